This design comes from an exercise in tuning for small area and a short achievable clock period on the open sky130 flow, not from production work. At most, simulation tests tie the RTL to the original design; equivalence was not proved. The runs stand in the order in which they began. Some may have run side by side, so a run need not build on the results above it, and the first need not be the original design. Some runs may be left out. An edit can pass the tests and still lose a function that they never use. Only the layout flow was run in runs 7 and 8; the RTL was not checked for function there. Power is estimated from default activity; no workload was simulated.

==> design.v <==
module DECOODER 
  (
  input wire [3:0] alu_fun ,
  output reg arith_enable , logic_enable , shift_enable , cmp_enable 
  );
always @ (*)
      begin
          casex (alu_fun)
            4'b00xx :      
            begin
              arith_enable =1'b1;
              logic_enable =1'b0;
              shift_enable =1'b0;
              cmp_enable =1'b0;
            end
            4'b01xx :    
            begin
              arith_enable =1'b0;
              logic_enable =1'b1;
              shift_enable =1'b0;
              cmp_enable =1'b0;
            end
            4'b10xx:     
            begin
              arith_enable =1'b0;
              logic_enable =1'b0;
              shift_enable =1'b0;
              cmp_enable =1'b1;
            end
             4'b11xx:      
            begin
              arith_enable =1'b0;
              logic_enable =1'b0;
              shift_enable =1'b1;
              cmp_enable =1'b0;
            end
           default :
                begin
                  arith_enable =1'b0;
                  logic_enable =1'b0;
                  shift_enable =1'b0;
                  cmp_enable =1'b0;
                end
          endcase
        end
      endmodule          
module ARITHMETIC_UNIT #(parameter width = 32)
  (
  input wire [width-17:0] a, b ,
  input wire [3:0] alu_fun ,
  input wire clk , arith_enable , rst ,
  output reg [width-1:0] arith_out ,
  output reg arith_flag , carry_out
  );
  always @ (posedge clk or negedge rst )
  if (!rst)
    begin
    arith_out <=1'b0;
    carry_out <= 1'b0;
    arith_flag <=1'b0;
    end
  else
    begin
      if (arith_enable)
        begin
        casex (alu_fun)
        4'bxx00 : 
        begin
        {carry_out , arith_out } <= a + b ;
        arith_flag <= 1'b1;
        end
        4'bxx01: 
        begin
        {carry_out , arith_out } <= a - b ;
        arith_flag <= 1'b1;
        end
        4'bxx10 : 
        begin
        {carry_out , arith_out } <= a * b ;
        arith_flag <= 1'b1;
        end
        4'bxx11 : 
        begin
        if (b == 0)
          {carry_out , arith_out } <= 33'h0_0000_FFFF ;  
        else
          {carry_out , arith_out } <= a / b ;
        arith_flag <= 1'b1;
        end
        default :
        begin 
          arith_out <= 1'b0;
          arith_flag <= 1'b0;
          carry_out<= 1'b0;
        end
      endcase
    end
    else
      begin
      arith_flag <= 1'b0;
      arith_out <='b0;
      carry_out <= 1'b0;
    end
  end 
  endmodule
module LOGIC_UNIT #(parameter width = 16)
  (
  input wire [width-1:0] a, b ,
  input wire [3:0] alu_fun ,
  input wire clk , logic_enable , rst ,
  output reg [width-1:0] logic_out ,
  output reg logic_flag
  );
  always @ (posedge clk or negedge rst )
  if (!rst)
    begin
    logic_out <='b0;
    logic_flag <=1'b0;
    end
    else
    begin
      if (logic_enable)
        begin
        casex (alu_fun)
        'bxx00 : 
        begin
        logic_out <= a & b ;
        logic_flag <=1'b1;
        end
        'bxx01 : 
        begin
        logic_out <= a | b ;
        logic_flag <=1'b1;
        end
        'bxx10 : 
        begin
        logic_out <= ~(a & b) ;
        logic_flag <=1'b1;
        end
        'bxx11 : 
        begin
        logic_out <= ~(a | b) ;
        logic_flag <=1'b1;
        end
        default :
        begin 
          logic_out <= 'b0;
          logic_flag <= 1'b0;
        end
      endcase
    end
    else
      begin
      logic_out <='b0;
      logic_flag<= 1'b0;
    end
  end 
  endmodule
module CMP_UNIT #(parameter width = 16)
  (
  input wire [width-1:0] a, b ,
  input wire [3:0] alu_fun ,
  input wire clk , cmp_enable , rst ,
  output reg [width-1:0] cmp_out ,
  output reg cmp_flag
  );
  always @ (posedge clk or negedge rst )
  if (!rst)
    begin
    cmp_out <='b0;
    cmp_flag <=1'b0;
    end
    else
    begin
      if (cmp_enable)
        begin
          casex (alu_fun)
            'bxx00 :      
            begin
              cmp_out <= 'b0;
              cmp_flag <= 1'b1;
            end 
             'bxx01 :    
              begin
                if (a==b)
                  begin
                    cmp_out <= 'b1;
                    cmp_flag <= 1'b1;
                  end
                else
                  begin
                    cmp_out <= 'b0;
                    cmp_flag <= 1'b0;
                  end
                end
              'bxx10 :  
              begin
                if(a>b)
                  begin
                    cmp_out <= 'b1;
                    cmp_flag <= 1'b1;
                  end
                else
                  begin
                    cmp_out <= 'b0;
                    cmp_flag <= 1'b0;
                  end
                end
                'bxx11 :  
                begin
                  if(a<b)
                    begin
                      cmp_out <= 'b1;
                      cmp_flag <= 1'b1;
                    end
                  else
                    begin
                      cmp_out <= 'b0;
                      cmp_flag <= 1'b0;
                    end
                  end
                default :
                begin
                  cmp_out <= 'b0;
                  cmp_flag <= 1'b0;
                end
              endcase
            end
          else
            begin
              cmp_flag <= 1'b0;
              cmp_out <='b0;
            end
          end
          endmodule
module SHIFT_UNIT #(parameter width = 16)
  (
  input wire [width-1:0] a, b ,
  input wire [3:0] alu_fun ,
  input wire clk , shift_enable , rst ,
  output reg [width-1:0] shift_out ,
  output reg shift_flag
  );
  always @ (posedge clk or negedge rst )
  if (!rst)
    begin
    shift_out <='b0;
    shift_flag <=1'b0;
    end
    else
    begin
      if (shift_enable)
        begin
          casex (alu_fun)
            'bxx00 :      
            begin
              shift_out <=  a>>1;
              shift_flag <= 1'b1;
            end 
            'bxx01 :    
            begin
              shift_out <=  a<<1;
              shift_flag <= 1'b1;
            end
            'bxx10:     
            begin
              shift_out <=  b>>1;
              shift_flag <= 1'b1;
            end
            'bxx11:      
            begin
              shift_out <=  b<<1;
              shift_flag <= 1'b1;
            end
          endcase
        end
      else
        begin
          shift_out <=  'b0;
          shift_flag <= 1'b0;
        end
      end
      endmodule          
module ALU_TOP #(parameter width = 32)
  (
  input wire [width-17:0] A ,B,
  input wire [3:0] ALU_FUN,
  input wire CLK,
  input wire RST,
  output wire [width-1:0] ARITH_OUT , 
  output wire [width-17:0] LOGIC_OUT ,CMP_OUT ,SHIFT_OUT ,
  output wire CMP_FLAG ,CARRY_OUT ,LOGIC_FLAG ,SHIFT_FLAG , ARITH_FLAG
  );
  wire ARITH_ENABLE , CMP_ENABLE , SHIFT_ENABLE ,LOGIC_ENABLE ;
      DECOODER  U_decoder(
      .alu_fun(ALU_FUN),
      .arith_enable(ARITH_ENABLE),
      .cmp_enable(CMP_ENABLE),
      .shift_enable(SHIFT_ENABLE),
      .logic_enable(LOGIC_ENABLE)
      );
       ARITHMETIC_UNIT U_arithmetic (
       .a(A),
       .b(B),
       .rst(RST),
       .clk(CLK),
       .alu_fun(ALU_FUN),
       .arith_enable(ARITH_ENABLE),
       .arith_out(ARITH_OUT),
       .carry_out(CARRY_OUT),
       .arith_flag(ARITH_FLAG)
       );
       LOGIC_UNIT U_logic (
       .a(A),
       .b(B),
       .clk(CLK),
       .rst(RST),
       .alu_fun(ALU_FUN),
       .logic_flag(LOGIC_FLAG),
       .logic_out(LOGIC_OUT),
       .logic_enable(LOGIC_ENABLE)
       );
       CMP_UNIT U_cmp (
       .a(A),
       .b(B),
       .rst(RST),
       .clk(CLK),
       .alu_fun(ALU_FUN),
       .cmp_enable(CMP_ENABLE),
       .cmp_flag(CMP_FLAG),
       .cmp_out(CMP_OUT)
       );
       SHIFT_UNIT U_shift (
       .a(A),
       .b(B),
       .rst(RST),
       .clk(CLK),
       .alu_fun(ALU_FUN),
       .shift_enable(SHIFT_ENABLE),
       .shift_flag(SHIFT_FLAG),
       .shift_out(SHIFT_OUT)
       );
     endmodule
==> run.sh <==
#!/bin/bash
# synth_recipe.tcl (not shown) runs the flow's synth.tcl, then flattens the netlist and writes it again
# the make line also repeats each setting of config.mk as NAME=value (left out here)
make -C /OpenROAD-flow-scripts/flow DESIGN_CONFIG=/design/flow/config.mk WORK_HOME=/design/flow/orfs CLKGATE_MAP_FILE= SYNTH_SCRIPT=/design/flow/synth_recipe.tcl finish
==> config.mk <==
export PLATFORM = sky130hd
export DESIGN_NAME = ALU_TOP
export DESIGN_NICKNAME = ALU_TOP
export VERILOG_FILES = /design/flow/design.v
export SDC_FILE = /design/flow/constraint.sdc
export NUM_CORES = 4
export LEC_CHECK = 0
export CAP_MARGIN = 20
export CORE_MARGIN = 2
export CORE_UTILIZATION = 40
export SLEW_MARGIN = 20
==> constraint.sdc <==
create_clock -name core_clock -period 130.0 [get_ports {CLK}]
set_input_delay 26.0000 -clock core_clock [delete_from_list [all_inputs] [get_ports {CLK}]]
set_output_delay 26.0000 -clock core_clock [all_outputs]
set_load 0.01 [all_outputs]
==> impl_results.md, run 1 <==
* Routed vias/inst at 6.06
* Status: finished clean
* Hpwl dp at 101,000 um
* Antenna violations before repair at 0
* Global-route wire length before repair at 202,000 um
* Mapped Cells at 4,873
* Top area cells in the synthesized netlist: ha_1, fa_1, nor2_1
* WP data required at 130.26 ns
* Multi-input logic area at 33,200 sq um
* Ports at 123
* Fin crit share at 94.3%
* Netlist cell types at 122
* Final slew viol count at 0
* Max-slew headroom at 19.5%
* Die width at 307 um
* Via count at 37,066
* DR iter-0 viols at 3,250
* Post-route antenna net violation count at 0
* Final TNS setup at 0 ns
* Final Wtd Congestion at 0.966
* Vias in the first global route at 34,768
* Fmax at 0.00816 GHz
* Total iterations of the first detailed-routing run at 6
* HP Class: input port to async pin
* Async set or reset register ratio after synthesis at 100%
* Reg clk slew, reported paths at 0.07 ns
* Worst-margin pin slew at 1.20 ns
* Die Y at 307 um
* Area Growth Syn to Fin at 8.57%
* FP Rows at 111
* Routed len/inst at 21.3 um
* Worst EP arrival at 122.82 ns
* Met1 WL at 61,500 um
* Final Util at 43.7%
* Cell accounting for the most synthesized area: ha_1
* Synth top area share at 19.2%
* Clock Tree Buf Depth at 2
* Met3 Wirelength at 10,600 um
* Ys flop type: dfrtp_1
* WL met2 at 55,300 um
* Storage element area at 1750 sq um
* Crit end category: flop
* Max incr delay on CP at 0.53 ns
* Total global-route track usage at 27.1%
* H-tree depth at 3
* Remaining routing DRC violations at 0
* Port Buffers at 107
* Grt ovf at 0
* Worst Slack Setup Final at 7.43 ns
* Avg Cell Area, Syn at 7.53 sq um
* # diodes at 0
* Initial cell density of the core at 40.2%
* Yosys warns at 5
* CP max stage cell: a2111oi_1
* Crit path time final at 122.57 ns
* # setup viols final at 0
* DR top layer: met4
* Die area at 94,200 sq um
* Seq cells post-synth at 70
* Post-Syn Area at 36,700 sq um
* Final Hold Viols at 0
* Final WL at 131,000 um
* EDFF count, synth at 0
* Sequential element share of the synthesized area at 4.77%
* CP max FO at 32
* Setup Slack @ Placement at 1.75 ns
* Top cell by count, worst path: o21a_1
* Share of cells above drive strength 1 at 8.49%
* Design area at 39,800 sq um
* CTS tree: yes
* # Max-Cap Violations at 0
* Clock Sinks at 70
* Core area at 91,200 sq um
* CTS Root Cell: clkbuf_16
* CTS buffer count at 9
* Largest net degree at the start of global routing at 50
* Type of the worst setup path: input port to flop
* Placed instance area at 39,100 sq um
* Fillers at 9,373
* Final Net Count at 5,727
* CP Launch Type: input port
==> per-layer routing <==
metal | up-vias | track usage, %
met5 | - | 0
met4 | 0 | 6.91
met3 | 173 | 3.94
met2 | 1377 | 41.4
met1 | 17740 | 39.5
li1 | 17776 | -
==> layout make-up <==
cell class                      instances  area share [%]
Sequential cell                        70            4.40
Tap cell                             1186            3.72
Inverter                              337            3.17
Timing Repair Buffer                  206            4.55
Clock buffer                            9           0.565
Multi-Input combinational cell       4306            83.4
Clock inverter                          7           0.173
==> worst max path at each step <==
| stage | from | slack, ns | endpoint | cells after the start |
|---|---|---|---|---|
| after global routing | B[0] | -0.09 | U_arithmetic.arith_out[0] | 450 |
| final | B[0] | 7.43 | U_arithmetic.arith_out[0] | 446 |
| after global placement | B[0] | 4.24 | U_arithmetic.arith_out[0] | 432 |
| after detailed placement | B[0] | 1.75 | U_arithmetic.arith_out[0] | 431 |
| after floorplan | B[1] | 9.47 | U_arithmetic.arith_out[0] | 465 |
| after CTS | B[0] | 1.84 | U_arithmetic.arith_out[0] | 433 |
==> logic make-up after synthesis <==
family / share of synthesized area (%)
adder cells (fa/ha/maj): 29.9
flip-flops: 4.77
other: 0.0102
AND/OR/NAND/NOR: 23.7
XOR/XNOR: 5.87
multiplexers: 5.23
AO/OA/AOI/OAI: 24.7
buffers and inverters: 5.82
==> cells in the mapped netlist (all sizes together), types with 12 or more instances <==
library cell / n
nor2b: 61
nand2b: 48
mux2: 98
a221oi: 14
or3: 45
and3: 30
a21o: 102
and2: 38
o21ai: 195
or4: 19
nand3: 101
dfrtp: 70
fa: 196
nor2: 525
nor4: 47
or2: 55
buf: 58
xnor2: 168
nand2: 454
o31a: 18
a2111oi: 12
o2111ai: 13
a211o: 13
inv: 333
clkbuf: 136
o221ai: 13
ha: 563
xor2: 78
a211oi: 37
and4: 13
o21a: 217
o22ai: 18
mux4: 14
mux2i: 48
a31oi: 39
o21bai: 31
a21oi: 312
o211ai: 41
nor3: 255
nand4: 56
o31ai: 112
==> layout by cell type, fill, tap and decap left out, types with 35 or more instances in the layout <==
cell / instances
a21o_1: 102
a21oi_1: 300
a31oi_1: 36
and2_1: 35
buf_4: 99
clkdlybuf4s50_1: 104
dfrtp_1: 70
fa_1: 196
ha_1: 563
inv_1: 324
mux2_2: 95
mux2i_1: 43
nand2_1: 449
nand2b_1: 48
nand3_1: 101
nand4_1: 55
nor2_1: 522
nor2b_1: 60
nor3_1: 244
nor4_1: 38
o211ai_1: 40
o21a_1: 217
o21ai_0: 181
o31ai_1: 110
or2_2: 49
or3_1: 45
xnor2_1: 168
xor2_1: 78
==> worst max-delay path, delay by kind of cell <==
kind | cells | cell delay, ns
AOI/OAI and AO/OA | 275 | 58.27
xor gates and xnor gates | 1 | 0.16
adders and majority gates | 32 | 10.01
buffers and inverters | 27 | 4.51
muxes | 14 | 4.30
and+or+nand+nor | 97 | 19.22
==> metrics by stage <==
stage | cells | hold slack (ns)
2_1_floorplan | 4904 | 25.70
3_3_place_gp | 6084 | 25.96
3_5_place_dp | 6084 | 25.96
4_1_cts | 6100 | 25.55
5_1_grt | 6121 | 25.56
6_report | 6121 | 25.55
==> what timing repair did <==
| action | CTS | global route |
|---|---|---|
| hold buffers | 0 | 0 |
| buffers inserted | 0 | 17 |
| setup endpoints to repair | 0 | 2 |
| resized for setup | 0 | 53 |
==> state kept, by name (all words and copies together) (netlist names) <==
| signal | flops |
|---|---|
| U_cmp.cmp_flag | 1 |
| U_cmp.cmp_out | 1 |
| U_arithmetic.arith_flag | 1 |
| U_arithmetic.carry_out | 1 |
| U_shift.shift_out | 16 |
| U_logic.logic_out | 16 |
| U_arithmetic.arith_out | 32 |
| U_shift.shift_flag | 1 |
| U_logic.logic_flag | 1 |
Power of run 1 is not shown: default switching activity piles up to over one toggle a cycle in this logic, so the estimate is an artifact.
==> inputs of run 2 (changes only) <==
==> design.v (replaced) <==
module ALU_TOP (
  input  wire [15:0] A, B,
  input  wire [3:0]  ALU_FUN,
  input  wire        CLK,
  input  wire        RST,
  output reg  [31:0] ARITH_OUT,
  output reg  [15:0] LOGIC_OUT,
  output wire [15:0] CMP_OUT,
  output reg  [15:0] SHIFT_OUT,
  output reg         CMP_FLAG, CARRY_OUT, LOGIC_FLAG, SHIFT_FLAG, ARITH_FLAG
);
  wire [1:0] unit = ALU_FUN[3:2];
  wire [1:0] op   = ALU_FUN[1:0];
  wire        sub = unit[1] | op[0];
  wire [16:0] s   = {1'b0, A} + {1'b0, B ^ {16{sub}}} + sub;
  wire        c16 = s[16];
  wire        eq  = (A == B);
  wire        lt  = ~c16;
  wire        gt  = c16 & ~eq;
  wire [31:0] prod = A * B;
  wire [15:0] q;
  wire [15:0] r [0:16];
  assign r[0] = 16'd0;
  genvar k;
  generate
    for (k = 1; k <= 16; k = k + 1) begin : div_row
      wire [k-1:0] x = (k == 1) ? A[16-k] : {r[k-1][k-2:0], A[16-k]};
      wire hiz;
      if (k == 16) begin : top
        assign hiz = 1'b1;
      end else begin : nt
        assign hiz = ~|B[15:k];
      end
      wire [k:0] d = {1'b0, x} - {1'b0, B[k-1:0]};
      assign q[16-k] = hiz & ~d[k];
      if (k < 16) begin : rr
        assign r[k] = {{(16-k){1'b0}}, (q[16-k] ? d[k-1:0] : x)};
      end
    end
  endgenerate
  reg [32:0] arith;
  always @* begin
    case (op)
      2'b00: arith = {16'd0, s};
      2'b01: arith = {{16{~c16}}, s[16:0] ^ 17'h10000} ;
      2'b10: arith = {1'b0, prod};
      default: arith = {17'd0, q};
    endcase
  end
  reg [15:0] logic_r;
  always @* begin
    case (op)
      2'b00: logic_r = A & B;
      2'b01: logic_r = A | B;
      2'b10: logic_r = ~(A & B);
      default: logic_r = ~(A | B);
    endcase
  end
  reg cmp_r;
  always @* begin
    case (op)
      2'b00: cmp_r = 1'b0;
      2'b01: cmp_r = eq;
      2'b10: cmp_r = gt;
      default: cmp_r = lt;
    endcase
  end
  reg [15:0] shift_r;
  always @* begin
    case (op)
      2'b00: shift_r = {1'b0, A[15:1]};
      2'b01: shift_r = {A[14:0], 1'b0};
      2'b10: shift_r = {1'b0, B[15:1]};
      default: shift_r = {B[14:0], 1'b0};
    endcase
  end
  reg cmp_bit;
  assign CMP_OUT = {15'd0, cmp_bit};
  always @(posedge CLK or negedge RST) begin
    if (!RST) begin
      {CARRY_OUT, ARITH_OUT} <= 33'd0;
      ARITH_FLAG <= 1'b0;
      LOGIC_OUT  <= 16'd0;
      LOGIC_FLAG <= 1'b0;
      cmp_bit    <= 1'b0;
      CMP_FLAG   <= 1'b0;
      SHIFT_OUT  <= 16'd0;
      SHIFT_FLAG <= 1'b0;
    end else begin
      {CARRY_OUT, ARITH_OUT} <= (unit == 2'b00) ? arith : 33'd0;
      ARITH_FLAG <= (unit == 2'b00);
      LOGIC_OUT  <= (unit == 2'b01) ? logic_r : 16'd0;
      LOGIC_FLAG <= (unit == 2'b01);
      cmp_bit    <= (unit == 2'b10) & cmp_r;
      CMP_FLAG   <= (unit == 2'b10) & (cmp_r | (op == 2'b00));
      SHIFT_OUT  <= (unit == 2'b11) ? shift_r : 16'd0;
      SHIFT_FLAG <= (unit == 2'b11);
    end
  end
endmodule
==> impl_results.md, run 2 <==
* Fmax at 0.0180 GHz (was 0.00816 GHz)
* CP Launch Type: input port (unchanged)
* Cell accounting for the most synthesized area: fa_1 (was ha_1)
* Final Wtd Congestion at 0.944 (was 0.966)
* Initial cell density of the core at 40.3% (was 40.2%)
* Via count at 18,253 (was 37,066)
* Reg clk slew, reported paths at 0.07 ns (about the same)
* Inst Count DP at 3,185 (was 6,084)
* Antenna violations before repair at 3 (was 0)
* Final TNS setup at 0 ns (unchanged)
* Maximum vdd ir drop at 0.0217 mV
* Remaining routing DRC violations at 0 (unchanged)
* Max incr delay on CP at 0.85 ns (was 0.53 ns)
* CTS Root Cell: clkbuf_16 (unchanged)
* Avg Cell Area, Syn at 8.24 sq um (was 7.53 sq um)
* CP max stage cell: nor2_1 (was a2111oi_1)
* CTS tree: yes (unchanged)
* Async set or reset register ratio after synthesis at 100% (unchanged)
* Final cell count without fillers at 3,201 (was 6,121)
* # Max-Cap Violations at 0 (unchanged)
* HP Class: input port to async pin (unchanged)
* Commonest non-fill, non-tap cell in the layout: inv_1 (was ha_1)
* Top area cells in the synthesized netlist: fa_1, ha_1, dfrtp_1 (was ha_1, fa_1, nor2_1)
* CTS resizes at 0 (unchanged)
* CP max FO at 24 (was 32)
* Post-synth top cells: inv_1, ha_1, nor2_1, nand2_1, fa_1 (was ha_1, nor2_1, nand2_1, inv_1, a21oi_1)
* Largest net degree at the start of global routing at 50 (unchanged)
* Post-CTS Setup Bufs at 0 (unchanged)
* DR iter-0 viols at 1,658 (was 3,250)
* Sequential element share of the synthesized area at 8.69% (was 4.77%)
* Final Hold Viols at 0 (unchanged)
* RSZ-0062 raised after global routing: false
* Total iterations of the first detailed-routing run at 6 (unchanged)
* Port Buffers at 107 (unchanged)
* WP data required at 130.26 ns (about the same)
* Routed len/inst at 21.6 um (was 21.3 um)
* Global-route wire length before repair at 107,000 um (was 202,000 um)
* Die Y at 228 um (was 307 um)
* Die area at 52,200 sq um (was 94,200 sq um)
* FP Rows at 82 (was 111)
* H-tree depth at 3 (unchanged)
* Leakage at 10.7 nW
* Final Net Count at 3,072 (was 5,727)
* Max-slew headroom at 22.5% (was 19.5%)
* Final slew viol count at 0 (unchanged)
* Type of the worst setup path: input port to flop (unchanged)
* Mapped Cells at 2,447 (was 4,873)
* Fin crit share at 42.8% (was 94.3%)
* Hpwl dp at 53,100 um (was 101,000 um)
* Total global-route track usage at 26.5% (was 27.1%)
* Synth top area share at 20.8% (was 19.2%)
* Netlist cell types at 88 (was 122)
* EDFF count, synth at 0 (unchanged)
* Worst-margin pin slew at 1.16 ns (was 1.20 ns)
* # setup viols final at 0 (unchanged)
* Post-route antenna net violation count at 0 (unchanged)
* Yosys warns at 1 (was 5)
* Share of cells above drive strength 1 at 5.77% (was 8.49%)
* Ports at 123 (unchanged)
* Status: finished clean (unchanged)
* CTS buffer count at 9 (unchanged)
* Fillers at 4,948 (was 9,373)
* CTS Hold Buffers Added at 0 (unchanged)
* Grt ovf at 0 (unchanged)
* Largest register FFs at 32 (unchanged)
* Final WL at 69,200 um (was 131,000 um)
* Die width at 228 um (was 307 um)
* Vias in the first global route at 18,313 (was 34,768)
* Most numerous cell in the Yosys netlist: inv_1 (was ha_1)
* Power Density at 17.1 nW/um^2
* Clock Sinks at 70 (unchanged)
* Post-Syn Area at 20,200 sq um (was 36,700 sq um)
* Seq cells post-synth at 70 (unchanged)
* Routed vias/inst at 5.70 (was 6.06)
* Clock Tree Buf Depth at 2 (unchanged)
* # diodes at 0 (unchanged)
* Area Growth Syn to Fin at 10.8% (was 8.57%)
* Ys flop type: dfrtp_1 (unchanged)
* Most frequent cells in the layout: inv_1, ha_1, nor2_1 (was ha_1, nor2_1, nand2_1)
* Crit end category: flop (unchanged)
* Top cell by count, worst path: ha_1 (was o21a_1)
* Core area at 50,000 sq um (was 91,200 sq um)
* Worst EP arrival at 55.89 ns (was 122.82 ns)
* Crit path time final at 55.63 ns (was 122.57 ns)
run 2: cell types whose count changed in the layout (fill, tap and decap cells not counted), sizes merged, moves of 167 or more:
cell,before,now
a21oi,312,112
ha,563,301
nand2,454,245
nor2,525,266
nor3,255,56
o21a,217,50
run 2: worst max-delay path: cells and delay by family:
family,cells,cell delay [ns]
AND/OR/NAND/NOR,32,7.49
adder cells (fa/ha/maj),15,4.95
AO/OA/AOI/OAI,56,14.59
buffers and inverters,8,1.53
multiplexers,3,1.32
run 2: report_power, final:
part | internal, W | switching, W | leakage [nW]
clock network | 0.0000174 | 0.0000116 | 0.160
registers | 0.0000245 | 0.000000849 | 0.947
logic | 0.000141 | 0.000186 | 9.64
run 2: layout make-up:
| cell class | count | area, sq um | share of cell area, % |
|---|---|---|---|
| multi-input combinational | 1964 | 16800 | 75.1 |
| timing repair buffer | 159 | 1450 | 6.50 |
| inverter | 320 | 1200 | 5.38 |
| sequential | 70 | 1750 | 7.84 |
| clock buffer | 11 | 243 | 1.09 |
| clock inverter | 5 | 82.6 | 0.370 |
| tap | 672 | 841 | 3.76 |
run 2: stage by stage:
stage | worst slack (ns) | hold WS, ns | instance area [sq um] | power [W] | utilization [%]
global placement | 75.17 | 25.93 | 22000 | 0.000347 | 44.0
CTS | 74.70 | 25.52 | 22300 | 0.000382 | 44.7
global route | 72.15 | 25.54 | 22300 | 0.000422 | 44.7
finish | 74.37 | 25.51 | 22300 | 0.000382 | 44.7
detailed placement | 74.43 | 25.94 | 22000 | 0.000349 | 44.1
floorplan | 78.89 | 25.70 | 20200 | 0.000268 | -
run 2: worst paths after layout:
check / from / to / cells past startpoint
max in group asynchronous: RST / ARITH_OUT[10] / 2
setup / recovery: B[15] / ARITH_OUT[0] / 114
min in group core_clock: ALU_FUN[1] / ARITH_OUT[1] / 2
hold / removal: RST / ARITH_OUT[25] / 1
run 2: layer usage:
layer	part of all wire, %	track usage [%]
met2	46	43.6
met5	0.039	0
met3	8.0	4.07
met4	4.0	10.8
met1	42	34.7
run 2: cell families after synthesis:
kind of cell | Yosys count | share of synthesized area [%]
XOR/XNOR | 139 | 6.04
AO/OA/AOI/OAI | 476 | 16.0
multiplexers | 61 | 4.01
buffers and inverters | 427 | 8.45
AND/OR/NAND/NOR | 763 | 17.3
other | 1 | 0.0186
flip-flops | 70 | 8.69
adder cells (fa/ha/maj) | 510 | 39.4
==> inputs of run 3 (changes only) <==
--- a/design.v
+++ b/design.v
@@ -1,3 +1,1183 @@
+module mul16 (input wire [15:0] a, input wire [15:0] b, output wire [31:0] p);
+  wire pp_0_0 = a[0] & b[0];
+  wire pp_0_1 = a[1] & b[0];
+  wire pp_0_2 = a[2] & b[0];
+  wire pp_0_3 = a[3] & b[0];
+  wire pp_0_4 = a[4] & b[0];
+  wire pp_0_5 = a[5] & b[0];
+  wire pp_0_6 = a[6] & b[0];
+  wire pp_0_7 = a[7] & b[0];
+  wire pp_0_8 = a[8] & b[0];
+  wire pp_0_9 = a[9] & b[0];
+  wire pp_0_10 = a[10] & b[0];
+  wire pp_0_11 = a[11] & b[0];
+  wire pp_0_12 = a[12] & b[0];
+  wire pp_0_13 = a[13] & b[0];
+  wire pp_0_14 = a[14] & b[0];
+  wire pp_0_15 = a[15] & b[0];
+  wire pp_1_0 = a[0] & b[1];
+  wire pp_1_1 = a[1] & b[1];
+  wire pp_1_2 = a[2] & b[1];
+  wire pp_1_3 = a[3] & b[1];
+  wire pp_1_4 = a[4] & b[1];
+  wire pp_1_5 = a[5] & b[1];
+  wire pp_1_6 = a[6] & b[1];
+  wire pp_1_7 = a[7] & b[1];
+  wire pp_1_8 = a[8] & b[1];
+  wire pp_1_9 = a[9] & b[1];
+  wire pp_1_10 = a[10] & b[1];
+  wire pp_1_11 = a[11] & b[1];
+  wire pp_1_12 = a[12] & b[1];
+  wire pp_1_13 = a[13] & b[1];
+  wire pp_1_14 = a[14] & b[1];
+  wire pp_1_15 = a[15] & b[1];
+  wire pp_2_0 = a[0] & b[2];
+  wire pp_2_1 = a[1] & b[2];
+  wire pp_2_2 = a[2] & b[2];
+  wire pp_2_3 = a[3] & b[2];
+  wire pp_2_4 = a[4] & b[2];
+  wire pp_2_5 = a[5] & b[2];
+  wire pp_2_6 = a[6] & b[2];
+  wire pp_2_7 = a[7] & b[2];
+  wire pp_2_8 = a[8] & b[2];
+  wire pp_2_9 = a[9] & b[2];
+  wire pp_2_10 = a[10] & b[2];
+  wire pp_2_11 = a[11] & b[2];
+  wire pp_2_12 = a[12] & b[2];
+  wire pp_2_13 = a[13] & b[2];
+  wire pp_2_14 = a[14] & b[2];
+  wire pp_2_15 = a[15] & b[2];
+  wire pp_3_0 = a[0] & b[3];
+  wire pp_3_1 = a[1] & b[3];
+  wire pp_3_2 = a[2] & b[3];
+  wire pp_3_3 = a[3] & b[3];
+  wire pp_3_4 = a[4] & b[3];
+  wire pp_3_5 = a[5] & b[3];
+  wire pp_3_6 = a[6] & b[3];
+  wire pp_3_7 = a[7] & b[3];
+  wire pp_3_8 = a[8] & b[3];
+  wire pp_3_9 = a[9] & b[3];
+  wire pp_3_10 = a[10] & b[3];
+  wire pp_3_11 = a[11] & b[3];
+  wire pp_3_12 = a[12] & b[3];
+  wire pp_3_13 = a[13] & b[3];
+  wire pp_3_14 = a[14] & b[3];
+  wire pp_3_15 = a[15] & b[3];
+  wire pp_4_0 = a[0] & b[4];
+  wire pp_4_1 = a[1] & b[4];
+  wire pp_4_2 = a[2] & b[4];
+  wire pp_4_3 = a[3] & b[4];
+  wire pp_4_4 = a[4] & b[4];
+  wire pp_4_5 = a[5] & b[4];
+  wire pp_4_6 = a[6] & b[4];
+  wire pp_4_7 = a[7] & b[4];
+  wire pp_4_8 = a[8] & b[4];
+  wire pp_4_9 = a[9] & b[4];
+  wire pp_4_10 = a[10] & b[4];
+  wire pp_4_11 = a[11] & b[4];
+  wire pp_4_12 = a[12] & b[4];
+  wire pp_4_13 = a[13] & b[4];
+  wire pp_4_14 = a[14] & b[4];
+  wire pp_4_15 = a[15] & b[4];
+  wire pp_5_0 = a[0] & b[5];
+  wire pp_5_1 = a[1] & b[5];
+  wire pp_5_2 = a[2] & b[5];
+  wire pp_5_3 = a[3] & b[5];
+  wire pp_5_4 = a[4] & b[5];
+  wire pp_5_5 = a[5] & b[5];
+  wire pp_5_6 = a[6] & b[5];
+  wire pp_5_7 = a[7] & b[5];
+  wire pp_5_8 = a[8] & b[5];
+  wire pp_5_9 = a[9] & b[5];
+  wire pp_5_10 = a[10] & b[5];
+  wire pp_5_11 = a[11] & b[5];
+  wire pp_5_12 = a[12] & b[5];
+  wire pp_5_13 = a[13] & b[5];
+  wire pp_5_14 = a[14] & b[5];
+  wire pp_5_15 = a[15] & b[5];
+  wire pp_6_0 = a[0] & b[6];
+  wire pp_6_1 = a[1] & b[6];
+  wire pp_6_2 = a[2] & b[6];
+  wire pp_6_3 = a[3] & b[6];
+  wire pp_6_4 = a[4] & b[6];
+  wire pp_6_5 = a[5] & b[6];
+  wire pp_6_6 = a[6] & b[6];
+  wire pp_6_7 = a[7] & b[6];
+  wire pp_6_8 = a[8] & b[6];
+  wire pp_6_9 = a[9] & b[6];
+  wire pp_6_10 = a[10] & b[6];
+  wire pp_6_11 = a[11] & b[6];
+  wire pp_6_12 = a[12] & b[6];
+  wire pp_6_13 = a[13] & b[6];
+  wire pp_6_14 = a[14] & b[6];
+  wire pp_6_15 = a[15] & b[6];
+  wire pp_7_0 = a[0] & b[7];
+  wire pp_7_1 = a[1] & b[7];
+  wire pp_7_2 = a[2] & b[7];
+  wire pp_7_3 = a[3] & b[7];
+  wire pp_7_4 = a[4] & b[7];
+  wire pp_7_5 = a[5] & b[7];
+  wire pp_7_6 = a[6] & b[7];
+  wire pp_7_7 = a[7] & b[7];
+  wire pp_7_8 = a[8] & b[7];
+  wire pp_7_9 = a[9] & b[7];
+  wire pp_7_10 = a[10] & b[7];
+  wire pp_7_11 = a[11] & b[7];
+  wire pp_7_12 = a[12] & b[7];
+  wire pp_7_13 = a[13] & b[7];
+  wire pp_7_14 = a[14] & b[7];
+  wire pp_7_15 = a[15] & b[7];
+  wire pp_8_0 = a[0] & b[8];
+  wire pp_8_1 = a[1] & b[8];
+  wire pp_8_2 = a[2] & b[8];
+  wire pp_8_3 = a[3] & b[8];
+  wire pp_8_4 = a[4] & b[8];
+  wire pp_8_5 = a[5] & b[8];
+  wire pp_8_6 = a[6] & b[8];
+  wire pp_8_7 = a[7] & b[8];
+  wire pp_8_8 = a[8] & b[8];
+  wire pp_8_9 = a[9] & b[8];
+  wire pp_8_10 = a[10] & b[8];
+  wire pp_8_11 = a[11] & b[8];
+  wire pp_8_12 = a[12] & b[8];
+  wire pp_8_13 = a[13] & b[8];
+  wire pp_8_14 = a[14] & b[8];
+  wire pp_8_15 = a[15] & b[8];
+  wire pp_9_0 = a[0] & b[9];
+  wire pp_9_1 = a[1] & b[9];
+  wire pp_9_2 = a[2] & b[9];
+  wire pp_9_3 = a[3] & b[9];
+  wire pp_9_4 = a[4] & b[9];
+  wire pp_9_5 = a[5] & b[9];
+  wire pp_9_6 = a[6] & b[9];
+  wire pp_9_7 = a[7] & b[9];
+  wire pp_9_8 = a[8] & b[9];
+  wire pp_9_9 = a[9] & b[9];
+  wire pp_9_10 = a[10] & b[9];
+  wire pp_9_11 = a[11] & b[9];
+  wire pp_9_12 = a[12] & b[9];
+  wire pp_9_13 = a[13] & b[9];
+  wire pp_9_14 = a[14] & b[9];
+  wire pp_9_15 = a[15] & b[9];
+  wire pp_10_0 = a[0] & b[10];
+  wire pp_10_1 = a[1] & b[10];
+  wire pp_10_2 = a[2] & b[10];
+  wire pp_10_3 = a[3] & b[10];
+  wire pp_10_4 = a[4] & b[10];
+  wire pp_10_5 = a[5] & b[10];
+  wire pp_10_6 = a[6] & b[10];
+  wire pp_10_7 = a[7] & b[10];
+  wire pp_10_8 = a[8] & b[10];
+  wire pp_10_9 = a[9] & b[10];
+  wire pp_10_10 = a[10] & b[10];
+  wire pp_10_11 = a[11] & b[10];
+  wire pp_10_12 = a[12] & b[10];
+  wire pp_10_13 = a[13] & b[10];
+  wire pp_10_14 = a[14] & b[10];
+  wire pp_10_15 = a[15] & b[10];
+  wire pp_11_0 = a[0] & b[11];
+  wire pp_11_1 = a[1] & b[11];
+  wire pp_11_2 = a[2] & b[11];
+  wire pp_11_3 = a[3] & b[11];
+  wire pp_11_4 = a[4] & b[11];
+  wire pp_11_5 = a[5] & b[11];
+  wire pp_11_6 = a[6] & b[11];
+  wire pp_11_7 = a[7] & b[11];
+  wire pp_11_8 = a[8] & b[11];
+  wire pp_11_9 = a[9] & b[11];
+  wire pp_11_10 = a[10] & b[11];
+  wire pp_11_11 = a[11] & b[11];
+  wire pp_11_12 = a[12] & b[11];
+  wire pp_11_13 = a[13] & b[11];
+  wire pp_11_14 = a[14] & b[11];
+  wire pp_11_15 = a[15] & b[11];
+  wire pp_12_0 = a[0] & b[12];
+  wire pp_12_1 = a[1] & b[12];
+  wire pp_12_2 = a[2] & b[12];
+  wire pp_12_3 = a[3] & b[12];
+  wire pp_12_4 = a[4] & b[12];
+  wire pp_12_5 = a[5] & b[12];
+  wire pp_12_6 = a[6] & b[12];
+  wire pp_12_7 = a[7] & b[12];
+  wire pp_12_8 = a[8] & b[12];
+  wire pp_12_9 = a[9] & b[12];
+  wire pp_12_10 = a[10] & b[12];
+  wire pp_12_11 = a[11] & b[12];
+  wire pp_12_12 = a[12] & b[12];
+  wire pp_12_13 = a[13] & b[12];
+  wire pp_12_14 = a[14] & b[12];
+  wire pp_12_15 = a[15] & b[12];
+  wire pp_13_0 = a[0] & b[13];
+  wire pp_13_1 = a[1] & b[13];
+  wire pp_13_2 = a[2] & b[13];
+  wire pp_13_3 = a[3] & b[13];
+  wire pp_13_4 = a[4] & b[13];
+  wire pp_13_5 = a[5] & b[13];
+  wire pp_13_6 = a[6] & b[13];
+  wire pp_13_7 = a[7] & b[13];
+  wire pp_13_8 = a[8] & b[13];
+  wire pp_13_9 = a[9] & b[13];
+  wire pp_13_10 = a[10] & b[13];
+  wire pp_13_11 = a[11] & b[13];
+  wire pp_13_12 = a[12] & b[13];
+  wire pp_13_13 = a[13] & b[13];
+  wire pp_13_14 = a[14] & b[13];
+  wire pp_13_15 = a[15] & b[13];
+  wire pp_14_0 = a[0] & b[14];
+  wire pp_14_1 = a[1] & b[14];
+  wire pp_14_2 = a[2] & b[14];
+  wire pp_14_3 = a[3] & b[14];
+  wire pp_14_4 = a[4] & b[14];
+  wire pp_14_5 = a[5] & b[14];
+  wire pp_14_6 = a[6] & b[14];
+  wire pp_14_7 = a[7] & b[14];
+  wire pp_14_8 = a[8] & b[14];
+  wire pp_14_9 = a[9] & b[14];
+  wire pp_14_10 = a[10] & b[14];
+  wire pp_14_11 = a[11] & b[14];
+  wire pp_14_12 = a[12] & b[14];
+  wire pp_14_13 = a[13] & b[14];
+  wire pp_14_14 = a[14] & b[14];
+  wire pp_14_15 = a[15] & b[14];
+  wire pp_15_0 = a[0] & b[15];
+  wire pp_15_1 = a[1] & b[15];
+  wire pp_15_2 = a[2] & b[15];
+  wire pp_15_3 = a[3] & b[15];
+  wire pp_15_4 = a[4] & b[15];
+  wire pp_15_5 = a[5] & b[15];
+  wire pp_15_6 = a[6] & b[15];
+  wire pp_15_7 = a[7] & b[15];
+  wire pp_15_8 = a[8] & b[15];
+  wire pp_15_9 = a[9] & b[15];
+  wire pp_15_10 = a[10] & b[15];
+  wire pp_15_11 = a[11] & b[15];
+  wire pp_15_12 = a[12] & b[15];
+  wire pp_15_13 = a[13] & b[15];
+  wire pp_15_14 = a[14] & b[15];
+  wire pp_15_15 = a[15] & b[15];
+  wire s1, c1;
+  assign s1 = pp_0_13 ^ pp_1_12;
+  assign c1 = pp_0_13 & pp_1_12;
+  wire s2, c2;
+  assign s2 = pp_0_14 ^ pp_1_13 ^ pp_2_12;
+  assign c2 = (pp_0_14 & pp_1_13) | (pp_0_14 & pp_2_12) | (pp_1_13 & pp_2_12);
+  wire s3, c3;
+  assign s3 = pp_3_11 ^ pp_4_10;
+  assign c3 = pp_3_11 & pp_4_10;
+  wire s4, c4;
+  assign s4 = pp_0_15 ^ pp_1_14 ^ pp_2_13;
+  assign c4 = (pp_0_15 & pp_1_14) | (pp_0_15 & pp_2_13) | (pp_1_14 & pp_2_13);
+  wire s5, c5;
+  assign s5 = pp_3_12 ^ pp_4_11 ^ pp_5_10;
+  assign c5 = (pp_3_12 & pp_4_11) | (pp_3_12 & pp_5_10) | (pp_4_11 & pp_5_10);
+  wire s6, c6;
+  assign s6 = pp_6_9 ^ pp_7_8;
+  assign c6 = pp_6_9 & pp_7_8;
+  wire s7, c7;
+  assign s7 = pp_1_15 ^ pp_2_14 ^ pp_3_13;
+  assign c7 = (pp_1_15 & pp_2_14) | (pp_1_15 & pp_3_13) | (pp_2_14 & pp_3_13);
+  wire s8, c8;
+  assign s8 = pp_4_12 ^ pp_5_11 ^ pp_6_10;
+  assign c8 = (pp_4_12 & pp_5_11) | (pp_4_12 & pp_6_10) | (pp_5_11 & pp_6_10);
+  wire s9, c9;
+  assign s9 = pp_7_9 ^ pp_8_8;
+  assign c9 = pp_7_9 & pp_8_8;
+  wire s10, c10;
+  assign s10 = pp_2_15 ^ pp_3_14 ^ pp_4_13;
+  assign c10 = (pp_2_15 & pp_3_14) | (pp_2_15 & pp_4_13) | (pp_3_14 & pp_4_13);
+  wire s11, c11;
+  assign s11 = pp_5_12 ^ pp_6_11 ^ pp_7_10;
+  assign c11 = (pp_5_12 & pp_6_11) | (pp_5_12 & pp_7_10) | (pp_6_11 & pp_7_10);
+  wire s12, c12;
+  assign s12 = pp_3_15 ^ pp_4_14 ^ pp_5_13;
+  assign c12 = (pp_3_15 & pp_4_14) | (pp_3_15 & pp_5_13) | (pp_4_14 & pp_5_13);
+  wire s13, c13;
+  assign s13 = pp_0_9 ^ pp_1_8;
+  assign c13 = pp_0_9 & pp_1_8;
+  wire s14, c14;
+  assign s14 = pp_0_10 ^ pp_1_9 ^ pp_2_8;
+  assign c14 = (pp_0_10 & pp_1_9) | (pp_0_10 & pp_2_8) | (pp_1_9 & pp_2_8);
+  wire s15, c15;
+  assign s15 = pp_3_7 ^ pp_4_6;
+  assign c15 = pp_3_7 & pp_4_6;
+  wire s16, c16;
+  assign s16 = pp_0_11 ^ pp_1_10 ^ pp_2_9;
+  assign c16 = (pp_0_11 & pp_1_10) | (pp_0_11 & pp_2_9) | (pp_1_10 & pp_2_9);
+  wire s17, c17;
+  assign s17 = pp_3_8 ^ pp_4_7 ^ pp_5_6;
+  assign c17 = (pp_3_8 & pp_4_7) | (pp_3_8 & pp_5_6) | (pp_4_7 & pp_5_6);
+  wire s18, c18;
+  assign s18 = pp_6_5 ^ pp_7_4;
+  assign c18 = pp_6_5 & pp_7_4;
+  wire s19, c19;
+  assign s19 = pp_0_12 ^ pp_1_11 ^ pp_2_10;
+  assign c19 = (pp_0_12 & pp_1_11) | (pp_0_12 & pp_2_10) | (pp_1_11 & pp_2_10);
+  wire s20, c20;
+  assign s20 = pp_3_9 ^ pp_4_8 ^ pp_5_7;
+  assign c20 = (pp_3_9 & pp_4_8) | (pp_3_9 & pp_5_7) | (pp_4_8 & pp_5_7);
+  wire s21, c21;
+  assign s21 = pp_6_6 ^ pp_7_5 ^ pp_8_4;
+  assign c21 = (pp_6_6 & pp_7_5) | (pp_6_6 & pp_8_4) | (pp_7_5 & pp_8_4);
+  wire s22, c22;
+  assign s22 = pp_9_3 ^ pp_10_2;
+  assign c22 = pp_9_3 & pp_10_2;
+  wire s23, c23;
+  assign s23 = s1 ^ pp_2_11 ^ pp_3_10;
+  assign c23 = (s1 & pp_2_11) | (s1 & pp_3_10) | (pp_2_11 & pp_3_10);
+  wire s24, c24;
+  assign s24 = pp_4_9 ^ pp_5_8 ^ pp_6_7;
+  assign c24 = (pp_4_9 & pp_5_8) | (pp_4_9 & pp_6_7) | (pp_5_8 & pp_6_7);
+  wire s25, c25;
+  assign s25 = pp_7_6 ^ pp_8_5 ^ pp_9_4;
+  assign c25 = (pp_7_6 & pp_8_5) | (pp_7_6 & pp_9_4) | (pp_8_5 & pp_9_4);
+  wire s26, c26;
+  assign s26 = pp_10_3 ^ pp_11_2 ^ pp_12_1;
+  assign c26 = (pp_10_3 & pp_11_2) | (pp_10_3 & pp_12_1) | (pp_11_2 & pp_12_1);
+  wire s27, c27;
+  assign s27 = c1 ^ s2 ^ s3;
+  assign c27 = (c1 & s2) | (c1 & s3) | (s2 & s3);
+  wire s28, c28;
+  assign s28 = pp_5_9 ^ pp_6_8 ^ pp_7_7;
+  assign c28 = (pp_5_9 & pp_6_8) | (pp_5_9 & pp_7_7) | (pp_6_8 & pp_7_7);
+  wire s29, c29;
+  assign s29 = pp_8_6 ^ pp_9_5 ^ pp_10_4;
+  assign c29 = (pp_8_6 & pp_9_5) | (pp_8_6 & pp_10_4) | (pp_9_5 & pp_10_4);
+  wire s30, c30;
+  assign s30 = pp_11_3 ^ pp_12_2 ^ pp_13_1;
+  assign c30 = (pp_11_3 & pp_12_2) | (pp_11_3 & pp_13_1) | (pp_12_2 & pp_13_1);
+  wire s31, c31;
+  assign s31 = c2 ^ c3 ^ s4;
+  assign c31 = (c2 & c3) | (c2 & s4) | (c3 & s4);
+  wire s32, c32;
+  assign s32 = s5 ^ s6 ^ pp_8_7;
+  assign c32 = (s5 & s6) | (s5 & pp_8_7) | (s6 & pp_8_7);
+  wire s33, c33;
+  assign s33 = pp_9_6 ^ pp_10_5 ^ pp_11_4;
+  assign c33 = (pp_9_6 & pp_10_5) | (pp_9_6 & pp_11_4) | (pp_10_5 & pp_11_4);
+  wire s34, c34;
+  assign s34 = pp_12_3 ^ pp_13_2 ^ pp_14_1;
+  assign c34 = (pp_12_3 & pp_13_2) | (pp_12_3 & pp_14_1) | (pp_13_2 & pp_14_1);
+  wire s35, c35;
+  assign s35 = c4 ^ c5 ^ c6;
+  assign c35 = (c4 & c5) | (c4 & c6) | (c5 & c6);
+  wire s36, c36;
+  assign s36 = s7 ^ s8 ^ s9;
+  assign c36 = (s7 & s8) | (s7 & s9) | (s8 & s9);
+  wire s37, c37;
+  assign s37 = pp_9_7 ^ pp_10_6 ^ pp_11_5;
+  assign c37 = (pp_9_7 & pp_10_6) | (pp_9_7 & pp_11_5) | (pp_10_6 & pp_11_5);
+  wire s38, c38;
+  assign s38 = pp_12_4 ^ pp_13_3 ^ pp_14_2;
+  assign c38 = (pp_12_4 & pp_13_3) | (pp_12_4 & pp_14_2) | (pp_13_3 & pp_14_2);
+  wire s39, c39;
+  assign s39 = c7 ^ c8 ^ c9;
+  assign c39 = (c7 & c8) | (c7 & c9) | (c8 & c9);
+  wire s40, c40;
+  assign s40 = s10 ^ s11 ^ pp_8_9;
+  assign c40 = (s10 & s11) | (s10 & pp_8_9) | (s11 & pp_8_9);
+  wire s41, c41;
+  assign s41 = pp_9_8 ^ pp_10_7 ^ pp_11_6;
+  assign c41 = (pp_9_8 & pp_10_7) | (pp_9_8 & pp_11_6) | (pp_10_7 & pp_11_6);
+  wire s42, c42;
+  assign s42 = pp_12_5 ^ pp_13_4 ^ pp_14_3;
+  assign c42 = (pp_12_5 & pp_13_4) | (pp_12_5 & pp_14_3) | (pp_13_4 & pp_14_3);
+  wire s43, c43;
+  assign s43 = c10 ^ c11 ^ s12;
+  assign c43 = (c10 & c11) | (c10 & s12) | (c11 & s12);
+  wire s44, c44;
+  assign s44 = pp_6_12 ^ pp_7_11 ^ pp_8_10;
+  assign c44 = (pp_6_12 & pp_7_11) | (pp_6_12 & pp_8_10) | (pp_7_11 & pp_8_10);
+  wire s45, c45;
+  assign s45 = pp_9_9 ^ pp_10_8 ^ pp_11_7;
+  assign c45 = (pp_9_9 & pp_10_8) | (pp_9_9 & pp_11_7) | (pp_10_8 & pp_11_7);
+  wire s46, c46;
+  assign s46 = pp_12_6 ^ pp_13_5 ^ pp_14_4;
+  assign c46 = (pp_12_6 & pp_13_5) | (pp_12_6 & pp_14_4) | (pp_13_5 & pp_14_4);
+  wire s47, c47;
+  assign s47 = c12 ^ pp_4_15 ^ pp_5_14;
+  assign c47 = (c12 & pp_4_15) | (c12 & pp_5_14) | (pp_4_15 & pp_5_14);
+  wire s48, c48;
+  assign s48 = pp_6_13 ^ pp_7_12 ^ pp_8_11;
+  assign c48 = (pp_6_13 & pp_7_12) | (pp_6_13 & pp_8_11) | (pp_7_12 & pp_8_11);
+  wire s49, c49;
+  assign s49 = pp_9_10 ^ pp_10_9 ^ pp_11_8;
+  assign c49 = (pp_9_10 & pp_10_9) | (pp_9_10 & pp_11_8) | (pp_10_9 & pp_11_8);
+  wire s50, c50;
+  assign s50 = pp_12_7 ^ pp_13_6 ^ pp_14_5;
+  assign c50 = (pp_12_7 & pp_13_6) | (pp_12_7 & pp_14_5) | (pp_13_6 & pp_14_5);
+  wire s51, c51;
+  assign s51 = pp_5_15 ^ pp_6_14 ^ pp_7_13;
+  assign c51 = (pp_5_15 & pp_6_14) | (pp_5_15 & pp_7_13) | (pp_6_14 & pp_7_13);
+  wire s52, c52;
+  assign s52 = pp_8_12 ^ pp_9_11 ^ pp_10_10;
+  assign c52 = (pp_8_12 & pp_9_11) | (pp_8_12 & pp_10_10) | (pp_9_11 & pp_10_10);
+  wire s53, c53;
+  assign s53 = pp_11_9 ^ pp_12_8 ^ pp_13_7;
+  assign c53 = (pp_11_9 & pp_12_8) | (pp_11_9 & pp_13_7) | (pp_12_8 & pp_13_7);
+  wire s54, c54;
+  assign s54 = pp_6_15 ^ pp_7_14 ^ pp_8_13;
+  assign c54 = (pp_6_15 & pp_7_14) | (pp_6_15 & pp_8_13) | (pp_7_14 & pp_8_13);
+  wire s55, c55;
+  assign s55 = pp_9_12 ^ pp_10_11 ^ pp_11_10;
+  assign c55 = (pp_9_12 & pp_10_11) | (pp_9_12 & pp_11_10) | (pp_10_11 & pp_11_10);
+  wire s56, c56;
+  assign s56 = pp_7_15 ^ pp_8_14 ^ pp_9_13;
+  assign c56 = (pp_7_15 & pp_8_14) | (pp_7_15 & pp_9_13) | (pp_8_14 & pp_9_13);
+  wire s57, c57;
+  assign s57 = pp_0_6 ^ pp_1_5;
+  assign c57 = pp_0_6 & pp_1_5;
+  wire s58, c58;
+  assign s58 = pp_0_7 ^ pp_1_6 ^ pp_2_5;
+  assign c58 = (pp_0_7 & pp_1_6) | (pp_0_7 & pp_2_5) | (pp_1_6 & pp_2_5);
+  wire s59, c59;
+  assign s59 = pp_3_4 ^ pp_4_3;
+  assign c59 = pp_3_4 & pp_4_3;
+  wire s60, c60;
+  assign s60 = pp_0_8 ^ pp_1_7 ^ pp_2_6;
+  assign c60 = (pp_0_8 & pp_1_7) | (pp_0_8 & pp_2_6) | (pp_1_7 & pp_2_6);
+  wire s61, c61;
+  assign s61 = pp_3_5 ^ pp_4_4 ^ pp_5_3;
+  assign c61 = (pp_3_5 & pp_4_4) | (pp_3_5 & pp_5_3) | (pp_4_4 & pp_5_3);
+  wire s62, c62;
+  assign s62 = pp_6_2 ^ pp_7_1;
+  assign c62 = pp_6_2 & pp_7_1;
+  wire s63, c63;
+  assign s63 = s13 ^ pp_2_7 ^ pp_3_6;
+  assign c63 = (s13 & pp_2_7) | (s13 & pp_3_6) | (pp_2_7 & pp_3_6);
+  wire s64, c64;
+  assign s64 = pp_4_5 ^ pp_5_4 ^ pp_6_3;
+  assign c64 = (pp_4_5 & pp_5_4) | (pp_4_5 & pp_6_3) | (pp_5_4 & pp_6_3);
+  wire s65, c65;
+  assign s65 = pp_7_2 ^ pp_8_1 ^ pp_9_0;
+  assign c65 = (pp_7_2 & pp_8_1) | (pp_7_2 & pp_9_0) | (pp_8_1 & pp_9_0);
+  wire s66, c66;
+  assign s66 = c13 ^ s14 ^ s15;
+  assign c66 = (c13 & s14) | (c13 & s15) | (s14 & s15);
+  wire s67, c67;
+  assign s67 = pp_5_5 ^ pp_6_4 ^ pp_7_3;
+  assign c67 = (pp_5_5 & pp_6_4) | (pp_5_5 & pp_7_3) | (pp_6_4 & pp_7_3);
+  wire s68, c68;
+  assign s68 = pp_8_2 ^ pp_9_1 ^ pp_10_0;
+  assign c68 = (pp_8_2 & pp_9_1) | (pp_8_2 & pp_10_0) | (pp_9_1 & pp_10_0);
+  wire s69, c69;
+  assign s69 = c14 ^ c15 ^ s16;
+  assign c69 = (c14 & c15) | (c14 & s16) | (c15 & s16);
+  wire s70, c70;
+  assign s70 = s17 ^ s18 ^ pp_8_3;
+  assign c70 = (s17 & s18) | (s17 & pp_8_3) | (s18 & pp_8_3);
+  wire s71, c71;
+  assign s71 = pp_9_2 ^ pp_10_1 ^ pp_11_0;
+  assign c71 = (pp_9_2 & pp_10_1) | (pp_9_2 & pp_11_0) | (pp_10_1 & pp_11_0);
+  wire s72, c72;
+  assign s72 = c16 ^ c17 ^ c18;
+  assign c72 = (c16 & c17) | (c16 & c18) | (c17 & c18);
+  wire s73, c73;
+  assign s73 = s19 ^ s20 ^ s21;
+  assign c73 = (s19 & s20) | (s19 & s21) | (s20 & s21);
+  wire s74, c74;
+  assign s74 = s22 ^ pp_11_1 ^ pp_12_0;
+  assign c74 = (s22 & pp_11_1) | (s22 & pp_12_0) | (pp_11_1 & pp_12_0);
+  wire s75, c75;
+  assign s75 = c19 ^ c20 ^ c21;
+  assign c75 = (c19 & c20) | (c19 & c21) | (c20 & c21);
+  wire s76, c76;
+  assign s76 = c22 ^ s23 ^ s24;
+  assign c76 = (c22 & s23) | (c22 & s24) | (s23 & s24);
+  wire s77, c77;
+  assign s77 = s25 ^ s26 ^ pp_13_0;
+  assign c77 = (s25 & s26) | (s25 & pp_13_0) | (s26 & pp_13_0);
+  wire s78, c78;
+  assign s78 = c23 ^ c24 ^ c25;
+  assign c78 = (c23 & c24) | (c23 & c25) | (c24 & c25);
+  wire s79, c79;
+  assign s79 = c26 ^ s27 ^ s28;
+  assign c79 = (c26 & s27) | (c26 & s28) | (s27 & s28);
+  wire s80, c80;
+  assign s80 = s29 ^ s30 ^ pp_14_0;
+  assign c80 = (s29 & s30) | (s29 & pp_14_0) | (s30 & pp_14_0);
+  wire s81, c81;
+  assign s81 = c27 ^ c28 ^ c29;
+  assign c81 = (c27 & c28) | (c27 & c29) | (c28 & c29);
+  wire s82, c82;
+  assign s82 = c30 ^ s31 ^ s32;
+  assign c82 = (c30 & s31) | (c30 & s32) | (s31 & s32);
+  wire s83, c83;
+  assign s83 = s33 ^ s34 ^ pp_15_0;
+  assign c83 = (s33 & s34) | (s33 & pp_15_0) | (s34 & pp_15_0);
+  wire s84, c84;
+  assign s84 = c31 ^ c32 ^ c33;
+  assign c84 = (c31 & c32) | (c31 & c33) | (c32 & c33);
+  wire s85, c85;
+  assign s85 = c34 ^ s35 ^ s36;
+  assign c85 = (c34 & s35) | (c34 & s36) | (s35 & s36);
+  wire s86, c86;
+  assign s86 = s37 ^ s38 ^ pp_15_1;
+  assign c86 = (s37 & s38) | (s37 & pp_15_1) | (s38 & pp_15_1);
+  wire s87, c87;
+  assign s87 = c35 ^ c36 ^ c37;
+  assign c87 = (c35 & c36) | (c35 & c37) | (c36 & c37);
+  wire s88, c88;
+  assign s88 = c38 ^ s39 ^ s40;
+  assign c88 = (c38 & s39) | (c38 & s40) | (s39 & s40);
+  wire s89, c89;
+  assign s89 = s41 ^ s42 ^ pp_15_2;
+  assign c89 = (s41 & s42) | (s41 & pp_15_2) | (s42 & pp_15_2);
+  wire s90, c90;
+  assign s90 = c39 ^ c40 ^ c41;
+  assign c90 = (c39 & c40) | (c39 & c41) | (c40 & c41);
+  wire s91, c91;
+  assign s91 = c42 ^ s43 ^ s44;
+  assign c91 = (c42 & s43) | (c42 & s44) | (s43 & s44);
+  wire s92, c92;
+  assign s92 = s45 ^ s46 ^ pp_15_3;
+  assign c92 = (s45 & s46) | (s45 & pp_15_3) | (s46 & pp_15_3);
+  wire s93, c93;
+  assign s93 = c43 ^ c44 ^ c45;
+  assign c93 = (c43 & c44) | (c43 & c45) | (c44 & c45);
+  wire s94, c94;
+  assign s94 = c46 ^ s47 ^ s48;
+  assign c94 = (c46 & s47) | (c46 & s48) | (s47 & s48);
+  wire s95, c95;
+  assign s95 = s49 ^ s50 ^ pp_15_4;
+  assign c95 = (s49 & s50) | (s49 & pp_15_4) | (s50 & pp_15_4);
+  wire s96, c96;
+  assign s96 = c47 ^ c48 ^ c49;
+  assign c96 = (c47 & c48) | (c47 & c49) | (c48 & c49);
+  wire s97, c97;
+  assign s97 = c50 ^ s51 ^ s52;
+  assign c97 = (c50 & s51) | (c50 & s52) | (s51 & s52);
+  wire s98, c98;
+  assign s98 = s53 ^ pp_14_6 ^ pp_15_5;
+  assign c98 = (s53 & pp_14_6) | (s53 & pp_15_5) | (pp_14_6 & pp_15_5);
+  wire s99, c99;
+  assign s99 = c51 ^ c52 ^ c53;
+  assign c99 = (c51 & c52) | (c51 & c53) | (c52 & c53);
+  wire s100, c100;
+  assign s100 = s54 ^ s55 ^ pp_12_9;
+  assign c100 = (s54 & s55) | (s54 & pp_12_9) | (s55 & pp_12_9);
+  wire s101, c101;
+  assign s101 = pp_13_8 ^ pp_14_7 ^ pp_15_6;
+  assign c101 = (pp_13_8 & pp_14_7) | (pp_13_8 & pp_15_6) | (pp_14_7 & pp_15_6);
+  wire s102, c102;
+  assign s102 = c54 ^ c55 ^ s56;
+  assign c102 = (c54 & c55) | (c54 & s56) | (c55 & s56);
+  wire s103, c103;
+  assign s103 = pp_10_12 ^ pp_11_11 ^ pp_12_10;
+  assign c103 = (pp_10_12 & pp_11_11) | (pp_10_12 & pp_12_10) | (pp_11_11 & pp_12_10);
+  wire s104, c104;
+  assign s104 = pp_13_9 ^ pp_14_8 ^ pp_15_7;
+  assign c104 = (pp_13_9 & pp_14_8) | (pp_13_9 & pp_15_7) | (pp_14_8 & pp_15_7);
+  wire s105, c105;
+  assign s105 = c56 ^ pp_8_15 ^ pp_9_14;
+  assign c105 = (c56 & pp_8_15) | (c56 & pp_9_14) | (pp_8_15 & pp_9_14);
+  wire s106, c106;
+  assign s106 = pp_10_13 ^ pp_11_12 ^ pp_12_11;
+  assign c106 = (pp_10_13 & pp_11_12) | (pp_10_13 & pp_12_11) | (pp_11_12 & pp_12_11);
+  wire s107, c107;
+  assign s107 = pp_13_10 ^ pp_14_9 ^ pp_15_8;
+  assign c107 = (pp_13_10 & pp_14_9) | (pp_13_10 & pp_15_8) | (pp_14_9 & pp_15_8);
+  wire s108, c108;
+  assign s108 = pp_9_15 ^ pp_10_14 ^ pp_11_13;
+  assign c108 = (pp_9_15 & pp_10_14) | (pp_9_15 & pp_11_13) | (pp_10_14 & pp_11_13);
+  wire s109, c109;
+  assign s109 = pp_12_12 ^ pp_13_11 ^ pp_14_10;
+  assign c109 = (pp_12_12 & pp_13_11) | (pp_12_12 & pp_14_10) | (pp_13_11 & pp_14_10);
+  wire s110, c110;
+  assign s110 = pp_10_15 ^ pp_11_14 ^ pp_12_13;
+  assign c110 = (pp_10_15 & pp_11_14) | (pp_10_15 & pp_12_13) | (pp_11_14 & pp_12_13);
+  wire s111, c111;
+  assign s111 = pp_0_4 ^ pp_1_3;
+  assign c111 = pp_0_4 & pp_1_3;
+  wire s112, c112;
+  assign s112 = pp_0_5 ^ pp_1_4 ^ pp_2_3;
+  assign c112 = (pp_0_5 & pp_1_4) | (pp_0_5 & pp_2_3) | (pp_1_4 & pp_2_3);
+  wire s113, c113;
+  assign s113 = pp_3_2 ^ pp_4_1;
+  assign c113 = pp_3_2 & pp_4_1;
+  wire s114, c114;
+  assign s114 = s57 ^ pp_2_4 ^ pp_3_3;
+  assign c114 = (s57 & pp_2_4) | (s57 & pp_3_3) | (pp_2_4 & pp_3_3);
+  wire s115, c115;
+  assign s115 = pp_4_2 ^ pp_5_1 ^ pp_6_0;
+  assign c115 = (pp_4_2 & pp_5_1) | (pp_4_2 & pp_6_0) | (pp_5_1 & pp_6_0);
+  wire s116, c116;
+  assign s116 = c57 ^ s58 ^ s59;
+  assign c116 = (c57 & s58) | (c57 & s59) | (s58 & s59);
+  wire s117, c117;
+  assign s117 = pp_5_2 ^ pp_6_1 ^ pp_7_0;
+  assign c117 = (pp_5_2 & pp_6_1) | (pp_5_2 & pp_7_0) | (pp_6_1 & pp_7_0);
+  wire s118, c118;
+  assign s118 = c58 ^ c59 ^ s60;
+  assign c118 = (c58 & c59) | (c58 & s60) | (c59 & s60);
+  wire s119, c119;
+  assign s119 = s61 ^ s62 ^ pp_8_0;
+  assign c119 = (s61 & s62) | (s61 & pp_8_0) | (s62 & pp_8_0);
+  wire s120, c120;
+  assign s120 = c60 ^ c61 ^ c62;
+  assign c120 = (c60 & c61) | (c60 & c62) | (c61 & c62);
+  wire s121, c121;
+  assign s121 = s63 ^ s64 ^ s65;
+  assign c121 = (s63 & s64) | (s63 & s65) | (s64 & s65);
+  wire s122, c122;
+  assign s122 = c63 ^ c64 ^ c65;
+  assign c122 = (c63 & c64) | (c63 & c65) | (c64 & c65);
+  wire s123, c123;
+  assign s123 = s66 ^ s67 ^ s68;
+  assign c123 = (s66 & s67) | (s66 & s68) | (s67 & s68);
+  wire s124, c124;
+  assign s124 = c66 ^ c67 ^ c68;
+  assign c124 = (c66 & c67) | (c66 & c68) | (c67 & c68);
+  wire s125, c125;
+  assign s125 = s69 ^ s70 ^ s71;
+  assign c125 = (s69 & s70) | (s69 & s71) | (s70 & s71);
+  wire s126, c126;
+  assign s126 = c69 ^ c70 ^ c71;
+  assign c126 = (c69 & c70) | (c69 & c71) | (c70 & c71);
+  wire s127, c127;
+  assign s127 = s72 ^ s73 ^ s74;
+  assign c127 = (s72 & s73) | (s72 & s74) | (s73 & s74);
+  wire s128, c128;
+  assign s128 = c72 ^ c73 ^ c74;
+  assign c128 = (c72 & c73) | (c72 & c74) | (c73 & c74);
+  wire s129, c129;
+  assign s129 = s75 ^ s76 ^ s77;
+  assign c129 = (s75 & s76) | (s75 & s77) | (s76 & s77);
+  wire s130, c130;
+  assign s130 = c75 ^ c76 ^ c77;
+  assign c130 = (c75 & c76) | (c75 & c77) | (c76 & c77);
+  wire s131, c131;
+  assign s131 = s78 ^ s79 ^ s80;
+  assign c131 = (s78 & s79) | (s78 & s80) | (s79 & s80);
+  wire s132, c132;
+  assign s132 = c78 ^ c79 ^ c80;
+  assign c132 = (c78 & c79) | (c78 & c80) | (c79 & c80);
+  wire s133, c133;
+  assign s133 = s81 ^ s82 ^ s83;
+  assign c133 = (s81 & s82) | (s81 & s83) | (s82 & s83);
+  wire s134, c134;
+  assign s134 = c81 ^ c82 ^ c83;
+  assign c134 = (c81 & c82) | (c81 & c83) | (c82 & c83);
+  wire s135, c135;
+  assign s135 = s84 ^ s85 ^ s86;
+  assign c135 = (s84 & s85) | (s84 & s86) | (s85 & s86);
+  wire s136, c136;
+  assign s136 = c84 ^ c85 ^ c86;
+  assign c136 = (c84 & c85) | (c84 & c86) | (c85 & c86);
+  wire s137, c137;
+  assign s137 = s87 ^ s88 ^ s89;
+  assign c137 = (s87 & s88) | (s87 & s89) | (s88 & s89);
+  wire s138, c138;
+  assign s138 = c87 ^ c88 ^ c89;
+  assign c138 = (c87 & c88) | (c87 & c89) | (c88 & c89);
+  wire s139, c139;
+  assign s139 = s90 ^ s91 ^ s92;
+  assign c139 = (s90 & s91) | (s90 & s92) | (s91 & s92);
+  wire s140, c140;
+  assign s140 = c90 ^ c91 ^ c92;
+  assign c140 = (c90 & c91) | (c90 & c92) | (c91 & c92);
+  wire s141, c141;
+  assign s141 = s93 ^ s94 ^ s95;
+  assign c141 = (s93 & s94) | (s93 & s95) | (s94 & s95);
+  wire s142, c142;
+  assign s142 = c93 ^ c94 ^ c95;
+  assign c142 = (c93 & c94) | (c93 & c95) | (c94 & c95);
+  wire s143, c143;
+  assign s143 = s96 ^ s97 ^ s98;
+  assign c143 = (s96 & s97) | (s96 & s98) | (s97 & s98);
+  wire s144, c144;
+  assign s144 = c96 ^ c97 ^ c98;
+  assign c144 = (c96 & c97) | (c96 & c98) | (c97 & c98);
+  wire s145, c145;
+  assign s145 = s99 ^ s100 ^ s101;
+  assign c145 = (s99 & s100) | (s99 & s101) | (s100 & s101);
+  wire s146, c146;
+  assign s146 = c99 ^ c100 ^ c101;
+  assign c146 = (c99 & c100) | (c99 & c101) | (c100 & c101);
+  wire s147, c147;
+  assign s147 = s102 ^ s103 ^ s104;
+  assign c147 = (s102 & s103) | (s102 & s104) | (s103 & s104);
+  wire s148, c148;
+  assign s148 = c102 ^ c103 ^ c104;
+  assign c148 = (c102 & c103) | (c102 & c104) | (c103 & c104);
+  wire s149, c149;
+  assign s149 = s105 ^ s106 ^ s107;
+  assign c149 = (s105 & s106) | (s105 & s107) | (s106 & s107);
+  wire s150, c150;
+  assign s150 = c105 ^ c106 ^ c107;
+  assign c150 = (c105 & c106) | (c105 & c107) | (c106 & c107);
+  wire s151, c151;
+  assign s151 = s108 ^ s109 ^ pp_15_9;
+  assign c151 = (s108 & s109) | (s108 & pp_15_9) | (s109 & pp_15_9);
+  wire s152, c152;
+  assign s152 = c108 ^ c109 ^ s110;
+  assign c152 = (c108 & c109) | (c108 & s110) | (c109 & s110);
+  wire s153, c153;
+  assign s153 = pp_13_12 ^ pp_14_11 ^ pp_15_10;
+  assign c153 = (pp_13_12 & pp_14_11) | (pp_13_12 & pp_15_10) | (pp_14_11 & pp_15_10);
+  wire s154, c154;
+  assign s154 = c110 ^ pp_11_15 ^ pp_12_14;
+  assign c154 = (c110 & pp_11_15) | (c110 & pp_12_14) | (pp_11_15 & pp_12_14);
+  wire s155, c155;
+  assign s155 = pp_13_13 ^ pp_14_12 ^ pp_15_11;
+  assign c155 = (pp_13_13 & pp_14_12) | (pp_13_13 & pp_15_11) | (pp_14_12 & pp_15_11);
+  wire s156, c156;
+  assign s156 = pp_12_15 ^ pp_13_14 ^ pp_14_13;
+  assign c156 = (pp_12_15 & pp_13_14) | (pp_12_15 & pp_14_13) | (pp_13_14 & pp_14_13);
+  wire s157, c157;
+  assign s157 = pp_0_3 ^ pp_1_2;
+  assign c157 = pp_0_3 & pp_1_2;
+  wire s158, c158;
+  assign s158 = s111 ^ pp_2_2 ^ pp_3_1;
+  assign c158 = (s111 & pp_2_2) | (s111 & pp_3_1) | (pp_2_2 & pp_3_1);
+  wire s159, c159;
+  assign s159 = c111 ^ s112 ^ s113;
+  assign c159 = (c111 & s112) | (c111 & s113) | (s112 & s113);
+  wire s160, c160;
+  assign s160 = c112 ^ c113 ^ s114;
+  assign c160 = (c112 & c113) | (c112 & s114) | (c113 & s114);
+  wire s161, c161;
+  assign s161 = c114 ^ c115 ^ s116;
+  assign c161 = (c114 & c115) | (c114 & s116) | (c115 & s116);
+  wire s162, c162;
+  assign s162 = c116 ^ c117 ^ s118;
+  assign c162 = (c116 & c117) | (c116 & s118) | (c117 & s118);
+  wire s163, c163;
+  assign s163 = c118 ^ c119 ^ s120;
+  assign c163 = (c118 & c119) | (c118 & s120) | (c119 & s120);
+  wire s164, c164;
+  assign s164 = c120 ^ c121 ^ s122;
+  assign c164 = (c120 & c121) | (c120 & s122) | (c121 & s122);
+  wire s165, c165;
+  assign s165 = c122 ^ c123 ^ s124;
+  assign c165 = (c122 & c123) | (c122 & s124) | (c123 & s124);
+  wire s166, c166;
+  assign s166 = c124 ^ c125 ^ s126;
+  assign c166 = (c124 & c125) | (c124 & s126) | (c125 & s126);
+  wire s167, c167;
+  assign s167 = c126 ^ c127 ^ s128;
+  assign c167 = (c126 & c127) | (c126 & s128) | (c127 & s128);
+  wire s168, c168;
+  assign s168 = c128 ^ c129 ^ s130;
+  assign c168 = (c128 & c129) | (c128 & s130) | (c129 & s130);
+  wire s169, c169;
+  assign s169 = c130 ^ c131 ^ s132;
+  assign c169 = (c130 & c131) | (c130 & s132) | (c131 & s132);
+  wire s170, c170;
+  assign s170 = c132 ^ c133 ^ s134;
+  assign c170 = (c132 & c133) | (c132 & s134) | (c133 & s134);
+  wire s171, c171;
+  assign s171 = c134 ^ c135 ^ s136;
+  assign c171 = (c134 & c135) | (c134 & s136) | (c135 & s136);
+  wire s172, c172;
+  assign s172 = c136 ^ c137 ^ s138;
+  assign c172 = (c136 & c137) | (c136 & s138) | (c137 & s138);
+  wire s173, c173;
+  assign s173 = c138 ^ c139 ^ s140;
+  assign c173 = (c138 & c139) | (c138 & s140) | (c139 & s140);
+  wire s174, c174;
+  assign s174 = c140 ^ c141 ^ s142;
+  assign c174 = (c140 & c141) | (c140 & s142) | (c141 & s142);
+  wire s175, c175;
+  assign s175 = c142 ^ c143 ^ s144;
+  assign c175 = (c142 & c143) | (c142 & s144) | (c143 & s144);
+  wire s176, c176;
+  assign s176 = c144 ^ c145 ^ s146;
+  assign c176 = (c144 & c145) | (c144 & s146) | (c145 & s146);
+  wire s177, c177;
+  assign s177 = c146 ^ c147 ^ s148;
+  assign c177 = (c146 & c147) | (c146 & s148) | (c147 & s148);
+  wire s178, c178;
+  assign s178 = c148 ^ c149 ^ s150;
+  assign c178 = (c148 & c149) | (c148 & s150) | (c149 & s150);
+  wire s179, c179;
+  assign s179 = c150 ^ c151 ^ s152;
+  assign c179 = (c150 & c151) | (c150 & s152) | (c151 & s152);
+  wire s180, c180;
+  assign s180 = c152 ^ c153 ^ s154;
+  assign c180 = (c152 & c153) | (c152 & s154) | (c153 & s154);
+  wire s181, c181;
+  assign s181 = c154 ^ c155 ^ s156;
+  assign c181 = (c154 & c155) | (c154 & s156) | (c155 & s156);
+  wire s182, c182;
+  assign s182 = c156 ^ pp_13_15 ^ pp_14_14;
+  assign c182 = (c156 & pp_13_15) | (c156 & pp_14_14) | (pp_13_15 & pp_14_14);
+  wire s183, c183;
+  assign s183 = pp_0_2 ^ pp_1_1;
+  assign c183 = pp_0_2 & pp_1_1;
+  wire s184, c184;
+  assign s184 = s157 ^ pp_2_1 ^ pp_3_0;
+  assign c184 = (s157 & pp_2_1) | (s157 & pp_3_0) | (pp_2_1 & pp_3_0);
+  wire s185, c185;
+  assign s185 = c157 ^ s158 ^ pp_4_0;
+  assign c185 = (c157 & s158) | (c157 & pp_4_0) | (s158 & pp_4_0);
+  wire s186, c186;
+  assign s186 = c158 ^ s159 ^ pp_5_0;
+  assign c186 = (c158 & s159) | (c158 & pp_5_0) | (s159 & pp_5_0);
+  wire s187, c187;
+  assign s187 = c159 ^ s160 ^ s115;
+  assign c187 = (c159 & s160) | (c159 & s115) | (s160 & s115);
+  wire s188, c188;
+  assign s188 = c160 ^ s161 ^ s117;
+  assign c188 = (c160 & s161) | (c160 & s117) | (s161 & s117);
+  wire s189, c189;
+  assign s189 = c161 ^ s162 ^ s119;
+  assign c189 = (c161 & s162) | (c161 & s119) | (s162 & s119);
+  wire s190, c190;
+  assign s190 = c162 ^ s163 ^ s121;
+  assign c190 = (c162 & s163) | (c162 & s121) | (s163 & s121);
+  wire s191, c191;
+  assign s191 = c163 ^ s164 ^ s123;
+  assign c191 = (c163 & s164) | (c163 & s123) | (s164 & s123);
+  wire s192, c192;
+  assign s192 = c164 ^ s165 ^ s125;
+  assign c192 = (c164 & s165) | (c164 & s125) | (s165 & s125);
+  wire s193, c193;
+  assign s193 = c165 ^ s166 ^ s127;
+  assign c193 = (c165 & s166) | (c165 & s127) | (s166 & s127);
+  wire s194, c194;
+  assign s194 = c166 ^ s167 ^ s129;
+  assign c194 = (c166 & s167) | (c166 & s129) | (s167 & s129);
+  wire s195, c195;
+  assign s195 = c167 ^ s168 ^ s131;
+  assign c195 = (c167 & s168) | (c167 & s131) | (s168 & s131);
+  wire s196, c196;
+  assign s196 = c168 ^ s169 ^ s133;
+  assign c196 = (c168 & s169) | (c168 & s133) | (s169 & s133);
+  wire s197, c197;
+  assign s197 = c169 ^ s170 ^ s135;
+  assign c197 = (c169 & s170) | (c169 & s135) | (s170 & s135);
+  wire s198, c198;
+  assign s198 = c170 ^ s171 ^ s137;
+  assign c198 = (c170 & s171) | (c170 & s137) | (s171 & s137);
+  wire s199, c199;
+  assign s199 = c171 ^ s172 ^ s139;
+  assign c199 = (c171 & s172) | (c171 & s139) | (s172 & s139);
+  wire s200, c200;
+  assign s200 = c172 ^ s173 ^ s141;
+  assign c200 = (c172 & s173) | (c172 & s141) | (s173 & s141);
+  wire s201, c201;
+  assign s201 = c173 ^ s174 ^ s143;
+  assign c201 = (c173 & s174) | (c173 & s143) | (s174 & s143);
+  wire s202, c202;
+  assign s202 = c174 ^ s175 ^ s145;
+  assign c202 = (c174 & s175) | (c174 & s145) | (s175 & s145);
+  wire s203, c203;
+  assign s203 = c175 ^ s176 ^ s147;
+  assign c203 = (c175 & s176) | (c175 & s147) | (s176 & s147);
+  wire s204, c204;
+  assign s204 = c176 ^ s177 ^ s149;
+  assign c204 = (c176 & s177) | (c176 & s149) | (s177 & s149);
+  wire s205, c205;
+  assign s205 = c177 ^ s178 ^ s151;
+  assign c205 = (c177 & s178) | (c177 & s151) | (s178 & s151);
+  wire s206, c206;
+  assign s206 = c178 ^ s179 ^ s153;
+  assign c206 = (c178 & s179) | (c178 & s153) | (s179 & s153);
+  wire s207, c207;
+  assign s207 = c179 ^ s180 ^ s155;
+  assign c207 = (c179 & s180) | (c179 & s155) | (s180 & s155);
+  wire s208, c208;
+  assign s208 = c180 ^ s181 ^ pp_15_12;
+  assign c208 = (c180 & s181) | (c180 & pp_15_12) | (s181 & pp_15_12);
+  wire s209, c209;
+  assign s209 = c181 ^ s182 ^ pp_15_13;
+  assign c209 = (c181 & s182) | (c181 & pp_15_13) | (s182 & pp_15_13);
+  wire s210, c210;
+  assign s210 = c182 ^ pp_14_15 ^ pp_15_14;
+  assign c210 = (c182 & pp_14_15) | (c182 & pp_15_14) | (pp_14_15 & pp_15_14);
+  assign p[0] = pp_0_0;
+  wire s211, c211;
+  assign s211 = pp_0_1 ^ pp_1_0;
+  assign c211 = pp_0_1 & pp_1_0;
+  assign p[1] = s211;
+  wire s212, c212;
+  assign s212 = s183 ^ pp_2_0 ^ c211;
+  assign c212 = (s183 & pp_2_0) | (s183 & c211) | (pp_2_0 & c211);
+  assign p[2] = s212;
+  wire s213, c213;
+  assign s213 = c183 ^ s184 ^ c212;
+  assign c213 = (c183 & s184) | (c183 & c212) | (s184 & c212);
+  assign p[3] = s213;
+  wire s214, c214;
+  assign s214 = c184 ^ s185 ^ c213;
+  assign c214 = (c184 & s185) | (c184 & c213) | (s185 & c213);
+  assign p[4] = s214;
+  wire s215, c215;
+  assign s215 = c185 ^ s186 ^ c214;
+  assign c215 = (c185 & s186) | (c185 & c214) | (s186 & c214);
+  assign p[5] = s215;
+  wire s216, c216;
+  assign s216 = c186 ^ s187 ^ c215;
+  assign c216 = (c186 & s187) | (c186 & c215) | (s187 & c215);
+  assign p[6] = s216;
+  wire s217, c217;
+  assign s217 = c187 ^ s188 ^ c216;
+  assign c217 = (c187 & s188) | (c187 & c216) | (s188 & c216);
+  assign p[7] = s217;
+  wire s218, c218;
+  assign s218 = c188 ^ s189 ^ c217;
+  assign c218 = (c188 & s189) | (c188 & c217) | (s189 & c217);
+  assign p[8] = s218;
+  wire s219, c219;
+  assign s219 = c189 ^ s190 ^ c218;
+  assign c219 = (c189 & s190) | (c189 & c218) | (s190 & c218);
+  assign p[9] = s219;
+  wire s220, c220;
+  assign s220 = c190 ^ s191 ^ c219;
+  assign c220 = (c190 & s191) | (c190 & c219) | (s191 & c219);
+  assign p[10] = s220;
+  wire s221, c221;
+  assign s221 = c191 ^ s192 ^ c220;
+  assign c221 = (c191 & s192) | (c191 & c220) | (s192 & c220);
+  assign p[11] = s221;
+  wire s222, c222;
+  assign s222 = c192 ^ s193 ^ c221;
+  assign c222 = (c192 & s193) | (c192 & c221) | (s193 & c221);
+  assign p[12] = s222;
+  wire s223, c223;
+  assign s223 = c193 ^ s194 ^ c222;
+  assign c223 = (c193 & s194) | (c193 & c222) | (s194 & c222);
+  assign p[13] = s223;
+  wire s224, c224;
+  assign s224 = c194 ^ s195 ^ c223;
+  assign c224 = (c194 & s195) | (c194 & c223) | (s195 & c223);
+  assign p[14] = s224;
+  wire s225, c225;
+  assign s225 = c195 ^ s196 ^ c224;
+  assign c225 = (c195 & s196) | (c195 & c224) | (s196 & c224);
+  assign p[15] = s225;
+  wire s226, c226;
+  assign s226 = c196 ^ s197 ^ c225;
+  assign c226 = (c196 & s197) | (c196 & c225) | (s197 & c225);
+  assign p[16] = s226;
+  wire s227, c227;
+  assign s227 = c197 ^ s198 ^ c226;
+  assign c227 = (c197 & s198) | (c197 & c226) | (s198 & c226);
+  assign p[17] = s227;
+  wire s228, c228;
+  assign s228 = c198 ^ s199 ^ c227;
+  assign c228 = (c198 & s199) | (c198 & c227) | (s199 & c227);
+  assign p[18] = s228;
+  wire s229, c229;
+  assign s229 = c199 ^ s200 ^ c228;
+  assign c229 = (c199 & s200) | (c199 & c228) | (s200 & c228);
+  assign p[19] = s229;
+  wire s230, c230;
+  assign s230 = c200 ^ s201 ^ c229;
+  assign c230 = (c200 & s201) | (c200 & c229) | (s201 & c229);
+  assign p[20] = s230;
+  wire s231, c231;
+  assign s231 = c201 ^ s202 ^ c230;
+  assign c231 = (c201 & s202) | (c201 & c230) | (s202 & c230);
+  assign p[21] = s231;
+  wire s232, c232;
+  assign s232 = c202 ^ s203 ^ c231;
+  assign c232 = (c202 & s203) | (c202 & c231) | (s203 & c231);
+  assign p[22] = s232;
+  wire s233, c233;
+  assign s233 = c203 ^ s204 ^ c232;
+  assign c233 = (c203 & s204) | (c203 & c232) | (s204 & c232);
+  assign p[23] = s233;
+  wire s234, c234;
+  assign s234 = c204 ^ s205 ^ c233;
+  assign c234 = (c204 & s205) | (c204 & c233) | (s205 & c233);
+  assign p[24] = s234;
+  wire s235, c235;
+  assign s235 = c205 ^ s206 ^ c234;
+  assign c235 = (c205 & s206) | (c205 & c234) | (s206 & c234);
+  assign p[25] = s235;
+  wire s236, c236;
+  assign s236 = c206 ^ s207 ^ c235;
+  assign c236 = (c206 & s207) | (c206 & c235) | (s207 & c235);
+  assign p[26] = s236;
+  wire s237, c237;
+  assign s237 = c207 ^ s208 ^ c236;
+  assign c237 = (c207 & s208) | (c207 & c236) | (s208 & c236);
+  assign p[27] = s237;
+  wire s238, c238;
+  assign s238 = c208 ^ s209 ^ c237;
+  assign c238 = (c208 & s209) | (c208 & c237) | (s209 & c237);
+  assign p[28] = s238;
+  wire s239, c239;
+  assign s239 = c209 ^ s210 ^ c238;
+  assign c239 = (c209 & s210) | (c209 & c238) | (s210 & c238);
+  assign p[29] = s239;
+  wire s240, c240;
+  assign s240 = c210 ^ pp_15_15 ^ c239;
+  assign c240 = (c210 & pp_15_15) | (c210 & c239) | (pp_15_15 & c239);
+  assign p[30] = s240;
+  assign p[31] = c240;
+endmodule
+module div16 (input wire [15:0] a, input wire [15:0] b, output wire [15:0] q);
+  wire [0:0] r1;
+  wire [1:0] r2;
+  wire [2:0] r3;
+  wire [3:0] r4;
+  wire [4:0] r5;
+  wire [5:0] r6;
+  wire [6:0] r7;
+  wire [7:0] r8;
+  wire [8:0] r9;
+  wire [9:0] r10;
+  wire [10:0] r11;
+  wire [11:0] r12;
+  wire [12:0] r13;
+  wire [13:0] r14;
+  wire [14:0] r15;
+  wire [15:0] r0 = 16'd0;
+  wire [1:0] d1 = {1'b0, {a[15]}} - {1'b0, b[0:0]};
+  assign q[15] = (~|b[15:1]) & ~d1[1];
+  assign r1[0] = q[15] ? d1[0] : a[15];
+  wire [2:0] d2 = {1'b0, {r1[0], a[14]}} - {1'b0, b[1:0]};
+  assign q[14] = (~|b[15:2]) & ~d2[2];
+  assign r2[0] = q[14] ? d2[0] : a[14];
+  assign r2[1] = q[14] ? d2[1] : r1[0];
+  wire [3:0] d3 = {1'b0, {r2[1], r2[0], a[13]}} - {1'b0, b[2:0]};
+  assign q[13] = (~|b[15:3]) & ~d3[3];
+  assign r3[0] = q[13] ? d3[0] : a[13];
+  assign r3[1] = q[13] ? d3[1] : r2[0];
+  assign r3[2] = q[13] ? d3[2] : r2[1];
+  wire [4:0] d4 = {1'b0, {r3[2], r3[1], r3[0], a[12]}} - {1'b0, b[3:0]};
+  assign q[12] = (~|b[15:4]) & ~d4[4];
+  assign r4[0] = q[12] ? d4[0] : a[12];
+  assign r4[1] = q[12] ? d4[1] : r3[0];
+  assign r4[2] = q[12] ? d4[2] : r3[1];
+  assign r4[3] = q[12] ? d4[3] : r3[2];
+  wire [5:0] d5 = {1'b0, {r4[3], r4[2], r4[1], r4[0], a[11]}} - {1'b0, b[4:0]};
+  assign q[11] = (~|b[15:5]) & ~d5[5];
+  assign r5[0] = q[11] ? d5[0] : a[11];
+  assign r5[1] = q[11] ? d5[1] : r4[0];
+  assign r5[2] = q[11] ? d5[2] : r4[1];
+  assign r5[3] = q[11] ? d5[3] : r4[2];
+  assign r5[4] = q[11] ? d5[4] : r4[3];
+  wire [6:0] d6 = {1'b0, {r5[4], r5[3], r5[2], r5[1], r5[0], a[10]}} - {1'b0, b[5:0]};
+  assign q[10] = (~|b[15:6]) & ~d6[6];
+  assign r6[0] = q[10] ? d6[0] : a[10];
+  assign r6[1] = q[10] ? d6[1] : r5[0];
+  assign r6[2] = q[10] ? d6[2] : r5[1];
+  assign r6[3] = q[10] ? d6[3] : r5[2];
+  assign r6[4] = q[10] ? d6[4] : r5[3];
+  assign r6[5] = q[10] ? d6[5] : r5[4];
+  wire [7:0] d7 = {1'b0, {r6[5], r6[4], r6[3], r6[2], r6[1], r6[0], a[9]}} - {1'b0, b[6:0]};
+  assign q[9] = (~|b[15:7]) & ~d7[7];
+  assign r7[0] = q[9] ? d7[0] : a[9];
+  assign r7[1] = q[9] ? d7[1] : r6[0];
+  assign r7[2] = q[9] ? d7[2] : r6[1];
+  assign r7[3] = q[9] ? d7[3] : r6[2];
+  assign r7[4] = q[9] ? d7[4] : r6[3];
+  assign r7[5] = q[9] ? d7[5] : r6[4];
+  assign r7[6] = q[9] ? d7[6] : r6[5];
+  wire [8:0] d8 = {1'b0, {r7[6], r7[5], r7[4], r7[3], r7[2], r7[1], r7[0], a[8]}} - {1'b0, b[7:0]};
+  assign q[8] = (~|b[15:8]) & ~d8[8];
+  assign r8[0] = q[8] ? d8[0] : a[8];
+  assign r8[1] = q[8] ? d8[1] : r7[0];
+  assign r8[2] = q[8] ? d8[2] : r7[1];
+  assign r8[3] = q[8] ? d8[3] : r7[2];
+  assign r8[4] = q[8] ? d8[4] : r7[3];
+  assign r8[5] = q[8] ? d8[5] : r7[4];
+  assign r8[6] = q[8] ? d8[6] : r7[5];
+  assign r8[7] = q[8] ? d8[7] : r7[6];
+  wire [9:0] d9 = {1'b0, {r8[7], r8[6], r8[5], r8[4], r8[3], r8[2], r8[1], r8[0], a[7]}} - {1'b0, b[8:0]};
+  assign q[7] = (~|b[15:9]) & ~d9[9];
+  assign r9[0] = q[7] ? d9[0] : a[7];
+  assign r9[1] = q[7] ? d9[1] : r8[0];
+  assign r9[2] = q[7] ? d9[2] : r8[1];
+  assign r9[3] = q[7] ? d9[3] : r8[2];
+  assign r9[4] = q[7] ? d9[4] : r8[3];
+  assign r9[5] = q[7] ? d9[5] : r8[4];
+  assign r9[6] = q[7] ? d9[6] : r8[5];
+  assign r9[7] = q[7] ? d9[7] : r8[6];
+  assign r9[8] = q[7] ? d9[8] : r8[7];
+  wire [10:0] d10 = {1'b0, {r9[8], r9[7], r9[6], r9[5], r9[4], r9[3], r9[2], r9[1], r9[0], a[6]}} - {1'b0, b[9:0]};
+  assign q[6] = (~|b[15:10]) & ~d10[10];
+  assign r10[0] = q[6] ? d10[0] : a[6];
+  assign r10[1] = q[6] ? d10[1] : r9[0];
+  assign r10[2] = q[6] ? d10[2] : r9[1];
+  assign r10[3] = q[6] ? d10[3] : r9[2];
+  assign r10[4] = q[6] ? d10[4] : r9[3];
+  assign r10[5] = q[6] ? d10[5] : r9[4];
+  assign r10[6] = q[6] ? d10[6] : r9[5];
+  assign r10[7] = q[6] ? d10[7] : r9[6];
+  assign r10[8] = q[6] ? d10[8] : r9[7];
+  assign r10[9] = q[6] ? d10[9] : r9[8];
+  wire [11:0] d11 = {1'b0, {r10[9], r10[8], r10[7], r10[6], r10[5], r10[4], r10[3], r10[2], r10[1], r10[0], a[5]}} - {1'b0, b[10:0]};
+  assign q[5] = (~|b[15:11]) & ~d11[11];
+  assign r11[0] = q[5] ? d11[0] : a[5];
+  assign r11[1] = q[5] ? d11[1] : r10[0];
+  assign r11[2] = q[5] ? d11[2] : r10[1];
+  assign r11[3] = q[5] ? d11[3] : r10[2];
+  assign r11[4] = q[5] ? d11[4] : r10[3];
+  assign r11[5] = q[5] ? d11[5] : r10[4];
+  assign r11[6] = q[5] ? d11[6] : r10[5];
+  assign r11[7] = q[5] ? d11[7] : r10[6];
+  assign r11[8] = q[5] ? d11[8] : r10[7];
+  assign r11[9] = q[5] ? d11[9] : r10[8];
+  assign r11[10] = q[5] ? d11[10] : r10[9];
+  wire [12:0] d12 = {1'b0, {r11[10], r11[9], r11[8], r11[7], r11[6], r11[5], r11[4], r11[3], r11[2], r11[1], r11[0], a[4]}} - {1'b0, b[11:0]};
+  assign q[4] = (~|b[15:12]) & ~d12[12];
+  assign r12[0] = q[4] ? d12[0] : a[4];
+  assign r12[1] = q[4] ? d12[1] : r11[0];
+  assign r12[2] = q[4] ? d12[2] : r11[1];
+  assign r12[3] = q[4] ? d12[3] : r11[2];
+  assign r12[4] = q[4] ? d12[4] : r11[3];
+  assign r12[5] = q[4] ? d12[5] : r11[4];
+  assign r12[6] = q[4] ? d12[6] : r11[5];
+  assign r12[7] = q[4] ? d12[7] : r11[6];
+  assign r12[8] = q[4] ? d12[8] : r11[7];
+  assign r12[9] = q[4] ? d12[9] : r11[8];
+  assign r12[10] = q[4] ? d12[10] : r11[9];
+  assign r12[11] = q[4] ? d12[11] : r11[10];
+  wire [13:0] d13 = {1'b0, {r12[11], r12[10], r12[9], r12[8], r12[7], r12[6], r12[5], r12[4], r12[3], r12[2], r12[1], r12[0], a[3]}} - {1'b0, b[12:0]};
+  assign q[3] = (~|b[15:13]) & ~d13[13];
+  assign r13[0] = q[3] ? d13[0] : a[3];
+  assign r13[1] = q[3] ? d13[1] : r12[0];
+  assign r13[2] = q[3] ? d13[2] : r12[1];
+  assign r13[3] = q[3] ? d13[3] : r12[2];
+  assign r13[4] = q[3] ? d13[4] : r12[3];
+  assign r13[5] = q[3] ? d13[5] : r12[4];
+  assign r13[6] = q[3] ? d13[6] : r12[5];
+  assign r13[7] = q[3] ? d13[7] : r12[6];
+  assign r13[8] = q[3] ? d13[8] : r12[7];
+  assign r13[9] = q[3] ? d13[9] : r12[8];
+  assign r13[10] = q[3] ? d13[10] : r12[9];
+  assign r13[11] = q[3] ? d13[11] : r12[10];
+  assign r13[12] = q[3] ? d13[12] : r12[11];
+  wire [14:0] d14 = {1'b0, {r13[12], r13[11], r13[10], r13[9], r13[8], r13[7], r13[6], r13[5], r13[4], r13[3], r13[2], r13[1], r13[0], a[2]}} - {1'b0, b[13:0]};
+  assign q[2] = (~|b[15:14]) & ~d14[14];
+  assign r14[0] = q[2] ? d14[0] : a[2];
+  assign r14[1] = q[2] ? d14[1] : r13[0];
+  assign r14[2] = q[2] ? d14[2] : r13[1];
+  assign r14[3] = q[2] ? d14[3] : r13[2];
+  assign r14[4] = q[2] ? d14[4] : r13[3];
+  assign r14[5] = q[2] ? d14[5] : r13[4];
+  assign r14[6] = q[2] ? d14[6] : r13[5];
+  assign r14[7] = q[2] ? d14[7] : r13[6];
+  assign r14[8] = q[2] ? d14[8] : r13[7];
+  assign r14[9] = q[2] ? d14[9] : r13[8];
+  assign r14[10] = q[2] ? d14[10] : r13[9];
+  assign r14[11] = q[2] ? d14[11] : r13[10];
+  assign r14[12] = q[2] ? d14[12] : r13[11];
+  assign r14[13] = q[2] ? d14[13] : r13[12];
+  wire [15:0] d15 = {1'b0, {r14[13], r14[12], r14[11], r14[10], r14[9], r14[8], r14[7], r14[6], r14[5], r14[4], r14[3], r14[2], r14[1], r14[0], a[1]}} - {1'b0, b[14:0]};
+  assign q[1] = (~|b[15:15]) & ~d15[15];
+  assign r15[0] = q[1] ? d15[0] : a[1];
+  assign r15[1] = q[1] ? d15[1] : r14[0];
+  assign r15[2] = q[1] ? d15[2] : r14[1];
+  assign r15[3] = q[1] ? d15[3] : r14[2];
+  assign r15[4] = q[1] ? d15[4] : r14[3];
+  assign r15[5] = q[1] ? d15[5] : r14[4];
+  assign r15[6] = q[1] ? d15[6] : r14[5];
+  assign r15[7] = q[1] ? d15[7] : r14[6];
+  assign r15[8] = q[1] ? d15[8] : r14[7];
+  assign r15[9] = q[1] ? d15[9] : r14[8];
+  assign r15[10] = q[1] ? d15[10] : r14[9];
+  assign r15[11] = q[1] ? d15[11] : r14[10];
+  assign r15[12] = q[1] ? d15[12] : r14[11];
+  assign r15[13] = q[1] ? d15[13] : r14[12];
+  assign r15[14] = q[1] ? d15[14] : r14[13];
+  wire [16:0] d16 = {1'b0, {r15[14], r15[13], r15[12], r15[11], r15[10], r15[9], r15[8], r15[7], r15[6], r15[5], r15[4], r15[3], r15[2], r15[1], r15[0], a[0]}} - {1'b0, b[15:0]};
+  assign q[0] = (1'b1) & ~d16[16];
+endmodule
 module ALU_TOP (
   input  wire [15:0] A, B,
   input  wire [3:0]  ALU_FUN,
@@ -17,27 +1197,10 @@
   wire        eq  = (A == B);
   wire        lt  = ~c16;
   wire        gt  = c16 & ~eq;
-  wire [31:0] prod = A * B;
+  wire [31:0] prod;
+  mul16 u_mul (.a(A), .b(B), .p(prod));
   wire [15:0] q;
-  wire [15:0] r [0:16];
-  assign r[0] = 16'd0;
-  genvar k;
-  generate
-    for (k = 1; k <= 16; k = k + 1) begin : div_row
-      wire [k-1:0] x = (k == 1) ? A[16-k] : {r[k-1][k-2:0], A[16-k]};
-      wire hiz;
-      if (k == 16) begin : top
-        assign hiz = 1'b1;
-      end else begin : nt
-        assign hiz = ~|B[15:k];
-      end
-      wire [k:0] d = {1'b0, x} - {1'b0, B[k-1:0]};
-      assign q[16-k] = hiz & ~d[k];
-      if (k < 16) begin : rr
-        assign r[k] = {{(16-k){1'b0}}, (q[16-k] ? d[k-1:0] : x)};
-      end
-    end
-  endgenerate
+  div16 u_div (.a(A), .b(B), .q(q));
   reg [32:0] arith;
   always @* begin
     case (op)
--- a/config.mk
+++ b/config.mk
@@ -5,6 +5,7 @@
 export SDC_FILE = /design/flow/constraint.sdc
 export NUM_CORES = 4
 export LEC_CHECK = 0
+export ABC_AREA = 1
 export CAP_MARGIN = 20
 export CORE_MARGIN = 2
 export CORE_UTILIZATION = 40
==> impl_results.md, run 3 <==
* Post-synth top cells: inv_1, nand2_1, fa_1, ha_1, a21oi_1 (was inv_1, ha_1, nor2_1, nand2_1, fa_1)
* Share of cells above drive strength 1 at 5.40% (was 5.77%)
* Leakage at 11.4 nW (was 10.7 nW)
* Clock Tree Buf Depth at 2 (unchanged)
* Hold_ws at 25.66 ns (was 25.51 ns)
* Most numerous cell in the Yosys netlist: inv_1 (unchanged)
* Worst Path Buf+Inv at 17 (was 8)
* Crit path time final at 55.83 ns (was 55.63 ns)
* Netlist cell types at 51 (was 88)
* Final Hold Viols at 0 (unchanged)
* Setup Slack @ Placement at 74.21 ns (was 74.43 ns)
* DR top layer: met4 (was met5)
* Final TNS setup at 0 ns (unchanged)
* Max incr delay on CP at 0.60 ns (was 0.85 ns)
* Post-CTS Setup Bufs at 0 (unchanged)
* Most frequent cells in the layout: inv_1, nand2_1, fa_1 (was inv_1, ha_1, nor2_1)
* Ports at 123 (unchanged)
* Die Y at 219 um (was 228 um)
* CTS tree: yes (unchanged)
* Worst-margin pin slew at 1.10 ns (was 1.16 ns)
* Fmax at 0.0179 GHz (was 0.0180 GHz)
* Worst EP arrival at 56.09 ns (was 55.89 ns)
* Crit end category: flop (unchanged)
* Placed instance area at 20,100 sq um (was 22,000 sq um)
* Total iterations of the first detailed-routing run at 6 (unchanged)
* Ys flop type: dfrtp_1 (unchanged)
* Die width at 219 um (was 228 um)
* WL met2 at 28,300 um (was 31,700 um)
* Net Sw Frac at 50.1% (was 52.0%)
* Clock Sinks at 70 (unchanged)
* Mapped Cells at 2,488 (was 2,447)
* Share of power burned in registers at 11.1% (was 6.6%)
* WP data required at 130.26 ns (about the same)
* Total global-route track usage at 25.6% (was 26.5%)
* Vias in the first global route at 16,657 (was 18,313)
* Antenna violations before repair at 4 (was 3)
* Status: finished clean (unchanged)
* CTS Hold Buffers Added at 0 (unchanged)
* Final slew viol count at 0 (unchanged)
* Global-route wire length before repair at 93,400 um (was 107,000 um)
* Post-Syn Area at 18,500 sq um (was 20,200 sq um)
* Largest register FFs at 32 (unchanged)
* Routed vias/inst at 5.19 (was 5.70)
* Largest delay share family, worst path: compound AO/OA/AOI/OAI gates (unchanged)
* CTS resizes at 0 (unchanged)
* Reg clk slew, reported paths at 0.08 ns (was 0.07 ns)
* Hpwl dp at 44,200 um (was 53,100 um)
* Top area cells in the synthesized netlist: fa_1, ha_1, inv_1 (was fa_1, ha_1, dfrtp_1)
* H-tree depth at 3 (unchanged)
* HP Class: input port to async pin (unchanged)
* Maximum vdd ir drop at 0.0127 mV (was 0.0217 mV)
* # Max-Cap Violations at 0 (unchanged)
* Area Growth Syn to Fin at 10.5% (was 10.8%)
* Avg Cell Area, Syn at 7.43 sq um (was 8.24 sq um)
* Pint at 0.000113 W (was 0.000183 W)
* Power Density at 11.1 nW/um^2 (was 17.1 nW/um^2)
* Worst Slack Setup Final at 74.17 ns (was 74.37 ns)
* Synth top area share at 25.9% (was 20.8%)
* Psw at 0.000114 W (was 0.000199 W)
* Remaining routing DRC violations at 0 (unchanged)
* Core area at 45,500 sq um (was 50,000 sq um)
* Largest net degree at the start of global routing at 71 (was 50)
* Sequential element share of the synthesized area at 9.48% (was 8.69%)
* Multi-input logic area at 13,900 sq um (was 16,800 sq um)
* Design area at 20,400 sq um (was 22,300 sq um)
* FP Rows at 78 (was 82)
* Via count at 16,377 (was 18,253)
* Top cell by count, worst path: nand2_1 (was ha_1)
* Storage element area at 1750 sq um (unchanged)
* Die area at 47,900 sq um (was 52,200 sq um)
* CTS buffer count at 9 (unchanged)
* Routed len/inst at 18.8 um (was 21.6 um)
* CTS Root Cell: clkbuf_16 (unchanged)
* Final WL at 59,400 um (was 69,200 um)
* Grt ovf at 0 (unchanged)
* Initial cell density of the core at 40.6% (was 40.3%)
* Met3 Wirelength at 4180 um (was 5560 um)
* EDFF count, synth at 0 (unchanged)
* Port Buffers at 107 (unchanged)
* Fin crit share at 42.9% (was 42.8%)
* Yosys warns at 1 (unchanged)
* Async set or reset register ratio after synthesis at 100% (unchanged)
* Comb pwr share at 75.8% (was 85.8%)
* Seq cells post-synth at 70 (unchanged)
* CP Launch Type: input port (unchanged)
* Power, Total at 0.000227 W (was 0.000382 W)
* Met1 WL at 25,000 um (was 29,100 um)
* CP max stage cell: nand3_1 (was nor2_1)
* Post-route antenna net violation count at 0 (unchanged)
* Final Wtd Congestion at 0.918 (was 0.944)
* Final Net Count at 3,039 (was 3,072)
* Clk pwr share at 13.1% (was 7.6%)
* Fillers at 4,650 (was 4,948)
* Type of the worst setup path: input port to flop (unchanged)
* Commonest non-fill, non-tap cell in the layout: inv_1 (unchanged)
* # setup viols final at 0 (unchanged)
* CP max FO at 26 (was 24)
* Cell accounting for the most synthesized area: fa_1 (unchanged)
* RSZ-0062 raised after global routing: false (unchanged)
* DR iter-0 viols at 1,316 (was 1,658)
* Max-slew headroom at 26.4% (was 22.5%)
run 3: cell types whose count changed in the layout (fill, tap and decap cells not counted), moves of 40 or more:
cell     previous run  this run
a21oi_1           111       151
ha_1              301       213
inv_1             314       589
nand2_1           245       546
nand3_1            32        80
nor2_1            266        42
nor2b_1            44         0
nor3_1             52         5
o21a_1             50         4
xnor2_1            98        30
run 3: routing by layer:
layer	up-vias	track usage, %
met2	581	43.2
met5	-	0
li1	7729	-
met3	115	4.13
met1	7952	33.1
met4	0	9.08
run 3: power by group through the flow:
| stage | clock (W) | combinational [W] | sequential (W) |
|---|---|---|---|
| global placement | 0 | 0.000168 | 0.0000257 |
| CTS | 0.0000306 | 0.000173 | 0.0000253 |
| finish | 0.0000298 | 0.000172 | 0.0000253 |
| floorplan | 0 | 0.000116 | 0.0000270 |
| global route | 0.0000315 | 0.000198 | 0.0000255 |
| detailed placement | 0 | 0.000169 | 0.0000257 |
run 3: cell type report:
type                    instances  share of cell area [%]
multi-input cells            1715                    68.2
repair buffers                147                    6.70
diodes                          3                  0.0368
inverters                     606                    11.1
flip-flops and latches         70                    8.58
clock inverters                 7                   0.515
well taps                     600                    3.68
clock buffers                   9                    1.10
run 3: worst paths after layout:
kind / startpoint / end / slack, ns / depth (start not counted)
setup / recovery: B[5] / ARITH_OUT[0] / 74.17 / 171
hold / removal: RST / ARITH_OUT[7] / 25.66 / 1
max in group asynchronous: RST / cmp_bit / 103.79 / 1
min in group core_clock: B[1] / SHIFT_OUT[0] / 26.36 / 4
run 3: logic make-up (layout without fill, tap and decap cells):
kind of cell               after synthesis  after routing  share of synthesized area (%)
xor gates and xnor gates                93             93                           4.41
adders and majority gates              452            452                           40.3
DFF                                     70             70                           9.48
AOI/OAI and AO/OA                      391            391                           12.5
buffers and inverters                  717            769                           15.4
other                                    1             18                         0.0203
and+or+nand+nor                        764            764                           17.8
run 3: per-stage QoR:
step,cells,utilization (%)
5_1_grt,3156,44.9
6_report,3157,44.9
3_5_place_dp,3138,44.1
2_1_floorplan,2502,-
3_3_place_gp,3138,44.1
4_1_cts,3154,44.9
==> inputs of run 4 (changes only) <==
--- a/config.mk
+++ b/config.mk
@@ -8,5 +8,5 @@
 export ABC_AREA = 1
 export CAP_MARGIN = 20
 export CORE_MARGIN = 2
-export CORE_UTILIZATION = 40
+export CORE_UTILIZATION = 65
 export SLEW_MARGIN = 20
==> impl_results.md, run 4 <==
* CP max FO at 26 (unchanged)
* Max incr delay on CP at 0.58 ns (was 0.60 ns)
* EDFF count, synth at 0 (unchanged)
* Largest delay share family, worst path: compound AO/OA/AOI/OAI gates (unchanged)
* FP Rows at 61 (was 78)
* Total global-route track usage at 39.3% (was 25.6%)
* Total iterations of the first detailed-routing run at 7 (was 6)
* Final TNS setup at 0 ns (unchanged)
* Crit path from: B[5] (unchanged)
* HP Class: input port to async pin (unchanged)
* Top area cells in the synthesized netlist: fa_1, ha_1, inv_1 (unchanged)
* Hold_ws at 25.61 ns (was 25.66 ns)
* CTS Hold Buffers Added at 0 (unchanged)
* Largest register FFs at 32 (unchanged)
* Mapped Cells at 2,488 (unchanged)
* Fillers at 2,285 (was 4,650)
* Seq cells post-synth at 70 (unchanged)
* Final Net Count at 3,042 (was 3,039)
* Met3 Wirelength at 5350 um (was 4180 um)
* # Max-Cap Violations at 0 (unchanged)
* CTS resizes at 0 (unchanged)
* Most frequent cells in the layout: inv_1, nand2_1, fa_1 (unchanged)
* Power Density at 11.1 nW/um^2 (about the same)
* Most numerous cell in the Yosys netlist: inv_1 (unchanged)
* Ys flop type: dfrtp_1 (unchanged)
* Crit end category: flop (unchanged)
* # setup viols final at 0 (unchanged)
* Cell accounting for the most synthesized area: fa_1 (unchanged)
* Clock Sinks at 70 (unchanged)
* Async set or reset register ratio after synthesis at 100% (unchanged)
* Worst path depth at 174 (was 171)
* Final Hold Viols at 0 (unchanged)
* Worst-margin pin slew at 1.13 ns (was 1.10 ns)
* Placed instance area at 19,800 sq um (was 20,100 sq um)
* Routed len/inst at 19.5 um (was 18.8 um)
* Maximum vdd ir drop at 0.0221 mV (was 0.0127 mV)
* # diodes at 0 (was 3)
* Vias in the first global route at 17,230 (was 16,657)
* Post-route antenna net violation count at 0 (unchanged)
* Global-route wire length before repair at 91,600 um (was 93,400 um)
* Clock Tree Buf Depth at 2 (unchanged)
* Fin crit share at 42.8% (was 42.9%)
* Synth top area share at 25.9% (unchanged)
* Grt ovf at 0 (unchanged)
* Max-slew headroom at 24.4% (was 26.4%)
* Final slew viol count at 0 (unchanged)
* Post-CTS Setup Bufs at 0 (unchanged)
* Die width at 173 um (was 219 um)
* Worst Setup EP: ARITH_OUT[0] (unchanged)
* Multi-input logic area at 13,900 sq um (about the same)
* Worst EP arrival at 55.95 ns (was 56.09 ns)
* Area Growth Syn to Fin at 9.00% (was 10.5%)
* CTS Root Cell: clkbuf_16 (unchanged)
* Initial cell density of the core at 66.3% (was 40.6%)
* Ports at 123 (unchanged)
* Routed vias/inst at 5.77 (was 5.19)
* Worst Path Buf+Inv at 17 (unchanged)
* Post-synth top cells: inv_1, nand2_1, fa_1, ha_1, a21oi_1 (unchanged)
* Crit path time final at 55.68 ns (was 55.83 ns)
* CP Launch Type: input port (unchanged)
* Storage element area at 1750 sq um (unchanged)
* Via count at 16,937 (was 16,377)
* Avg Cell Area, Syn at 7.43 sq um (unchanged)
* Die area at 29,800 sq um (was 47,900 sq um)
* Status: finished clean (unchanged)
* RSZ-0062 raised after global routing: false (unchanged)
* Type of the worst setup path: input port to flop (unchanged)
* DR iter-0 viols at 1,646 (was 1,316)
* WL met2 at 26,700 um (was 28,300 um)
* Core area at 27,900 sq um (was 45,500 sq um)
* WP data required at 130.26 ns (about the same)
* Commonest non-fill, non-tap cell in the layout: inv_1 (unchanged)
* H-tree depth at 3 (unchanged)
* Largest net degree at the start of global routing at 71 (unchanged)
* Top cell by count, worst path: nand2_1 (unchanged)
* Fmax at 0.0180 GHz (was 0.0179 GHz)
* Die Y at 173 um (was 219 um)
* Design area at 20,100 sq um (was 20,400 sq um)
* CTS buffer count at 9 (unchanged)
* Inst Count DP at 2,917 (was 3,138)
* Port Buffers at 107 (unchanged)
* Yosys warns at 1 (unchanged)
* Met1 WL at 22,000 um (was 25,000 um)
* Final cell count without fillers at 2,935 (was 3,157)
* Sequential element share of the synthesized area at 9.48% (unchanged)
* Leakage at 11.4 nW (about the same)
* Netlist cell types at 51 (unchanged)
* CP max stage cell: nand3_1 (unchanged)
* Final WL at 57,200 um (was 59,400 um)
* CTS tree: yes (unchanged)
* Remaining routing DRC violations at 0 (unchanged)
* Post-Syn Area at 18,500 sq um (unchanged)
* Antenna violations before repair at 1 (was 4)
* Hpwl dp at 42,500 um (was 44,200 um)
* Share of cells above drive strength 1 at 5.48% (was 5.40%)
* Reg clk slew, reported paths at 0.07 ns (was 0.08 ns)
* DR top layer: met4 (unchanged)
* Final Wtd Congestion at 0.971 (was 0.918)
[run 4: cell counts after synthesis]
Identical to the previous run, type by type.
[run 4: report_power, final]
part / leakage, nW / internal (W) / switching (W)
Clock: 0.147 / 0.0000151 / 0.0000119
Combinational: 10.3 / 0.0000712 / 0.0000994
Sequential: 0.945 / 0.0000244 / 0.000000908
[run 4: kinds of logic after synthesis]
family	Yosys count	synth area share (%)
AO/OA/AOI/OAI	391	12.5
XOR/XNOR	93	4.41
adder cells (fa/ha/maj)	452	40.3
buffers and inverters	717	15.4
flip-flops	70	9.48
other	1	0.0203
AND/OR/NAND/NOR	764	17.8
[run 4: how the worst min path moves through the flow]
stage               startpoint  slack (ns)       endpoint  depth (start not counted)
finish                     RST       25.61  ARITH_OUT[13]                          1
global route               RST       25.64  ARITH_OUT[13]                          1
CTS                        RST       25.84  ARITH_OUT[13]                          1
detailed placement         RST       26.22  ARITH_OUT[13]                          1
global placement           RST       26.21  ARITH_OUT[13]                          1
floorplan                  RST       25.70     ARITH_FLAG                          0
[run 4: metrics by stage]
step / utilization (%) / setup slack [ns] / total power [W]
CTS: 72.2 / 74.81 / 0.000221
finish: 72.3 / 74.32 / 0.000223
floorplan: - / 80.76 / 0.000143
global route: 72.3 / 71.10 / 0.000248
global placement: 71.1 / 75.91 / 0.000190
detailed placement: 71.1 / 74.50 / 0.000192
[run 4: area by class of cell]
cell class,instances,share of cell area [%]
sequential,70,8.70
multi-input combinational,1715,69.2
inverter,606,11.3
timing repair buffer,150,6.95
clock inverter,7,0.404
tap,378,2.35
clock buffer,9,1.12
[run 4: layer usage]
metal | global-route usage, % | vias up
met2 | 64.5 | 950
met3 | 5.61 | 241
met5 | 0 | -
met4 | 20.2 | 0
li1 | - | 7734
met1 | 51.1 | 8012
==> inputs of run 5 (changes only) <==
==> flow/run.sh (new file) <==
#!/bin/bash
# Own layout flow: the standard synthesis, then a netlist pass that moves
# full adders to the polarity that needs the fewest inverters (flow/polfix.py),
# then the standard layout from floorplan to finish, with the resizer's
# setup repair asked to keep a margin below the clock period.
set -euo pipefail
R=orfs/results/${FLOW_PLATFORM}/ALU_TOP/base
bash standard.sh synth > run_synth.log 2>&1
cp "$R/1_2_yosys.v" polfix_in.v
python3 flow/polfix.py polfix_in.v polfix_out.v > polfix.log 2>&1
cp polfix_out.v "$R/1_2_yosys.v"
touch "$R/1_2_yosys.v"
export SETUP_SLACK_MARGIN=$(cat flow/setup_margin.txt)
bash standard.sh finish > run_layout.log 2>&1
==> flow/polfix.py (new file) <==
#!/usr/bin/env python3
"""Remove inverters around full adders in a flat Yosys netlist of sky130hd cells.

A full adder is self-dual: FA(~a,~b,~c) = (~sum, ~cout).  Yosys's extract_fa
often leaves an inverter between one adder's output and the next adder's
input.  This script picks, for each fa cell, whether it computes in true or
complemented polarity so that as few inverters as possible are needed, and
swaps simple gates for their complement (nand2 <-> and2, ...) when all of a
gate's loads want the complement.  Every net keeps its logical function; only
inverters are removed or added and gate types swapped.

usage: polfix.py IN.v OUT.v"""
import re, sys, random
from collections import defaultdict

LIB = "sky130_fd_sc_hd__"
OUTPINS = {"X", "Y", "Q", "Q_N", "SUM", "COUT", "HI", "LO"}
AREA = {"inv_1": 3.7536, "nand2_1": 3.7536, "and2_1": 6.256, "and2_0": 6.256, "nor2_1": 3.7536,
        "or2_1": 6.256, "or2_0": 6.256, "xor2_1": 8.7584, "xnor2_1": 8.7584,
        "nand3_1": 5.0048, "and3_1": 6.256, "nor3_1": 5.0048, "or3_1": 6.256,
        "a21oi_1": 5.0048, "a21o_1": 7.5072, "o21ai_0": 5.0048, "o21ai_1": 5.0048, "o21a_1": 7.5072,
        "a22oi_1": 7.5072, "a22o_1": 8.7584, "o22ai_1": 6.256, "o22a_1": 8.7584,
        "nand4_1": 6.256, "and4_1": 8.7584, "nor4_1": 6.256, "or4_1": 7.5072,
        "xnor3_1": 22.5216, "xor3_1": 23.7728, "mux2i_1": 10.0096, "mux2_1": 11.2608}
# complementary pairs (same inputs, complemented output)
COMP = {}
for a, b in [("nand2_1", "and2_1"), ("nor2_1", "or2_1"), ("xor2_1", "xnor2_1"), ("nand3_1", "and3_1"),
             ("nor3_1", "or3_1"), ("a21oi_1", "a21o_1"), ("o21ai_1", "o21a_1"),
             ("a22oi_1", "a22o_1"), ("o22ai_1", "o22a_1"), ("nand4_1", "and4_1"), ("nor4_1", "or4_1"),
             ("xor3_1", "xnor3_1")]:
    COMP[a] = b; COMP[b] = a
COMP["o21ai_0"] = "o21a_1"
COMP["and2_0"] = "nand2_1"; COMP["or2_0"] = "nor2_1"
INV_AREA = AREA["inv_1"]
def outpin(t):
    return "Y" if re.match(r"(nand|nor|xnor2|a21oi|o21ai|a22oi|o22ai)", t) else "X"

def main(src, dst):
    text = open(src).read()
    m = re.search(r"module\s+(\S+)\s*\((.*?)\);", text, re.S)
    head_end = m.end()
    body = text[head_end:text.rindex("endmodule")]
    cell_re = re.compile(r"^\s*(sky130_fd_sc_hd__\w+)\s+(\S+)\s*\((.*?)\);", re.S | re.M)
    decls = []
    cells = []
    pos = 0
    for cm in cell_re.finditer(body):
        cells.append([cm.group(1)[len(LIB):], cm.group(2),
                      [(p, n.strip()) for p, n in re.findall(r"\.(\w+)\(([^()]*)\)", cm.group(3))]])
    decl_text = cell_re.sub("", body)
    if "assign" in decl_text:
        raise SystemExit("netlist has assign statements; not handled")
    ports = set()
    for dm in re.finditer(r"^\s*(input|output)\s*(\[(\d+):(\d+)\])?\s*(\S+);", decl_text, re.M):
        if dm.group(2):
            hi, lo = int(dm.group(3)), int(dm.group(4))
            for i in range(min(hi, lo), max(hi, lo) + 1):
                ports.add(f"{dm.group(5)}[{i}]")
        else:
            ports.add(dm.group(5))

    driver = {}
    for ci, (t, nm, pins) in enumerate(cells):
        for p, n in pins:
            if p in OUTPINS:
                driver[n] = (ci, p)
    def is_inv(ci):
        t = cells[ci][0]
        return (t.startswith("inv_") or t.startswith("clkinv_"))
    # inverters that drive a port stay as they are
    fixed_inv = set()
    for ci, (t, nm, pins) in enumerate(cells):
        if (t.startswith("inv_") or t.startswith("clkinv_")):
            y = dict(pins)["Y"]
            if y in ports:
                fixed_inv.add(ci)
    removable = lambda ci: is_inv(ci) and ci not in fixed_inv
    memo = {}
    def base(n):
        if n in memo: return memo[n]
        d = driver.get(n)
        if d is not None and removable(d[0]):
            a = dict(cells[d[0]][2])["A"]
            b, p = base(a)
            r = (b, p ^ 1)
        else:
            r = (n, 0)
        memo[n] = r
        return r
    # consumers: (cell index, pin) -> (base, pol)
    cons = []   # list of [ci, pin, base, pol]
    for ci, (t, nm, pins) in enumerate(cells):
        if removable(ci):
            continue
        for p, n in pins:
            if p in OUTPINS or n.startswith("1'") or n == "":
                continue
            b, pol = base(n)
            cons.append([ci, p, b, pol])
    # port outputs driven through removable inverters: treat the port as a consumer
    # (not expected for this design: every output port comes straight from a flip-flop)
    for n in ports:
        d = driver.get(n)
        if d is not None and removable(d[0]):
            raise SystemExit(f"port {n} driven by an inverter")
    fa = [ci for ci, c in enumerate(cells) if c[0].startswith("fa_")]
    x = defaultdict(int)           # flip of fa cells
    swap = defaultdict(int)        # complement-swap of simple gates
    by_base = defaultdict(list)
    for k, (ci, p, b, pol) in enumerate(cons):
        by_base[b].append(k)
    def drv_cell(b):
        d = driver.get(b)
        return d[0] if d else None
    def base_cost(b):
        dc = drv_cell(b)
        s = x[dc] if (dc is not None and cells[dc][0].startswith("fa_")) else 0
        want = [cons[k][3] ^ x[cons[k][0]] ^ s for k in by_base[b]]
        # swappable driver
        if dc is not None and cells[dc][0] in COMP and b not in ports and all(cells[dc][2][i][0] not in ("Q",) for i in range(len(cells[dc][2]))):
            t = cells[dc][0]
            n1 = sum(want); n0 = len(want) - n1
            keep = (INV_AREA if n1 else 0.0)
            other = AREA.get(COMP[t], 99) - AREA.get(t, 0) + (INV_AREA if n0 else 0.0)
            return min(keep, other)
        return INV_AREA if any(want) else 0.0
    # bases touched by each fa
    touch = defaultdict(set)
    for ci in fa:
        for p, n in cells[ci][2]:
            if p in OUTPINS:
                touch[ci].add(n)
    for k, (ci, p, b, pol) in enumerate(cons):
        if ci in touch:
            touch[ci].add(b)
    total = sum(base_cost(b) for b in by_base)
    print(f"initial inverter-equivalent cost {total:.1f}", file=sys.stderr)
    improved = True
    it = 0
    while improved and it < 50:
        improved = False; it += 1
        for ci in fa:
            bs = touch[ci]
            before = sum(base_cost(b) for b in bs)
            x[ci] ^= 1
            after = sum(base_cost(b) for b in bs)
            if after < before - 1e-9:
                improved = True
                total += after - before
            else:
                x[ci] ^= 1
    print(f"after flips {total:.1f} ({it} passes, {sum(x.values())} of {len(fa)} adders flipped)", file=sys.stderr)

    # rebuild
    out_cells = []
    newwires = []
    inv_of = {}
    cnt = [0]
    def need_inv(phys_net):
        if phys_net not in inv_of:
            cnt[0] += 1
            w = f"_polfix_n{cnt[0]}_"
            newwires.append(w)
            out_cells.append(["inv_1", f"_polfix_inv{cnt[0]}_", [("A", phys_net), ("Y", w)]])
            inv_of[phys_net] = w
        return inv_of[phys_net]
    # decide per base: physical polarity s_b, whether driver swapped
    s_of = {}
    for b in by_base:
        dc = drv_cell(b)
        s = x[dc] if (dc is not None and cells[dc][0].startswith("fa_")) else 0
        if dc is not None and cells[dc][0] in COMP and b not in ports:
            want = [cons[k][3] ^ x[cons[k][0]] ^ s for k in by_base[b]]
            n1 = sum(want); n0 = len(want) - n1
            keep = (INV_AREA if n1 else 0.0)
            t = cells[dc][0]
            other = AREA.get(COMP[t], 99) - AREA.get(t, 0) + (INV_AREA if n0 else 0.0)
            if other < keep:
                swap[dc] = 1
                s = 1
        s_of[b] = s
    consmap = {(ci, p): (b, pol) for ci, p, b, pol in cons}
    for ci, (t, nm, pins) in enumerate(cells):
        if removable(ci):
            continue
        nt = COMP[t] if swap[ci] else t
        npins = []
        for p, n in pins:
            if swap[ci] and p in ("X", "Y"):
                p = outpin(nt)
            if (ci, p) in consmap:
                b, pol = consmap[(ci, p)]
                phys = pol ^ (x[ci] if t.startswith("fa_") else 0) ^ s_of[b]
                npins.append((p, need_inv(b) if phys else b))
            else:
                npins.append((p, n))
        out_cells.append([nt, nm, npins])
    nrem = sum(1 for ci in range(len(cells)) if removable(ci))
    print(f"removed {nrem} inverters, added {cnt[0]}, swapped {sum(swap.values())} gates", file=sys.stderr)
    # used nets
    used = set()
    for t, nm, pins in out_cells:
        for p, n in pins:
            used.add(n)
    # declarations: keep port decls, keep wire decls of used nets
    keep_lines = []
    for line in decl_text.splitlines():
        s = line.strip()
        if not s:
            continue
        wm = re.match(r"wire\s+(\[[^\]]*\]\s*)?(\S+);", s)
        if wm and not wm.group(1):
            if wm.group(2) not in used and wm.group(2) not in ports:
                continue
        keep_lines.append(line)
    with open(dst, "w") as f:
        f.write(text[:head_end] + "\n")
        f.write("\n".join(keep_lines) + "\n")
        for w in newwires:
            f.write(f"  wire {w};\n")
        for t, nm, pins in out_cells:
            f.write(f"  {LIB}{t} {nm} (\n" + ",\n".join(f"    .{p}({n})" for p, n in pins) + "\n  );\n")
        f.write("endmodule\n")

if __name__ == "__main__":
    main(sys.argv[1], sys.argv[2])
==> flow/setup_margin.txt (new file) <==
0
==> standard.sh (new file) <==
#!/bin/bash
# synth_recipe.tcl (not shown) runs the flow's synth.tcl, then flattens the netlist and writes it again
# the make line also repeats each setting of config.mk as NAME=value (left out here)
make -C /OpenROAD-flow-scripts/flow DESIGN_CONFIG=/design/flow/config.mk WORK_HOME=/design/flow/orfs CLKGATE_MAP_FILE= SYNTH_SCRIPT=/design/flow/synth_recipe.tcl "${@:-finish}"
--- a/config.mk
+++ b/config.mk
@@ -8,5 +8,5 @@
 export ABC_AREA = 1
 export CAP_MARGIN = 20
 export CORE_MARGIN = 2
-export CORE_UTILIZATION = 65
+export CORE_UTILIZATION = 40
 export SLEW_MARGIN = 20
removed: run.sh
==> impl_results.md, run 5 <==
* Ports at 123 (unchanged)
* Crit end category: flop (unchanged)
* Reg clk slew, reported paths at 0.08 ns (was 0.07 ns)
* Final TNS setup at 0 ns (unchanged)
* Final Wtd Congestion at 0.963 (was 0.971)
* Total global-route track usage at 26.8% (was 39.3%)
* Largest net degree at the start of global routing at 71 (unchanged)
* Setup Slack @ Placement at 73.99 ns (was 74.50 ns)
* Top cell by count, worst path: nand2_1 (unchanged)
* Commonest non-fill, non-tap cell in the layout: nand2_1 (was inv_1)
* CTS Hold Buffers Added at 0 (unchanged)
* Status: finished clean (unchanged)
* Post-Syn Area at 17,300 sq um (was 18,500 sq um)
* # Max-Cap Violations at 0 (unchanged)
* Remaining routing DRC violations at 0 (unchanged)
* Avg Cell Area, Syn at 8.05 sq um (was 7.43 sq um)
* Via count at 15,257 (was 16,937)
* Initial cell density of the core at 40.4% (was 66.3%)
* HP Class: input port to async pin (unchanged)
* Mapped Cells at 2,151 (was 2,488)
* Worst EP arrival at 56.20 ns (was 55.95 ns)
* Total iterations of the first detailed-routing run at 6 (was 7)
* Global-route wire length before repair at 90,400 um (was 91,600 um)
* CP Launch Type: input port (unchanged)
* Post-route antenna net violation count at 0 (unchanged)
* RSZ-0062 raised after global routing: false (unchanged)
* DR iter-0 viols at 1,286 (was 1,646)
* Max incr delay on CP at 0.99 ns (was 0.58 ns)
* Final Hold Viols at 0 (unchanged)
* Crit path time final at 55.91 ns (was 55.68 ns)
* Largest register FFs at 32 (unchanged)
* Clock Tree Buf Depth at 2 (unchanged)
* Vias in the first global route at 15,680 (was 17,230)
* Yosys warns at 1 (unchanged)
* Worst-margin pin slew at 1.09 ns (was 1.13 ns)
* Share of cells above drive strength 1 at 5.85% (was 5.48%)
* Max-slew headroom at 26.8% (was 24.4%)
* Die width at 212 um (was 173 um)
* FP Rows at 76 (was 61)
* Routed vias/inst at 5.43 (was 5.77)
* Fin crit share at 43.0% (was 42.8%)
* Final Net Count at 2,709 (was 3,042)
* CP max stage cell: clkdlybuf4s50_1 (was nand3_1)
* Antenna violations before repair at 2 (was 1)
* Type of the worst setup path: input port to flop (unchanged)
* Die Y at 212 um (was 173 um)
* Routed len/inst at 20.4 um (was 19.5 um)
* Maximum vdd ir drop at 0.0107 mV (was 0.0221 mV)
* Hpwl dp at 42,800 um (was 42,500 um)
* Final slew viol count at 0 (unchanged)
* Final WL at 57,200 um (about the same)
* CTS tree: yes (unchanged)
* H-tree depth at 3 (unchanged)
* # diodes at 0 (unchanged)
* Grt ovf at 0 (unchanged)
* Power Density at 11.2 nW/um^2 (was 11.1 nW/um^2)
* CTS buffer count at 9 (unchanged)
* Fmax at 0.0179 GHz (was 0.0180 GHz)
* Port Buffers at 107 (unchanged)
* CTS Root Cell: clkbuf_16 (unchanged)
* Clock Sinks at 70 (unchanged)
* Most frequent cells in the layout: nand2_1, inv_1, fa_1 (was inv_1, nand2_1, fa_1)
* Post-CTS Setup Bufs at 0 (unchanged)
* CTS resizes at 0 (unchanged)
* Leakage at 9.13 nW (was 11.4 nW)
* CP max FO at 26 (unchanged)
* Core area at 42,900 sq um (was 27,900 sq um)
* Area Growth Syn to Fin at 11.3% (was 9.00%)
* # setup viols final at 0 (unchanged)
* Worst Slack Setup Final at 74.09 ns (was 74.32 ns)
* Die area at 45,000 sq um (was 29,800 sq um)
* WP data required at 130.29 ns (was 130.26 ns)
## run 5: power by group
group	internal [W]	switching (W)
sequential	0.0000244	0.000000811
clock	0.0000174	0.0000117
combinational	0.0000698	0.0000927
## run 5: final cells by class
class                           count  area [sq um]
Clock buffer                       11           243
Clock inverter                      5          82.6
Fill cell                        4188         23600
Inverter                          269          1010
Multi-Input combinational cell   1715         14000
Sequential cell                    70          1750
Tap cell                          585           732
Timing Repair Buffer              154          1420
## run 5: worst paths after layout
kind	from	endpoint	slack (ns)	depth (start not counted)
setup / recovery	B[6]	ARITH_OUT[0]	74.09	169
max in group asynchronous	RST	ARITH_FLAG	103.80	1
hold / removal	RST	LOGIC_OUT[9]	25.59	1
min in group core_clock	ALU_FUN[3]	cmp_bit	26.34	3
## run 5: per-layer routing
layer,vias to the layer above,global-route usage (%),wire length (um)
met3,110,6.03,5030
met5,-,0,11
met4,2,10.8,2150
li1,7063,-,-
met2,623,42.0,25800
met1,7459,35.9,24200
## run 5: critical path: cells and delay by family
kind | cells | cell delay, ns
simple gates | 64 | 9.09
compound gates | 74 | 12.19
buf+inv | 16 | 3.12
fa+ha+maj | 15 | 5.64
## run 5: per-stage QoR
stage          hold WS, ns  cell area (sq um)  power (W)  std cells  util [%]
4_1_cts              25.80              19300   0.000220       2809      44.9
6_report             25.59              19300   0.000217       2809      44.9
2_1_floorplan        25.70              17400   0.000140       2165         -
3_3_place_gp         26.21              18900   0.000188       2793      44.2
3_5_place_dp         26.23              18900   0.000188       2793      44.2
5_1_grt              25.67              19300   0.000244       2809      44.9
==> inputs of run 6 (changes only) <==
==> flow/setup_margin.txt (replaced) <==
40
==> impl_results.md, run 6 <==
* Ports at 123 (unchanged)
* Hpwl dp at 42,800 um (unchanged)
* Max incr delay on CP at 0.99 ns (about the same)
* Global-route wire length before repair at 90,400 um (unchanged)
* Clock Tree Buf Depth at 2 (unchanged)
* Largest net degree at the start of global routing at 71 (unchanged)
* Antenna violations before repair at 2 (unchanged)
* Largest register FFs at 32 (unchanged)
* CTS resizes at 0 (unchanged)
* Post-route antenna net violation count at 0 (unchanged)
* Leakage at 9.13 nW (unchanged)
* Top cell by count, worst path: nand2_1 (unchanged)
* Vias in the first global route at 15,680 (unchanged)
* H-tree depth at 3 (unchanged)
* Total global-route track usage at 26.8% (unchanged)
* Port Buffers at 107 (unchanged)
* Die width at 212 um (unchanged)
* Mapped Cells at 2,151 (unchanged)
* Maximum vdd ir drop at 0.0107 mV (unchanged)
* CP max FO at 26 (unchanged)
* Status: finished clean (unchanged)
* Die Y at 212 um (unchanged)
* Clock Sinks at 70 (unchanged)
* Design area at 19,300 sq um (unchanged)
* Power Density at 11.2 nW/um^2 (unchanged)
* Final TNS setup at 0 ns (unchanged)
* WP data required at 130.29 ns (about the same)
* Crit end category: flop (unchanged)
* Final Wtd Congestion at 0.963 (unchanged)
* RSZ-0062 raised after global routing: false (unchanged)
* Total iterations of the first detailed-routing run at 6 (unchanged)
* Fmax at 0.0179 GHz (unchanged)
* Crit path time final at 55.91 ns (unchanged)
* CP Launch Type: input port (unchanged)
* # diodes at 0 (unchanged)
* Initial cell density of the core at 40.4% (unchanged)
* Final Hold Viols at 0 (unchanged)
* Final Net Count at 2,709 (unchanged)
* Remaining routing DRC violations at 0 (unchanged)
* # setup viols final at 0 (unchanged)
* Final slew viol count at 0 (unchanged)
* Routed vias/inst at 5.43 (unchanged)
* Via count at 15,257 (unchanged)
* FP Rows at 76 (unchanged)
* Fin crit share at 43.0% (unchanged)
* CP max stage cell: clkdlybuf4s50_1 (unchanged)
* Avg Cell Area, Syn at 8.05 sq um (unchanged)
* Most frequent cells in the layout: nand2_1, inv_1, fa_1 (unchanged)
* Grt ovf at 0 (unchanged)
* Share of cells above drive strength 1 at 5.85% (unchanged)
* Commonest non-fill, non-tap cell in the layout: nand2_1 (unchanged)
* Worst-margin pin slew at 1.09 ns (unchanged)
* HP Class: input port to async pin (unchanged)
* DR iter-0 viols at 1,286 (unchanged)
* Post-Syn Area at 17,300 sq um (unchanged)
* Type of the worst setup path: input port to flop (unchanged)
* Routed len/inst at 20.4 um (unchanged)
* Area Growth Syn to Fin at 11.3% (unchanged)
* Core area at 42,900 sq um (unchanged)
* Max-slew headroom at 26.8% (unchanged)
* Worst EP arrival at 56.20 ns (about the same)
* Die area at 45,000 sq um (unchanged)
* Reg clk slew, reported paths at 0.08 ns (about the same)
* Placed instance area at 18,900 sq um (unchanged)
* # Max-Cap Violations at 0 (unchanged)
* Post-CTS Setup Bufs at 0 (unchanged)
* CTS Hold Buffers Added at 0 (unchanged)
* Final WL at 57,200 um (unchanged)
* CTS Root Cell: clkbuf_16 (unchanged)
* Yosys warns at 1 (unchanged)
* CTS buffer count at 9 (unchanged)
* CTS tree: yes (unchanged)
[run 6: how the worst max path moves through the flow]
| stage | startpoint | depth (start not counted) | endpoint | slack, ns |
|---|---|---|---|---|
| after floorplan | B[5] | 174 | ARITH_OUT[0] | 80.67 |
| after global placement | B[6] | 170 | ARITH_OUT[0] | 75.12 |
| after detailed placement | B[6] | 169 | ARITH_OUT[0] | 73.99 |
| after CTS | B[6] | 170 | ARITH_OUT[0] | 74.36 |
| after global routing | B[6] | 169 | ARITH_OUT[0] | 70.61 |
| final | B[6] | 169 | ARITH_OUT[0] | 74.09 |
[run 6: area by class of cell]
| class | count | area [sq um] |
|---|---|---|
| Fill cell | 4188 | 23600 |
| Clock buffer | 11 | 243 |
| Multi-Input combinational cell | 1715 | 14000 |
| Sequential cell | 70 | 1750 |
| Timing Repair Buffer | 154 | 1420 |
| Inverter | 269 | 1010 |
| Clock inverter | 5 | 82.6 |
| Tap cell | 585 | 732 |
[run 6: layer usage]
| layer | vias up | track usage [%] | share of wire (%) |
|---|---|---|---|
| met1 | 7459 | 35.9 | 42 |
| met3 | 110 | 6.03 | 8.8 |
| met5 | - | 0 | 0.019 |
| met2 | 623 | 42.0 | 45 |
| li1 | 7063 | - | - |
| met4 | 2 | 10.8 | 3.8 |
[run 6: worst max-delay path: cells and delay by family]
family	cells	cell delay, ns
AO/OA/AOI/OAI	74	12.19
buffers and inverters	16	3.12
AND/OR/NAND/NOR	64	9.09
adder cells (fa/ha/maj)	15	5.64
[run 6: report_power, final]
group          switching (W)  internal, W
clock network      0.0000117    0.0000174
registers        0.000000811    0.0000244
logic              0.0000927    0.0000698
[run 6: metrics by stage]
step                      util [%]  worst slack (ns)  power, W  hold WS [ns]  instances
after floorplan                  -             80.67  0.000140         25.70       2165
after global placement        44.2             75.12  0.000188         26.21       2793
after detailed placement      44.2             73.99  0.000188         26.23       2793
after CTS                     44.9             74.36  0.000220         25.80       2809
after global routing          44.9             70.61  0.000244         25.67       2809
final                         44.9             74.09  0.000217         25.59       2809
==> inputs of run 7 (changes only) <==
--- a/design.v
+++ b/design.v
@@ -1192,9 +1192,20 @@
   wire [1:0] unit = ALU_FUN[3:2];
   wire [1:0] op   = ALU_FUN[1:0];
   wire        sub = unit[1] | op[0];
-  wire [16:0] s   = {1'b0, A} + {1'b0, B ^ {16{sub}}} + sub;
+  wire [15:0] bx = B ^ {16{sub}};
+  wire [16:0] cy;
+  wire [16:0] s;
+  assign cy[0] = sub;
+  genvar i;
+  generate
+    for (i = 0; i < 16; i = i + 1) begin : add_bit
+      assign s[i]    = A[i] ^ bx[i] ^ cy[i];
+      assign cy[i+1] = (A[i] & bx[i]) | (A[i] & cy[i]) | (bx[i] & cy[i]);
+    end
+  endgenerate
+  assign s[16] = cy[16];
   wire        c16 = s[16];
-  wire        eq  = (A == B);
+  wire        eq  = ~|s[15:0];
   wire        lt  = ~c16;
   wire        gt  = c16 & ~eq;
   wire [31:0] prod;
==> flow/setup_margin.txt (replaced) <==
80
==> impl_results.md, run 7 <==
* Top cell by count, worst path: nand2_1 (unchanged)
* Worst Path Buf+Inv at 39 (was 16)
* CTS Hold Buffers Added at 0 (unchanged)
* Largest delay share family, worst path: compound AO/OA/AOI/OAI gates (unchanged)
* Inst Count DP at 2,660 (was 2,793)
* Initial cell density of the core at 40.5% (was 40.4%)
* Clock Tree Buf Depth at 2 (unchanged)
* Fin crit share at 37.8% (was 43.0%)
* Via count at 15,751 (was 15,257)
* Setup Slack @ Placement at 76.28 ns (was 73.99 ns)
* Met1 WL at 24,500 um (was 24,200 um)
* Post-route antenna net violation count at 0 (unchanged)
* Largest register FFs at 32 (unchanged)
* Max-slew headroom at 25.0% (was 26.8%)
* Reg clk slew, reported paths at 0.08 ns (about the same)
* CP Launch Type: input port (unchanged)
* Routed len/inst at 21.8 um (was 20.4 um)
* Mapped Cells at 2,067 (was 2,151)
* Port Buffers at 107 (unchanged)
* Remaining routing DRC violations at 0 (unchanged)
* CP max FO at 11 (was 26)
* CP max stage cell: fa_2 (was clkdlybuf4s50_1)
* Worst Slack Setup Final at 80.87 ns (was 74.09 ns)
* Max incr delay on CP at 0.36 ns (was 0.99 ns)
* Global-route wire length before repair at 90,600 um (was 90,400 um)
* Die area at 44,300 sq um (was 45,000 sq um)
* H-tree depth at 3 (unchanged)
* Fmax at 0.0204 GHz (was 0.0179 GHz)
* Total global-route track usage at 26.8% (about the same)
* RSZ-0062 raised after global routing: false (unchanged)
* Final Wtd Congestion at 0.935 (was 0.963)
* Storage element area at 1750 sq um (unchanged)
* Worst-margin pin slew at 1.12 ns (was 1.09 ns)
* HP Class: input port to async pin (unchanged)
* Type of the worst setup path: input port to flop (unchanged)
* Antenna violations before repair at 2 (unchanged)
* Status: finished clean (unchanged)
* Ports at 123 (unchanged)
* Crit path time final at 49.13 ns (was 55.91 ns)
* Worst EP arrival at 49.45 ns (was 56.20 ns)
* Most frequent cells in the layout: nand2_1, fa_1, inv_1 (was nand2_1, inv_1, fa_1)
* Power Density at 11.0 nW/um^2 (was 11.2 nW/um^2)
* Share of cells above drive strength 1 at 24.1% (was 5.85%)
* Final Hold Viols at 0 (unchanged)
* Yosys warns at 1 (unchanged)
* Fillers at 3,795 (was 4,188)
* Final slew viol count at 0 (unchanged)
* Met3 Wirelength at 4640 um (was 5030 um)
* Grt ovf at 0 (unchanged)
* WL met2 at 29,600 um (was 25,800 um)
* Hold_ws at 25.76 ns (was 25.59 ns)
* # setup viols final at 0 (unchanged)
* CTS buffer count at 9 (unchanged)
* FP Rows at 75 (was 76)
* Crit end category: flop (unchanged)
* Post-Syn Area at 17,000 sq um (was 17,300 sq um)
* Avg Cell Area, Syn at 8.24 sq um (was 8.05 sq um)
* Final TNS setup at 0 ns (unchanged)
* Commonest non-fill, non-tap cell in the layout: nand2_1 (unchanged)
* Clock Sinks at 70 (unchanged)
* Hpwl dp at 40,600 um (was 42,800 um)
* DR top layer: met5 (unchanged)
* Vias in the first global route at 16,139 (was 15,680)
* Largest net degree at the start of global routing at 71 (unchanged)
* Final WL at 61,900 um (was 57,200 um)
* Die Y at 210 um (was 212 um)
* # Max-Cap Violations at 0 (unchanged)
* Final Net Count at 2,746 (was 2,709)
* Routed vias/inst at 5.56 (was 5.43)
* Area Growth Syn to Fin at 28.3% (was 11.3%)
* Final Util at 52.0% (was 44.9%)
* WP data required at 130.33 ns (was 130.29 ns)
* Leakage at 10.1 nW (was 9.13 nW)
* Maximum vdd ir drop at 0.0116 mV (was 0.0107 mV)
* Die width at 210 um (was 212 um)
* Multi-input logic area at 15,100 sq um (was 14,000 sq um)
* Total iterations of the first detailed-routing run at 6 (unchanged)
* Core area at 42,000 sq um (was 42,900 sq um)
* DR iter-0 viols at 1,208 (was 1,286)
* CTS Root Cell: clkbuf_16 (unchanged)
* Final cell count without fillers at 2,832 (was 2,809)
* CTS tree: yes (unchanged)
-- run 7: area by class of cell --
cell class / instances / share of cell area, %
Multi-Input combinational cell: 1646 / 69.1
Timing Repair Buffer: 303 / 13.9
Sequential cell: 70 / 8.01
Inverter: 257 / 4.56
Tap cell: 539 / 3.08
Clock buffer: 9 / 1.03
Clock inverter: 7 / 0.286
Antenna cell: 1 / 0.0114
-- run 7: power breakdown --
group | total [W] | leakage, nW | switching, W | internal (W)
clock | 0.0000259 | 0.139 | 0.0000126 | 0.0000133
combinational | 0.000189 | 9.03 | 0.000106 | 0.0000832
sequential | 0.0000254 | 0.945 | 0.000000929 | 0.0000244
-- run 7: path summary, 6_finish.rpt --
check / endpoint / slack, ns / start / cells past startpoint
worst max-delay path: ARITH_OUT[0] / 80.87 / B[12] / 181
worst min-delay path: SHIFT_OUT[11] / 25.76 / RST / 1
max in group asynchronous: ARITH_OUT[12] / 103.61 / RST / 1
min in group core_clock: SHIFT_OUT[0] / 26.19 / B[1] / 4
-- run 7: metal layers --
metal | GRT usage (%) | up-vias
met1 | 33.3 | 7789
met5 | 0 | -
li1 | - | 7079
met3 | 4.38 | 169
met2 | 45.9 | 712
met4 | 12.1 | 2
-- run 7: metrics by stage --
step                      instance area, sq um  total power [W]
final                                    21900         0.000240
after floorplan                          17100         0.000140
after CTS                                19900         0.000229
after global routing                     21900         0.000264
after detailed placement                 18600         0.000196
after global placement                   18600         0.000195
-- run 7: timing repair --
item                       4_1_cts  5_1_grt
setup endpoints to repair        2        2
resized for setup               81      259
pin swaps                       33      110
setup buffers                   66       70
gates cloned                     6       13
==> inputs of run 8 (changes only) <==
==> flow/setup_margin.txt (replaced) <==
90
==> impl_results.md, run 8 <==
* Maximum vdd ir drop at 0.0104 mV (was 0.0116 mV)
* RSZ-0062 raised after global routing: true (was false)
* Clock Tree Buf Depth at 2 (unchanged)
* CP Launch Type: input port (unchanged)
* Area Growth Syn to Fin at 40.7% (was 28.3%)
* H-tree depth at 3 (unchanged)
* CTS Hold Buffers Added at 0 (unchanged)
* Status: finished clean (unchanged)
* Power Density at 10.3 nW/um^2 (was 11.0 nW/um^2)
* Ports at 123 (unchanged)
* Crit end category: flop (unchanged)
* Top cell by count, worst path: buf_4 (was nand2_1)
* Final Wtd Congestion at 0.913 (was 0.935)
* Max incr delay on CP at 0.38 ns (was 0.36 ns)
* Routed vias/inst at 5.65 (was 5.56)
* Largest net degree at the start of global routing at 71 (unchanged)
* Final WL at 67,400 um (was 61,900 um)
* Avg Cell Area, Syn at 8.24 sq um (unchanged)
* Grt ovf at 0 (unchanged)
* Placed instance area at 19,100 sq um (was 18,600 sq um)
* Post-Syn Area at 17,000 sq um (unchanged)
* Fin crit share at 37.6% (was 37.8%)
* Commonest non-fill, non-tap cell in the layout: nand2_1 (unchanged)
* Final Hold Viols at 0 (unchanged)
* Type of the worst setup path: input port to flop (unchanged)
* Mapped Cells at 2,067 (unchanged)
* Via count at 16,982 (was 15,751)
* Die width at 210 um (unchanged)
* Post-route antenna net violation count at 0 (unchanged)
* WP data required at 130.36 ns (was 130.33 ns)
* Largest register FFs at 32 (unchanged)
* Share of cells above drive strength 1 at 33.1% (was 24.1%)
* Crit path time final at 48.86 ns (was 49.13 ns)
* Die area at 44,300 sq um (unchanged)
* Reg clk slew, reported paths at 0.09 ns (was 0.08 ns)
* Antenna violations before repair at 0 (was 2)
* Fillers at 3,561 (was 3,795)
* Final TNS setup at 0 ns (unchanged)
* Yosys warns at 1 (unchanged)
* CTS Root Cell: clkbuf_16 (unchanged)
* Routed len/inst at 22.4 um (was 21.8 um)
* CP max stage cell: fa_2 (unchanged)
* Clock Sinks at 70 (unchanged)
* Most frequent cells in the layout: nand2_1, buf_4, fa_1 (was nand2_1, fa_1, inv_1)
* Total global-route track usage at 30.6% (was 26.8%)
* CP max FO at 8 (was 11)
* Worst EP arrival at 49.21 ns (was 49.45 ns)
* # setup viols final at 0 (unchanged)
* Core area at 42,000 sq um (unchanged)
* Final Net Count at 2,923 (was 2,746)
* Leakage at 11.1 nW (was 10.1 nW)
* Worst Setup EP: ARITH_OUT[0] (unchanged)
* DR iter-0 viols at 1,253 (was 1,208)
* Worst Slack Setup Final at 81.14 ns (was 80.87 ns)
* Max-slew headroom at 26.4% (was 25.0%)
* Global-route wire length before repair at 103,000 um (was 90,600 um)
* Final slew viol count at 0 (unchanged)
* FP Rows at 75 (unchanged)
* Remaining routing DRC violations at 0 (unchanged)
* Fmax at 0.0205 GHz (was 0.0204 GHz)
* HP Class: input port to async pin (unchanged)
* Design area at 24,000 sq um (was 21,900 sq um)
* CTS tree: yes (unchanged)
* Die Y at 210 um (unchanged)
* CTS buffer count at 9 (unchanged)
* Vias in the first global route at 17,938 (was 16,139)
* Crit path from: B[0] (was B[12])
* Initial cell density of the core at 40.5% (unchanged)
* Setup Slack @ Placement at 76.95 ns (was 76.28 ns)
* Worst-margin pin slew at 1.10 ns (was 1.12 ns)
* Total iterations of the first detailed-routing run at 5 (was 6)
* Port Buffers at 107 (unchanged)
* # diodes at 0 (was 1)
* Hpwl dp at 41,600 um (was 40,600 um)
* # Max-Cap Violations at 0 (unchanged)
[run 8: critical path: cells and delay by family]
kind | cells | cell delay [ns]
adders and majority gates | 15 | 4.38
and+or+nand+nor | 68 | 6.74
buffers and inverters | 42 | 4.57
AOI/OAI and AO/OA | 54 | 7.43
[run 8: report_power, final]
part	leakage (nW)	switching (W)	internal, W
registers	0.945	0.000000870	0.0000244
clock network	0.146	0.0000121	0.0000149
logic	10.0	0.000106	0.0000898
[run 8: cell type report]
type	count	area, sq um	share of cell area (%)
well taps	539	674	2.81
repair buffers	477	4540	18.9
multi-input cells	1648	15700	65.4
clock buffers	9	225	0.939
clock inverters	7	73.8	0.308
inverters	257	1030	4.29
repair inverters	1	7.51	0.0313
flip-flops and latches	70	1750	7.30
[run 8: how the worst min path moves through the flow]
| stage | start | end | slack, ns |
|---|---|---|---|
| floorplan | RST | ARITH_FLAG | 25.70 |
| global placement | RST | ARITH_OUT[25] | 26.24 |
| detailed placement | RST | ARITH_OUT[25] | 26.25 |
| CTS | RST | CMP_FLAG | 25.81 |
| global route | RST | ARITH_OUT[24] | 25.70 |
| finish | RST | ARITH_OUT[25] | 25.65 |
[run 8: per-stage QoR]
step | utilization (%) | hold slack, ns | total power (W) | std cells
6_report | 57.0 | 25.65 | 0.000248 | 3008
5_1_grt | 57.0 | 25.70 | 0.000275 | 3008
4_1_cts | 54.8 | 25.81 | 0.000241 | 2952
3_5_place_dp | 45.3 | 26.25 | 0.000191 | 2652
3_3_place_gp | 45.3 | 26.24 | 0.000190 | 2652
2_1_floorplan | - | 25.70 | 0.000143 | 2081
[run 8: routing by layer]
metal	global-route usage [%]	up-vias	routed length [um]
met5	0	-	0
met4	17.2	0	4300
met3	5.75	269	5540
met2	50.4	885	31500
met1	38.0	8403	26000
li1	-	7425	-
[run 8: repair_timing]
action / in CTS / in global routing
cloned: 23 / 0
resized for setup: 349 / 110
pin swaps: 172 / 142
setup buffers: 261 / 56
endpoints found under the setup margin: 7 / 6
==> inputs of run 9 (changes only) <==
--- a/design.v
+++ b/design.v
@@ -1025,158 +1025,734 @@
   wire [13:0] r14;
   wire [14:0] r15;
   wire [15:0] r0 = 16'd0;
-  wire [1:0] d1 = {1'b0, {a[15]}} - {1'b0, b[0:0]};
-  assign q[15] = (~|b[15:1]) & ~d1[1];
-  assign r1[0] = q[15] ? d1[0] : a[15];
-  wire [2:0] d2 = {1'b0, {r1[0], a[14]}} - {1'b0, b[1:0]};
-  assign q[14] = (~|b[15:2]) & ~d2[2];
-  assign r2[0] = q[14] ? d2[0] : a[14];
-  assign r2[1] = q[14] ? d2[1] : r1[0];
-  wire [3:0] d3 = {1'b0, {r2[1], r2[0], a[13]}} - {1'b0, b[2:0]};
-  assign q[13] = (~|b[15:3]) & ~d3[3];
-  assign r3[0] = q[13] ? d3[0] : a[13];
-  assign r3[1] = q[13] ? d3[1] : r2[0];
-  assign r3[2] = q[13] ? d3[2] : r2[1];
-  wire [4:0] d4 = {1'b0, {r3[2], r3[1], r3[0], a[12]}} - {1'b0, b[3:0]};
-  assign q[12] = (~|b[15:4]) & ~d4[4];
-  assign r4[0] = q[12] ? d4[0] : a[12];
-  assign r4[1] = q[12] ? d4[1] : r3[0];
-  assign r4[2] = q[12] ? d4[2] : r3[1];
-  assign r4[3] = q[12] ? d4[3] : r3[2];
-  wire [5:0] d5 = {1'b0, {r4[3], r4[2], r4[1], r4[0], a[11]}} - {1'b0, b[4:0]};
-  assign q[11] = (~|b[15:5]) & ~d5[5];
-  assign r5[0] = q[11] ? d5[0] : a[11];
-  assign r5[1] = q[11] ? d5[1] : r4[0];
-  assign r5[2] = q[11] ? d5[2] : r4[1];
-  assign r5[3] = q[11] ? d5[3] : r4[2];
-  assign r5[4] = q[11] ? d5[4] : r4[3];
-  wire [6:0] d6 = {1'b0, {r5[4], r5[3], r5[2], r5[1], r5[0], a[10]}} - {1'b0, b[5:0]};
-  assign q[10] = (~|b[15:6]) & ~d6[6];
-  assign r6[0] = q[10] ? d6[0] : a[10];
-  assign r6[1] = q[10] ? d6[1] : r5[0];
-  assign r6[2] = q[10] ? d6[2] : r5[1];
-  assign r6[3] = q[10] ? d6[3] : r5[2];
-  assign r6[4] = q[10] ? d6[4] : r5[3];
-  assign r6[5] = q[10] ? d6[5] : r5[4];
-  wire [7:0] d7 = {1'b0, {r6[5], r6[4], r6[3], r6[2], r6[1], r6[0], a[9]}} - {1'b0, b[6:0]};
-  assign q[9] = (~|b[15:7]) & ~d7[7];
-  assign r7[0] = q[9] ? d7[0] : a[9];
-  assign r7[1] = q[9] ? d7[1] : r6[0];
-  assign r7[2] = q[9] ? d7[2] : r6[1];
-  assign r7[3] = q[9] ? d7[3] : r6[2];
-  assign r7[4] = q[9] ? d7[4] : r6[3];
-  assign r7[5] = q[9] ? d7[5] : r6[4];
-  assign r7[6] = q[9] ? d7[6] : r6[5];
-  wire [8:0] d8 = {1'b0, {r7[6], r7[5], r7[4], r7[3], r7[2], r7[1], r7[0], a[8]}} - {1'b0, b[7:0]};
-  assign q[8] = (~|b[15:8]) & ~d8[8];
-  assign r8[0] = q[8] ? d8[0] : a[8];
-  assign r8[1] = q[8] ? d8[1] : r7[0];
-  assign r8[2] = q[8] ? d8[2] : r7[1];
-  assign r8[3] = q[8] ? d8[3] : r7[2];
-  assign r8[4] = q[8] ? d8[4] : r7[3];
-  assign r8[5] = q[8] ? d8[5] : r7[4];
-  assign r8[6] = q[8] ? d8[6] : r7[5];
-  assign r8[7] = q[8] ? d8[7] : r7[6];
-  wire [9:0] d9 = {1'b0, {r8[7], r8[6], r8[5], r8[4], r8[3], r8[2], r8[1], r8[0], a[7]}} - {1'b0, b[8:0]};
-  assign q[7] = (~|b[15:9]) & ~d9[9];
-  assign r9[0] = q[7] ? d9[0] : a[7];
-  assign r9[1] = q[7] ? d9[1] : r8[0];
-  assign r9[2] = q[7] ? d9[2] : r8[1];
-  assign r9[3] = q[7] ? d9[3] : r8[2];
-  assign r9[4] = q[7] ? d9[4] : r8[3];
-  assign r9[5] = q[7] ? d9[5] : r8[4];
-  assign r9[6] = q[7] ? d9[6] : r8[5];
-  assign r9[7] = q[7] ? d9[7] : r8[6];
-  assign r9[8] = q[7] ? d9[8] : r8[7];
-  wire [10:0] d10 = {1'b0, {r9[8], r9[7], r9[6], r9[5], r9[4], r9[3], r9[2], r9[1], r9[0], a[6]}} - {1'b0, b[9:0]};
-  assign q[6] = (~|b[15:10]) & ~d10[10];
-  assign r10[0] = q[6] ? d10[0] : a[6];
-  assign r10[1] = q[6] ? d10[1] : r9[0];
-  assign r10[2] = q[6] ? d10[2] : r9[1];
-  assign r10[3] = q[6] ? d10[3] : r9[2];
-  assign r10[4] = q[6] ? d10[4] : r9[3];
-  assign r10[5] = q[6] ? d10[5] : r9[4];
-  assign r10[6] = q[6] ? d10[6] : r9[5];
-  assign r10[7] = q[6] ? d10[7] : r9[6];
-  assign r10[8] = q[6] ? d10[8] : r9[7];
-  assign r10[9] = q[6] ? d10[9] : r9[8];
-  wire [11:0] d11 = {1'b0, {r10[9], r10[8], r10[7], r10[6], r10[5], r10[4], r10[3], r10[2], r10[1], r10[0], a[5]}} - {1'b0, b[10:0]};
-  assign q[5] = (~|b[15:11]) & ~d11[11];
-  assign r11[0] = q[5] ? d11[0] : a[5];
-  assign r11[1] = q[5] ? d11[1] : r10[0];
-  assign r11[2] = q[5] ? d11[2] : r10[1];
-  assign r11[3] = q[5] ? d11[3] : r10[2];
-  assign r11[4] = q[5] ? d11[4] : r10[3];
-  assign r11[5] = q[5] ? d11[5] : r10[4];
-  assign r11[6] = q[5] ? d11[6] : r10[5];
-  assign r11[7] = q[5] ? d11[7] : r10[6];
-  assign r11[8] = q[5] ? d11[8] : r10[7];
-  assign r11[9] = q[5] ? d11[9] : r10[8];
-  assign r11[10] = q[5] ? d11[10] : r10[9];
-  wire [12:0] d12 = {1'b0, {r11[10], r11[9], r11[8], r11[7], r11[6], r11[5], r11[4], r11[3], r11[2], r11[1], r11[0], a[4]}} - {1'b0, b[11:0]};
-  assign q[4] = (~|b[15:12]) & ~d12[12];
-  assign r12[0] = q[4] ? d12[0] : a[4];
-  assign r12[1] = q[4] ? d12[1] : r11[0];
-  assign r12[2] = q[4] ? d12[2] : r11[1];
-  assign r12[3] = q[4] ? d12[3] : r11[2];
-  assign r12[4] = q[4] ? d12[4] : r11[3];
-  assign r12[5] = q[4] ? d12[5] : r11[4];
-  assign r12[6] = q[4] ? d12[6] : r11[5];
-  assign r12[7] = q[4] ? d12[7] : r11[6];
-  assign r12[8] = q[4] ? d12[8] : r11[7];
-  assign r12[9] = q[4] ? d12[9] : r11[8];
-  assign r12[10] = q[4] ? d12[10] : r11[9];
-  assign r12[11] = q[4] ? d12[11] : r11[10];
-  wire [13:0] d13 = {1'b0, {r12[11], r12[10], r12[9], r12[8], r12[7], r12[6], r12[5], r12[4], r12[3], r12[2], r12[1], r12[0], a[3]}} - {1'b0, b[12:0]};
-  assign q[3] = (~|b[15:13]) & ~d13[13];
-  assign r13[0] = q[3] ? d13[0] : a[3];
-  assign r13[1] = q[3] ? d13[1] : r12[0];
-  assign r13[2] = q[3] ? d13[2] : r12[1];
-  assign r13[3] = q[3] ? d13[3] : r12[2];
-  assign r13[4] = q[3] ? d13[4] : r12[3];
-  assign r13[5] = q[3] ? d13[5] : r12[4];
-  assign r13[6] = q[3] ? d13[6] : r12[5];
-  assign r13[7] = q[3] ? d13[7] : r12[6];
-  assign r13[8] = q[3] ? d13[8] : r12[7];
-  assign r13[9] = q[3] ? d13[9] : r12[8];
-  assign r13[10] = q[3] ? d13[10] : r12[9];
-  assign r13[11] = q[3] ? d13[11] : r12[10];
-  assign r13[12] = q[3] ? d13[12] : r12[11];
-  wire [14:0] d14 = {1'b0, {r13[12], r13[11], r13[10], r13[9], r13[8], r13[7], r13[6], r13[5], r13[4], r13[3], r13[2], r13[1], r13[0], a[2]}} - {1'b0, b[13:0]};
-  assign q[2] = (~|b[15:14]) & ~d14[14];
-  assign r14[0] = q[2] ? d14[0] : a[2];
-  assign r14[1] = q[2] ? d14[1] : r13[0];
-  assign r14[2] = q[2] ? d14[2] : r13[1];
-  assign r14[3] = q[2] ? d14[3] : r13[2];
-  assign r14[4] = q[2] ? d14[4] : r13[3];
-  assign r14[5] = q[2] ? d14[5] : r13[4];
-  assign r14[6] = q[2] ? d14[6] : r13[5];
-  assign r14[7] = q[2] ? d14[7] : r13[6];
-  assign r14[8] = q[2] ? d14[8] : r13[7];
-  assign r14[9] = q[2] ? d14[9] : r13[8];
-  assign r14[10] = q[2] ? d14[10] : r13[9];
-  assign r14[11] = q[2] ? d14[11] : r13[10];
-  assign r14[12] = q[2] ? d14[12] : r13[11];
-  assign r14[13] = q[2] ? d14[13] : r13[12];
-  wire [15:0] d15 = {1'b0, {r14[13], r14[12], r14[11], r14[10], r14[9], r14[8], r14[7], r14[6], r14[5], r14[4], r14[3], r14[2], r14[1], r14[0], a[1]}} - {1'b0, b[14:0]};
-  assign q[1] = (~|b[15:15]) & ~d15[15];
-  assign r15[0] = q[1] ? d15[0] : a[1];
-  assign r15[1] = q[1] ? d15[1] : r14[0];
-  assign r15[2] = q[1] ? d15[2] : r14[1];
-  assign r15[3] = q[1] ? d15[3] : r14[2];
-  assign r15[4] = q[1] ? d15[4] : r14[3];
-  assign r15[5] = q[1] ? d15[5] : r14[4];
-  assign r15[6] = q[1] ? d15[6] : r14[5];
-  assign r15[7] = q[1] ? d15[7] : r14[6];
-  assign r15[8] = q[1] ? d15[8] : r14[7];
-  assign r15[9] = q[1] ? d15[9] : r14[8];
-  assign r15[10] = q[1] ? d15[10] : r14[9];
-  assign r15[11] = q[1] ? d15[11] : r14[10];
-  assign r15[12] = q[1] ? d15[12] : r14[11];
-  assign r15[13] = q[1] ? d15[13] : r14[12];
-  assign r15[14] = q[1] ? d15[14] : r14[13];
-  wire [16:0] d16 = {1'b0, {r15[14], r15[13], r15[12], r15[11], r15[10], r15[9], r15[8], r15[7], r15[6], r15[5], r15[4], r15[3], r15[2], r15[1], r15[0], a[0]}} - {1'b0, b[15:0]};
-  assign q[0] = (1'b1) & ~d16[16];
+  wire g1_0 = a[15] & ~b[0];
+  wire p1_0 = ~(a[15] ^ b[0]);
+  wire g1_0c = a[15] | ~b[0];
+  assign q[15] = (~|b[15:1]) & g1_0c;
+  assign r1[0] = q[15] ? (p1_0 ^ 1'b1) : a[15];
+  wire g2_0 = a[14] & ~b[0];
+  wire p2_0 = ~(a[14] ^ b[0]);
+  wire g2_1 = r1[0] & ~b[1];
+  wire p2_1 = ~(r1[0] ^ b[1]);
+  wire g2_0c = a[14] | ~b[0];
+  wire n2_1_g = g2_1 | (p2_1 & g2_0c);
+  assign q[14] = (~|b[15:2]) & n2_1_g;
+  assign r2[0] = q[14] ? (p2_0 ^ 1'b1) : a[14];
+  assign r2[1] = q[14] ? (p2_1 ^ g2_0c) : r1[0];
+  wire g3_0 = a[13] & ~b[0];
+  wire p3_0 = ~(a[13] ^ b[0]);
+  wire g3_1 = r2[0] & ~b[1];
+  wire p3_1 = ~(r2[0] ^ b[1]);
+  wire g3_2 = r2[1] & ~b[2];
+  wire p3_2 = ~(r2[1] ^ b[2]);
+  wire g3_0c = a[13] | ~b[0];
+  wire n3_1_g = g3_1 | (p3_1 & g3_0c);
+  wire n3_2_g = g3_2 | (p3_2 & n3_1_g);
+  assign q[13] = (~|b[15:3]) & n3_2_g;
+  assign r3[0] = q[13] ? (p3_0 ^ 1'b1) : a[13];
+  assign r3[1] = q[13] ? (p3_1 ^ g3_0c) : r2[0];
+  assign r3[2] = q[13] ? (p3_2 ^ n3_1_g) : r2[1];
+  wire g4_0 = a[12] & ~b[0];
+  wire p4_0 = ~(a[12] ^ b[0]);
+  wire g4_1 = r3[0] & ~b[1];
+  wire p4_1 = ~(r3[0] ^ b[1]);
+  wire g4_2 = r3[1] & ~b[2];
+  wire p4_2 = ~(r3[1] ^ b[2]);
+  wire g4_3 = r3[2] & ~b[3];
+  wire p4_3 = ~(r3[2] ^ b[3]);
+  wire g4_0c = a[12] | ~b[0];
+  wire n4_1_g = g4_1 | (p4_1 & g4_0c);
+  wire n4_2_g = g4_3 | (p4_3 & g4_2);
+  wire n4_2_p = p4_3 & p4_2;
+  wire n4_3_g = g4_2 | (p4_2 & n4_1_g);
+  wire n4_4_g = n4_2_g | (n4_2_p & n4_1_g);
+  assign q[12] = (~|b[15:4]) & n4_4_g;
+  assign r4[0] = q[12] ? (p4_0 ^ 1'b1) : a[12];
+  assign r4[1] = q[12] ? (p4_1 ^ g4_0c) : r3[0];
+  assign r4[2] = q[12] ? (p4_2 ^ n4_1_g) : r3[1];
+  assign r4[3] = q[12] ? (p4_3 ^ n4_3_g) : r3[2];
+  wire g5_0 = a[11] & ~b[0];
+  wire p5_0 = ~(a[11] ^ b[0]);
+  wire g5_1 = r4[0] & ~b[1];
+  wire p5_1 = ~(r4[0] ^ b[1]);
+  wire g5_2 = r4[1] & ~b[2];
+  wire p5_2 = ~(r4[1] ^ b[2]);
+  wire g5_3 = r4[2] & ~b[3];
+  wire p5_3 = ~(r4[2] ^ b[3]);
+  wire g5_4 = r4[3] & ~b[4];
+  wire p5_4 = ~(r4[3] ^ b[4]);
+  wire g5_0c = a[11] | ~b[0];
+  wire n5_1_g = g5_1 | (p5_1 & g5_0c);
+  wire n5_2_g = g5_3 | (p5_3 & g5_2);
+  wire n5_2_p = p5_3 & p5_2;
+  wire n5_3_g = g5_2 | (p5_2 & n5_1_g);
+  wire n5_4_g = n5_2_g | (n5_2_p & n5_1_g);
+  wire n5_5_g = g5_4 | (p5_4 & n5_4_g);
+  assign q[11] = (~|b[15:5]) & n5_5_g;
+  assign r5[0] = q[11] ? (p5_0 ^ 1'b1) : a[11];
+  assign r5[1] = q[11] ? (p5_1 ^ g5_0c) : r4[0];
+  assign r5[2] = q[11] ? (p5_2 ^ n5_1_g) : r4[1];
+  assign r5[3] = q[11] ? (p5_3 ^ n5_3_g) : r4[2];
+  assign r5[4] = q[11] ? (p5_4 ^ n5_4_g) : r4[3];
+  wire g6_0 = a[10] & ~b[0];
+  wire p6_0 = ~(a[10] ^ b[0]);
+  wire g6_1 = r5[0] & ~b[1];
+  wire p6_1 = ~(r5[0] ^ b[1]);
+  wire g6_2 = r5[1] & ~b[2];
+  wire p6_2 = ~(r5[1] ^ b[2]);
+  wire g6_3 = r5[2] & ~b[3];
+  wire p6_3 = ~(r5[2] ^ b[3]);
+  wire g6_4 = r5[3] & ~b[4];
+  wire p6_4 = ~(r5[3] ^ b[4]);
+  wire g6_5 = r5[4] & ~b[5];
+  wire p6_5 = ~(r5[4] ^ b[5]);
+  wire g6_0c = a[10] | ~b[0];
+  wire n6_1_g = g6_1 | (p6_1 & g6_0c);
+  wire n6_2_g = g6_3 | (p6_3 & g6_2);
+  wire n6_2_p = p6_3 & p6_2;
+  wire n6_3_g = g6_5 | (p6_5 & g6_4);
+  wire n6_3_p = p6_5 & p6_4;
+  wire n6_4_g = g6_2 | (p6_2 & n6_1_g);
+  wire n6_5_g = n6_2_g | (n6_2_p & n6_1_g);
+  wire n6_6_g = g6_4 | (p6_4 & n6_5_g);
+  wire n6_7_g = n6_3_g | (n6_3_p & n6_5_g);
+  assign q[10] = (~|b[15:6]) & n6_7_g;
+  assign r6[0] = q[10] ? (p6_0 ^ 1'b1) : a[10];
+  assign r6[1] = q[10] ? (p6_1 ^ g6_0c) : r5[0];
+  assign r6[2] = q[10] ? (p6_2 ^ n6_1_g) : r5[1];
+  assign r6[3] = q[10] ? (p6_3 ^ n6_4_g) : r5[2];
+  assign r6[4] = q[10] ? (p6_4 ^ n6_5_g) : r5[3];
+  assign r6[5] = q[10] ? (p6_5 ^ n6_6_g) : r5[4];
+  wire g7_0 = a[9] & ~b[0];
+  wire p7_0 = ~(a[9] ^ b[0]);
+  wire g7_1 = r6[0] & ~b[1];
+  wire p7_1 = ~(r6[0] ^ b[1]);
+  wire g7_2 = r6[1] & ~b[2];
+  wire p7_2 = ~(r6[1] ^ b[2]);
+  wire g7_3 = r6[2] & ~b[3];
+  wire p7_3 = ~(r6[2] ^ b[3]);
+  wire g7_4 = r6[3] & ~b[4];
+  wire p7_4 = ~(r6[3] ^ b[4]);
+  wire g7_5 = r6[4] & ~b[5];
+  wire p7_5 = ~(r6[4] ^ b[5]);
+  wire g7_6 = r6[5] & ~b[6];
+  wire p7_6 = ~(r6[5] ^ b[6]);
+  wire g7_0c = a[9] | ~b[0];
+  wire n7_1_g = g7_1 | (p7_1 & g7_0c);
+  wire n7_2_g = g7_3 | (p7_3 & g7_2);
+  wire n7_2_p = p7_3 & p7_2;
+  wire n7_3_g = g7_5 | (p7_5 & g7_4);
+  wire n7_3_p = p7_5 & p7_4;
+  wire n7_4_g = g7_2 | (p7_2 & n7_1_g);
+  wire n7_5_g = n7_2_g | (n7_2_p & n7_1_g);
+  wire n7_6_g = g7_6 | (p7_6 & n7_3_g);
+  wire n7_6_p = p7_6 & n7_3_p;
+  wire n7_7_g = g7_4 | (p7_4 & n7_5_g);
+  wire n7_8_g = n7_3_g | (n7_3_p & n7_5_g);
+  wire n7_9_g = n7_6_g | (n7_6_p & n7_5_g);
+  assign q[9] = (~|b[15:7]) & n7_9_g;
+  assign r7[0] = q[9] ? (p7_0 ^ 1'b1) : a[9];
+  assign r7[1] = q[9] ? (p7_1 ^ g7_0c) : r6[0];
+  assign r7[2] = q[9] ? (p7_2 ^ n7_1_g) : r6[1];
+  assign r7[3] = q[9] ? (p7_3 ^ n7_4_g) : r6[2];
+  assign r7[4] = q[9] ? (p7_4 ^ n7_5_g) : r6[3];
+  assign r7[5] = q[9] ? (p7_5 ^ n7_7_g) : r6[4];
+  assign r7[6] = q[9] ? (p7_6 ^ n7_8_g) : r6[5];
+  wire g8_0 = a[8] & ~b[0];
+  wire p8_0 = ~(a[8] ^ b[0]);
+  wire g8_1 = r7[0] & ~b[1];
+  wire p8_1 = ~(r7[0] ^ b[1]);
+  wire g8_2 = r7[1] & ~b[2];
+  wire p8_2 = ~(r7[1] ^ b[2]);
+  wire g8_3 = r7[2] & ~b[3];
+  wire p8_3 = ~(r7[2] ^ b[3]);
+  wire g8_4 = r7[3] & ~b[4];
+  wire p8_4 = ~(r7[3] ^ b[4]);
+  wire g8_5 = r7[4] & ~b[5];
+  wire p8_5 = ~(r7[4] ^ b[5]);
+  wire g8_6 = r7[5] & ~b[6];
+  wire p8_6 = ~(r7[5] ^ b[6]);
+  wire g8_7 = r7[6] & ~b[7];
+  wire p8_7 = ~(r7[6] ^ b[7]);
+  wire g8_0c = a[8] | ~b[0];
+  wire n8_1_g = g8_1 | (p8_1 & g8_0c);
+  wire n8_2_g = g8_3 | (p8_3 & g8_2);
+  wire n8_2_p = p8_3 & p8_2;
+  wire n8_3_g = g8_5 | (p8_5 & g8_4);
+  wire n8_3_p = p8_5 & p8_4;
+  wire n8_4_g = g8_7 | (p8_7 & g8_6);
+  wire n8_4_p = p8_7 & p8_6;
+  wire n8_5_g = g8_2 | (p8_2 & n8_1_g);
+  wire n8_6_g = n8_2_g | (n8_2_p & n8_1_g);
+  wire n8_7_g = g8_6 | (p8_6 & n8_3_g);
+  wire n8_7_p = p8_6 & n8_3_p;
+  wire n8_8_g = n8_4_g | (n8_4_p & n8_3_g);
+  wire n8_8_p = n8_4_p & n8_3_p;
+  wire n8_9_g = g8_4 | (p8_4 & n8_6_g);
+  wire n8_10_g = n8_3_g | (n8_3_p & n8_6_g);
+  wire n8_11_g = n8_7_g | (n8_7_p & n8_6_g);
+  wire n8_12_g = n8_8_g | (n8_8_p & n8_6_g);
+  assign q[8] = (~|b[15:8]) & n8_12_g;
+  assign r8[0] = q[8] ? (p8_0 ^ 1'b1) : a[8];
+  assign r8[1] = q[8] ? (p8_1 ^ g8_0c) : r7[0];
+  assign r8[2] = q[8] ? (p8_2 ^ n8_1_g) : r7[1];
+  assign r8[3] = q[8] ? (p8_3 ^ n8_5_g) : r7[2];
+  assign r8[4] = q[8] ? (p8_4 ^ n8_6_g) : r7[3];
+  assign r8[5] = q[8] ? (p8_5 ^ n8_9_g) : r7[4];
+  assign r8[6] = q[8] ? (p8_6 ^ n8_10_g) : r7[5];
+  assign r8[7] = q[8] ? (p8_7 ^ n8_11_g) : r7[6];
+  wire g9_0 = a[7] & ~b[0];
+  wire p9_0 = ~(a[7] ^ b[0]);
+  wire g9_1 = r8[0] & ~b[1];
+  wire p9_1 = ~(r8[0] ^ b[1]);
+  wire g9_2 = r8[1] & ~b[2];
+  wire p9_2 = ~(r8[1] ^ b[2]);
+  wire g9_3 = r8[2] & ~b[3];
+  wire p9_3 = ~(r8[2] ^ b[3]);
+  wire g9_4 = r8[3] & ~b[4];
+  wire p9_4 = ~(r8[3] ^ b[4]);
+  wire g9_5 = r8[4] & ~b[5];
+  wire p9_5 = ~(r8[4] ^ b[5]);
+  wire g9_6 = r8[5] & ~b[6];
+  wire p9_6 = ~(r8[5] ^ b[6]);
+  wire g9_7 = r8[6] & ~b[7];
+  wire p9_7 = ~(r8[6] ^ b[7]);
+  wire g9_8 = r8[7] & ~b[8];
+  wire p9_8 = ~(r8[7] ^ b[8]);
+  wire g9_0c = a[7] | ~b[0];
+  wire n9_1_g = g9_1 | (p9_1 & g9_0c);
+  wire n9_2_g = g9_3 | (p9_3 & g9_2);
+  wire n9_2_p = p9_3 & p9_2;
+  wire n9_3_g = g9_5 | (p9_5 & g9_4);
+  wire n9_3_p = p9_5 & p9_4;
+  wire n9_4_g = g9_7 | (p9_7 & g9_6);
+  wire n9_4_p = p9_7 & p9_6;
+  wire n9_5_g = g9_2 | (p9_2 & n9_1_g);
+  wire n9_6_g = n9_2_g | (n9_2_p & n9_1_g);
+  wire n9_7_g = g9_6 | (p9_6 & n9_3_g);
+  wire n9_7_p = p9_6 & n9_3_p;
+  wire n9_8_g = n9_4_g | (n9_4_p & n9_3_g);
+  wire n9_8_p = n9_4_p & n9_3_p;
+  wire n9_9_g = g9_4 | (p9_4 & n9_6_g);
+  wire n9_10_g = n9_3_g | (n9_3_p & n9_6_g);
+  wire n9_11_g = n9_7_g | (n9_7_p & n9_6_g);
+  wire n9_12_g = n9_8_g | (n9_8_p & n9_6_g);
+  wire n9_13_g = g9_8 | (p9_8 & n9_12_g);
+  assign q[7] = (~|b[15:9]) & n9_13_g;
+  assign r9[0] = q[7] ? (p9_0 ^ 1'b1) : a[7];
+  assign r9[1] = q[7] ? (p9_1 ^ g9_0c) : r8[0];
+  assign r9[2] = q[7] ? (p9_2 ^ n9_1_g) : r8[1];
+  assign r9[3] = q[7] ? (p9_3 ^ n9_5_g) : r8[2];
+  assign r9[4] = q[7] ? (p9_4 ^ n9_6_g) : r8[3];
+  assign r9[5] = q[7] ? (p9_5 ^ n9_9_g) : r8[4];
+  assign r9[6] = q[7] ? (p9_6 ^ n9_10_g) : r8[5];
+  assign r9[7] = q[7] ? (p9_7 ^ n9_11_g) : r8[6];
+  assign r9[8] = q[7] ? (p9_8 ^ n9_12_g) : r8[7];
+  wire g10_0 = a[6] & ~b[0];
+  wire p10_0 = ~(a[6] ^ b[0]);
+  wire g10_1 = r9[0] & ~b[1];
+  wire p10_1 = ~(r9[0] ^ b[1]);
+  wire g10_2 = r9[1] & ~b[2];
+  wire p10_2 = ~(r9[1] ^ b[2]);
+  wire g10_3 = r9[2] & ~b[3];
+  wire p10_3 = ~(r9[2] ^ b[3]);
+  wire g10_4 = r9[3] & ~b[4];
+  wire p10_4 = ~(r9[3] ^ b[4]);
+  wire g10_5 = r9[4] & ~b[5];
+  wire p10_5 = ~(r9[4] ^ b[5]);
+  wire g10_6 = r9[5] & ~b[6];
+  wire p10_6 = ~(r9[5] ^ b[6]);
+  wire g10_7 = r9[6] & ~b[7];
+  wire p10_7 = ~(r9[6] ^ b[7]);
+  wire g10_8 = r9[7] & ~b[8];
+  wire p10_8 = ~(r9[7] ^ b[8]);
+  wire g10_9 = r9[8] & ~b[9];
+  wire p10_9 = ~(r9[8] ^ b[9]);
+  wire g10_0c = a[6] | ~b[0];
+  wire n10_1_g = g10_1 | (p10_1 & g10_0c);
+  wire n10_2_g = g10_3 | (p10_3 & g10_2);
+  wire n10_2_p = p10_3 & p10_2;
+  wire n10_3_g = g10_5 | (p10_5 & g10_4);
+  wire n10_3_p = p10_5 & p10_4;
+  wire n10_4_g = g10_7 | (p10_7 & g10_6);
+  wire n10_4_p = p10_7 & p10_6;
+  wire n10_5_g = g10_9 | (p10_9 & g10_8);
+  wire n10_5_p = p10_9 & p10_8;
+  wire n10_6_g = g10_2 | (p10_2 & n10_1_g);
+  wire n10_7_g = n10_2_g | (n10_2_p & n10_1_g);
+  wire n10_8_g = g10_6 | (p10_6 & n10_3_g);
+  wire n10_8_p = p10_6 & n10_3_p;
+  wire n10_9_g = n10_4_g | (n10_4_p & n10_3_g);
+  wire n10_9_p = n10_4_p & n10_3_p;
+  wire n10_10_g = g10_4 | (p10_4 & n10_7_g);
+  wire n10_11_g = n10_3_g | (n10_3_p & n10_7_g);
+  wire n10_12_g = n10_8_g | (n10_8_p & n10_7_g);
+  wire n10_13_g = n10_9_g | (n10_9_p & n10_7_g);
+  wire n10_14_g = g10_8 | (p10_8 & n10_13_g);
+  wire n10_15_g = n10_5_g | (n10_5_p & n10_13_g);
+  assign q[6] = (~|b[15:10]) & n10_15_g;
+  assign r10[0] = q[6] ? (p10_0 ^ 1'b1) : a[6];
+  assign r10[1] = q[6] ? (p10_1 ^ g10_0c) : r9[0];
+  assign r10[2] = q[6] ? (p10_2 ^ n10_1_g) : r9[1];
+  assign r10[3] = q[6] ? (p10_3 ^ n10_6_g) : r9[2];
+  assign r10[4] = q[6] ? (p10_4 ^ n10_7_g) : r9[3];
+  assign r10[5] = q[6] ? (p10_5 ^ n10_10_g) : r9[4];
+  assign r10[6] = q[6] ? (p10_6 ^ n10_11_g) : r9[5];
+  assign r10[7] = q[6] ? (p10_7 ^ n10_12_g) : r9[6];
+  assign r10[8] = q[6] ? (p10_8 ^ n10_13_g) : r9[7];
+  assign r10[9] = q[6] ? (p10_9 ^ n10_14_g) : r9[8];
+  wire g11_0 = a[5] & ~b[0];
+  wire p11_0 = ~(a[5] ^ b[0]);
+  wire g11_1 = r10[0] & ~b[1];
+  wire p11_1 = ~(r10[0] ^ b[1]);
+  wire g11_2 = r10[1] & ~b[2];
+  wire p11_2 = ~(r10[1] ^ b[2]);
+  wire g11_3 = r10[2] & ~b[3];
+  wire p11_3 = ~(r10[2] ^ b[3]);
+  wire g11_4 = r10[3] & ~b[4];
+  wire p11_4 = ~(r10[3] ^ b[4]);
+  wire g11_5 = r10[4] & ~b[5];
+  wire p11_5 = ~(r10[4] ^ b[5]);
+  wire g11_6 = r10[5] & ~b[6];
+  wire p11_6 = ~(r10[5] ^ b[6]);
+  wire g11_7 = r10[6] & ~b[7];
+  wire p11_7 = ~(r10[6] ^ b[7]);
+  wire g11_8 = r10[7] & ~b[8];
+  wire p11_8 = ~(r10[7] ^ b[8]);
+  wire g11_9 = r10[8] & ~b[9];
+  wire p11_9 = ~(r10[8] ^ b[9]);
+  wire g11_10 = r10[9] & ~b[10];
+  wire p11_10 = ~(r10[9] ^ b[10]);
+  wire g11_0c = a[5] | ~b[0];
+  wire n11_1_g = g11_1 | (p11_1 & g11_0c);
+  wire n11_2_g = g11_3 | (p11_3 & g11_2);
+  wire n11_2_p = p11_3 & p11_2;
+  wire n11_3_g = g11_5 | (p11_5 & g11_4);
+  wire n11_3_p = p11_5 & p11_4;
+  wire n11_4_g = g11_7 | (p11_7 & g11_6);
+  wire n11_4_p = p11_7 & p11_6;
+  wire n11_5_g = g11_9 | (p11_9 & g11_8);
+  wire n11_5_p = p11_9 & p11_8;
+  wire n11_6_g = g11_2 | (p11_2 & n11_1_g);
+  wire n11_7_g = n11_2_g | (n11_2_p & n11_1_g);
+  wire n11_8_g = g11_6 | (p11_6 & n11_3_g);
+  wire n11_8_p = p11_6 & n11_3_p;
+  wire n11_9_g = n11_4_g | (n11_4_p & n11_3_g);
+  wire n11_9_p = n11_4_p & n11_3_p;
+  wire n11_10_g = g11_10 | (p11_10 & n11_5_g);
+  wire n11_10_p = p11_10 & n11_5_p;
+  wire n11_11_g = g11_4 | (p11_4 & n11_7_g);
+  wire n11_12_g = n11_3_g | (n11_3_p & n11_7_g);
+  wire n11_13_g = n11_8_g | (n11_8_p & n11_7_g);
+  wire n11_14_g = n11_9_g | (n11_9_p & n11_7_g);
+  wire n11_15_g = g11_8 | (p11_8 & n11_14_g);
+  wire n11_16_g = n11_5_g | (n11_5_p & n11_14_g);
+  wire n11_17_g = n11_10_g | (n11_10_p & n11_14_g);
+  assign q[5] = (~|b[15:11]) & n11_17_g;
+  assign r11[0] = q[5] ? (p11_0 ^ 1'b1) : a[5];
+  assign r11[1] = q[5] ? (p11_1 ^ g11_0c) : r10[0];
+  assign r11[2] = q[5] ? (p11_2 ^ n11_1_g) : r10[1];
+  assign r11[3] = q[5] ? (p11_3 ^ n11_6_g) : r10[2];
+  assign r11[4] = q[5] ? (p11_4 ^ n11_7_g) : r10[3];
+  assign r11[5] = q[5] ? (p11_5 ^ n11_11_g) : r10[4];
+  assign r11[6] = q[5] ? (p11_6 ^ n11_12_g) : r10[5];
+  assign r11[7] = q[5] ? (p11_7 ^ n11_13_g) : r10[6];
+  assign r11[8] = q[5] ? (p11_8 ^ n11_14_g) : r10[7];
+  assign r11[9] = q[5] ? (p11_9 ^ n11_15_g) : r10[8];
+  assign r11[10] = q[5] ? (p11_10 ^ n11_16_g) : r10[9];
+  wire g12_0 = a[4] & ~b[0];
+  wire p12_0 = ~(a[4] ^ b[0]);
+  wire g12_1 = r11[0] & ~b[1];
+  wire p12_1 = ~(r11[0] ^ b[1]);
+  wire g12_2 = r11[1] & ~b[2];
+  wire p12_2 = ~(r11[1] ^ b[2]);
+  wire g12_3 = r11[2] & ~b[3];
+  wire p12_3 = ~(r11[2] ^ b[3]);
+  wire g12_4 = r11[3] & ~b[4];
+  wire p12_4 = ~(r11[3] ^ b[4]);
+  wire g12_5 = r11[4] & ~b[5];
+  wire p12_5 = ~(r11[4] ^ b[5]);
+  wire g12_6 = r11[5] & ~b[6];
+  wire p12_6 = ~(r11[5] ^ b[6]);
+  wire g12_7 = r11[6] & ~b[7];
+  wire p12_7 = ~(r11[6] ^ b[7]);
+  wire g12_8 = r11[7] & ~b[8];
+  wire p12_8 = ~(r11[7] ^ b[8]);
+  wire g12_9 = r11[8] & ~b[9];
+  wire p12_9 = ~(r11[8] ^ b[9]);
+  wire g12_10 = r11[9] & ~b[10];
+  wire p12_10 = ~(r11[9] ^ b[10]);
+  wire g12_11 = r11[10] & ~b[11];
+  wire p12_11 = ~(r11[10] ^ b[11]);
+  wire g12_0c = a[4] | ~b[0];
+  wire n12_1_g = g12_1 | (p12_1 & g12_0c);
+  wire n12_2_g = g12_3 | (p12_3 & g12_2);
+  wire n12_2_p = p12_3 & p12_2;
+  wire n12_3_g = g12_5 | (p12_5 & g12_4);
+  wire n12_3_p = p12_5 & p12_4;
+  wire n12_4_g = g12_7 | (p12_7 & g12_6);
+  wire n12_4_p = p12_7 & p12_6;
+  wire n12_5_g = g12_9 | (p12_9 & g12_8);
+  wire n12_5_p = p12_9 & p12_8;
+  wire n12_6_g = g12_11 | (p12_11 & g12_10);
+  wire n12_6_p = p12_11 & p12_10;
+  wire n12_7_g = g12_2 | (p12_2 & n12_1_g);
+  wire n12_8_g = n12_2_g | (n12_2_p & n12_1_g);
+  wire n12_9_g = g12_6 | (p12_6 & n12_3_g);
+  wire n12_9_p = p12_6 & n12_3_p;
+  wire n12_10_g = n12_4_g | (n12_4_p & n12_3_g);
+  wire n12_10_p = n12_4_p & n12_3_p;
+  wire n12_11_g = g12_10 | (p12_10 & n12_5_g);
+  wire n12_11_p = p12_10 & n12_5_p;
+  wire n12_12_g = n12_6_g | (n12_6_p & n12_5_g);
+  wire n12_12_p = n12_6_p & n12_5_p;
+  wire n12_13_g = g12_4 | (p12_4 & n12_8_g);
+  wire n12_14_g = n12_3_g | (n12_3_p & n12_8_g);
+  wire n12_15_g = n12_9_g | (n12_9_p & n12_8_g);
+  wire n12_16_g = n12_10_g | (n12_10_p & n12_8_g);
+  wire n12_17_g = g12_8 | (p12_8 & n12_16_g);
+  wire n12_18_g = n12_5_g | (n12_5_p & n12_16_g);
+  wire n12_19_g = n12_11_g | (n12_11_p & n12_16_g);
+  wire n12_20_g = n12_12_g | (n12_12_p & n12_16_g);
+  assign q[4] = (~|b[15:12]) & n12_20_g;
+  assign r12[0] = q[4] ? (p12_0 ^ 1'b1) : a[4];
+  assign r12[1] = q[4] ? (p12_1 ^ g12_0c) : r11[0];
+  assign r12[2] = q[4] ? (p12_2 ^ n12_1_g) : r11[1];
+  assign r12[3] = q[4] ? (p12_3 ^ n12_7_g) : r11[2];
+  assign r12[4] = q[4] ? (p12_4 ^ n12_8_g) : r11[3];
+  assign r12[5] = q[4] ? (p12_5 ^ n12_13_g) : r11[4];
+  assign r12[6] = q[4] ? (p12_6 ^ n12_14_g) : r11[5];
+  assign r12[7] = q[4] ? (p12_7 ^ n12_15_g) : r11[6];
+  assign r12[8] = q[4] ? (p12_8 ^ n12_16_g) : r11[7];
+  assign r12[9] = q[4] ? (p12_9 ^ n12_17_g) : r11[8];
+  assign r12[10] = q[4] ? (p12_10 ^ n12_18_g) : r11[9];
+  assign r12[11] = q[4] ? (p12_11 ^ n12_19_g) : r11[10];
+  wire g13_0 = a[3] & ~b[0];
+  wire p13_0 = ~(a[3] ^ b[0]);
+  wire g13_1 = r12[0] & ~b[1];
+  wire p13_1 = ~(r12[0] ^ b[1]);
+  wire g13_2 = r12[1] & ~b[2];
+  wire p13_2 = ~(r12[1] ^ b[2]);
+  wire g13_3 = r12[2] & ~b[3];
+  wire p13_3 = ~(r12[2] ^ b[3]);
+  wire g13_4 = r12[3] & ~b[4];
+  wire p13_4 = ~(r12[3] ^ b[4]);
+  wire g13_5 = r12[4] & ~b[5];
+  wire p13_5 = ~(r12[4] ^ b[5]);
+  wire g13_6 = r12[5] & ~b[6];
+  wire p13_6 = ~(r12[5] ^ b[6]);
+  wire g13_7 = r12[6] & ~b[7];
+  wire p13_7 = ~(r12[6] ^ b[7]);
+  wire g13_8 = r12[7] & ~b[8];
+  wire p13_8 = ~(r12[7] ^ b[8]);
+  wire g13_9 = r12[8] & ~b[9];
+  wire p13_9 = ~(r12[8] ^ b[9]);
+  wire g13_10 = r12[9] & ~b[10];
+  wire p13_10 = ~(r12[9] ^ b[10]);
+  wire g13_11 = r12[10] & ~b[11];
+  wire p13_11 = ~(r12[10] ^ b[11]);
+  wire g13_12 = r12[11] & ~b[12];
+  wire p13_12 = ~(r12[11] ^ b[12]);
+  wire g13_0c = a[3] | ~b[0];
+  wire n13_1_g = g13_1 | (p13_1 & g13_0c);
+  wire n13_2_g = g13_3 | (p13_3 & g13_2);
+  wire n13_2_p = p13_3 & p13_2;
+  wire n13_3_g = g13_5 | (p13_5 & g13_4);
+  wire n13_3_p = p13_5 & p13_4;
+  wire n13_4_g = g13_7 | (p13_7 & g13_6);
+  wire n13_4_p = p13_7 & p13_6;
+  wire n13_5_g = g13_9 | (p13_9 & g13_8);
+  wire n13_5_p = p13_9 & p13_8;
+  wire n13_6_g = g13_11 | (p13_11 & g13_10);
+  wire n13_6_p = p13_11 & p13_10;
+  wire n13_7_g = g13_2 | (p13_2 & n13_1_g);
+  wire n13_8_g = n13_2_g | (n13_2_p & n13_1_g);
+  wire n13_9_g = g13_6 | (p13_6 & n13_3_g);
+  wire n13_9_p = p13_6 & n13_3_p;
+  wire n13_10_g = n13_4_g | (n13_4_p & n13_3_g);
+  wire n13_10_p = n13_4_p & n13_3_p;
+  wire n13_11_g = g13_10 | (p13_10 & n13_5_g);
+  wire n13_11_p = p13_10 & n13_5_p;
+  wire n13_12_g = n13_6_g | (n13_6_p & n13_5_g);
+  wire n13_12_p = n13_6_p & n13_5_p;
+  wire n13_13_g = g13_4 | (p13_4 & n13_8_g);
+  wire n13_14_g = n13_3_g | (n13_3_p & n13_8_g);
+  wire n13_15_g = n13_9_g | (n13_9_p & n13_8_g);
+  wire n13_16_g = n13_10_g | (n13_10_p & n13_8_g);
+  wire n13_17_g = g13_12 | (p13_12 & n13_12_g);
+  wire n13_17_p = p13_12 & n13_12_p;
+  wire n13_18_g = g13_8 | (p13_8 & n13_16_g);
+  wire n13_19_g = n13_5_g | (n13_5_p & n13_16_g);
+  wire n13_20_g = n13_11_g | (n13_11_p & n13_16_g);
+  wire n13_21_g = n13_12_g | (n13_12_p & n13_16_g);
+  wire n13_22_g = n13_17_g | (n13_17_p & n13_16_g);
+  assign q[3] = (~|b[15:13]) & n13_22_g;
+  assign r13[0] = q[3] ? (p13_0 ^ 1'b1) : a[3];
+  assign r13[1] = q[3] ? (p13_1 ^ g13_0c) : r12[0];
+  assign r13[2] = q[3] ? (p13_2 ^ n13_1_g) : r12[1];
+  assign r13[3] = q[3] ? (p13_3 ^ n13_7_g) : r12[2];
+  assign r13[4] = q[3] ? (p13_4 ^ n13_8_g) : r12[3];
+  assign r13[5] = q[3] ? (p13_5 ^ n13_13_g) : r12[4];
+  assign r13[6] = q[3] ? (p13_6 ^ n13_14_g) : r12[5];
+  assign r13[7] = q[3] ? (p13_7 ^ n13_15_g) : r12[6];
+  assign r13[8] = q[3] ? (p13_8 ^ n13_16_g) : r12[7];
+  assign r13[9] = q[3] ? (p13_9 ^ n13_18_g) : r12[8];
+  assign r13[10] = q[3] ? (p13_10 ^ n13_19_g) : r12[9];
+  assign r13[11] = q[3] ? (p13_11 ^ n13_20_g) : r12[10];
+  assign r13[12] = q[3] ? (p13_12 ^ n13_21_g) : r12[11];
+  wire g14_0 = a[2] & ~b[0];
+  wire p14_0 = ~(a[2] ^ b[0]);
+  wire g14_1 = r13[0] & ~b[1];
+  wire p14_1 = ~(r13[0] ^ b[1]);
+  wire g14_2 = r13[1] & ~b[2];
+  wire p14_2 = ~(r13[1] ^ b[2]);
+  wire g14_3 = r13[2] & ~b[3];
+  wire p14_3 = ~(r13[2] ^ b[3]);
+  wire g14_4 = r13[3] & ~b[4];
+  wire p14_4 = ~(r13[3] ^ b[4]);
+  wire g14_5 = r13[4] & ~b[5];
+  wire p14_5 = ~(r13[4] ^ b[5]);
+  wire g14_6 = r13[5] & ~b[6];
+  wire p14_6 = ~(r13[5] ^ b[6]);
+  wire g14_7 = r13[6] & ~b[7];
+  wire p14_7 = ~(r13[6] ^ b[7]);
+  wire g14_8 = r13[7] & ~b[8];
+  wire p14_8 = ~(r13[7] ^ b[8]);
+  wire g14_9 = r13[8] & ~b[9];
+  wire p14_9 = ~(r13[8] ^ b[9]);
+  wire g14_10 = r13[9] & ~b[10];
+  wire p14_10 = ~(r13[9] ^ b[10]);
+  wire g14_11 = r13[10] & ~b[11];
+  wire p14_11 = ~(r13[10] ^ b[11]);
+  wire g14_12 = r13[11] & ~b[12];
+  wire p14_12 = ~(r13[11] ^ b[12]);
+  wire g14_13 = r13[12] & ~b[13];
+  wire p14_13 = ~(r13[12] ^ b[13]);
+  wire g14_0c = a[2] | ~b[0];
+  wire n14_1_g = g14_1 | (p14_1 & g14_0c);
+  wire n14_2_g = g14_3 | (p14_3 & g14_2);
+  wire n14_2_p = p14_3 & p14_2;
+  wire n14_3_g = g14_5 | (p14_5 & g14_4);
+  wire n14_3_p = p14_5 & p14_4;
+  wire n14_4_g = g14_7 | (p14_7 & g14_6);
+  wire n14_4_p = p14_7 & p14_6;
+  wire n14_5_g = g14_9 | (p14_9 & g14_8);
+  wire n14_5_p = p14_9 & p14_8;
+  wire n14_6_g = g14_11 | (p14_11 & g14_10);
+  wire n14_6_p = p14_11 & p14_10;
+  wire n14_7_g = g14_13 | (p14_13 & g14_12);
+  wire n14_7_p = p14_13 & p14_12;
+  wire n14_8_g = g14_2 | (p14_2 & n14_1_g);
+  wire n14_9_g = n14_2_g | (n14_2_p & n14_1_g);
+  wire n14_10_g = g14_6 | (p14_6 & n14_3_g);
+  wire n14_10_p = p14_6 & n14_3_p;
+  wire n14_11_g = n14_4_g | (n14_4_p & n14_3_g);
+  wire n14_11_p = n14_4_p & n14_3_p;
+  wire n14_12_g = g14_10 | (p14_10 & n14_5_g);
+  wire n14_12_p = p14_10 & n14_5_p;
+  wire n14_13_g = n14_6_g | (n14_6_p & n14_5_g);
+  wire n14_13_p = n14_6_p & n14_5_p;
+  wire n14_14_g = g14_4 | (p14_4 & n14_9_g);
+  wire n14_15_g = n14_3_g | (n14_3_p & n14_9_g);
+  wire n14_16_g = n14_10_g | (n14_10_p & n14_9_g);
+  wire n14_17_g = n14_11_g | (n14_11_p & n14_9_g);
+  wire n14_18_g = g14_12 | (p14_12 & n14_13_g);
+  wire n14_18_p = p14_12 & n14_13_p;
+  wire n14_19_g = n14_7_g | (n14_7_p & n14_13_g);
+  wire n14_19_p = n14_7_p & n14_13_p;
+  wire n14_20_g = g14_8 | (p14_8 & n14_17_g);
+  wire n14_21_g = n14_5_g | (n14_5_p & n14_17_g);
+  wire n14_22_g = n14_12_g | (n14_12_p & n14_17_g);
+  wire n14_23_g = n14_13_g | (n14_13_p & n14_17_g);
+  wire n14_24_g = n14_18_g | (n14_18_p & n14_17_g);
+  wire n14_25_g = n14_19_g | (n14_19_p & n14_17_g);
+  assign q[2] = (~|b[15:14]) & n14_25_g;
+  assign r14[0] = q[2] ? (p14_0 ^ 1'b1) : a[2];
+  assign r14[1] = q[2] ? (p14_1 ^ g14_0c) : r13[0];
+  assign r14[2] = q[2] ? (p14_2 ^ n14_1_g) : r13[1];
+  assign r14[3] = q[2] ? (p14_3 ^ n14_8_g) : r13[2];
+  assign r14[4] = q[2] ? (p14_4 ^ n14_9_g) : r13[3];
+  assign r14[5] = q[2] ? (p14_5 ^ n14_14_g) : r13[4];
+  assign r14[6] = q[2] ? (p14_6 ^ n14_15_g) : r13[5];
+  assign r14[7] = q[2] ? (p14_7 ^ n14_16_g) : r13[6];
+  assign r14[8] = q[2] ? (p14_8 ^ n14_17_g) : r13[7];
+  assign r14[9] = q[2] ? (p14_9 ^ n14_20_g) : r13[8];
+  assign r14[10] = q[2] ? (p14_10 ^ n14_21_g) : r13[9];
+  assign r14[11] = q[2] ? (p14_11 ^ n14_22_g) : r13[10];
+  assign r14[12] = q[2] ? (p14_12 ^ n14_23_g) : r13[11];
+  assign r14[13] = q[2] ? (p14_13 ^ n14_24_g) : r13[12];
+  wire g15_0 = a[1] & ~b[0];
+  wire p15_0 = ~(a[1] ^ b[0]);
+  wire g15_1 = r14[0] & ~b[1];
+  wire p15_1 = ~(r14[0] ^ b[1]);
+  wire g15_2 = r14[1] & ~b[2];
+  wire p15_2 = ~(r14[1] ^ b[2]);
+  wire g15_3 = r14[2] & ~b[3];
+  wire p15_3 = ~(r14[2] ^ b[3]);
+  wire g15_4 = r14[3] & ~b[4];
+  wire p15_4 = ~(r14[3] ^ b[4]);
+  wire g15_5 = r14[4] & ~b[5];
+  wire p15_5 = ~(r14[4] ^ b[5]);
+  wire g15_6 = r14[5] & ~b[6];
+  wire p15_6 = ~(r14[5] ^ b[6]);
+  wire g15_7 = r14[6] & ~b[7];
+  wire p15_7 = ~(r14[6] ^ b[7]);
+  wire g15_8 = r14[7] & ~b[8];
+  wire p15_8 = ~(r14[7] ^ b[8]);
+  wire g15_9 = r14[8] & ~b[9];
+  wire p15_9 = ~(r14[8] ^ b[9]);
+  wire g15_10 = r14[9] & ~b[10];
+  wire p15_10 = ~(r14[9] ^ b[10]);
+  wire g15_11 = r14[10] & ~b[11];
+  wire p15_11 = ~(r14[10] ^ b[11]);
+  wire g15_12 = r14[11] & ~b[12];
+  wire p15_12 = ~(r14[11] ^ b[12]);
+  wire g15_13 = r14[12] & ~b[13];
+  wire p15_13 = ~(r14[12] ^ b[13]);
+  wire g15_14 = r14[13] & ~b[14];
+  wire p15_14 = ~(r14[13] ^ b[14]);
+  wire g15_0c = a[1] | ~b[0];
+  wire n15_1_g = g15_1 | (p15_1 & g15_0c);
+  wire n15_2_g = g15_3 | (p15_3 & g15_2);
+  wire n15_2_p = p15_3 & p15_2;
+  wire n15_3_g = g15_5 | (p15_5 & g15_4);
+  wire n15_3_p = p15_5 & p15_4;
+  wire n15_4_g = g15_7 | (p15_7 & g15_6);
+  wire n15_4_p = p15_7 & p15_6;
+  wire n15_5_g = g15_9 | (p15_9 & g15_8);
+  wire n15_5_p = p15_9 & p15_8;
+  wire n15_6_g = g15_11 | (p15_11 & g15_10);
+  wire n15_6_p = p15_11 & p15_10;
+  wire n15_7_g = g15_13 | (p15_13 & g15_12);
+  wire n15_7_p = p15_13 & p15_12;
+  wire n15_8_g = g15_2 | (p15_2 & n15_1_g);
+  wire n15_9_g = n15_2_g | (n15_2_p & n15_1_g);
+  wire n15_10_g = g15_6 | (p15_6 & n15_3_g);
+  wire n15_10_p = p15_6 & n15_3_p;
+  wire n15_11_g = n15_4_g | (n15_4_p & n15_3_g);
+  wire n15_11_p = n15_4_p & n15_3_p;
+  wire n15_12_g = g15_10 | (p15_10 & n15_5_g);
+  wire n15_12_p = p15_10 & n15_5_p;
+  wire n15_13_g = n15_6_g | (n15_6_p & n15_5_g);
+  wire n15_13_p = n15_6_p & n15_5_p;
+  wire n15_14_g = g15_14 | (p15_14 & n15_7_g);
+  wire n15_14_p = p15_14 & n15_7_p;
+  wire n15_15_g = g15_4 | (p15_4 & n15_9_g);
+  wire n15_16_g = n15_3_g | (n15_3_p & n15_9_g);
+  wire n15_17_g = n15_10_g | (n15_10_p & n15_9_g);
+  wire n15_18_g = n15_11_g | (n15_11_p & n15_9_g);
+  wire n15_19_g = g15_12 | (p15_12 & n15_13_g);
+  wire n15_19_p = p15_12 & n15_13_p;
+  wire n15_20_g = n15_7_g | (n15_7_p & n15_13_g);
+  wire n15_20_p = n15_7_p & n15_13_p;
+  wire n15_21_g = n15_14_g | (n15_14_p & n15_13_g);
+  wire n15_21_p = n15_14_p & n15_13_p;
+  wire n15_22_g = g15_8 | (p15_8 & n15_18_g);
+  wire n15_23_g = n15_5_g | (n15_5_p & n15_18_g);
+  wire n15_24_g = n15_12_g | (n15_12_p & n15_18_g);
+  wire n15_25_g = n15_13_g | (n15_13_p & n15_18_g);
+  wire n15_26_g = n15_19_g | (n15_19_p & n15_18_g);
+  wire n15_27_g = n15_20_g | (n15_20_p & n15_18_g);
+  wire n15_28_g = n15_21_g | (n15_21_p & n15_18_g);
+  assign q[1] = (~|b[15:15]) & n15_28_g;
+  assign r15[0] = q[1] ? (p15_0 ^ 1'b1) : a[1];
+  assign r15[1] = q[1] ? (p15_1 ^ g15_0c) : r14[0];
+  assign r15[2] = q[1] ? (p15_2 ^ n15_1_g) : r14[1];
+  assign r15[3] = q[1] ? (p15_3 ^ n15_8_g) : r14[2];
+  assign r15[4] = q[1] ? (p15_4 ^ n15_9_g) : r14[3];
+  assign r15[5] = q[1] ? (p15_5 ^ n15_15_g) : r14[4];
+  assign r15[6] = q[1] ? (p15_6 ^ n15_16_g) : r14[5];
+  assign r15[7] = q[1] ? (p15_7 ^ n15_17_g) : r14[6];
+  assign r15[8] = q[1] ? (p15_8 ^ n15_18_g) : r14[7];
+  assign r15[9] = q[1] ? (p15_9 ^ n15_22_g) : r14[8];
+  assign r15[10] = q[1] ? (p15_10 ^ n15_23_g) : r14[9];
+  assign r15[11] = q[1] ? (p15_11 ^ n15_24_g) : r14[10];
+  assign r15[12] = q[1] ? (p15_12 ^ n15_25_g) : r14[11];
+  assign r15[13] = q[1] ? (p15_13 ^ n15_26_g) : r14[12];
+  assign r15[14] = q[1] ? (p15_14 ^ n15_27_g) : r14[13];
+  wire g16_0 = a[0] & ~b[0];
+  wire p16_0 = ~(a[0] ^ b[0]);
+  wire g16_1 = r15[0] & ~b[1];
+  wire p16_1 = ~(r15[0] ^ b[1]);
+  wire g16_2 = r15[1] & ~b[2];
+  wire p16_2 = ~(r15[1] ^ b[2]);
+  wire g16_3 = r15[2] & ~b[3];
+  wire p16_3 = ~(r15[2] ^ b[3]);
+  wire g16_4 = r15[3] & ~b[4];
+  wire p16_4 = ~(r15[3] ^ b[4]);
+  wire g16_5 = r15[4] & ~b[5];
+  wire p16_5 = ~(r15[4] ^ b[5]);
+  wire g16_6 = r15[5] & ~b[6];
+  wire p16_6 = ~(r15[5] ^ b[6]);
+  wire g16_7 = r15[6] & ~b[7];
+  wire p16_7 = ~(r15[6] ^ b[7]);
+  wire g16_8 = r15[7] & ~b[8];
+  wire p16_8 = ~(r15[7] ^ b[8]);
+  wire g16_9 = r15[8] & ~b[9];
+  wire p16_9 = ~(r15[8] ^ b[9]);
+  wire g16_10 = r15[9] & ~b[10];
+  wire p16_10 = ~(r15[9] ^ b[10]);
+  wire g16_11 = r15[10] & ~b[11];
+  wire p16_11 = ~(r15[10] ^ b[11]);
+  wire g16_12 = r15[11] & ~b[12];
+  wire p16_12 = ~(r15[11] ^ b[12]);
+  wire g16_13 = r15[12] & ~b[13];
+  wire p16_13 = ~(r15[12] ^ b[13]);
+  wire g16_14 = r15[13] & ~b[14];
+  wire p16_14 = ~(r15[13] ^ b[14]);
+  wire g16_15 = r15[14] & ~b[15];
+  wire p16_15 = ~(r15[14] ^ b[15]);
+  wire g16_0c = a[0] | ~b[0];
+  wire n16_1_g = g16_1 | (p16_1 & g16_0c);
+  wire n16_2_g = g16_3 | (p16_3 & g16_2);
+  wire n16_2_p = p16_3 & p16_2;
+  wire n16_3_g = g16_5 | (p16_5 & g16_4);
+  wire n16_3_p = p16_5 & p16_4;
+  wire n16_4_g = g16_7 | (p16_7 & g16_6);
+  wire n16_4_p = p16_7 & p16_6;
+  wire n16_5_g = g16_9 | (p16_9 & g16_8);
+  wire n16_5_p = p16_9 & p16_8;
+  wire n16_6_g = g16_11 | (p16_11 & g16_10);
+  wire n16_6_p = p16_11 & p16_10;
+  wire n16_7_g = g16_13 | (p16_13 & g16_12);
+  wire n16_7_p = p16_13 & p16_12;
+  wire n16_8_g = g16_15 | (p16_15 & g16_14);
+  wire n16_8_p = p16_15 & p16_14;
+  wire n16_9_g = g16_2 | (p16_2 & n16_1_g);
+  wire n16_10_g = n16_2_g | (n16_2_p & n16_1_g);
+  wire n16_11_g = g16_6 | (p16_6 & n16_3_g);
+  wire n16_11_p = p16_6 & n16_3_p;
+  wire n16_12_g = n16_4_g | (n16_4_p & n16_3_g);
+  wire n16_12_p = n16_4_p & n16_3_p;
+  wire n16_13_g = g16_10 | (p16_10 & n16_5_g);
+  wire n16_13_p = p16_10 & n16_5_p;
+  wire n16_14_g = n16_6_g | (n16_6_p & n16_5_g);
+  wire n16_14_p = n16_6_p & n16_5_p;
+  wire n16_15_g = g16_14 | (p16_14 & n16_7_g);
+  wire n16_15_p = p16_14 & n16_7_p;
+  wire n16_16_g = n16_8_g | (n16_8_p & n16_7_g);
+  wire n16_16_p = n16_8_p & n16_7_p;
+  wire n16_17_g = g16_4 | (p16_4 & n16_10_g);
+  wire n16_18_g = n16_3_g | (n16_3_p & n16_10_g);
+  wire n16_19_g = n16_11_g | (n16_11_p & n16_10_g);
+  wire n16_20_g = n16_12_g | (n16_12_p & n16_10_g);
+  wire n16_21_g = g16_12 | (p16_12 & n16_14_g);
+  wire n16_21_p = p16_12 & n16_14_p;
+  wire n16_22_g = n16_7_g | (n16_7_p & n16_14_g);
+  wire n16_22_p = n16_7_p & n16_14_p;
+  wire n16_23_g = n16_15_g | (n16_15_p & n16_14_g);
+  wire n16_23_p = n16_15_p & n16_14_p;
+  wire n16_24_g = n16_16_g | (n16_16_p & n16_14_g);
+  wire n16_24_p = n16_16_p & n16_14_p;
+  wire n16_25_g = g16_8 | (p16_8 & n16_20_g);
+  wire n16_26_g = n16_5_g | (n16_5_p & n16_20_g);
+  wire n16_27_g = n16_13_g | (n16_13_p & n16_20_g);
+  wire n16_28_g = n16_14_g | (n16_14_p & n16_20_g);
+  wire n16_29_g = n16_21_g | (n16_21_p & n16_20_g);
+  wire n16_30_g = n16_22_g | (n16_22_p & n16_20_g);
+  wire n16_31_g = n16_23_g | (n16_23_p & n16_20_g);
+  wire n16_32_g = n16_24_g | (n16_24_p & n16_20_g);
+  assign q[0] = (1'b1) & n16_32_g;
 endmodule
 module ALU_TOP (
   input  wire [15:0] A, B,
==> flow/setup_margin.txt (replaced) <==
78
==> impl_results.md, run 9 <==
* Die width at 206 um (was 210 um)
* Commonest non-fill, non-tap cell in the layout: nand2_1 (unchanged)
* Status: finished clean (unchanged)
* Vias in the first global route at 14,736 (was 17,938)
* Worst-margin pin slew at 1.11 ns (was 1.10 ns)
* Area Growth Syn to Fin at 25.5% (was 40.7%)
* Share of cells above drive strength 1 at 23.6% (was 33.1%)
* CP max FO at 14 (was 8)
* Final Net Count at 2,584 (was 2,923)
* Power, Total at 0.000223 W (was 0.000248 W)
* Hpwl dp at 38,500 um (was 41,600 um)
* CP max stage cell: fa_1 (was fa_2)
* Clock Sinks at 70 (unchanged)
* Yosys warns at 1 (unchanged)
* Final Wtd Congestion at 0.886 (was 0.913)
* # setup viols final at 0 (unchanged)
* Via count at 14,350 (was 16,982)
* Most frequent cells in the layout: nand2_1, fa_1, inv_1 (was nand2_1, buf_4, fa_1)
* Final TNS setup at 0 ns (unchanged)
* Clock Tree Buf Depth at 2 (unchanged)
* Core area at 39,900 sq um (was 42,000 sq um)
* WP data required at 130.27 ns (was 130.36 ns)
* Port Buffers at 107 (unchanged)
* Type of the worst setup path: input port to flop (unchanged)
* Final Hold Viols at 0 (unchanged)
* Ports at 123 (unchanged)
* HP Class: input port to async pin (unchanged)
* CTS Hold Buffers Added at 0 (unchanged)
* Power Density at 10.9 nW/um^2 (was 10.3 nW/um^2)
* Largest register FFs at 32 (unchanged)
* Global-route wire length before repair at 81,000 um (was 103,000 um)
* Total global-route track usage at 25.4% (was 30.6%)
* Maximum vdd ir drop at 0.0112 mV (was 0.0104 mV)
* FP Rows at 73 (was 75)
* Leakage at 9.47 nW (was 11.1 nW)
* Die Y at 206 um (was 210 um)
* Largest net degree at the start of global routing at 71 (unchanged)
* Hold_ws at 25.75 ns (was 25.65 ns)
* Mapped Cells at 1,892 (was 2,067)
* Crit path time final at 50.77 ns (was 48.86 ns)
* Reg clk slew, reported paths at 0.06 ns (was 0.09 ns)
* Routed vias/inst at 5.44 (was 5.65)
* Final WL at 56,200 um (was 67,400 um)
* CTS tree: yes (unchanged)
* CTS Root Cell: clkbuf_16 (unchanged)
* Avg Cell Area, Syn at 8.59 sq um (was 8.24 sq um)
* H-tree depth at 3 (unchanged)
* Die area at 42,300 sq um (was 44,300 sq um)
* DR iter-0 viols at 1,074 (was 1,253)
* Final slew viol count at 0 (unchanged)
* Initial cell density of the core at 40.7% (was 40.5%)
* # diodes at 0 (unchanged)
* Grt ovf at 0 (unchanged)
* Remaining routing DRC violations at 0 (unchanged)
* Max-slew headroom at 25.8% (was 26.4%)
* Post-Syn Area at 16,300 sq um (was 17,000 sq um)
* CTS buffer count at 9 (unchanged)
* Worst EP arrival at 51.04 ns (was 49.21 ns)
* # Max-Cap Violations at 0 (unchanged)
* Crit end category: flop (unchanged)
* Fin crit share at 39.1% (was 37.6%)
* CP Launch Type: input port (unchanged)
* Top cell by count, worst path: nand2_2 (was buf_4)
* Routed len/inst at 21.3 um (was 22.4 um)
* RSZ-0062 raised after global routing: false (was true)
* Antenna violations before repair at 0 (unchanged)
* Max incr delay on CP at 0.53 ns (was 0.38 ns)
* Post-route antenna net violation count at 0 (unchanged)
* Total iterations of the first detailed-routing run at 7 (was 5)
* Fmax at 0.0197 GHz (was 0.0205 GHz)
[run 9: layer usage]
metal	vias to the layer above	track usage [%]	part of all wire, %
met3	174	2.34	6.4
met4	0	10.6	4.4
li1	6357	-	-
met5	-	0	0
met1	7255	30.7	38
met2	564	46.2	51
[run 9: worst max-delay path by stage]
| stage | from | end | slack [ns] | cells past startpoint |
|---|---|---|---|---|
| global route | B[8] | ARITH_OUT[0] | 77.38 | 202 |
| CTS | A[15] | ARITH_OUT[0] | 78.03 | 202 |
| floorplan | B[3] | ARITH_OUT[0] | 80.33 | 201 |
| global placement | B[3] | ARITH_OUT[0] | 76.00 | 202 |
| detailed placement | B[3] | ARITH_OUT[0] | 74.81 | 202 |
| finish | B[8] | ARITH_OUT[0] | 79.23 | 202 |
[run 9: cell type report]
class	instances	area [sq um]
repair buffers	303	2950
clock inverters	6	45.0
well taps	525	657
flip-flops and latches	70	1750
multi-input cells	1502	13900
inverters	224	883
clock buffers	10	239
fillers	3710	19500
[run 9: power breakdown]
group | total (W) | internal, W | switching, W
combinational | 0.000173 | 0.0000763 | 0.0000964
sequential | 0.0000250 | 0.0000242 | 0.000000787
clock | 0.0000248 | 0.0000135 | 0.0000113
total | 0.000223 | 0.000114 | 0.000108
[run 9: timing repair]
action	4_1_cts	5_1_grt
setup buffers	24	122
pin swaps	13	117
setup endpoints to repair	2	2
gates resized for setup	47	257
cloned	0	11
hold endpoints to repair	0	0
[run 9: stage by stage]
step / area (sq um) / util [%] / setup WS (ns) / cells
after CTS: 18400 / 46.0 / 78.03 / 2506
after global routing: 20400 / 51.1 / 77.38 / 2640
final: 20400 / 51.1 / 79.23 / 2640
after floorplan: 16300 / - / 80.33 / 1906
after detailed placement: 17700 / 44.4 / 74.81 / 2466
after global placement: 17700 / 44.4 / 76.00 / 2466
[run 9: worst max-delay path, delay by kind of cell]
family	cells	cell delay, ns
AO/OA/AOI/OAI	40	5.56
multiplexers	1	0.20
adder cells (fa/ha/maj)	19	6.15
buffers and inverters	19	2.49
AND/OR/NAND/NOR	123	10.60
==> inputs of run 10 (changes only) <==
==> flow/setup_margin.txt (replaced) <==
75
==> impl_results.md, run 10 <==
* CTS tree: yes (unchanged)
* Pint at 0.000108 W (was 0.000114 W)
* Crit path time final at 52.63 ns (was 50.77 ns)
* Global-route wire length before repair at 80,100 um (was 81,000 um)
* WL met2 at 26,500 um (was 28,700 um)
* Total global-route track usage at 25.1% (was 25.4%)
* Storage element area at 1750 sq um (unchanged)
* Power Density at 11.4 nW/um^2 (was 10.9 nW/um^2)
* Max-slew headroom at 27.9% (was 25.8%)
* Hpwl dp at 38,500 um (unchanged)
* Share of cells above drive strength 1 at 13.1% (was 23.6%)
* Area Growth Syn to Fin at 14.4% (was 25.5%)
* Avg Cell Area, Syn at 8.59 sq um (unchanged)
* Final TNS setup at 0 ns (unchanged)
* CP Launch Type: input port (unchanged)
* # Max-Cap Violations at 0 (unchanged)
* Crit end category: flop (unchanged)
* Comb pwr share at 76.6% (was 77.6%)
* Ports at 123 (unchanged)
* Via count at 13,665 (was 14,350)
* Fillers at 3,873 (was 3,710)
* CTS buffer count at 9 (unchanged)
* Leakage at 8.74 nW (was 9.47 nW)
* HP Class: input port to async pin (unchanged)
* Top cell by count, worst path: nand2_1 (was nand2_2)
* Multi-input logic area at 13,200 sq um (was 13,900 sq um)
* Remaining routing DRC violations at 0 (unchanged)
* Antenna violations before repair at 0 (unchanged)
* # diodes at 0 (unchanged)
* Largest net degree at the start of global routing at 71 (unchanged)
* Met3 Wirelength at 2500 um (was 3580 um)
* Worst Slack Setup Final at 77.37 ns (was 79.23 ns)
* CTS Hold Buffers Added at 0 (unchanged)
* Post-route antenna net violation count at 0 (unchanged)
* WP data required at 130.26 ns (was 130.27 ns)
* Clk pwr share at 11.6% (was 11.2%)
* DR iter-0 viols at 941 (was 1,074)
* Vias in the first global route at 14,518 (was 14,736)
* Final Util at 46.6% (was 51.1%)
* Max incr delay on CP at 0.50 ns (was 0.53 ns)
* Clock Tree Buf Depth at 2 (unchanged)
* Final cell count without fillers at 2,542 (was 2,640)
* Clock Sinks at 70 (unchanged)
* Share of power burned in registers at 11.8% (was 11.2%)
* Commonest non-fill, non-tap cell in the layout: nand2_1 (unchanged)
* CTS Root Cell: clkbuf_16 (unchanged)
* CP max FO at 18 (was 14)
* Reg clk slew, reported paths at 0.06 ns (about the same)
* Status: finished clean (unchanged)
* Core area at 39,900 sq um (unchanged)
* # setup viols final at 0 (unchanged)
* RSZ-0062 raised after global routing: false (unchanged)
* Grt ovf at 0 (unchanged)
* Routed len/inst at 20.3 um (was 21.3 um)
* Psw at 0.000104 W (was 0.000108 W)
* CP max stage cell: fa_1 (unchanged)
* Final slew viol count at 0 (unchanged)
* Port Buffers at 107 (unchanged)
* Largest delay share family, worst path: simple AND/OR/NAND/NOR gates (unchanged)
* Final WL at 51,600 um (was 56,200 um)
* Yosys warns at 1 (unchanged)
* Maximum vdd ir drop at 0.0113 mV (was 0.0112 mV)
* Inst Count DP at 2,466 (unchanged)
* Setup Slack @ Placement at 74.81 ns (unchanged)
* Type of the worst setup path: input port to flop (unchanged)
* Post-Syn Area at 16,300 sq um (unchanged)
* H-tree depth at 3 (unchanged)
* Fin crit share at 40.5% (was 39.1%)
* DR top layer: met4 (unchanged)
* Die area at 42,300 sq um (unchanged)
* Worst EP arrival at 52.89 ns (was 51.04 ns)
* Worst Path Buf+Inv at 19 (unchanged)
* Total iterations of the first detailed-routing run at 5 (was 7)
* Final Net Count at 2,486 (was 2,584)
* Net Sw Frac at 49.0% (was 48.7%)
* Die width at 206 um (unchanged)
* Routed vias/inst at 5.38 (was 5.44)
* Fmax at 0.0190 GHz (was 0.0197 GHz)
* Met1 WL at 20,500 um (was 21,500 um)
* Final Hold Viols at 0 (unchanged)
* Die Y at 206 um (unchanged)
* Largest register FFs at 32 (unchanged)
* Worst-margin pin slew at 1.08 ns (was 1.11 ns)
* Final Wtd Congestion at 0.886 (unchanged)
* FP Rows at 73 (unchanged)
* Mapped Cells at 1,892 (unchanged)
* Initial cell density of the core at 40.7% (unchanged)
* Most frequent cells in the layout: nand2_1, fa_1, inv_1 (unchanged)
## run 10: final timing paths
path                                 end  cells after the start  startpoint
setup / recovery            ARITH_OUT[0]                    198        B[7]
hold / removal              LOGIC_OUT[0]                      1         RST
max in group asynchronous  SHIFT_OUT[11]                      1         RST
min in group core_clock     LOGIC_OUT[8]                      3  ALU_FUN[1]
## run 10: area by class of cell
type	instances	area share, %
flip-flops and latches	70	9.42
repair buffers	206	9.76
inverters	224	4.66
well taps	525	3.53
clock buffers	10	1.29
multi-input cells	1501	71.1
clock inverters	6	0.242
## run 10: what timing repair did
item | CTS | global route
buffers inserted | 0 | 58
gates resized for setup | 0 | 37
setup endpoints to repair | 0 | 2
## run 10: metrics by stage
stage	instance area (sq um)	hold slack [ns]	power [W]
finish	18600	25.76	0.000212
global route	18600	25.85	0.000238
CTS	18000	25.80	0.000212
detailed placement	17700	26.20	0.000187
global placement	17700	26.19	0.000183
floorplan	16300	25.70	0.000133
## run 10: power groups by stage
stage	clock [W]	combinational, W	sequential, W
after floorplan	0	0.000106	0.0000266
after global placement	0	0.000157	0.0000254
after detailed placement	0	0.000161	0.0000255
after CTS	0.0000253	0.000162	0.0000251
after global routing	0.0000262	0.000186	0.0000252
final	0.0000246	0.000163	0.0000250
## run 10: routing by layer
layer  GRT usage (%)  up-vias
li1                -     6171
met1            30.6     6891
met2            45.6      469
met3            2.28      134
met4            10.2        0
met5               0        -
==> inputs of run 11 (changes only) <==
==> flow/run.sh (replaced) <==
#!/bin/bash
# Own layout flow: the standard synthesis, then a netlist pass that moves
# full adders to the polarity that needs the fewest inverters (flow/polfix.py),
# then the standard layout from floorplan to finish.  flow/env.sh sets the
# resizer's setup margin (how far below the clock period its repair aims) and
# any other ORFS variables for the layout steps.
set -euo pipefail
R=orfs/results/${FLOW_PLATFORM}/ALU_TOP/base
bash standard.sh synth > run_synth.log 2>&1
cp "$R/1_2_yosys.v" polfix_in.v
python3 flow/polfix.py polfix_in.v polfix_out.v > polfix.log 2>&1
cp polfix_out.v "$R/1_2_yosys.v"
touch "$R/1_2_yosys.v"
source flow/env.sh
bash standard.sh finish > run_layout.log 2>&1
==> flow/env.sh (new file) <==
export SETUP_SLACK_MARGIN=75
--- a/config.mk
+++ b/config.mk
@@ -6,7 +6,7 @@
 export NUM_CORES = 4
 export LEC_CHECK = 0
 export ABC_AREA = 1
-export CAP_MARGIN = 20
+export CAP_MARGIN = 5
 export CORE_MARGIN = 2
 export CORE_UTILIZATION = 40
-export SLEW_MARGIN = 20
+export SLEW_MARGIN = 5
removed: flow/setup_margin.txt
==> impl_results.md, run 11 <==
* Status: finished clean (unchanged)
* # diodes at 0 (unchanged)
* Type of the worst setup path: input port to flop (unchanged)
* HP Class: input port to async pin (unchanged)
* Fillers at 3,872 (was 3,873)
* Largest register FFs at 32 (unchanged)
* Routed len/inst at 20.3 um (about the same)
* Core area at 39,900 sq um (unchanged)
* Die width at 206 um (unchanged)
* Hold_ws at 25.75 ns (was 25.76 ns)
* Top cell by count, worst path: nand2_1 (unchanged)
* Max incr delay on CP at 0.50 ns (about the same)
* CP max FO at 18 (unchanged)
* Ports at 123 (unchanged)
* Hpwl dp at 38,500 um (unchanged)
* Crit path time final at 52.63 ns (about the same)
* Commonest non-fill, non-tap cell in the layout: nand2_1 (unchanged)
* # Max-Cap Violations at 0 (unchanged)
* Global-route wire length before repair at 80,100 um (unchanged)
* Final Net Count at 2,485 (was 2,486)
* Power Density at 11.4 nW/um^2 (about the same)
* Yosys warns at 1 (unchanged)
* Worst EP arrival at 52.90 ns (was 52.89 ns)
* Die area at 42,300 sq um (unchanged)
* Final WL at 51,500 um (was 51,600 um)
* CP Launch Type: input port (unchanged)
* CTS Hold Buffers Added at 0 (unchanged)
* Pint at 0.000108 W (about the same)
* Crit end category: flop (unchanged)
* Final TNS setup at 0 ns (unchanged)
* Most frequent cells in the layout: nand2_1, fa_1, inv_1 (unchanged)
* Die Y at 206 um (unchanged)
* Initial cell density of the core at 40.7% (unchanged)
* Antenna violations before repair at 0 (unchanged)
* Final Hold Viols at 0 (unchanged)
* Clk pwr share at 11.6% (about the same)
* Share of power burned in registers at 11.8% (about the same)
* RSZ-0062 raised after global routing: false (unchanged)
* Via count at 13,683 (was 13,665)
* FP Rows at 73 (unchanged)
* Final slew viol count at 0 (unchanged)
* Total iterations of the first detailed-routing run at 7 (was 5)
* Net Sw Frac at 49.0% (about the same)
* CP max stage cell: fa_1 (unchanged)
* Mapped Cells at 1,892 (unchanged)
* CTS buffer count at 9 (unchanged)
* Post-Syn Area at 16,300 sq um (unchanged)
* Vias in the first global route at 14,518 (unchanged)
* Avg Cell Area, Syn at 8.59 sq um (unchanged)
* Reg clk slew, reported paths at 0.06 ns (about the same)
* Port Buffers at 107 (unchanged)
* Fmax at 0.0190 GHz (about the same)
* Post-route antenna net violation count at 0 (unchanged)
* Area Growth Syn to Fin at 14.4% (about the same)
* Clock Sinks at 70 (unchanged)
* Final Wtd Congestion at 0.886 (unchanged)
* Inst Count DP at 2,466 (unchanged)
* Total global-route track usage at 25.1% (unchanged)
* H-tree depth at 3 (unchanged)
* Leakage at 8.74 nW (about the same)
* Clock Tree Buf Depth at 2 (unchanged)
* Final cell count without fillers at 2,541 (was 2,542)
* Worst-margin pin slew at 1.07 ns (was 1.08 ns)
* WP data required at 130.27 ns (was 130.26 ns)
* # setup viols final at 0 (unchanged)
* CTS tree: yes (unchanged)
* Remaining routing DRC violations at 0 (unchanged)
* Comb pwr share at 76.6% (about the same)
* Largest net degree at the start of global routing at 71 (unchanged)
* DR iter-0 viols at 910 (was 941)
* Grt ovf at 0 (unchanged)
* Psw at 0.000104 W (about the same)
* Share of cells above drive strength 1 at 13.0% (was 13.1%)
* Max-slew headroom at 28.6% (was 27.9%)
* Routed vias/inst at 5.38 (about the same)
* Maximum vdd ir drop at 0.0113 mV (about the same)
* Fin crit share at 40.5% (about the same)
* CTS Root Cell: clkbuf_16 (unchanged)
==> run 11: worst max-delay path by stage <==
| stage | to | slack [ns] | startpoint |
|---|---|---|---|
| CTS | ARITH_OUT[0] | 75.16 | B[3] |
| global placement | ARITH_OUT[0] | 76.00 | B[3] |
| global route | ARITH_OUT[0] | 74.90 | A[15] |
| finish | ARITH_OUT[0] | 77.37 | B[7] |
| detailed placement | ARITH_OUT[0] | 74.81 | B[3] |
| floorplan | ARITH_OUT[0] | 80.33 | B[3] |
==> run 11: cell type report <==
type / instances / area [sq um] / area share, %
Multi-Input combinational cell: 1501 / 13200 / 71.1
Timing Repair Buffer: 205 / 1810 / 9.72
Sequential cell: 70 / 1750 / 9.43
Inverter: 224 / 867 / 4.67
Tap cell: 525 / 657 / 3.53
Clock buffer: 10 / 239 / 1.29
Clock inverter: 6 / 45.0 / 0.242
==> run 11: power groups by stage <==
stage	registers (W)	clock network (W)	logic, W
final	0.0000250	0.0000247	0.000163
after global routing	0.0000252	0.0000262	0.000186
after CTS	0.0000251	0.0000253	0.000162
after detailed placement	0.0000255	0	0.000161
after global placement	0.0000254	0	0.000157
after floorplan	0.0000266	0	0.000106
==> run 11: routing by layer <==
metal | GRT usage [%] | part of all wire (%) | vias to the layer above
li1 | - | - | 6170
met4 | 10.2 | 4.1 | 0
met3 | 2.28 | 4.7 | 140
met2 | 45.6 | 51 | 449
met5 | 0 | 0 | -
met1 | 30.6 | 40 | 6924
==> run 11: repair_timing <==
action,in CTS,in global routing
endpoints found under the setup margin,0,2
buffers inserted,0,58
gates resized for setup,0,37
hold endpoints to repair,0,0
==> run 11: metrics by stage <==
step | setup WS (ns) | cell area [sq um] | power [W] | utilization (%)
after floorplan | 80.33 | 16300 | 0.000133 | -
after global placement | 76.00 | 17700 | 0.000183 | 44.4
after detailed placement | 74.81 | 17700 | 0.000187 | 44.4
after CTS | 75.16 | 18000 | 0.000212 | 45.1
after global routing | 74.90 | 18600 | 0.000238 | 46.6
final | 77.37 | 18600 | 0.000212 | 46.6
==> run 11: critical path: cells and delay by family <==
family | cells | cell delay, ns
simple gates | 123 | 11.22
fa+ha+maj | 19 | 6.97
compound gates | 39 | 5.40
buf+inv | 20 | 2.88
mux | 1 | 0.32
==> inputs of run 12 (changes only) <==
==> flow/env.sh (replaced) <==
export SETUP_SLACK_MARGIN=75
export REMOVE_ABC_BUFFERS=1
--- a/config.mk
+++ b/config.mk
@@ -6,7 +6,7 @@
 export NUM_CORES = 4
 export LEC_CHECK = 0
 export ABC_AREA = 1
-export CAP_MARGIN = 5
+export CAP_MARGIN = 20
 export CORE_MARGIN = 2
 export CORE_UTILIZATION = 40
-export SLEW_MARGIN = 5
+export SLEW_MARGIN = 20
==> impl_results.md, run 12 <==
* Type of the worst setup path: input port to flop (unchanged)
* Initial cell density of the core at 40.7% (unchanged)
* Post-route antenna net violation count at 0 (unchanged)
* Power, Total at 0.000211 W (was 0.000212 W)
* Max-slew headroom at 28.6% (about the same)
* CP max FO at 27 (was 18)
* # setup viols final at 0 (unchanged)
* Antenna violations before repair at 0 (unchanged)
* Die area at 42,300 sq um (unchanged)
* Ports at 123 (unchanged)
* Hpwl dp at 37,200 um (was 38,500 um)
* Hold_ws at 25.55 ns (was 25.75 ns)
* CTS Hold Buffers Added at 0 (unchanged)
* Total global-route track usage at 25.4% (was 25.1%)
* Vias in the first global route at 14,278 (was 14,518)
* CTS Root Cell: clkbuf_16 (unchanged)
* Max incr delay on CP at 0.50 ns (about the same)
* Core area at 39,900 sq um (unchanged)
* Remaining routing DRC violations at 0 (unchanged)
* Net Sw Frac at 47.9% (was 49.0%)
* Share of cells above drive strength 1 at 13.6% (was 13.0%)
* Grt ovf at 0 (unchanged)
* Reg clk slew, reported paths at 0.07 ns (was 0.06 ns)
* Yosys warns at 1 (unchanged)
* Most frequent cells in the layout: nand2_1, fa_1, inv_1 (unchanged)
* RSZ-0062 raised after global routing: false (unchanged)
* Top cell by count, worst path: nand2_1 (unchanged)
* Commonest non-fill, non-tap cell in the layout: nand2_1 (unchanged)
* Global-route wire length before repair at 81,000 um (was 80,100 um)
* M3 GR Usage at 4.47% (was 2.28%)
* Mapped Cells at 1,892 (unchanged)
* Setup Slack @ Placement at 74.65 ns (was 74.81 ns)
* Die Y at 206 um (unchanged)
* Routed vias/inst at 5.36 (was 5.38)
* Comb pwr share at 74.4% (was 76.6%)
* # Max-Cap Violations at 0 (unchanged)
* Routed len/inst at 19.9 um (was 20.3 um)
* Final Net Count at 2,492 (was 2,485)
* HP Class: input port to async pin (unchanged)
* Final Util at 46.9% (was 46.6%)
* GR Util met2 at 40.8% (was 45.6%)
* Final Hold Viols at 0 (unchanged)
* Maximum vdd ir drop at 0.00959 mV (was 0.0113 mV)
* Crit path time final at 52.60 ns (was 52.63 ns)
* Final TNS setup at 0 ns (unchanged)
* Clk pwr share at 13.8% (was 11.6%)
* Status: finished clean (unchanged)
* GRT Max-Usage Layer: met2 (unchanged)
* Clock Sinks at 70 (unchanged)
* Final WL at 50,800 um (was 51,500 um)
* Crit end category: flop (unchanged)
* Port Buffers at 107 (unchanged)
* Psw at 0.000101 W (was 0.000104 W)
* H-tree depth at 3 (unchanged)
* Grt met1 use at 34.6% (was 30.6%)
* DR iter-0 viols at 1,057 (was 910)
* Largest register FFs at 32 (unchanged)
* Post-Syn Area at 16,300 sq um (unchanged)
* Worst EP arrival at 52.89 ns (was 52.90 ns)
* # diodes at 0 (unchanged)
* CTS buffer count at 9 (unchanged)
* Final Wtd Congestion at 0.914 (was 0.886)
* Fin crit share at 40.5% (about the same)
* Avg Cell Area, Syn at 8.59 sq um (unchanged)
* Total iterations of the first detailed-routing run at 5 (was 7)
* Power Density at 11.3 nW/um^2 (was 11.4 nW/um^2)
* Share of power burned in registers at 11.8% (about the same)
* Largest net degree at the start of global routing at 71 (unchanged)
* Clock Tree Buf Depth at 2 (unchanged)
* Worst Slack Setup Final at 77.40 ns (was 77.37 ns)
* WP data required at 130.29 ns (was 130.27 ns)
* Die width at 206 um (unchanged)
* Worst-margin pin slew at 1.07 ns (about the same)
* FP Rows at 73 (unchanged)
* Leakage at 8.81 nW (was 8.74 nW)
* Fmax at 0.0190 GHz (about the same)
* Final slew viol count at 0 (unchanged)
* Area Growth Syn to Fin at 15.3% (was 14.4%)
* Via count at 13,662 (was 13,683)
* Pint at 0.000110 W (was 0.000108 W)
* CTS tree: yes (unchanged)
* CP max stage cell: clkdlybuf4s50_1 (was fa_1)
* CP Launch Type: input port (unchanged)
## run 12: per-layer routing
layer	share of wire [%]	vias to the layer above	wire, um
li1	-	6189	-
met2	46	553	23500
met1	43	6816	21800
met5	0	-	0
met4	3.1	0	1580
met3	7.9	104	3990
## run 12: layout make-up
type,count,area (sq um)
Timing Repair Buffer,211,1890
Clock inverter,6,93.8
Multi-Input combinational cell,1500,13200
Timing Repair inverter,2,10.0
Tap cell,525,657
Sequential cell,70,1750
Inverter,224,877
Fill cell,3821,21200
Clock buffer,10,229
## run 12: power by group through the flow
stage	combinational [W]	clock (W)	sequential, W
2_1_floorplan	0.000103	0	0.0000266
3_3_place_gp	0.000153	0	0.0000253
3_5_place_dp	0.000154	0	0.0000253
4_1_cts	0.000156	0.0000298	0.0000250
5_1_grt	0.000182	0.0000305	0.0000251
6_report	0.000157	0.0000290	0.0000249
## run 12: timing repair
item                                    CTS  global route
endpoints found under the setup margin    0             2
resized for setup                         0            44
hold endpoints to repair                  0             0
setup buffers                             0            61
## run 12: critical path: cells and delay by family
family / cells / cell delay (ns)
and+or+nand+nor: 120 / 10.90
adders and majority gates: 19 / 6.89
AOI/OAI and AO/OA: 41 / 5.93
buffers and inverters: 20 / 3.06
## run 12: how the worst max path moves through the flow
stage / start / to
floorplan: B[6] / ARITH_OUT[0]
global placement: B[6] / ARITH_OUT[0]
detailed placement: B[6] / ARITH_OUT[0]
CTS: B[6] / ARITH_OUT[0]
global route: A[15] / ARITH_OUT[0]
finish: B[8] / ARITH_OUT[0]
## run 12: metrics by stage
step,cells,instance area [sq um]
detailed placement,2468,17700
global route,2548,18700
CTS,2484,18100
finish,2548,18700
global placement,2468,17700
floorplan,1794,15700
==> inputs of run 13 (changes only) <==
==> flow/env.sh (replaced) <==
export SETUP_SLACK_MARGIN=75
export BUFFER_PORTS_ARGS="-buffer_cell sky130_fd_sc_hd__buf_1"
==> impl_results.md, run 13 <==
* RSZ-0062 raised after global routing: false (unchanged)
* Fmax at 0.0191 GHz (was 0.0190 GHz)
* Routed vias/inst at 5.39 (was 5.36)
* Multi-input logic area at 13,200 sq um (about the same)
* Type of the worst setup path: input port to flop (unchanged)
* Largest register FFs at 32 (unchanged)
* Fin crit share at 40.3% (was 40.5%)
* WP data required at 130.26 ns (was 130.29 ns)
* Reg clk slew, reported paths at 0.07 ns (about the same)
* Storage element area at 1750 sq um (unchanged)
* Final slew viol count at 0 (unchanged)
* Power, Total at 0.000207 W (was 0.000211 W)
* Max incr delay on CP at 0.51 ns (was 0.50 ns)
* Power Density at 11.6 nW/um^2 (was 11.3 nW/um^2)
* Crit path time final at 52.42 ns (was 52.60 ns)
* Worst EP arrival at 52.68 ns (was 52.89 ns)
* Final Net Count at 2,464 (was 2,492)
* Die width at 206 um (unchanged)
* Final Util at 44.6% (was 46.9%)
* Status: finished clean (unchanged)
* Total global-route track usage at 24.9% (was 25.4%)
* Ports at 123 (unchanged)
* Hpwl dp at 38,300 um (was 37,200 um)
* DR iter-0 viols at 862 (was 1,057)
* Most frequent cells in the layout: nand2_1, fa_1, inv_1 (unchanged)
* Clock Sinks at 70 (unchanged)
* CP Launch Type: input port (unchanged)
* Total iterations of the first detailed-routing run at 5 (unchanged)
* Remaining routing DRC violations at 0 (unchanged)
* Avg Cell Area, Syn at 8.59 sq um (unchanged)
* Fillers at 3,965 (was 3,821)
* Routed len/inst at 20.2 um (was 19.9 um)
* Final WL at 50,800 um (about the same)
* Share of cells above drive strength 1 at 12.0% (was 13.6%)
* CTS Hold Buffers Added at 0 (unchanged)
* FP Rows at 73 (unchanged)
* Final TNS setup at 0 ns (unchanged)
* Die Y at 206 um (unchanged)
* Mapped Cells at 1,892 (unchanged)
* Die area at 42,300 sq um (unchanged)
* Area Growth Syn to Fin at 9.63% (was 15.3%)
* Maximum vdd ir drop at 0.0107 mV (was 0.00959 mV)
* Post-Syn Area at 16,300 sq um (unchanged)
* # setup viols final at 0 (unchanged)
* Global-route wire length before repair at 79,500 um (was 81,000 um)
* Top cell by count, worst path: nand2_1 (unchanged)
* Largest net degree at the start of global routing at 71 (unchanged)
* Post-route antenna net violation count at 0 (unchanged)
* Yosys warns at 1 (unchanged)
* Final Wtd Congestion at 0.886 (was 0.914)
* Grt ovf at 0 (unchanged)
* CTS buffer count at 9 (unchanged)
* Via count at 13,577 (was 13,662)
* # Max-Cap Violations at 0 (unchanged)
* Max-slew headroom at 27.3% (was 28.6%)
* Antenna violations before repair at 0 (unchanged)
* Port Buffers at 107 (unchanged)
* Commonest non-fill, non-tap cell in the layout: nand2_1 (unchanged)
* H-tree depth at 3 (unchanged)
* Leakage at 8.42 nW (was 8.81 nW)
* Worst-margin pin slew at 1.09 ns (was 1.07 ns)
* CTS Root Cell: clkbuf_16 (unchanged)
* CTS tree: yes (unchanged)
* Clock Tree Buf Depth at 2 (unchanged)
* Crit end category: flop (unchanged)
* HP Class: input port to async pin (unchanged)
* CP max stage cell: fa_1 (was clkdlybuf4s50_1)
* Initial cell density of the core at 40.7% (unchanged)
* Vias in the first global route at 14,403 (was 14,278)
* Final Hold Viols at 0 (unchanged)
* # diodes at 0 (unchanged)
* CP max FO at 19 (was 27)
* Core area at 39,900 sq um (unchanged)
run 13: worst max-delay path: cells and delay by family:
family	cells	cell delay, ns
AOI/OAI and AO/OA	41	5.44
adders and majority gates	19	7.23
buffers and inverters	17	2.39
and+or+nand+nor	121	11.51
run 13: cell type report:
cell class,instances,share of cell area [%]
Multi-Input combinational cell,1500,74.0
Sequential cell,70,9.83
Timing Repair Buffer,183,5.91
Inverter,224,4.88
Tap cell,525,3.69
Clock buffer,10,1.34
Clock inverter,6,0.253
Timing Repair inverter,2,0.0562
run 13: where the power goes:
| part | internal, W | switching [W] | total (W) |
|---|---|---|---|
| Clock | 0.0000135 | 0.0000107 | 0.0000243 |
| Sequential | 0.0000242 | 0.000000740 | 0.0000250 |
| Combinational | 0.0000662 | 0.0000916 | 0.000158 |
| Total | 0.000104 | 0.000103 | 0.000207 |
run 13: how the worst max path moves through the flow:
stage                   end  depth (start not counted)  slack (ns)   from
2_1_floorplan  ARITH_OUT[0]                        201       80.33   B[3]
3_3_place_gp   ARITH_OUT[0]                        202       76.54   B[8]
3_5_place_dp   ARITH_OUT[0]                        202       75.18   B[8]
4_1_cts        ARITH_OUT[0]                        200       75.51   B[8]
5_1_grt        ARITH_OUT[0]                        202       74.88  A[15]
6_report       ARITH_OUT[0]                        198       77.58   B[7]
run 13: per-stage QoR:
step	area, sq um	cells	setup slack (ns)	hold slack (ns)
floorplan	16300	1906	80.33	25.70
global placement	17100	2466	76.54	26.24
detailed placement	17100	2466	75.18	26.25
CTS	17400	2482	75.51	25.87
global route	17800	2520	74.88	25.85
finish	17800	2520	77.58	25.76
run 13: repair_timing:
item / CTS / global route
endpoints found under the hold margin: 0 / 0
resized for setup: 0 / 42
setup endpoints to repair: 0 / 2
buffers inserted: 0 / 36
run 13: per-layer routing:
| layer | part of all wire, % | track usage [%] |
|---|---|---|
| met4 | 4.9 | 12.1 |
| met3 | 4.7 | 2.64 |
| met1 | 40 | 30.4 |
| met2 | 50 | 43.9 |
| met5 | 0 | 0 |
==> inputs of run 14 (changes only) <==
==> flow/polfix.py (replaced) <==
#!/usr/bin/env python3
"""Polarity optimisation of a flat Yosys netlist of sky130hd cells.

Yosys's extract_fa often leaves inverters between adders.  This pass removes
every inverter and then chooses, cell by cell, the polarity each signal is
built in, re-adding only the inverters that are still needed:
  * a full adder (fa) is self-dual, FA(~a,~b,~c) = (~sum, ~cout), so it may
    compute in complemented polarity (all inputs and both outputs inverted);
  * a half adder (ha) is split into its sum, an xor2/xnor2 (any input or
    output polarity at the same area), and its carry, a 2-input AND in the
    polarity that fits (and2, nand2, nor2, or2, and2b, nand2b, or2b, nor2b);
  * xor2/xnor2 take any input and output polarity;
  * a simple gate with a complement (nand2/and2, nor2/or2, ...) is swapped
    when all its loads want its complement.
Every net keeps its logical function.  usage: polfix2.py IN.v OUT.v"""
import re, sys, random, math
from collections import defaultdict

LIB = "sky130_fd_sc_hd__"
OUTPINS = {"X", "Y", "Q", "Q_N", "SUM", "COUT", "HI", "LO"}
AREA = {"inv_1": 3.7536, "nand2_1": 3.7536, "and2_1": 6.256, "and2_0": 6.256, "nor2_1": 3.7536,
        "or2_1": 6.256, "or2_0": 6.256, "xor2_1": 8.7584, "xnor2_1": 8.7584,
        "nand3_1": 5.0048, "and3_1": 6.256, "nor3_1": 5.0048, "or3_1": 6.256,
        "a21oi_1": 5.0048, "a21o_1": 7.5072, "o21ai_0": 5.0048, "o21ai_1": 5.0048, "o21a_1": 7.5072,
        "a22oi_1": 7.5072, "a22o_1": 8.7584, "o22ai_1": 6.256, "o22a_1": 8.7584,
        "nand4_1": 6.256, "and4_1": 8.7584, "nor4_1": 6.256, "or4_1": 7.5072,
        "and2b_1": 7.5072, "nand2b_1": 6.256, "or2b_1": 7.5072, "nor2b_1": 6.256}
COMP = {}
for a, b in [("nand2_1", "and2_1"), ("nor2_1", "or2_1"), ("nand3_1", "and3_1"),
             ("nor3_1", "or3_1"), ("a21oi_1", "a21o_1"), ("o21ai_1", "o21a_1"),
             ("a22oi_1", "a22o_1"), ("o22ai_1", "o22a_1"), ("nand4_1", "and4_1"), ("nor4_1", "or4_1")]:
    COMP[a] = b; COMP[b] = a
COMP["o21ai_0"] = "o21a_1"; COMP["and2_0"] = "nand2_1"; COMP["or2_0"] = "nor2_1"
INV = AREA["inv_1"]

def outpin(t):
    return "Y" if re.match(r"(nand|nor|xnor2|a21oi|o21ai|a22oi|o22ai|inv|clkinv)", t) else "X"

# 2-input AND family: (inverted a, inverted b, inverted output) -> (cell, pin for a, pin for b)
# f = (a ^ ia) & (b ^ ib) ^ io
def and_variant(ia, ib, io):
    if not ia and not ib:
        return ("nand2_1", "A", "B") if io else ("and2_1", "A", "B")
    if ia and ib:   # ~a & ~b = nor(a,b); its complement = or(a,b)
        return ("or2_1", "A", "B") if io else ("nor2_1", "A", "B")
    if ia and not ib:   # ~a & b
        # and2b: X = !A_N & B ; nand2b: Y = !(!A_N & B) = A_N | !B
        return ("nand2b_1", "A_N", "B") if io else ("and2b_1", "A_N", "B")
    # a & ~b
    return ("nand2b_1", "B", "A_N") if io else ("and2b_1", "B", "A_N")

def main(src, dst):
    text = open(src).read()
    m = re.search(r"module\s+(\S+)\s*\((.*?)\);", text, re.S)
    head_end = m.end()
    body = text[head_end:text.rindex("endmodule")]
    cell_re = re.compile(r"^\s*(sky130_fd_sc_hd__\w+)\s+(\S+)\s*\((.*?)\);", re.S | re.M)
    cells = []
    for cm in cell_re.finditer(body):
        cells.append([cm.group(1)[len(LIB):], cm.group(2),
                      [(p, n.strip()) for p, n in re.findall(r"\.(\w+)\(([^()]*)\)", cm.group(3))]])
    decl_text = cell_re.sub("", body)
    if re.search(r"\bassign\b", decl_text):
        raise SystemExit("netlist has assign statements; not handled")
    ports = set()
    for dm in re.finditer(r"^\s*(input|output)\s*(\[(\d+):(\d+)\])?\s*(\S+);", decl_text, re.M):
        if dm.group(2):
            hi, lo = int(dm.group(3)), int(dm.group(4))
            for i in range(min(hi, lo), max(hi, lo) + 1):
                ports.add(f"{dm.group(5)}[{i}]")
        else:
            ports.add(dm.group(5))
    driver = {}
    for ci, (t, nm, pins) in enumerate(cells):
        for p, n in pins:
            if p in OUTPINS:
                driver[n] = (ci, p)
    is_inv = lambda ci: re.match(r"(inv|clkinv)_", cells[ci][0]) is not None
    fixed_inv = {ci for ci in range(len(cells)) if is_inv(ci) and dict(cells[ci][2])["Y"] in ports}
    removable = lambda ci: is_inv(ci) and ci not in fixed_inv
    memo = {}
    def base(n):
        if n in memo: return memo[n]
        d = driver.get(n)
        if d is not None and removable(d[0]):
            b, p = base(dict(cells[d[0]][2])["A"])
            r = (b, p ^ 1)
        else:
            r = (n, 0)
        memo[n] = r
        return r

    nodes = []        # dict(kind, ci, ins=[(pin, base, pol)], outs=[(pin, net)], t)
    for ci, (t, nm, pins) in enumerate(cells):
        if removable(ci):
            continue
        ins = []; outs = []
        for p, n in pins:
            if p in OUTPINS:
                outs.append((p, n))
            elif n.startswith("1'") or n == "":
                ins.append((p, n, None))
            else:
                b, pol = base(n)
                ins.append((p, b, pol))
        if t.startswith("fa_"):
            nodes.append(dict(kind="fa", ci=ci, t=t, ins=ins, outs=outs, name=nm))
        elif t.startswith("ha_"):
            d = dict((p, (b, pol)) for p, b, pol in ins)
            o = dict(outs)
            if "SUM" in o:
                nodes.append(dict(kind="xor", ci=ci, t="xor2_1", ins=[("A",) + d["A"], ("B",) + d["B"]],
                                  outs=[("X", o["SUM"])], name=nm + "_s", k=0))
            if "COUT" in o:
                nodes.append(dict(kind="and", ci=ci, t="and2_1", ins=[("A",) + d["A"], ("B",) + d["B"]],
                                  outs=[("X", o["COUT"])], name=nm + "_c"))
        elif t in ("xor2_1", "xnor2_1"):
            nodes.append(dict(kind="xor", ci=ci, t=t, ins=ins, outs=outs, name=nm, k=1 if t == "xnor2_1" else 0))
        elif t in COMP and len(outs) == 1 and outs[0][1] not in ports:
            nodes.append(dict(kind="swap", ci=ci, t=t, ins=ins, outs=outs, name=nm))
        else:
            nodes.append(dict(kind="fixed", ci=ci, t=t, ins=ins, outs=outs, name=nm))
    for n in ports:
        d = driver.get(n)
        if d is not None and removable(d[0]):
            raise SystemExit(f"port {n} driven by an inverter")
    # base net -> producing node
    prod = {}
    for ni, nd in enumerate(nodes):
        for p, n in nd["outs"]:
            prod[n] = ni
    # consumers per base
    cons = defaultdict(list)   # base -> list of (node index, input index)
    for ni, nd in enumerate(nodes):
        for ii, (p, b, pol) in enumerate(nd["ins"]):
            if pol is not None:
                cons[b].append((ni, ii))
    var = [0] * len(nodes)
    def s_of(b):
        ni = prod.get(b)
        return var[ni] if ni is not None and nodes[ni]["kind"] != "fixed" else 0
    def node_cost(ni):
        nd = nodes[ni]; k = nd["kind"]
        if k == "and":
            (_, b0, p0), (_, b1, p1) = nd["ins"]
            cell = and_variant(p0 ^ s_of(b0), p1 ^ s_of(b1), var[ni])[0]
            return AREA[cell]
        if k == "swap":
            return AREA.get(COMP[nd["t"]], 99) if var[ni] else AREA.get(nd["t"], 0)
        return 0.0
    def base_cost(b):
        s = s_of(b)
        for ni, ii in cons[b]:
            nd = nodes[ni]; k = nd["kind"]
            if k in ("xor", "and"):
                continue
            want = nd["ins"][ii][2] ^ (var[ni] if k == "fa" else 0) ^ s
            if want:
                return INV
        return 0.0
    # variable nodes and what their flip touches
    vnodes = [ni for ni, nd in enumerate(nodes) if nd["kind"] in ("fa", "xor", "and", "swap")]
    touch_b = {}; touch_n = {}
    for ni in vnodes:
        nd = nodes[ni]
        bs = set(n for p, n in nd["outs"])
        ns = {ni}
        for p, n in nd["outs"]:
            for cj, ii in cons[n]:
                if nodes[cj]["kind"] == "and":
                    ns.add(cj)
        if nd["kind"] == "fa":
            bs |= set(b for p, b, pol in nd["ins"] if pol is not None)
        touch_b[ni] = bs; touch_n[ni] = ns
    def local(ni):
        return sum(base_cost(b) for b in touch_b[ni]) + sum(node_cost(n) for n in touch_n[ni])
    total = sum(base_cost(b) for b in cons) + sum(node_cost(n) for n in range(len(nodes)))
    start = total
    rng = random.Random(1)
    best = total; best_var = list(var)
    # greedy then annealing
    for rnd in range(3):
        for ni in vnodes:
            before = local(ni); var[ni] ^= 1; after = local(ni)
            if after < before - 1e-9: total += after - before
            else: var[ni] ^= 1
    if total < best: best = total; best_var = list(var)
    steps = 40 * len(vnodes) * 20
    for s in range(steps):
        T = 3.0 * (1 - s / steps) + 0.01
        ni = vnodes[rng.randrange(len(vnodes))]
        before = local(ni); var[ni] ^= 1; after = local(ni)
        d = after - before
        if d <= 0 or rng.random() < math.exp(-d / T):
            total += d
            if total < best - 1e-9:
                best = total; best_var = list(var)
        else:
            var[ni] ^= 1
    var[:] = best_var
    total = sum(base_cost(b) for b in cons) + sum(node_cost(n) for n in range(len(nodes)))
    print(f"polarity cost {start:.1f} -> {total:.1f}", file=sys.stderr)

    # rebuild
    out = []; newwires = []; inv_of = {}
    cnt = [0]
    def phys(b, want_comp):
        if not want_comp:
            return b
        if b not in inv_of:
            cnt[0] += 1
            w = f"_polfix_n{cnt[0]}_"
            newwires.append(w)
            out.append(["inv_1", f"_polfix_inv{cnt[0]}_", [("A", b), ("Y", w)]])
            inv_of[b] = w
        return inv_of[b]
    for ni, nd in enumerate(nodes):
        k = nd["kind"]; v = var[ni]
        if k == "fa":
            pins = [(p, n if pol is None else phys(b, pol ^ v ^ s_of(b))) for p, b, pol in nd["ins"]] + nd["outs"]
            out.append([nd["t"], nd["name"], pins])
        elif k == "xor":
            (pa, b0, p0), (pb, b1, p1) = nd["ins"]
            inv = (p0 ^ s_of(b0)) ^ (p1 ^ s_of(b1)) ^ nd["k"] ^ v
            t = "xnor2_1" if inv else "xor2_1"
            out.append([t, nd["name"], [("A", b0), ("B", b1), (outpin(t), nd["outs"][0][1])]])
        elif k == "and":
            (pa, b0, p0), (pb, b1, p1) = nd["ins"]
            t, pin0, pin1 = and_variant(p0 ^ s_of(b0), p1 ^ s_of(b1), v)
            out.append([t, nd["name"], [(pin0, b0), (pin1, b1), (outpin(t), nd["outs"][0][1])]])
        else:
            t = COMP[nd["t"]] if (k == "swap" and v) else nd["t"]
            pins = []
            for p, b, pol in nd["ins"]:
                pins.append((p, b if pol is None else phys(b, pol ^ s_of(b))))
            for p, n in nd["outs"]:
                pins.append((outpin(t) if k == "swap" else p, n))
            out.append([t, nd["name"], pins])
    nrem = sum(1 for ci in range(len(cells)) if removable(ci))
    print(f"removed {nrem} inverters, added {cnt[0]}", file=sys.stderr)
    used = set(n for t, nm, pins in out for p, n in pins)
    keep = []
    for line in decl_text.splitlines():
        s = line.strip()
        if not s: continue
        wm = re.match(r"wire\s+(\[[^\]]*\]\s*)?(\S+);", s)
        if wm and not wm.group(1) and wm.group(2) not in used and wm.group(2) not in ports:
            continue
        keep.append(line)
    with open(dst, "w") as f:
        f.write(text[:head_end] + "\n" + "\n".join(keep) + "\n")
        for w in newwires:
            f.write(f"  wire {w};\n")
        for t, nm, pins in out:
            nm2 = nm if nm.startswith("\\") else nm
            f.write(f"  {LIB}{t} {nm2} (\n" + ",\n".join(f"    .{p}({n})" for p, n in pins) + "\n  );\n")
        f.write("endmodule\n")

if __name__ == "__main__":
    main(sys.argv[1], sys.argv[2])
==> impl_results.md, run 14 <==
* Status: finished clean (unchanged)
* Final Hold Viols at 0 (unchanged)
* Clock Tree Buf Depth at 2 (unchanged)
* Top cell by count, worst path: nand2_1 (unchanged)
* CTS buffer count at 9 (unchanged)
* Core area at 39,500 sq um (was 39,900 sq um)
* Worst Slack Setup Final at 77.51 ns (was 77.58 ns)
* Placed instance area at 16,800 sq um (was 17,100 sq um)
* CP Launch Type: input port (unchanged)
* Share of power burned in registers at 11.4% (was 12.1%)
* Final TNS setup at 0 ns (unchanged)
* Final Wtd Congestion at 0.895 (was 0.886)
* DR iter-0 viols at 1,045 (was 862)
* Global-route wire length before repair at 80,400 um (was 79,500 um)
* CP max FO at 19 (unchanged)
* HP Class: input port to async pin (unchanged)
* Type of the worst setup path: input port to flop (unchanged)
* Largest register FFs at 32 (unchanged)
* Worst-margin pin slew at 1.10 ns (was 1.09 ns)
* Power Density at 12.6 nW/um^2 (was 11.6 nW/um^2)
* Ports at 123 (unchanged)
* Leakage at 7.54 nW (was 8.42 nW)
* Post-route antenna net violation count at 0 (unchanged)
* Worst Path Buf+Inv at 18 (was 17)
* M3 GR Usage at 3.88% (was 2.64%)
* # Max-Cap Violations at 0 (unchanged)
* CTS tree: yes (unchanged)
* Max-slew headroom at 26.6% (was 27.3%)
* Pint at 0.000109 W (was 0.000104 W)
* Die Y at 203 um (was 206 um)
* Reg clk slew, reported paths at 0.07 ns (about the same)
* Routed len/inst at 20.0 um (was 20.2 um)
* Crit path time final at 52.49 ns (was 52.42 ns)
* Share of cells above drive strength 1 at 13.4% (was 12.0%)
* Storage element area at 1750 sq um (unchanged)
* # setup viols final at 0 (unchanged)
* Final Net Count at 2,354 (was 2,464)
* Via count at 13,838 (was 13,577)
* CP max stage cell: fa_1 (unchanged)
* Setup Slack @ Placement at 75.25 ns (was 75.18 ns)
* Mapped Cells at 1,919 (was 1,892)
* Area Growth Syn to Fin at 10.9% (was 9.63%)
* Maximum vdd ir drop at 0.0142 mV (was 0.0107 mV)
* Post-Syn Area at 15,900 sq um (was 16,300 sq um)
* GR Util met2 at 44.4% (was 43.9%)
* Fin crit share at 40.4% (was 40.3%)
* Grt ovf at 0 (unchanged)
* Antenna violations before repair at 0 (unchanged)
* Largest delay share family, worst path: simple AND/OR/NAND/NOR gates (unchanged)
* Total iterations of the first detailed-routing run at 6 (was 5)
* Crit end category: flop (unchanged)
* Clock Sinks at 70 (unchanged)
* Clk pwr share at 11.9% (was 11.7%)
* Most frequent cells in the layout: nand2_1, fa_1, inv_1 (unchanged)
* CTS Root Cell: clkbuf_16 (unchanged)
* WP data required at 130.26 ns (about the same)
* H-tree depth at 3 (unchanged)
* Remaining routing DRC violations at 0 (unchanged)
* Largest net degree at the start of global routing at 63 (was 71)
* Avg Cell Area, Syn at 8.28 sq um (was 8.59 sq um)
* RSZ-0062 raised after global routing: false (unchanged)
* Grt met1 use at 32.2% (was 30.4%)
* Net Sw Frac at 50.9% (was 49.8%)
* FP Rows at 73 (unchanged)
* Port Buffers at 107 (unchanged)
* Vias in the first global route at 14,410 (was 14,403)
* Total global-route track usage at 25.6% (was 24.9%)
* Multi-input logic area at 13,300 sq um (was 13,200 sq um)
* GRT Max-Usage Layer: met2 (unchanged)
* Commonest non-fill, non-tap cell in the layout: nand2_1 (unchanged)
* Final Util at 44.7% (was 44.6%)
* Fillers at 3,953 (was 3,965)
* Hold_ws at 25.46 ns (was 25.76 ns)
* Die width at 203 um (was 206 um)
* Initial cell density of the core at 40.3% (was 40.7%)
* Final slew viol count at 0 (unchanged)
* Design area at 17,600 sq um (was 17,800 sq um)
* Comb pwr share at 76.7% (was 76.2%)
* Psw at 0.000113 W (was 0.000103 W)
* Die area at 41,300 sq um (was 42,300 sq um)
* Hpwl dp at 36,200 um (was 38,300 um)
* Max incr delay on CP at 0.46 ns (was 0.51 ns)
* Worst EP arrival at 52.75 ns (was 52.68 ns)
* Final WL at 51,200 um (was 50,800 um)
* Fmax at 0.0191 GHz (about the same)
* Routed vias/inst at 5.40 (was 5.39)
* Yosys warns at 1 (unchanged)
run 14: worst max path at each step:
stage	startpoint	endpoint	slack [ns]	depth (start not counted)
CTS	A[15]	ARITH_OUT[0]	75.57	193
global route	A[15]	ARITH_OUT[0]	74.77	200
detailed placement	A[15]	ARITH_OUT[0]	75.25	193
finish	A[15]	ARITH_OUT[0]	77.51	196
floorplan	B[3]	ARITH_OUT[0]	79.79	193
global placement	A[15]	ARITH_OUT[0]	76.52	193
run 14: area by class of cell:
type,instances,area share [%]
multi-input cells,1636,75.6
repair inverters,2,0.0568
clock buffers,9,1.28
clock inverters,7,0.362
repair buffers,197,6.44
inverters,116,2.59
well taps,525,3.73
diodes,1,0.0142
flip-flops and latches,70,9.94
run 14: through the flow:
| stage | cells | total power, W |
|---|---|---|
| after global routing | 2562 | 0.000249 |
| final | 2563 | 0.000222 |
| after floorplan | 1933 | 0.000144 |
| after detailed placement | 2494 | 0.000193 |
| after CTS | 2510 | 0.000221 |
| after global placement | 2494 | 0.000191 |
run 14: metal layers:
| layer | routed length (um) | vias to the layer above |
|---|---|---|
| met2 | 25400 | 549 |
| met1 | 20300 | 6974 |
| met5 | 0 | - |
| met4 | 1800 | 0 |
| met3 | 3720 | 108 |
| li1 | - | 6207 |
run 14: repair_timing:
action | in CTS | in global routing
buffers inserted | 0 | 48
hold buffers | 0 | 0
gates resized for setup | 0 | 45
setup endpoints to repair | 0 | 2
run 14: power groups by stage:
stage	clock (W)	combinational (W)	sequential [W]
floorplan	0	0.000117	0.0000266
global placement	0	0.000166	0.0000256
detailed placement	0	0.000168	0.0000256
CTS	0.0000270	0.000169	0.0000252
global route	0.0000276	0.000196	0.0000254
finish	0.0000265	0.000170	0.0000252
==> inputs of run 15 (changes only) <==
==> flow/env.sh (replaced) <==
export SETUP_SLACK_MARGIN=77
export TNS_END_PERCENT=0
export BUFFER_PORTS_ARGS="-buffer_cell sky130_fd_sc_hd__buf_1"
==> impl_results.md, run 15 <==
* Status: finished clean (unchanged)
* Share of power burned in registers at 11.2% (was 11.4%)
* Worst EP arrival at 51.43 ns (was 52.75 ns)
* Top cell by count, worst path: nand2_1 (unchanged)
* Initial cell density of the core at 40.3% (unchanged)
* Final Net Count at 2,396 (was 2,354)
* Final slew viol count at 0 (unchanged)
* Antenna violations before repair at 0 (unchanged)
* Vias in the first global route at 14,524 (was 14,410)
* Design area at 18,300 sq um (was 17,600 sq um)
* Remaining routing DRC violations at 0 (unchanged)
* Clk pwr share at 11.8% (was 11.9%)
* Worst-margin pin slew at 1.10 ns (about the same)
* Die Y at 203 um (unchanged)
* Largest net degree at the start of global routing at 63 (unchanged)
* Type of the worst setup path: input port to flop (unchanged)
* WP data required at 130.26 ns (about the same)
* Max incr delay on CP at 0.40 ns (was 0.46 ns)
* Crit end category: flop (unchanged)
* Post-route antenna net violation count at 0 (unchanged)
* CP Launch Type: input port (unchanged)
* RSZ-0062 raised after global routing: false (unchanged)
* Pint at 0.000111 W (was 0.000109 W)
* Psw at 0.000115 W (was 0.000113 W)
* CP max FO at 12 (was 19)
* Leakage at 7.79 nW (was 7.54 nW)
* Maximum vdd ir drop at 0.0142 mV (about the same)
* Avg Cell Area, Syn at 8.28 sq um (unchanged)
* # setup viols final at 0 (unchanged)
* Routed len/inst at 20.1 um (was 20.0 um)
* Comb pwr share at 77.0% (was 76.7%)
* Via count at 14,124 (was 13,838)
* Die width at 203 um (unchanged)
* CTS Root Cell: clkbuf_16 (unchanged)
* Final Hold Viols at 0 (unchanged)
* CTS tree: yes (unchanged)
* Final Util at 46.4% (was 44.7%)
* Total global-route track usage at 25.7% (was 25.6%)
* Placed instance area at 16,800 sq um (unchanged)
* # diodes at 0 (was 1)
* Largest register FFs at 32 (unchanged)
* Total iterations of the first detailed-routing run at 6 (unchanged)
* Crit path time final at 51.17 ns (was 52.49 ns)
* Hpwl dp at 36,200 um (unchanged)
* Global-route wire length before repair at 80,700 um (was 80,400 um)
* Share of cells above drive strength 1 at 18.7% (was 13.4%)
* Net Sw Frac at 50.9% (about the same)
* H-tree depth at 3 (unchanged)
* Port Buffers at 107 (unchanged)
* Yosys warns at 1 (unchanged)
* Mapped Cells at 1,919 (unchanged)
* HP Class: input port to async pin (unchanged)
* Ports at 123 (unchanged)
* Post-Syn Area at 15,900 sq um (unchanged)
* # Max-Cap Violations at 0 (unchanged)
* Commonest non-fill, non-tap cell in the layout: nand2_1 (unchanged)
* Final WL at 52,400 um (was 51,200 um)
* Final TNS setup at 0 ns (unchanged)
* DR iter-0 viols at 1,051 (was 1,045)
* Reg clk slew, reported paths at 0.07 ns (about the same)
* Max-slew headroom at 26.9% (was 26.6%)
* Die area at 41,300 sq um (unchanged)
* Clock Tree Buf Depth at 2 (unchanged)
* Fmax at 0.0195 GHz (was 0.0191 GHz)
* FP Rows at 73 (unchanged)
* Clock Sinks at 70 (unchanged)
* CTS Hold Buffers Added at 0 (unchanged)
* Power Density at 12.3 nW/um^2 (was 12.6 nW/um^2)
* Final Wtd Congestion at 0.895 (unchanged)
* Core area at 39,500 sq um (unchanged)
* Grt ovf at 0 (unchanged)
* Routed vias/inst at 5.42 (was 5.40)
* Most frequent cells in the layout: nand2_1, fa_1, buf_4 (was nand2_1, fa_1, inv_1)
* Area Growth Syn to Fin at 15.2% (was 10.9%)
* CP max stage cell: fa_2 (was fa_1)
* CTS buffer count at 9 (unchanged)
* Fin crit share at 39.4% (was 40.4%)
[run 15: timing repair]
item | CTS | global route
hold endpoints to repair | 0 | 0
buffers inserted | 13 | 74
pin swaps | 2 | 60
endpoints found under the setup margin | 1 | 2
resized for setup | 16 | 139
cloned | 0 | 7
[run 15: path summary, 6_finish.rpt]
check                                end  depth (start not counted)  slack, ns  startpoint
min in group core_clock       ARITH_FLAG                          2      25.89  ALU_FUN[2]
max in group asynchronous   ARITH_OUT[6]                          2     103.43         RST
worst min-delay path       ARITH_OUT[19]                          1      25.46         RST
worst max-delay path        ARITH_OUT[0]                        193      78.83       A[15]
[run 15: metal layers]
| metal | global-route usage, % | vias to the layer above | routed length, um |
|---|---|---|---|
| li1 | - | 6290 | - |
| met1 | 32.1 | 7134 | 20500 |
| met2 | 44.6 | 586 | 26300 |
| met3 | 4.03 | 114 | 3760 |
| met4 | 9.75 | 0 | 1950 |
| met5 | 0 | - | 0 |
[run 15: final cells by class]
| class | count | area [sq um] |
|---|---|---|
| clock buffer | 9 | 225 |
| clock inverter | 7 | 63.8 |
| fill | 3877 | 21100 |
| inverter | 116 | 464 |
| multi-input combinational | 1639 | 13700 |
| sequential | 70 | 1750 |
| tap | 525 | 657 |
| timing repair buffer | 236 | 1490 |
| timing repair inverter | 2 | 10.0 |
[run 15: power groups by stage]
stage	registers (W)	clock network (W)	logic, W
5_1_grt	0.0000254	0.0000276	0.000199
6_report	0.0000252	0.0000266	0.000174
3_3_place_gp	0.0000256	0	0.000166
2_1_floorplan	0.0000266	0	0.000117
4_1_cts	0.0000252	0.0000270	0.000170
3_5_place_dp	0.0000256	0	0.000168
[run 15: worst max-delay path, delay by kind of cell]
kind                     cells  cell delay [ns]
AO/OA/AOI/OAI               39             5.68
adder cells (fa/ha/maj)     11             3.91
XOR/XNOR                     7             1.32
buffers and inverters       17             2.24
AND/OR/NAND/NOR            119            12.08
[run 15: through the flow]
step	total power, W	hold slack (ns)	worst slack [ns]	std cells
3_5_place_dp	0.000193	25.86	75.25	2494
2_1_floorplan	0.000144	25.70	79.79	1933
5_1_grt	0.000252	25.47	76.54	2604
6_report	0.000225	25.46	78.83	2604
3_3_place_gp	0.000191	25.86	76.52	2494
4_1_cts	0.000222	25.46	77.05	2523

==> afterwards: timing with drivers on the ports <==
No port has a modelled driver above. Below, the same layouts with a new extraction and two added sets of constraints.
Step 1 (the two cells are an assumption about what drives the block):
set clk [get_ports {CLK}]
set_driving_cell -lib_cell sky130_fd_sc_hd__clkbuf_16 $clk
set_driving_cell -lib_cell sky130_fd_sc_hd__buf_2 [delete_from_list [all_inputs] $clk]
Step 2 times the ports against the registers' clock, not the clock port: input delays grow and output delays shrink by t, the midpoint of the rising clock arrivals with the driver on.
a / b / c = ideal / step 1 / step 2; a / b = the first two.
| run | shift t [ns] | setup WS [ns] | clock arrival spread, ns | worst slew at a driven data input, ns |
|---|---|---|---|---|
| run 1 | 0.436 | 7.434 / 7.460 / 7.023 | 0.019 / 0.019 | 0.08 |
| run 2 | 0.428 | 74.368 / 74.389 / 73.961 | 0.018 / 0.018 | 0.09 |
| run 3 | 0.436 | 74.170 / 74.204 / 73.767 | 0.020 / 0.019 | 0.09 |
| run 4 | 0.418 | 74.315 / 74.345 / 73.927 | 0.012 / 0.012 | 0.07 |
| run 5 | 0.442 | 74.090 / 74.120 / 73.678 | 0.026 / 0.026 | 0.05 |
| run 6 | 0.442 | 74.090 / 74.120 / 73.678 | 0.026 / 0.026 | 0.05 |
| run 7 | 0.432 | 80.873 / 80.894 / 80.462 | 0.017 / 0.017 | 0.07 |
| run 8 | 0.448 | 81.144 / 81.156 / 80.708 | 0.028 / 0.028 | 0.06 |
| run 9 | 0.411 | 79.227 / 79.245 / 78.834 | 0.015 / 0.015 | 0.08 |
| run 10 | 0.405 | 77.366 / 77.387 / 76.981 | 0.015 / 0.015 | 0.06 |
| run 11 | 0.406 | 77.369 / 77.387 / 76.981 | 0.015 / 0.015 | 0.07 |
| run 12 | 0.443 | 77.404 / 77.432 / 76.989 | 0.022 / 0.022 | 0.05 |
| run 13 | 0.404 | 77.585 / 77.603 / 77.199 | 0.015 / 0.015 | 0.06 |
| run 14 | 0.431 | 77.507 / 77.540 / 77.109 | 0.022 / 0.022 | 0.06 |
| run 15 | 0.431 | 78.830 / 78.856 / 78.425 | 0.023 / 0.023 | 0.06 |
After both steps setup and hold are still met in every run listed. The setup slack of run 8, which loses most, moves by +0.012 ns with the drivers and by -0.436 ns with both steps.
